This design comes from an exercise in tuning for small area on the open sky130 flow, not from production work.
RTL that was checked went through simulation tests only; none was proved equivalent to the original.
Runs are listed by start time; runs that overlapped did not see each other's results, and the first one shown may already differ from the original design.
Not every run is shown, and edits may drop behaviour that the tests do not exercise.
For runs 7, 8 and 21, only the layout was checked, not whether the RTL still works.
The clock cells of runs 12 to 22 come from the design's own scripts or RTL, not from TritonCTS.
The flow treats the clock pin as an ideal source. Dropping or thinning the clock tree relies on that and would not hold on a real chip.
Power and IR drop assume default switching activity.

## flow/run.sh

```bash
#!/bin/bash
# synth_recipe.tcl (not shown) runs the flow's synth.tcl, then flattens the netlist and writes it again
# the make line also repeats each setting of config.mk as NAME=value (left out here)
make -C /OpenROAD-flow-scripts/flow DESIGN_CONFIG=/design/flow/config.mk WORK_HOME=/design/flow/orfs CLKGATE_MAP_FILE= SYNTH_SCRIPT=/design/flow/synth_recipe.tcl finish
```

## flow/config.mk

```make
export PLATFORM = sky130hd
export DESIGN_NAME = adc_ctrl
export DESIGN_NICKNAME = adc_ctrl
export VERILOG_FILES = /design/flow/design.v
export SDC_FILE = /design/flow/constraint.sdc
export NUM_CORES = 4
export LEC_CHECK = 0
export CAP_MARGIN = 20
export CORE_MARGIN = 2
export CORE_UTILIZATION = 40
export SLEW_MARGIN = 20
```

## flow/design.v

```verilog
module adc128s022(
    input               clk,
    input               rstn,
    input       [2:0]   channel,
    output  reg [11:0]  data,    
    input               wr,
    output  reg         rdy,
    input       [7:0]   clk_div,
    output reg          adc_sclk,
    output reg          adc_css,
    input               adc_dout,
    output reg          adc_din
);
reg [2:0]chnl_rg;
reg [11:0]r_data;
reg [7:0]div_cnt;
reg sclk2x;
reg [5:0]sclk_cnt;    
reg en;    
always@(posedge clk)
    if(!rstn)     chnl_rg <= 3'd0;
    else if(wr) chnl_rg <= channel;
always@(posedge clk)
    if(!rstn)     en <= 1'b0;
    else if(wr) en <= 1'b1;
    else if(rdy)en <= 1'b0;
wire div_cmp = (div_cnt == (clk_div - 1'b1));
always@(posedge clk)
    if(en)  div_cnt  <= (div_cmp)?'h0:(div_cnt + 1'b1);
    else    div_cnt  <= 'h0;
always@(posedge clk)
    if(!rstn)                 sclk2x  <= 1'b0;
    else if(en && div_cmp)  sclk2x  <= 1'b1;
    else                    sclk2x  <= 1'b0;
wire sclk_cmp = (sclk_cnt == 6'd33);
always@(posedge clk)
    if(!en)         sclk_cnt  <= 'h0;
    else if(sclk2x) sclk_cnt  <= (sclk_cmp)?'h0:(sclk_cnt + 1'b1);
always@(posedge clk)
if(!rstn)begin
    adc_sclk    <= 1'b1;
    adc_css     <= 1'b1;
    adc_din     <= 1'b1;
end else if(en) begin
    if(sclk2x)begin
        case(sclk_cnt)
            6'd0:begin adc_css <= 1'b0; end
            6'd1:begin adc_sclk <= 1'b0; adc_din  <= 1'b0; end
            6'd2:begin adc_sclk <= 1'b1; end
            6'd3:begin adc_sclk <= 1'b0; end
            6'd4:begin adc_sclk <= 1'b1; end
            6'd5:begin adc_sclk <= 1'b0; adc_din  <= chnl_rg[2];end     
            6'd6:begin adc_sclk <= 1'b1; end
            6'd7:begin adc_sclk <= 1'b0; adc_din  <= chnl_rg[1];end     
            6'd8:begin adc_sclk <= 1'b1; end
            6'd9:begin adc_sclk <= 1'b0; adc_din  <= chnl_rg[0];end     
            6'd10,6'd12,6'd14,6'd16,6'd18,6'd20,6'd22,6'd24,6'd26,6'd28,6'd30,6'd32:
                begin adc_sclk <= 1'b1; r_data <= {r_data[10:0], adc_dout};  adc_din<=adc_din; end     
            6'd11,6'd13,6'd15,6'd17,6'd19,6'd21,6'd23,6'd25,6'd27,6'd29,6'd31:
                begin adc_sclk <= 1'b0; adc_din<=1'b0; end
            6'd33:begin adc_css <= 1'b1; end
            default:begin adc_css <= 1'b1; end
        endcase
    end
    else ;
end else begin
    adc_css <= 1'b1;
end
always@(posedge clk)
    if(!rstn)
        rdy     <= 1'b0;
    else if(en && sclk2x && sclk_cmp && !rdy)begin
        data    <= r_data; 
        rdy     <= 1'b1;
    end 
    else
        rdy     <= 1'b0;
endmodule
module slpf (
    input                       clk,
    input                       rstn,
    input           [2:0]       chnl,
    input                       we,
    input           [11:0]      di,
    output  logic   [17:0]      fres0,
    output  logic   [17:0]      fres1,
    output  logic               fres_val
);
localparam ADC_N = 2;
localparam ADC_W = 12;
localparam ADC_MAX = 1 << ADC_W;
localparam ADC_H = (ADC_MAX>>1);
localparam EXP_FLT_W = 18;
localparam EXP_FLT_A = 18'h07ca8;
localparam EXP_FLT_B = 18'h18358;
logic [2:0]chnl_rg;
logic [ADC_W-1:0]di_rg;
logic [EXP_FLT_W-1:0]acc_hi0, acc_hi1;
logic [EXP_FLT_W-1:0]acc_lo0, acc_lo1;
logic [EXP_FLT_W-1:0]a, b;
logic [3:0]est;
wire [EXP_FLT_W-1:0]acc_hi_c = (chnl_rg == 3'd0) ? acc_hi0 : acc_hi1;
wire [EXP_FLT_W-1:0]acc_lo_c = (chnl_rg == 3'd0) ? acc_lo0 : acc_lo1;
wire [2*EXP_FLT_W-1:0]prod_mul = a * b;
logic [2*EXP_FLT_W-1:0]acc;
always_comb begin
    if(est == 4'h0) begin
        a = EXP_FLT_B;
        b = acc_lo_c;
    end
    else if(est == 4'h1) begin
        a = EXP_FLT_B;
        b = acc_hi_c;
    end
    else begin
        a = EXP_FLT_A;
        b = {{(EXP_FLT_W-ADC_W){1'b0}}, di_rg};
    end
end
always_ff @(posedge clk)
    if(!rstn)   est <= 'h0;
    else        est <= {est[2:0], we};
always_ff @(posedge clk)
    if(est == 'h0)
        acc <= {{{(EXP_FLT_W-1)}{1'b0}}, prod_mul>>(EXP_FLT_W-1)};
    else if((est == 4'b0001) || (est == 4'b0010))
        acc <= acc + prod_mul;
always_ff @(posedge clk) begin
    if(!rstn) begin
        acc_hi0 <= (ADC_MAX>>1);
        acc_lo0 <= 'h0;
        acc_hi1 <= (ADC_MAX>>1);
        acc_lo1 <= 'h0;
    end
    else if((est == 4'b0100) && (chnl_rg == 3'd0))begin
        acc_hi0 <= acc >> (EXP_FLT_W-1);
        acc_lo0[EXP_FLT_W-1] <= 1'b0;
        acc_lo0[(EXP_FLT_W-2):0] <= acc[(EXP_FLT_W-2):0];
    end
    else if((est == 4'b0100) && (chnl_rg == 3'd1))begin
        acc_hi1 <= acc >> (EXP_FLT_W-1);
        acc_lo1[EXP_FLT_W-1] <= 1'b0;
        acc_lo1[(EXP_FLT_W-2):0] <= acc[(EXP_FLT_W-2):0];
    end
end
always_ff @(posedge clk)
    if(est == 4'b1000) begin
        if(chnl_rg == 3'd0)
            fres0 <= $signed(ADC_H - (acc_hi0[(EXP_FLT_W-3):0] + acc_lo0[(EXP_FLT_W-2)]));
        else if(chnl_rg == 3'd1)
            fres1 <= $signed(ADC_H - (acc_hi1[(EXP_FLT_W-3):0] + acc_lo1[(EXP_FLT_W-2)]));
    end
always_ff @(posedge clk)
    if(!rstn) begin
        chnl_rg <= 'h0;
        di_rg   <= 'h0;
    end
    else if(we) begin
        chnl_rg <= chnl;
        di_rg   <= di;
    end
always_ff @(posedge clk)
    if((est[3] == 1'b1) && (chnl_rg == (ADC_N-1)))
        fres_val <= 1'b1;
    else
        fres_val <= 1'b0;
endmodule
module adc_ctrl (
    input                   clk,
    input                   rstn,
    input                   adc_ce,
    output  logic   [11:0]  adc_data0,
    output  logic   [11:0]  adc_data1,
    output  logic           adc_val,
    output          [17:0]  flt_data0,
    output          [17:0]  flt_data1,
    output                  flt_val,
    output                  adc_sclk,
    output                  adc_css,
    output                  adc_dout,
    input                   adc_din
);
localparam ADC_N = 2;
localparam ADC_W = 12;
localparam [7:0] ADC_CLK_DIV = 8'h8;    
wire adc_rdy;
logic [2:0]adc_channel;
wire chnl_done = (adc_channel == (ADC_N-1));
localparam [1:0] IDLE = 2'd0, ADC_START = 2'd1, ADC_WAIT = 2'd2, ADC_FRDY = 2'd3;
logic [1:0] fsm, nfsm;
always_ff @(posedge clk)
    if(!rstn)   fsm <= IDLE;
    else        fsm <= nfsm;
always_comb
case (fsm)
    IDLE        :
        if(adc_ce)      nfsm = ADC_START;
        else            nfsm = IDLE;
    ADC_START   :       nfsm = ADC_WAIT;
    ADC_WAIT    :
        if(adc_rdy)     nfsm = ADC_FRDY;
        else            nfsm = ADC_WAIT;
    ADC_FRDY     :
        if(chnl_done & !adc_ce)
                        nfsm = IDLE;
        else            nfsm = ADC_START;
    default     :       nfsm = IDLE;
endcase
wire [ADC_W-1:0]adc_res;
adc128s022
adc128s022_u(
    .clk            ( clk                           ),
    .rstn           ( rstn                          ),
    .channel        ( adc_channel                   ),
    .data           ( adc_res                       ),
    .wr             ( (fsm == ADC_START)            ),
    .rdy            ( adc_rdy                       ),
    .clk_div        ( ADC_CLK_DIV                   ),
    .adc_sclk       ( adc_sclk                      ),
    .adc_css        ( adc_css                       ),
    .adc_dout       ( adc_din                       ),
    .adc_din        ( adc_dout                      )
);
always_ff @(posedge clk)
    if(adc_rdy) begin
        if(adc_channel == 3'd0)         adc_data0 <= adc_res;
        else if(adc_channel == 3'd1)    adc_data1 <= adc_res;
    end
always_ff @(posedge clk)
    if(adc_rdy && chnl_done)    adc_val <= 1'b1;
    else                        adc_val <= 1'b0;
always_ff @(posedge clk)
    if(fsm == IDLE)
        adc_channel <= '0;
    else if(fsm == ADC_FRDY)
        adc_channel <= (chnl_done)? '0: (adc_channel + 1'b1);
slpf
slpf_u (
    .clk            ( clk                           ),
    .rstn           ( rstn                          ),
    .chnl           ( adc_channel                   ),
    .we             ( adc_rdy                       ),
    .di             ( adc_res                       ),
    .fres0          ( flt_data0                     ),
    .fres1          ( flt_data1                     ),
    .fres_val       ( flt_val                       )
);
endmodule
```

## flow/constraint.sdc

```tcl
create_clock -name core_clock -period 20.0 [get_ports {clk}]
set_input_delay 4.0000 -clock core_clock [delete_from_list [all_inputs] [get_ports {clk}]]
set_output_delay 4.0000 -clock core_clock [all_outputs]
set_load 0.01 [all_outputs]
```

==> results of run 1 <==
logic make-up (layout without fill, tap and decap cells):
family	Yosys count	in the layout	share of synthesized area
buffers and inverters	355	392	0.07157
flip-flops	238	238	0.3000
AO/OA/AOI/OAI	374	374	0.1271
XOR/XNOR	121	121	0.05680
AND/OR/NAND/NOR	588	588	0.1452
adder cells (fa/ha/maj)	325	325	0.2676
multiplexers	60	60	0.03135
other	2	24	0.0003888
registers in the layout (all words and copies together), names as in the netlist, 4 cells and up:
| signal | cells |
|---|---|
| adc128s022_u.data | 12 |
| adc128s022_u.div_cnt | 8 |
| adc128s022_u.r_data | 12 |
| adc128s022_u.sclk_cnt | 6 |
| adc_data0 | 12 |
| adc_data1 | 12 |
| slpf_u.acc | 35 |
| slpf_u.acc_hi0 | 18 |
| slpf_u.acc_hi1 | 18 |
| slpf_u.acc_lo0 | 17 |
| slpf_u.acc_lo1 | 17 |
| slpf_u.di_rg | 12 |
| slpf_u.est | 4 |
| slpf_u.fres0 | 18 |
| slpf_u.fres1 | 18 |
synth_stat cells, types with 3 or more instances:
| library cell | n | share of area |
|---|---|---|
| nand2b_1 | 12 | 0.0039 |
| mux2_2 | 4 | 0.0023 |
| a31oi_1 | 16 | 0.0052 |
| o22ai_1 | 13 | 0.0042 |
| edfxtp_1 | 103 | 0.16 |
| dfxtp_1 | 135 | 0.14 |
| nor2b_1 | 22 | 0.0071 |
| or2_2 | 8 | 0.0026 |
| buf_6 | 3 | 0.0017 |
| nand3_1 | 34 | 0.0088 |
| nor3_1 | 25 | 0.0065 |
| nand2_1 | 267 | 0.052 |
| a21boi_0 | 72 | 0.028 |
| o211ai_1 | 10 | 0.0039 |
| a21oi_2 | 3 | 0.0014 |
| o221ai_1 | 4 | 0.0018 |
| o21ai_0 | 56 | 0.015 |
| o21a_1 | 10 | 0.0039 |
| nor4_1 | 18 | 0.0058 |
| a21oi_1 | 100 | 0.026 |
| clkbuf_1 | 66 | 0.013 |
| nor3_4 | 3 | 0.0025 |
| a21o_1 | 27 | 0.010 |
| and3_1 | 21 | 0.0068 |
| nand4b_1 | 4 | 0.0018 |
| o21ai_1 | 5 | 0.0013 |
| inv_1 | 258 | 0.050 |
| a31o_2 | 3 | 0.0014 |
| a211o_1 | 4 | 0.0018 |
| mux2i_1 | 56 | 0.029 |
| nand4_1 | 12 | 0.0039 |
| fa_1 | 147 | 0.15 |
| buf_1 | 9 | 0.0017 |
| inv_2 | 3 | 0.00058 |
| xor2_1 | 48 | 0.022 |
| and2_1 | 21 | 0.0068 |
| a211oi_1 | 13 | 0.0051 |
| xnor2_1 | 71 | 0.032 |
| o21bai_1 | 10 | 0.0039 |
| or3_1 | 10 | 0.0032 |
| buf_2 | 13 | 0.0034 |
| nor2_1 | 109 | 0.021 |
| buf_4 | 3 | 0.0012 |
| ha_1 | 178 | 0.12 |
power groups by stage:
| stage | Clock [mW] | Combinational (mW) | Sequential (mW) |
|---|---|---|---|
| floorplan | 0 | 0.241 | 0.539 |
| global placement | 0 | 0.311 | 0.546 |
| detailed placement | 0 | 0.315 | 0.545 |
| CTS | 0.480 | 0.318 | 0.535 |
| global route | 0.499 | 0.361 | 0.536 |
| finish | 0.470 | 0.323 | 0.535 |
placed cells by master (no fill, tap or decap), types with 10 or more instances in the layout:
master,count
clkbuf_16,28
nand2b_1,12
a31oi_1,16
nor3_1,24
nor2_1,109
nor2b_1,22
fa_1,147
o22ai_1,13
o211ai_1,10
xor2_1,48
nand3_1,33
edfxtp_1,103
nor4_1,16
a21o_1,27
a21oi_1,99
nand2_1,267
or3_1,10
and2_1,20
nand4_1,12
ha_1,178
and3_1,20
o21bai_1,10
buf_4,12
o21ai_0,56
mux2i_1,56
a21boi_0,72
xnor2_1,71
clkdlybuf4s50_1,67
a211oi_1,13
conb_1,22
dfxtp_1,135
clkbuf_1,10
o21a_1,10
inv_1,258
per-stage QoR:
| step | instances | cell area (um2) |
|---|---|---|
| finish | 2737 | 21420 |
| global route | 2735 | 21410 |
| CTS | 2735 | 21410 |
| detailed placement | 2684 | 20560 |
| global placement | 2684 | 20560 |
| floorplan | 2083 | 19390 |
worst paths after layout:
path	slack, ps	end	cells after the start
max	10010	slpf_u.acc[34]	36
min	420	adc128s022_u.data[11]	0
min reg2reg	420	adc128s022_u.data[11]	0
max reg2reg	10010	slpf_u.acc[34]	36
cell type report:
type,count,share of cell area
Antenna cell,2,0.0002337
Clock inverter,11,0.004031
Tap cell,615,0.03593
Timing Repair Buffer,80,0.03575
Clock buffer,40,0.03575
Multi-Input combinational cell,1490,0.5719
Inverter,261,0.04574
Sequential cell,238,0.2706
metal layers:
layer / up-vias / global-route usage / routed length (um)
met1: 6946 / 0.2644 / 22010
met2: 385 / 0.3229 / 22380
li1: 6973 / - / -
met4: 0 / 0.06473 / 1539
met5: - / 0 / 0
met3: 86 / 0.02820 / 2719
==> run summary, run 1 <==
Reg-to-Reg Start=slpf_u.est[1]; worst skew pair latency=570 ps; initial DRC count=954; crit path launch=slpf_u.est[1]; register area share after synthesis=0.3000; core area=approximately 48000 um2; I/O Pins=69; first-pass GRT wire length=78020 um; PwrDens=62.06 nW/um2; final period utilization=0.4993; Max stage delay on crit path=around 750 ps; CP Class=reg -> reg; Die W=223.8 um; CP max stage cell=nor3_4; setup bufs post-CTS=0; Setup TNS Final=0 ps; Tot Pwr=1.329 mW; Setup WS pre-CTS=a little over 10000 ps; vias in the first global route=around 14000; via count=14390; Critical Path Fanout Max=36; initial antenna violation count=1; status=no timing/DRC/antenna violations; Hold Path Class=reg -> reg; Final Util=0.4486; CTS tree=yes; final setup fails=0; worst slew pin tran=947.3 ps; Initial Utilization=0.4046; Max Fclk=0.1001 GHz; routed length per instance=17.77 um; layout cell share with drive strength beyond 1=0.04811; final WL=48650 um; number of synthesized flops with an enable pin=103; Leak Pwr=9.739 nW; Worst setup SP type=flip-flop; min Tclk post-route=9986 ps; CTS Hold Bufs=0; DRC=0; CTS Root Cell=clkbuf_16; Flop pwr share=0.403; Yosys cell types=84; DRT antenna net count=0; post-CTS sizing=0; Pins Over Slew Limit=0; Yosys warnings=3; Rel. slew slack=0.3678; required time of the critical path=20410 ps; Clk pwr share=0.354; Clk pin slew, worst setup/hold paths=60 ps; total CTS buffers=28; Mapped Cells=2063; Fin. Hold Viols=0; Crit. End Element=flip-flop; flops & latches, synth=238; RSZ-0062 raised after global routing=no; cell repeated most along the worst path=fa_1; Mapped Avg Cell Area=9.364 um2; Total Nets Final=2428; buffers and inverters on the worst path=5; CTS max path bufs=3; P_int=0.9150 mW; RePlAce Congestion=0.9435; worst setup margin=10010 ps; FFs w/ async S/R, synth=0; MaxCap Viol Count=0; CTS Sinks=238; Crit path max-delay family=adder cells; worst vdd ir=roughly 61 uV; IO buf count=68; die area=50070 um2; drt first pass iters=7; switching power=roughly 0.41 mW; mapped cell area=approximately 19000 um2; start point of the worst hold path=adc128s022_u.r_data[11]; area growth from synthesis to final layout=10.87%; worst hold slack=between 400 and 500 ps; sw frac=0.3116; worst clock skew=roughly 50 ps; H-tree Lvls=1; CP arrival=roughly 10000 ps; sequential cell area=approximately 5800 um2; GRT overflow=0; dpl hpwl=between 30000 and 40000 um; Die Y=223.8 um; via density per instance=about 5.3; GRT Total Usage=0.1957; Core Rows=80; fillcell total=4512; Post-synth top flop=dfxtp_1; Multi-input gate area=12250 um2; largest net degree at the start of global routing=101; Comb pwr share=0.243
==> inputs of run 2 (changes only) <==
==> flow/design.v (replaced) <==
module adc128s022 (
    input               clk,
    input               rstn,
    input               ce,
    input               miso,
    output reg  [8:0]   cnt,
    output reg          ch,
    output reg  [11:0]  sdata,
    output              sclk,
    output              css,
    output              mosi
);
localparam [8:0] C_IDLE  = 9'd0,
                 C_START = 9'd14,
                 C_T0    = 9'd15,
                 C_FRDY  = 9'd289,
                 C_GO    = 9'd290,
                 C_STOP  = 9'd291;
reg dflag;
always @(posedge clk)
    if (!rstn) cnt <= C_IDLE;
    else case (cnt)
        C_IDLE, C_STOP: cnt <= ce ? C_START : C_IDLE;
        C_FRDY:         cnt <= (ch & ~ce) ? C_STOP : C_GO;
        C_GO:           cnt <= C_T0;
        default:        cnt <= cnt + 1'b1;
    endcase
always @(posedge clk)
    if (cnt == C_IDLE)                      ch <= 1'b0;
    else if (cnt == C_GO || cnt == C_STOP)  ch <= ~ch;
always @(posedge clk)
    if (!rstn)              dflag <= 1'b1;
    else if (cnt == 9'd31)  dflag <= 1'b0;
wire samp = (cnt[3:0] == 4'd7) && (cnt >= 9'd103) && (cnt <= 9'd279);
always @(posedge clk)
    if (samp) sdata <= {sdata[10:0], miso};
assign css  = ~((cnt >= 9'd24) && (cnt <= 9'd287));
assign sclk = ~((cnt >= 9'd32) && (cnt <= 9'd279) && ~cnt[3]);
assign mosi = dflag | (ch && (cnt >= 9'd96) && (cnt <= 9'd111));
endmodule
module slpf (
    input               clk,
    input               rstn,
    input       [8:0]   cnt,
    input               ch,
    input       [11:0]  sdata,
    input               miso,
    output reg  [12:0]  f0,
    output reg  [12:0]  f1
);
localparam [17:0] B = 18'h18358;
localparam [17:0] A = 18'h07ca8;
reg [33:0] R;
reg r0, r1, fl0, fl1, k;
wire win  = (cnt >= 9'd64) && (cnt <= 9'd85);
wire p2   = (cnt >= 9'd279) && (cnt <= 9'd291);
wire last = (cnt == 9'd290) || (cnt == 9'd291);
reg xj, fj;
always @* begin
    case (cnt[3:0])
        4'd7:    begin xj = miso;      fj = ch ? f1[0]  : f0[0];  end
        4'd8:    begin xj = sdata[1];  fj = ch ? f1[1]  : f0[1];  end
        4'd9:    begin xj = sdata[2];  fj = ch ? f1[2]  : f0[2];  end
        4'd10:   begin xj = sdata[3];  fj = ch ? f1[3]  : f0[3];  end
        4'd11:   begin xj = sdata[4];  fj = ch ? f1[4]  : f0[4];  end
        4'd12:   begin xj = sdata[5];  fj = ch ? f1[5]  : f0[5];  end
        4'd13:   begin xj = sdata[6];  fj = ch ? f1[6]  : f0[6];  end
        4'd14:   begin xj = sdata[7];  fj = ch ? f1[7]  : f0[7];  end
        4'd15:   begin xj = sdata[8];  fj = ch ? f1[8]  : f0[8];  end
        4'd0:    begin xj = sdata[9];  fj = ch ? f1[9]  : f0[9];  end
        4'd1:    begin xj = sdata[10]; fj = ch ? f1[10] : f0[10]; end
        default: begin xj = sdata[11]; fj = ch ? f1[11] : f0[11]; end
    endcase
end
wire j0  = (cnt[3:0] == 4'd7);
wire j11 = (cnt[3:1] == 3'd1);
wire rsel = ch ? r1 : r0;
wire fsel = ch ? fl1 : fl0;
wire kin  = j0 ? ~rsel : k;
wire hj   = fsel ? j11 : (~fj ^ kin ^ j11);
always @(posedge clk)
    if (p2) k <= ~fj & kin;
wire mb = win ? (R[0] & ~fl0) : hj;
wire xb = p2 & xj;
reg [17:0] c;
always @* begin
    case ({mb, xb})
        2'b10:   c = B;
        2'b01:   c = A;
        2'b11:   c = 18'h20000;
        default: c = 18'h0;
    endcase
end
wire [17:0] s  = {1'b0, R[33:17]} + c;
wire [33:0] Rn = {s, R[16:1]};
wire [11:0] hi   = s[17:6];
wire        rr   = s[5];
wire [12:0] fnew = 13'd2048 - {1'b0, hi} - {12'b0, rr};
always @(posedge clk)
    if (win || p2) R <= last ? {12'b0, Rn[21:5], 5'b0} : Rn;
always @(posedge clk) begin
    if (last && !ch) begin f0 <= fnew; r0 <= rr; end
    if (last &&  ch) begin f1 <= fnew; r1 <= rr; end
end
always @(posedge clk)
    if (!rstn) begin
        fl0 <= 1'b1;
        fl1 <= 1'b1;
    end else if (last) begin
        if (ch) fl1 <= 1'b0;
        else    fl0 <= 1'b0;
    end
endmodule
module adc_ctrl (
    input                   clk,
    input                   rstn,
    input                   adc_ce,
    output  logic   [11:0]  adc_data0,
    output  logic   [11:0]  adc_data1,
    output  logic           adc_val,
    output          [17:0]  flt_data0,
    output          [17:0]  flt_data1,
    output  logic           flt_val,
    output                  adc_sclk,
    output                  adc_css,
    output                  adc_dout,
    input                   adc_din
);
wire [8:0]  cnt;
wire        ch;
wire [11:0] sdata;
wire [12:0] f0, f1;
adc128s022 adc128s022_u (
    .clk    ( clk       ),
    .rstn   ( rstn      ),
    .ce     ( adc_ce    ),
    .miso   ( adc_din   ),
    .cnt    ( cnt       ),
    .ch     ( ch        ),
    .sdata  ( sdata     ),
    .sclk   ( adc_sclk  ),
    .css    ( adc_css   ),
    .mosi   ( adc_dout  )
);
slpf slpf_u (
    .clk    ( clk       ),
    .rstn   ( rstn      ),
    .cnt    ( cnt       ),
    .ch     ( ch        ),
    .sdata  ( sdata     ),
    .miso   ( adc_din   ),
    .f0     ( f0        ),
    .f1     ( f1        )
);
always_ff @(posedge clk) begin
    adc_val <= (cnt == 9'd288) & ch;
    if (cnt == 9'd288 && !ch) adc_data0 <= sdata;
end
assign adc_data1 = sdata;
logic fa, fb;
always_ff @(posedge clk) begin
    fa      <= rstn & ch & ((cnt == 9'd290) || (cnt == 9'd291));
    fb      <= rstn & fa;
    flt_val <= fb;
end
assign flt_data0 = {{5{f0[12]}}, f0};
assign flt_data1 = {{5{f1[12]}}, f1};
endmodule
==> run 2 against run 1 <==
Critical path depth decreased by 14. Critical path type is now in -> reg. Core utilization increased by 3.8 points. Highest routed layer unchanged. Worst hold slack got worse by 93 ps. Via count decreased by 75%. Area after synthesis decreased by 72%. First-iteration DRC count decreased by 61%. Non-clock buffer count decreased by 10. Final area decreased by 70%. Sequential power decreased by about 50%. Clock power decreased by 64%. Die area decreased by 72%. Still clean.
==> run summary, run 2 <==
Leak Pwr=2.326 nW; vias in the first global route=3479; Crit. End Element=flip-flop; most frequent cells after synthesis=edfxtp_1 (87), nor2_1 (36), ha_1 (34); sw frac=0.3264; start point of the worst hold path=fb; most common cell after layout, fill and taps aside=edfxtp_1; Reg-to-Reg Start=adc128s022_u.ch; placed cell areas=6103 um2; area growth from synthesis to final layout=19.97%; switching power=about 0.21 mW; worst skew pair latency=roughly 350 ps; initial DRC count=370; crit-path cells=clkdlybuf4s50_1, nand2_1, mux4_2, a21oi_1, and3_1, inv_1, ha_1, ha_1, a21o_1, a21oi_2, nand2_1, a21o_1, a21oi_1, xor2_1, inv_1, ha_1, a21oi_1, o21bai_1, a21oi_1, a31oi_1, a221oi_1, nand3_1; Hold Path Class=reg -> reg; register area share after synthesis=0.5545; Multi-input gate area=2141 um2; Area contributors post-synth=edfxtp_1 (49%), ha_1 (8.0%), dfxtp_1 (6.4%), nor2_1 (2.5%), xnor2_1 (2.5%); Core Rows=42; Yosys warnings=3; die area=14250 um2; drt first pass iters=4; design area=6389 um2; post-CTS sizing=0; routed length per instance=~17 um; Setup TNS Final=0 ps; Non-Filler Instances=680; number of synthesized flops with an enable pin=87; placed cell count=664; largest net degree at the start of global routing=35; cell repeated most along the worst path=a21oi_1; Clk pwr share=0.264; most frequent cells in the layout=edfxtp_1 (87), clkdlybuf4s50_1 (68), nor2_1 (36), ha_1 (34), nand2_1 (29); Worst setup SP type=input pin; Mapped Cells=between 400 and 500; most flop-heavy register=slpf_u.R; total CTS buffers=9; Mapped Avg Cell Area=11.99 um2; worst vdd ir=47.02 uV; Largest regs=slpf_u.R x34, slpf_u.f0 x13, slpf_u.f1 x13; core area=between 10000 and 15000 um2; RSZ-0062 raised after global routing=no; Die Y=119.4 um; buffers and inverters on the worst path=3; most frequent cell after synthesis=edfxtp_1; worst clock skew=between 9 and 10 ps; Yosys cell types=66; PwrDens=100.0 nW/um2; dpl hpwl=a little over 8000 um; max reg flops=34; Tot Pwr=around 0.64 mW; CTS Sinks=104; GRT overflow=0; crit path launch=adc_din; initial antenna violation count=0; final WL=11290 um; Total Nets Final=538; CP max stage cell=clkdlybuf4s50_1; mapped cell area=5325 um2; DRC=0; required time of the critical path=20090 ps; Initial Utilization=0.4053; Synth area leader=edfxtp_1; DRT antenna net count=0; H-tree Lvls=3; Die W=between 100 and 150 um; P_int=0.4304 mW; setup bufs post-CTS=0; MaxCap Viol Count=0; Post-synth top flop=edfxtp_1; I/O Pins=roughly 70; CTS tree=yes; Comb pwr share=0.313; IO buf count=68; layout cell share with drive strength beyond 1=0.08929; worst slew pin tran=990.4 ps; diodes inserted=0; FFs w/ async S/R, synth=0; Flop pwr share=0.423; CP Class=in -> reg; final setup fails=0; CTS Root Cell=clkbuf_16; fillcell total=1157; Pins Over Slew Limit=0; CP arrival=9020 ps; Max Fclk=between 0.1 and 0.15 GHz; flops & latches, synth=104; first-pass GRT wire length=approximately 18000 um; Rel. slew slack=0.3373; RePlAce Congestion=between 0.8 and 0.9; Clk pin slew, worst setup/hold paths=about 70 ps; status=no timing/DRC/antenna violations; sequential cell area=2953 um2; GRT Total Usage=0.1666; Max stage delay on crit path=about 500 ps; final period utilization=0.4467; min Tclk post-route=8935 ps; worst setup margin=11070 ps; CTS Hold Bufs=0; CTS max path bufs=2; Yosys top cell area share=0.4906; Fin. Hold Viols=0; via count=around 3600; Critical Path Fanout Max=7; Setup WS pre-CTS=between 10000 and 15000 ps; via density per instance=5.224; Crit path max-delay family=compound AO/OA/AOI/OAI gates
-- run 2: kinds of logic (layout without fill, tap and decap cells) --
| logic type | Yosys count | after routing | share of synthesized area |
|---|---|---|---|
| simple gates | 124 | 124 | 0.1137 |
| flops | 104 | 104 | 0.5545 |
| compound gates | 88 | 88 | 0.1194 |
| buf+inv | 51 | 111 | 0.04394 |
| fa+ha+maj | 35 | 35 | 0.08365 |
| xor+xnor | 30 | 30 | 0.05357 |
| mux | 12 | 12 | 0.03125 |
-- run 2: layer usage --
layer / GRT usage / routed length (um) / up-vias
met3: 0.03736 / 438 / 17
met4: 0.05662 / 170 / 0
li1: - / - / 1726
met2: 0.2726 / 5466 / 83
met5: 0 / 0 / -
met1: 0.2195 / 5217 / 1726
-- run 2: final timing paths --
path / endpoint / slack [ps] / cells after the start
worst max-delay path: slpf_u.f1[11] / 11070 / 22
worst min-delay path: flt_val / 330 / 0
worst max register to register: slpf_u.f1[11] / 13230 / 26
worst min register to register: flt_val / 330 / 0
-- run 2: area by class of cell --
| type | count | area share |
|---|---|---|
| flip-flops and latches | 104 | 0.4622 |
| multi-input cells | 289 | 0.3351 |
| repair buffers | 70 | 0.1089 |
| clock buffers | 12 | 0.04034 |
| well taps | 176 | 0.03447 |
| inverters | 25 | 0.01469 |
| clock inverters | 4 | 0.004309 |
-- run 2: power by group through the flow --
stage	logic [mW]	registers [mW]	clock network [mW]
3_5_place_dp	0.200	0.275	0
5_1_grt	0.226	0.271	0.182
4_1_cts	0.201	0.270	0.173
3_3_place_gp	0.194	0.275	0
2_1_floorplan	0.162	0.265	0
6_report	0.200	0.270	0.168
-- run 2: through the flow --
stage,util,hold slack [ps]
after floorplan,-,309.6
after global placement,0.4646,310.0
after detailed placement,0.4646,312.1
after CTS,0.4863,328.5
after global routing,0.4863,341.4
final,0.4863,328.5
==> inputs of run 3 (changes only) <==
==> flow/flow/run.sh (new file) <==
#!/bin/bash
# Standard layout, but with the smallest buffer on the ports.
set -euo pipefail
cd "$(dirname "$0")/.."
bash standard.sh BUFFER_PORTS_ARGS="-buffer_cell sky130_fd_sc_hd__buf_1" finish > flow_make.log 2>&1
==> flow/standard.sh (new file) <==
#!/bin/bash
# synth_recipe.tcl (not shown) runs the flow's synth.tcl, then flattens the netlist and writes it again
# the make line also repeats each setting of config.mk as NAME=value (left out here)
make -C /OpenROAD-flow-scripts/flow DESIGN_CONFIG=/design/flow/config.mk WORK_HOME=/design/flow/orfs CLKGATE_MAP_FILE= SYNTH_SCRIPT=/design/flow/synth_recipe.tcl "${@:-finish}"
removed: flow/run.sh
==> run 3 against run 2 <==
First-iteration DRC count fell by 10%. Die area did not move. Register-to-register slack got worse by 20 ps. Clock skew barely moved. Highest routed layer unchanged. Area after synthesis did not move. Clock power barely moved. Critical path depth did not move. Critical endpoint unchanged. Combinational power barely moved. Largest power group unchanged.
==> run summary, run 3 <==
status=no timing/DRC/antenna violations; WL met3=526 um; mapped cell area=5325 um2; CTS Root Cell=clkbuf_16; GRT Total Usage=0.1633; MaxCap Viol Count=0; most common cell after layout, fill and taps aside=edfxtp_1; Post-Synth XOR/XNOR Area=0.05357; Fin. Hold Viols=0; worst vdd ir=between 50 and 60 uV; Rel. slew slack=0.3716; Register-to-Register Path Depth=26; CTS Sinks=104; via count=3573; RePlAce Congestion=0.8742; Area contributors post-synth=edfxtp_1 (49%), ha_1 (8.0%), dfxtp_1 (6.4%), nor2_1 (2.5%), xnor2_1 (2.5%); flops & latches, synth=104; P_int=roughly 0.43 mW; number of synthesized flops with an enable pin=87; uppermost layer routed=met4; total CTS buffers=9; CP Class=in -> reg; Largest regs=slpf_u.R x34, slpf_u.f0 x13, slpf_u.f1 x13; Clk pin slew, worst setup/hold paths=60 ps; die area=14250 um2; IO buf count=68; first-pass GRT wire length=17880 um; initial DRC count=333; compound-cell area share of the yosys netlist=0.1194; Initial Utilization=0.4053; setup bufs post-CTS=0; Setup TNS Final=0 ps; WL met2=5526 um; sw frac=0.3295; Non-Filler Instances=680; switching power=0.2110 mW; most frequent cells after synthesis=edfxtp_1 (87), nor2_1 (36), ha_1 (34); DRT antenna net count=0; Die Y=119.4 um; Pins Over Slew Limit=0; Multi-input gate area=2141 um2; post-CTS sizing=0; adder-cell share of the synthesized area=0.08365; Crit. End Element=flip-flop; Synth area leader=edfxtp_1; H-tree Lvls=3; fillcell total=1204; mux cell area share after synthesis=0.03125; CTS Hold Bufs=0; Tot Pwr=0.6406 mW; worst hold path depth=0; FFs w/ async S/R, synth=0; initial antenna violation count=0; Yosys cell types=66; worst clock skew=9.390 ps; Hold Path Class=reg -> reg; routed length per instance=16.54 um; reg2reg end=slpf_u.f1[11]; core area=13140 um2; Worst Hold Endpoint=flt_val; largest net degree at the start of global routing=35; Max Fclk=0.1168 GHz; CTS max path bufs=2; I/O Pins=69; Core Rows=42; Yosys top cell area share=0.4906; layout cell share with drive strength beyond 1=0.08929; DRC=0; largest family of logic cells by synthesized area=compound AO/OA/AOI/OAI gates; worst hold slack=roughly 330 ps; register area share after synthesis=0.5545; Reg-to-Reg Start=adc128s022_u.ch; final WL=11250 um; start point of the worst hold path=fb; Worst setup SP type=input pin; CTS tree=yes; min Tclk post-route=8561 ps; area growth from synthesis to final layout=11.98%; Flop pwr share=0.423; placed cell count=around 660; diodes inserted=0; Final Util=0.4539; GRT overflow=0; dpl hpwl=8039 um; PwrDens=107.4 nW/um2; drt first pass iters=4; sequential cell area=2953 um2; most frequent cell after synthesis=edfxtp_1; Leak Pwr=2.140 nW; Die W=119.4 um; flop2flop setup slack=between 10000 and 15000 ps; Mapped Cells=444; Yosys warnings=3; CP arrival=8640 ps; vias in the first global route=3409; most flop-heavy register=slpf_u.R; Total Nets Final=538; final period utilization=0.4280; required time of the critical path=approximately 20000 ps; Clk pwr share=0.261; Comb pwr share=0.316; Post-synth top flop=edfxtp_1; worst slew pin tran=939.1 ps; Mapped Avg Cell Area=11.99 um2; max reg flops=34; RSZ-0062 raised after global routing=no; M1 WL=5049 um; most frequent cells in the layout=edfxtp_1 (87), buf_1 (68), nor2_1 (36), ha_1 (34), nand2_1 (29); final setup fails=0; Synth Area in Simple Gates=0.1137; via density per instance=5.254; Critical Path Fanout Max=7; worst skew pair latency=350 ps
run 3: cell types whose count changed in the layout (fill, tap and decap cells not counted), sizes merged:
cell | previous run | this run
clkinv | 4 | 5
buf | 2 | 70
clkdlybuf4s50 | 68 | 0
clkbuf | 12 | 11
run 3: per-layer routing:
layer,GRT usage,vias up
li1,-,1728
met1,0.2122,1745
met2,0.2662,91
met3,0.04071,9
met4,0.05735,0
met5,0,-
run 3: power by group through the flow:
stage / Sequential, mW / Combinational [mW] / Clock, mW
2_1_floorplan: 0.265 / 0.162 / 0
3_3_place_gp: 0.275 / 0.193 / 0
3_5_place_dp: 0.276 / 0.201 / 0
4_1_cts: 0.271 / 0.202 / 0.172
5_1_grt: 0.272 / 0.225 / 0.181
6_report: 0.271 / 0.202 / 0.167
run 3: area by class of cell:
cell class              instances  share of cell area
clock buffers                  11             0.04259
multi-input cells             289              0.3590
well taps                     176             0.03693
inverters                      25             0.01574
clock inverters                 5            0.005245
flip-flops and latches        104              0.4952
repair buffers                 70             0.04532
run 3: how the worst max path moves through the flow:
stage	startpoint	end	slack, ps	cells past startpoint
2_1_floorplan	adc_din	slpf_u.f0[11]	11780	23
3_3_place_gp	adc_din	slpf_u.f0[11]	11280	22
3_5_place_dp	adc_din	slpf_u.f1[11]	11110	21
4_1_cts	adc_din	slpf_u.f1[11]	11480	22
5_1_grt	adc_din	slpf_u.f0[11]	11070	22
6_report	adc_din	slpf_u.f1[11]	11440	22
run 3: critical path, stage by stage:
cell and delay, ps:
buf_1 100, nand2_1 60, mux4_2 460, a21oi_1 170, and3_1 260, inv_1 70
ha_1 300, ha_1 380, a21o_1 210, a21oi_2 160, nand2_1 100, a21o_1 190
a21oi_1 160, xor2_1 300, inv_1 80, ha_1 350, a21oi_1 230, o21bai_1 100
a21oi_1 380, a31oi_1 180, a221oi_1 270, nand3_1 130
run 3: cells by family after synthesis:
kind of cell | after synthesis
simple gates | 124
xor+xnor | 30
flops | 104
mux | 12
compound gates | 88
fa+ha+maj | 35
buf+inv | 51
run 3: metrics by stage:
stage                     instance area (um2)  setup WS [ps]
after floorplan                          5325          11780
after global placement                   5678          11280
after detailed placement                 5678          11110
after CTS                                5963          11480
after global routing                     5963          11070
final                                    5963          11440
==> inputs of run 4 (changes only) <==
--- a/flow/design.v
+++ b/flow/design.v
@@ -18,4 +18,27 @@
                  C_STOP  = 9'd291;
 reg dflag;
+function automatic ge9(input [8:0] x, input [8:0] k);
+    integer b;
+    reg r;
+    begin
+        r = 1'b1;
+        for (b = 0; b < 9; b = b + 1)
+            r = k[b] ? (x[b] & r) : (x[b] | r);
+        ge9 = r;
+    end
+endfunction
+function automatic in9(input [8:0] x, input [8:0] lo, input [8:0] hi);
+    in9 = ge9(x, lo) & ~ge9(x, hi + 9'd1);
+endfunction
+wire [8:0] inc;
+wire [8:0] icy;
+assign icy[0] = 1'b1;
+genvar i;
+generate for (i = 0; i < 9; i = i + 1) begin : g_inc
+    assign inc[i] = cnt[i] ^ icy[i];
+    if (i < 8) begin : g_c
+        assign icy[i+1] = cnt[i] & icy[i];
+    end
+end endgenerate
 always @(posedge clk)
     if (!rstn) cnt <= C_IDLE;
@@ -24,5 +47,5 @@
         C_FRDY:         cnt <= (ch & ~ce) ? C_STOP : C_GO;
         C_GO:           cnt <= C_T0;
-        default:        cnt <= cnt + 1'b1;
+        default:        cnt <= inc;
     endcase
 always @(posedge clk)
@@ -32,10 +55,10 @@
     if (!rstn)              dflag <= 1'b1;
     else if (cnt == 9'd31)  dflag <= 1'b0;
-wire samp = (cnt[3:0] == 4'd7) && (cnt >= 9'd103) && (cnt <= 9'd279);
+wire samp = (cnt[3:0] == 4'd7) && in9(cnt, 9'd103, 9'd279);
 always @(posedge clk)
     if (samp) sdata <= {sdata[10:0], miso};
-assign css  = ~((cnt >= 9'd24) && (cnt <= 9'd287));
-assign sclk = ~((cnt >= 9'd32) && (cnt <= 9'd279) && ~cnt[3]);
-assign mosi = dflag | (ch && (cnt >= 9'd96) && (cnt <= 9'd111));
+assign css  = ~in9(cnt, 9'd24, 9'd287);
+assign sclk = ~(in9(cnt, 9'd32, 9'd279) && ~cnt[3]);
+assign mosi = dflag | (ch && in9(cnt, 9'd96, 9'd111));
 endmodule
 module slpf (
@@ -53,6 +76,19 @@
 reg [33:0] R;
 reg r0, r1, fl0, fl1, k;
-wire win  = (cnt >= 9'd64) && (cnt <= 9'd85);
-wire p2   = (cnt >= 9'd279) && (cnt <= 9'd291);
+function automatic ge9(input [8:0] x, input [8:0] k);
+    integer b;
+    reg r;
+    begin
+        r = 1'b1;
+        for (b = 0; b < 9; b = b + 1)
+            r = k[b] ? (x[b] & r) : (x[b] | r);
+        ge9 = r;
+    end
+endfunction
+function automatic in9(input [8:0] x, input [8:0] lo, input [8:0] hi);
+    in9 = ge9(x, lo) & ~ge9(x, hi + 9'd1);
+endfunction
+wire win  = in9(cnt, 9'd64, 9'd85);
+wire p2   = in9(cnt, 9'd279, 9'd291);
 wire last = (cnt == 9'd290) || (cnt == 9'd291);
 reg xj, fj;
@@ -92,9 +128,26 @@
     endcase
 end
-wire [17:0] s  = {1'b0, R[33:17]} + c;
+wire [17:0] s;
+wire [18:0] cy;
+assign cy[0] = 1'b0;
+genvar i;
+generate for (i = 0; i < 18; i = i + 1) begin : g_add
+    wire a = (i < 17) ? R[17 + i] : 1'b0;
+    assign s[i]     = a ^ c[i] ^ cy[i];
+    assign cy[i+1]  = (a & c[i]) | (cy[i] & (a ^ c[i]));
+end endgenerate
 wire [33:0] Rn = {s, R[16:1]};
 wire [11:0] hi   = s[17:6];
 wire        rr   = s[5];
-wire [12:0] fnew = 13'd2048 - {1'b0, hi} - {12'b0, rr};
+wire [12:0] fnew;
+wire [11:0] ic;
+assign ic[0] = ~rr;
+generate for (i = 0; i < 12; i = i + 1) begin : g_f
+    assign fnew[i] = ~hi[i] ^ ic[i] ^ (i == 11);
+    if (i < 11) begin : g_c
+        assign ic[i+1] = ~hi[i] & ic[i];
+    end
+end endgenerate
+assign fnew[12] = hi[11] & ~ic[11];
 always @(posedge clk)
     if (win || p2) R <= last ? {12'b0, Rn[21:5], 5'b0} : Rn;
==> run 4 against run 3 <==
Register-to-register slack worse by 2200 ps. Setup slack worse by 2100 ps. Worst hold slack better by 1.3 ps. Sequential power is 6% lower. Total power is 15% lower. Non-clock buffer count is 3 higher. Combinational power is 43% lower. Maximum frequency is 20% lower. Routed wire length is 16% lower. Largest cell class unchanged.
==> run summary, run 4 <==
status=no timing/DRC/antenna violations; final period utilization=0.5345; RSZ-0062 raised after global routing=no; CTS max path bufs=2; worst vdd ir=56.21 uV; mapped cell area=4798 um2; GRT overflow=0; drt first pass iters=5; MaxCap Viol Count=0; CTS Hold Bufs=0; Max stage delay on crit path=460 ps; initial DRC count=170; Mapped Cells=340; final WL=9424 um; Worst Hold Endpoint=flt_val; most frequent cells after synthesis=edfxtp_1 (87), inv_1 (35), ha_1 (28); most frequent cell after synthesis=edfxtp_1; post-CTS sizing=0; worst slew pin tran=914.6 ps; CP arrival=10800 ps; CTS Root Cell=clkbuf_16; setup bufs post-CTS=0; total CTS buffers=9; GRT Total Usage=0.1527; CP Class=in -> reg; Max Fclk=approximately 0.094 GHz; flop2flop setup slack=11020 ps; FFs w/ async S/R, synth=0; routed length per instance=16.98 um; Total Nets Final=between 400 and 500; Die W=approximately 110 um; initial antenna violation count=0; Setup WS pre-CTS=8866 ps; PwrDens=100.5 nW/um2; worst clock skew=roughly 6.6 ps; Critical Path Fanout Max=2; dpl hpwl=6732 um; Synth area leader=edfxtp_1; sequential cell area=2953 um2; Mapped Avg Cell Area=14.11 um2; H-tree Lvls=3; Setup TNS Final=0 ps; final setup fails=0; DRT antenna net count=0; fillcell total=1036; design area=5446 um2; Yosys top cell area share=0.5445; diodes inserted=0; DRC=0; register area share after synthesis=0.6154; min Tclk post-route=10690 ps; I/O Pins=69; Post-synth top flop=edfxtp_1; most frequent cells in the layout=edfxtp_1 (87), buf_1 (68), inv_1 (35), ha_1 (28); most common cell after layout, fill and taps aside=edfxtp_1; Clk pin slew, worst setup/hold paths=about 70 ps; Multi-input gate area=1578 um2; layout cell share with drive strength beyond 1=0.09069; Initial Utilization=0.4045; CTS tree=yes; Pins Over Slew Limit=0; Hold Path Class=reg -> reg; reg2reg end=slpf_u.f0[11]; required time of the critical path=about 20000 ps; CTS Sinks=roughly 100; Yosys warnings=3; via count=2845; max reg flops=34; Core Rows=40; cell repeated most along the worst path=fa_1; number of synthesized flops with an enable pin=between 80 and 90; placed cell areas=5139 um2; vias in the first global route=~2800; Fin. Hold Viols=0; CP max stage cell=fa_1; Largest regs=slpf_u.R x34, slpf_u.f0 x13, slpf_u.f1 x13; Leak Pwr=2.015 nW; Crit. End Element=flip-flop; via density per instance=roughly 5; Area contributors post-synth=edfxtp_1 (54%), ha_1 (7.3%), dfxtp_1 (7.1%), fa_1 (5.4%), inv_1 (2.7%); RePlAce Congestion=0.7676; IO buf count=approximately 70; worst hold slack=between 300 and 400 ps; Rel. slew slack=0.3894; worst hold path depth=0; die area=between 10000 and 15000 um2; area growth from synthesis to final layout=13.51%; most flop-heavy register=slpf_u.R; flops & latches, synth=104; Worst setup SP type=input pin; worst skew pair latency=between 300 and 400 ps; Reg-to-Reg Start=adc128s022_u.cnt[2]; Yosys cell types=between 50 and 60; start point of the worst hold path=fb; core area=11860 um2; worst setup margin=9309 ps; Register-to-Register Path Depth=32; largest net degree at the start of global routing=35; Die Y=113.5 um; first-pass GRT wire length=14900 um
==> run 4: changes by cell type in the layout (fill, tap and decap cells not counted), moves of 11 or more <==
cell	before	now
a21oi_1	23	9
fa_1	1	13
inv_1	24	35
nand2_1	29	17
nor2_1	36	16
xnor2_1	15	1
==> run 4: cell families (layout without fill, tap and decap cells) <==
| logic type | count (synthesis) | after routing | synth area share |
|---|---|---|---|
| buffers and inverters | 56 | 124 | 0.05711 |
| AND/OR/NAND/NOR | 78 | 78 | 0.09074 |
| XOR/XNOR | 4 | 4 | 0.007303 |
| AO/OA/AOI/OAI | 43 | 43 | 0.06675 |
| multiplexers | 14 | 14 | 0.03546 |
| flip-flops | 104 | 104 | 0.6154 |
| adder cells (fa/ha/maj) | 41 | 41 | 0.1272 |
==> run 4: through the flow <==
stage	std cells	util	total power [mW]
after floorplan	340	-	0.3434
after CTS	555	0.4592	0.5530
after global routing	555	0.4592	0.5744
after global placement	539	0.4332	0.3705
after detailed placement	539	0.4332	0.3727
final	555	0.4592	0.5475
==> run 4: where the power goes <==
part | internal, mW | total [mW] | switching (mW)
clock | 0.0973 | 0.177 | 0.0800
sequential | 0.245 | 0.254 | 0.00881
combinational | 0.0460 | 0.116 | 0.0704
total | 0.388 | 0.547 | 0.159
==> run 4: cell type report <==
type | instances | share of cell area
clock buffers | 11 | 0.04847
clock inverters | 5 | 0.008040
inverters | 35 | 0.02412
multi-input cells | 180 | 0.2897
flip-flops and latches | 104 | 0.5422
well taps | 147 | 0.03377
repair buffers | 73 | 0.05376
==> run 4: worst max-delay path by stage <==
stage,start,endpoint,cells after the start
after CTS,adc_din,slpf_u.f1[11],29
after detailed placement,adc_din,slpf_u.f1[11],29
after global routing,adc_din,slpf_u.f0[11],29
after global placement,adc_din,slpf_u.f0[11],29
after floorplan,adc_din,slpf_u.f0[11],28
final,adc_din,slpf_u.f0[11],29
==> run 4: worst max-delay path: cells and delay by family <==
family                   cells  cell delay, ps
buffers and inverters        8             550
AND/OR/NAND/NOR              1              60
AO/OA/AOI/OAI                3             720
adder cells (fa/ha/maj)     17            5450
==> run 4: per-layer routing <==
| layer | up-vias | track usage | part of all wire |
|---|---|---|---|
| li1 | 1339 | - | - |
| met1 | 1427 | 0.2154 | 0.47 |
| met2 | 67 | 0.2299 | 0.47 |
| met3 | 12 | 0.04251 | 0.050 |
| met4 | 0 | 0.05122 | 0.014 |
| met5 | - | 0 | 0 |
==> inputs of run 5 (changes only) <==
--- a/flow/config.mk
+++ b/flow/config.mk
@@ -9,3 +9,6 @@
 export CORE_MARGIN = 2
 export CORE_UTILIZATION = 40
+export CTS_BUF_LIST = sky130_fd_sc_hd__clkbuf_8
+export CTS_CLUSTER_DIAMETER = 100
+export CTS_CLUSTER_SIZE = 30
 export SLEW_MARGIN = 20
==> run 5 against run 4 <==
First-iteration DRC count grew 15%. Still clean on timing, DRC and antenna. Clock skew grew 6.4 ps. Cell count is the same. Critical path type unchanged. Highest routed layer unchanged. Worst hold slack gained 8.1 ps. Total power shrank 7.4%. Non-clock buffer count is the same. Critical path depth is the same. Area after synthesis is the same. Via count shrank 0.67%. Register-to-register slack is essentially flat. Critical endpoint unchanged. Clock power shrank 22%.
==> run summary, run 5 <==
status=no timing/DRC/antenna violations; CP arrival=about 11000 ps; initial DRC count=195; most frequent cells after synthesis=edfxtp_1 (87), inv_1 (35), ha_1 (28); most frequent cell after synthesis=edfxtp_1; Initial Utilization=0.4045; most common cell after layout, fill and taps aside=edfxtp_1; mapped cell area=roughly 4800 um2; diodes inserted=0; vias in the first global route=2757; required time of the critical path=20140 ps; Total Nets Final=448; CP Class=in -> reg; die area=12890 um2; cell repeated most along the worst path=fa_1; setup bufs post-CTS=0; placed cell count=between 500 and 600; final period utilization=0.5335; Mapped Cells=340; Crit path max-delay family=adder cells; GRT Total Usage=0.1506; I/O Pins=69; CTS tree=yes; worst hold path depth=0; post-CTS sizing=0; sequential cell area=2953 um2; CTS max path bufs=2; CTS Root Cell=clkbuf_8; Max Fclk=0.09372 GHz; Core Rows=40; max reg flops=34; Register-to-Register Path Depth=32; RSZ-0062 raised after global routing=no; core area=roughly 12000 um2; Non-Filler Instances=555; IO buf count=68; routed length per instance=about 17 um; Die W=113.5 um; MaxCap Viol Count=0; drt first pass iters=6; DRC=0; DRT antenna net count=0; worst clock skew=around 13 ps; Synth area leader=edfxtp_1; Fin. Hold Viols=0; FFs w/ async S/R, synth=0; Multi-input gate area=approximately 1600 um2; CTS Hold Bufs=0; buffers and inverters on the worst path=8; most frequent cells in the layout=edfxtp_1 (87), buf_1 (68), inv_1 (35), ha_1 (28); fillcell total=1046; Pins Over Slew Limit=0; Crit path depth=29; total CTS buffers=9; Max stage delay on crit path=460 ps; Critical Path Fanout Max=2; final setup fails=0; Die Y=113.5 um; layout cell share with drive strength beyond 1=0.09069; worst slew pin tran=between 800 and 900 ps; min Tclk post-route=10670 ps; Rel. slew slack=0.4018; H-tree Lvls=3; Yosys cell types=54; worst vdd ir=a little under 60 uV; worst skew pair latency=370 ps; Hold Path Class=reg -> reg; Leak Pwr=1.971 nW; largest net degree at the start of global routing=35; Area contributors post-synth=edfxtp_1 (54%), ha_1 (7.3%), dfxtp_1 (7.1%), fa_1 (5.4%), inv_1 (2.7%); worst hold slack=338.4 ps; Largest regs=slpf_u.R x34, slpf_u.f0 x13, slpf_u.f1 x13; via density per instance=5.092; Setup TNS Final=0 ps; GRT overflow=0; Mapped Avg Cell Area=approximately 14 um2; flops & latches, synth=~100; worst setup margin=slightly above 9000 ps; RePlAce Congestion=0.7676; number of synthesized flops with an enable pin=87; CP max stage cell=fa_1; area growth from synthesis to final layout=11.50%; via count=2826; final WL=roughly 9400 um; dpl hpwl=6732 um; first-pass GRT wire length=about 15000 um; most flop-heavy register=slpf_u.R; register area share after synthesis=0.6154; Yosys warnings=3; Clk pin slew, worst setup/hold paths=100 ps; Setup WS pre-CTS=8866 ps; Yosys top cell area share=0.5445; PwrDens=94.72 nW/um2; Worst setup SP type=input pin; Post-synth top flop=edfxtp_1; CTS Sinks=104; initial antenna violation count=0; Crit. End Element=flip-flop
[run 5: stage by stage]
step / power (mW) / util / instance area [um2]
2_1_floorplan: 0.3434 / - / 4798
3_3_place_gp: 0.3705 / 0.4332 / 5139
3_5_place_dp: 0.3727 / 0.4332 / 5139
4_1_cts: 0.5123 / 0.4511 / 5350
5_1_grt: 0.5340 / 0.4511 / 5350
6_report: 0.5068 / 0.4511 / 5350
[run 5: kinds of logic (layout without fill, tap and decap cells)]
group / Yosys count / after routing / share of synthesized area
DFF: 104 / 104 / 0.6154
and+or+nand+nor: 78 / 78 / 0.09074
buffers and inverters: 56 / 124 / 0.05711
AOI/OAI and AO/OA: 43 / 43 / 0.06675
adders and majority gates: 41 / 41 / 0.1272
muxes: 14 / 14 / 0.03546
xor gates and xnor gates: 4 / 4 / 0.007303
[run 5: per-layer routing]
layer,part of all wire,wire length (um),vias to the layer above,global-route usage
li1,-,-,1334,-
met1,0.48,4476,1418,0.2133
met2,0.47,4407,69,0.2299
met3,0.050,473,5,0.04091
met4,0.0043,40,0,0.04390
met5,0,0,-,0
[run 5: worst paths after layout]
kind	from	to	slack (ps)
setup / recovery	adc_din	slpf_u.f0[11]	9330
hold / removal	fb	flt_val	340
setup reg to reg	adc128s022_u.cnt[2]	slpf_u.f0[11]	11030
hold reg to reg	fb	flt_val	340
[run 5: area by class of cell]
cell class                      count  area share
Clock inverter                      6     0.01380
Clock buffer                       10     0.02572
Multi-Input combinational cell    180      0.2949
Inverter                           35     0.02456
Timing Repair Buffer               73     0.05472
Tap cell                          147     0.03438
Sequential cell                   104      0.5519
[run 5: power breakdown]
| part | total, mW | leakage, nW | internal (mW) | switching (mW) |
|---|---|---|---|---|
| combinational | 0.115 | 0.941 | 0.0456 | 0.0699 |
| clock | 0.138 | 0.109 | 0.0632 | 0.0745 |
| sequential | 0.254 | 0.921 | 0.245 | 0.00874 |
==> inputs of run 6 (changes only) <==
--- a/flow/design.v
+++ b/flow/design.v
@@ -4,4 +4,8 @@
     input               ce,
     input               miso,
+    input               fl0,         
+    input               ld,          
+    input       [4:0]   ldv,
+    input               xsh,         
     output reg  [8:0]   cnt,
     output reg          ch,
@@ -17,5 +21,4 @@
                  C_GO    = 9'd290,
                  C_STOP  = 9'd291;
-reg dflag;
 function automatic ge9(input [8:0] x, input [8:0] k);
     integer b;
@@ -52,13 +55,13 @@
     if (cnt == C_IDLE)                      ch <= 1'b0;
     else if (cnt == C_GO || cnt == C_STOP)  ch <= ~ch;
-always @(posedge clk)
-    if (!rstn)              dflag <= 1'b1;
-    else if (cnt == 9'd31)  dflag <= 1'b0;
 wire samp = (cnt[3:0] == 4'd7) && in9(cnt, 9'd103, 9'd279);
 always @(posedge clk)
-    if (samp) sdata <= {sdata[10:0], miso};
+    if (ld)
+        sdata <= {ldv, sdata[6:0]};
+    else if (samp || xsh)
+        sdata <= {sdata[10:0], miso};
 assign css  = ~in9(cnt, 9'd24, 9'd287);
 assign sclk = ~(in9(cnt, 9'd32, 9'd279) && ~cnt[3]);
-assign mosi = dflag | (ch && in9(cnt, 9'd96, 9'd111));
+assign mosi = (fl0 & ~in9(cnt, 9'd32, 9'd291)) | (ch & in9(cnt, 9'd96, 9'd111));
 endmodule
 module slpf (
@@ -70,10 +73,15 @@
     input               miso,
     output reg  [12:0]  f0,
-    output reg  [12:0]  f1
+    output reg  [12:0]  f1,
+    output reg          fl0,
+    output              last,
+    output      [4:0]   ldv,
+    output              xsh,
+    output              fa
 );
 localparam [17:0] B = 18'h18358;
 localparam [17:0] A = 18'h07ca8;
-reg [33:0] R;
-reg r0, r1, fl0, fl1, k;
+reg [28:0] R;
+reg r0, r1, fl1, k;
 function automatic ge9(input [8:0] x, input [8:0] k);
     integer b;
@@ -89,7 +97,8 @@
     in9 = ge9(x, lo) & ~ge9(x, hi + 9'd1);
 endfunction
-wire win  = in9(cnt, 9'd64, 9'd85);
-wire p2   = in9(cnt, 9'd279, 9'd291);
-wire last = (cnt == 9'd290) || (cnt == 9'd291);
+wire win  = in9(cnt, 9'd64, 9'd80);      
+assign xsh = in9(cnt, 9'd76, 9'd80);     
+wire p2   = in9(cnt, 9'd279, 9'd291);    
+assign last = (cnt == 9'd290) || (cnt == 9'd291);
 reg xj, fj;
 always @* begin
@@ -116,6 +125,8 @@
 wire hj   = fsel ? j11 : (~fj ^ kin ^ j11);
 always @(posedge clk)
-    if (p2) k <= ~fj & kin;
-wire mb = win ? (R[0] & ~fl0) : hj;
+    k <= p2 & (last ? (rstn & ch) : (~fj & kin));
+assign fa = k & ~p2;
+wire lb = xsh ? sdata[11] : R[0];
+wire mb = win ? (lb & ~fl0) : hj;
 wire xb = p2 & xj;
 reg [17:0] c;
@@ -133,23 +144,22 @@
 genvar i;
 generate for (i = 0; i < 18; i = i + 1) begin : g_add
-    wire a = (i < 17) ? R[17 + i] : 1'b0;
+    wire a = (i < 17) ? R[12 + i] : 1'b0;
     assign s[i]     = a ^ c[i] ^ cy[i];
     assign cy[i+1]  = (a & c[i]) | (cy[i] & (a ^ c[i]));
 end endgenerate
-wire [33:0] Rn = {s, R[16:1]};
 wire [11:0] hi   = s[17:6];
 wire        rr   = s[5];
+assign      ldv  = {s[1], s[2], s[3], s[4], s[5]};
 wire [12:0] fnew;
 wire [11:0] ic;
-assign ic[0] = ~rr;
-generate for (i = 0; i < 12; i = i + 1) begin : g_f
-    assign fnew[i] = ~hi[i] ^ ic[i] ^ (i == 11);
-    if (i < 11) begin : g_c
-        assign ic[i+1] = ~hi[i] & ic[i];
-    end
+assign ic[0] = rr;
+generate for (i = 0; i < 11; i = i + 1) begin : g_f
+    assign fnew[i]  = hi[i] ^ ic[i];
+    assign ic[i+1]  = hi[i] | ic[i];
 end endgenerate
-assign fnew[12] = hi[11] & ~ic[11];
-always @(posedge clk)
-    if (win || p2) R <= last ? {12'b0, Rn[21:5], 5'b0} : Rn;
+assign fnew[11] = ~(hi[11] ^ ic[11]);
+assign fnew[12] = hi[11] & ic[11];
+always @(posedge clk)
+    if (win || p2) R <= last ? {17'b0, s[0], R[11:1]} : {s, R[11:1]};
 always @(posedge clk) begin
     if (last && !ch) begin f0 <= fnew; r0 <= rr; end
@@ -184,4 +194,6 @@
 wire [11:0] sdata;
 wire [12:0] f0, f1;
+wire        fl0, last, xsh, fa;
+wire [4:0]  ldv;
 adc128s022 adc128s022_u (
     .clk    ( clk       ),
@@ -189,4 +201,8 @@
     .ce     ( adc_ce    ),
     .miso   ( adc_din   ),
+    .fl0    ( fl0       ),
+    .ld     ( last      ),
+    .ldv    ( ldv       ),
+    .xsh    ( xsh       ),
     .cnt    ( cnt       ),
     .ch     ( ch        ),
@@ -204,5 +220,10 @@
     .miso   ( adc_din   ),
     .f0     ( f0        ),
-    .f1     ( f1        )
+    .f1     ( f1        ),
+    .fl0    ( fl0       ),
+    .last   ( last      ),
+    .ldv    ( ldv       ),
+    .xsh    ( xsh       ),
+    .fa     ( fa        )
 );
 always_ff @(posedge clk) begin
@@ -211,7 +232,6 @@
 end
 assign adc_data1 = sdata;
-logic fa, fb;
+logic fb;
 always_ff @(posedge clk) begin
-    fa      <= rstn & ch & ((cnt == 9'd290) || (cnt == 9'd291));
     fb      <= rstn & fa;
     flt_val <= fb;
==> flow/flow/run.sh (replaced) <==
#!/bin/bash
# The standard layout (standard.sh) with these changes:
#  - synthesis: ABC maps for area (flow/synth.tcl); no full/half-adder cells
#  - the smallest buffer on the ports
#  - clock tree from clkbuf_8, larger sink clusters, no dummy loads
set -euo pipefail
cd "$(dirname "$0")/.."
bash standard.sh \
  SYNTH_SCRIPT="$PWD/flow/synth.tcl" \
  ADDER_MAP_FILE= \
  BUFFER_PORTS_ARGS="-buffer_cell sky130_fd_sc_hd__buf_1" \
  CTS_ARGS="-sink_clustering_enable -repair_clock_nets -buf_list sky130_fd_sc_hd__clkbuf_8 -sink_clustering_size 30 -sink_clustering_max_diameter 100 -dont_use_dummy_load" \
  finish > flow_make.log 2>&1
==> flow/flow/synth.tcl (new file) <==
# The standard flow's synthesis script (synth_recipe.tcl), with one change: ABC maps the
# logic with an area-oriented script instead of ORFS's delay-driven one (the
# delay target ORFS derives here is 20 ps, far below the 20 ns clock).
# Registers are left as they are, so they match the standard synthesis.
proc synth {args} { yosys synth -nofsm -noshare {*}$args }
proc abc {args} {
  set keep {}
  set i 0
  while { $i < [llength $args] } {
    set a [lindex $args $i]
    if { $a in {-script -constr -D} } {
      incr i 2
      continue
    }
    lappend keep $a
    incr i
  }
  lappend keep -script "+strash;&get -n;&deepsyn -J 100;&put;dch -f;amap"
  yosys abc {*}$keep
}
source $::env(SCRIPTS_DIR)/synth.tcl
# left out here: clear keep_hierarchy, flatten, clean up, hide names made inside functions, write 1_2_yosys.v
--- a/flow/config.mk
+++ b/flow/config.mk
@@ -9,6 +9,3 @@
 export CORE_MARGIN = 2
 export CORE_UTILIZATION = 40
-export CTS_BUF_LIST = sky130_fd_sc_hd__clkbuf_8
-export CTS_CLUSTER_DIAMETER = 100
-export CTS_CLUSTER_SIZE = 30
 export SLEW_MARGIN = 20
==> run 6 against run 5 <==
Combinational power decreased by 18%. Critical path depth shrank 4. Sequential share of layout area up 3.5 points. Global-route usage rose by 1.9 points. Routed wire length shrank 1.8%. Die area fell by 13%. Clock-buffer cell count decreased by 1. First-iteration DRC count down 25%. Non-clock buffer count grew 1. Setup slack better by 2400 ps. Core utilization grew 0.72 points. Register-to-register slack improved by 1700 ps. Critical endpoint is now slpf_u.f1[11]. Largest power group unchanged.
==> run summary, run 6 <==
status=no timing/DRC/antenna violations; Final Util=0.4582; mux cell area share after synthesis=0; most common cell after layout, fill and taps aside=edfxtp_1; FFs w/ async S/R, synth=0; crit path launch=adc_din; Critical Path Fanout Max=8; via count=3085; post-CTS sizing=0; DRT antenna net count=0; register area share after synthesis=0.6603; PwrDens=91.24 nW/um2; most frequent cells after synthesis=edfxtp_1 (81), nor2_1 (71), clkinv_1 (45); IO buf count=68; sw frac=0.2962; Multi-input gate area=1172 um2; worst vdd ir=42.92 uV; worst hold slack=between 300 and 400 ps; Comb pwr share=0.221; Reg-to-Reg Start=adc128s022_u.ch; flop2flop setup slack=12770 ps; largest family of logic cells by synthesized area=compound AO/OA/AOI/OAI gates; initial antenna violation count=0; Setup TNS Final=0 ps; Area contributors post-synth=edfxtp_1 (58%), dfxtp_1 (7.7%), nor2_1 (6.4%), clkinv_1 (4.1%), o22ai_1 (3.2%); Pins Over Slew Limit=0; max reg flops=29; Yosys top cell area share=0.5834; placed cell count=577; Flop pwr share=0.550; number of synthesized flops with an enable pin=81; reg2reg end=slpf_u.f1[11]; drt first pass iters=5; compound-cell area share of the yosys netlist=0.1438; CTS Hold Bufs=0; I/O Pins=between 60 and 70; Synth area leader=edfxtp_1; Fin. Hold Viols=0; dpl hpwl=approximately 6900 um; RePlAce Congestion=0.8822; switching power=0.1267 mW; Crit. End Element=flip-flop; Die Y=106.1 um; sequential cell area=2753 um2; largest net degree at the start of global routing=25; Die W=about 110 um; Worst setup SP type=input pin; DRC=0; final WL=9225 um; H-tree Lvls=3; Yosys cell types=34; RSZ-0062 raised after global routing=no; flops & latches, synth=97; Synth Area in Simple Gates=0.1375; P_int=0.3011 mW; Rel. slew slack=0.4684; most frequent cells in the layout=edfxtp_1 (81), nor2_1 (71), buf_1 (68), clkinv_1 (45), nand2_1 (34); CP arrival=~8300 ps; Hold Path Class=reg -> reg; worst clock skew=24.08 ps; CP Capture Point=slpf_u.f1[11]; layout cell share with drive strength beyond 1=0.03333; Non-Filler Instances=about 590; worst setup margin=11750 ps; Leak Pwr=about 1.5 nW; Post-Synth XOR/XNOR Area=0; min Tclk post-route=roughly 8200 ps; GRT overflow=0; Setup WS pre-CTS=11420 ps; mapped cell area=~4200 um2; diodes inserted=0; vias in the first global route=2868; Mapped Avg Cell Area=about 11 um2; worst hold path depth=0; Core Rows=37; Total Nets Final=about 460; first-pass GRT wire length=roughly 14000 um; fillcell total=981; Clk pin slew, worst setup/hold paths=approximately 70 ps; CTS tree=yes; routed length per instance=~16 um; Register-to-Register Path Depth=31; CTS Sinks=97; die area=11260 um2; Yosys warnings=3; Max Fclk=between 0.1 and 0.15 GHz; Post-synth top flop=edfxtp_1; required time of the critical path=20090 ps; setup bufs post-CTS=0; Initial Utilization=0.4075; most flop-heavy register=slpf_u.R; most frequent cell after synthesis=edfxtp_1; MaxCap Viol Count=0; CP Class=in -> reg; area growth from synthesis to final layout=12.46%; total CTS buffers=9; final setup fails=0; worst skew pair latency=370 ps; Clk pwr share=0.229; final period utilization=0.4124; via density per instance=between 5 and 6; initial DRC count=147; Largest regs=slpf_u.R x29, slpf_u.f0 x13, slpf_u.f1 x13; Mapped Cells=about 380; GRT Total Usage=0.1697; adder-cell share of the synthesized area=0; worst slew pin tran=787.1 ps; CTS Root Cell=clkbuf_8; CTS max path bufs=2; core area=10230 um2
run 6: cell types whose count changed in the layout (fill, tap and decap cells not counted), moves of 13 or more:
cell      before  now
clkinv_1       0   45
nor2_1        16   71
inv_1         35    0
o22ai_1        0   21
fa_1          13    0
ha_1          28    0
o21ai_0        3   17
nand2_1       17   34
run 6: power by group through the flow:
stage	Combinational, mW	Clock [mW]	Sequential, mW
3_5_place_dp	0.0933	0	0.240
2_1_floorplan	0.0728	0	0.237
3_3_place_gp	0.0920	0	0.240
6_report	0.0946	0.0978	0.235
5_1_grt	0.108	0.108	0.236
4_1_cts	0.0940	0.102	0.235
run 6: per-layer routing:
metal,up-vias,global-route usage,part of all wire
met3,19,0.04537,0.066
met1,1453,0.2254,0.45
met5,-,0,0
li1,1514,-,-
met2,99,0.2664,0.46
met4,0,0.06673,0.021
run 6: per-stage QoR:
stage	power [mW]	area, um2
2_1_floorplan	0.3102	4169
5_1_grt	0.4518	4688
4_1_cts	0.4310	4688
6_report	0.4277	4688
3_5_place_dp	0.3332	4564
3_3_place_gp	0.3316	4564
run 6: worst min path at each step:
| stage | startpoint | endpoint |
|---|---|---|
| 2_1_floorplan | fb | flt_val |
| 3_3_place_gp | fb | flt_val |
| 3_5_place_dp | fb | flt_val |
| 4_1_cts | fb | flt_val |
| 5_1_grt | fb | flt_val |
| 6_report | fb | flt_val |
run 6: kinds of logic (layout without fill, tap and decap cells):
logic type / Yosys count / count (layout)
buf+inv: 55 / 128
flops: 97 / 97
simple gates: 136 / 136
compound gates: 89 / 89
run 6: cell type report:
type / count / share of cell area
clock buffer: 9 / 0.02642
timing repair buffer: 74 / 0.06405
sequential: 97 / 0.5871
tap: 136 / 0.03630
inverter: 45 / 0.03603
multi-input combinational: 225 / 0.2501
run 6: critical path: stages:
cell and delay (ps):
buf_1 100, a222oi_1 90, o221ai_1 180, o21ai_0 170
nor2_1 450, clkinv_1 250, o22ai_1 260, o221ai_1 180
o221ai_1 130, nand2_1 100, o21ai_0 350, clkinv_1 150
nor3_1 230, nand2_1 100, o22ai_1 200, clkinv_1 120
o21ai_0 290, and2_0 200, nor2_1 50, a21oi_1 200
nand2_1 130, nor2_1 150, nor2_1 70, nand2_1 80
o21ai_0 100
==> inputs of run 7 (changes only) <==
--- a/flow/design.v
+++ b/flow/design.v
@@ -82,5 +82,5 @@
 localparam [17:0] B = 18'h18358;
 localparam [17:0] A = 18'h07ca8;
-reg [28:0] R;
+reg [29:0] R;
 reg r0, r1, fl1, k;
 function automatic ge9(input [8:0] x, input [8:0] k);
@@ -127,39 +127,35 @@
     k <= p2 & (last ? (rstn & ch) : (~fj & kin));
 assign fa = k & ~p2;
-wire lb = xsh ? sdata[11] : R[0];
+wire lb = xsh ? sdata[11] : ~R[0];
 wire mb = win ? (lb & ~fl0) : hj;
 wire xb = p2 & xj;
-reg [17:0] c;
+wire e  = (cnt == 9'd80) | last;
+reg [18:0] c;
 always @* begin
-    case ({mb, xb})
-        2'b10:   c = B;
-        2'b01:   c = A;
-        2'b11:   c = 18'h20000;
-        default: c = 18'h0;
+    case ({e, mb, xb})
+        3'b000:  c = 19'h0;
+        3'b010:  c = -{1'b0, B};
+        3'b001:  c = -{1'b0, A};
+        3'b011:  c = 19'h60000;     
+        3'b100:  c = 19'h20000;     
+        3'b110:  c = {1'b0, A};
+        3'b101:  c = {1'b0, B};
+        default: c = 19'h0;
     endcase
 end
-wire [17:0] s;
-wire [18:0] cy;
+wire [18:0] s;
+wire [19:0] cy;
 assign cy[0] = 1'b0;
 genvar i;
-generate for (i = 0; i < 18; i = i + 1) begin : g_add
-    wire a = (i < 17) ? R[12 + i] : 1'b0;
+generate for (i = 0; i < 19; i = i + 1) begin : g_add
+    wire a = (i < 18) ? R[12 + i] : R[29];
     assign s[i]     = a ^ c[i] ^ cy[i];
     assign cy[i+1]  = (a & c[i]) | (cy[i] & (a ^ c[i]));
 end endgenerate
-wire [11:0] hi   = s[17:6];
+wire [12:0] fnew = s[18:6];
 wire        rr   = s[5];
-assign      ldv  = {s[1], s[2], s[3], s[4], s[5]};
-wire [12:0] fnew;
-wire [11:0] ic;
-assign ic[0] = rr;
-generate for (i = 0; i < 11; i = i + 1) begin : g_f
-    assign fnew[i]  = hi[i] ^ ic[i];
-    assign ic[i+1]  = hi[i] | ic[i];
-end endgenerate
-assign fnew[11] = ~(hi[11] ^ ic[11]);
-assign fnew[12] = hi[11] & ic[11];
-always @(posedge clk)
-    if (win || p2) R <= last ? {17'b0, s[0], R[11:1]} : {s, R[11:1]};
+assign      ldv  = {~s[1], ~s[2], ~s[3], ~s[4], s[5]};
+always @(posedge clk)
+    if (win || p2 || !rstn) R <= (last || !rstn) ? {18'h3ffff, s[0], R[11:1]} : {s, R[11:1]};
 always @(posedge clk) begin
     if (last && !ch) begin f0 <= fnew; r0 <= rr; end
==> run 7 against run 6 <==
Via count is 3.2% lower. Die area decreased by 0.78%. Clock power is 2% higher. First-iteration DRC count decreased by 4.8%. Critical path depth rose by 1. Maximum frequency decreased by 0.54%. Register-to-register slack lost 640 ps. Worst hold slack got worse by 10 ps. Clock skew fell by 8.8 ps. Routed wire length rose by 0.94%. Final area decreased by 1.0%. Setup slack got worse by 45 ps. Critical endpoint is now slpf_u.R[28]. Largest cell class unchanged. Largest power group unchanged.
==> run summary, run 7 <==
status=no timing/DRC/antenna violations; routed length per instance=16.48 um; Total Nets Final=roughly 440; Initial Utilization=0.4060; MaxCap Viol Count=0; Pins Over Slew Limit=0; diodes inserted=0; FFs w/ async S/R, synth=0; Die W=105.7 um; required time of the critical path=20110 ps; worst clock skew=15.23 ps; flops & latches, synth=98; Crit path max-delay family=simple AND/OR/NAND/NOR gates; Non-Filler Instances=565; most frequent cells after synthesis=edfxtp_1 (82), nor2_1 (53), clkinv_1 (32); most frequent cell after synthesis=edfxtp_1; Setup TNS Final=0 ps; final setup fails=0; placed cell count=556; Largest regs=slpf_u.R x30, slpf_u.f0 x13, slpf_u.f1 x13; GRT overflow=0; drt first pass iters=5; Yosys cell types=34; post-CTS sizing=0; initial antenna violation count=0; max reg flops=30; Mapped Cells=358; Post-synth top flop=edfxtp_1; Reg-to-Reg Start=adc128s022_u.ch; Critical Path Fanout Max=10; cell repeated most along the worst path=nor2_1; number of synthesized flops with an enable pin=82; mapped cell area=just over 4000 um2; GRT Total Usage=0.1712; via count=between 2000 and 3000; via density per instance=5.287; register area share after synthesis=0.6729; final WL=9312 um; CTS max path bufs=2; Yosys warnings=3; final period utilization=0.4147; Clk pin slew, worst setup/hold paths=80 ps; RePlAce Congestion=0.9211; Max stage delay on crit path=490 ps; worst vdd ir=~40 uV; H-tree Lvls=3; Area contributors post-synth=edfxtp_1 (60%), dfxtp_1 (7.7%), nor2_1 (4.8%), or2_0 (3.3%), o21ai_0 (2.9%); PwrDens=95.06 nW/um2; min Tclk post-route=8293 ps; I/O Pins=69; Rel. slew slack=0.3257; CTS Root Cell=clkbuf_8; CP max stage cell=nor2_1; Crit path depth=26; DRT antenna net count=0; Max Fclk=0.1206 GHz; IO buf count=68; CTS Sinks=98; Register-to-Register Path Depth=33; Fin. Hold Viols=0; Yosys top cell area share=0.5955; Synth area leader=edfxtp_1; RSZ-0062 raised after global routing=no; Setup WS pre-CTS=~11000 ps; layout cell share with drive strength beyond 1=0.03030; Mapped Avg Cell Area=11.55 um2; worst skew pair latency=about 360 ps; first-pass GRT wire length=around 15000 um; worst hold slack=between 300 and 400 ps; buffers and inverters on the worst path=2; DRC=0; dpl hpwl=6713 um; area growth from synthesis to final layout=12.19%; largest net degree at the start of global routing=31; worst hold path depth=0; most common cell after layout, fill and taps aside=edfxtp_1; crit path launch=adc_din; Core Rows=37; total CTS buffers=9; Die Y=105.7 um; worst slew pin tran=1011 ps; Leak Pwr=1.415 nW; worst setup margin=11710 ps; die area=11170 um2; vias in the first global route=2750; setup bufs post-CTS=0; Worst setup SP type=input pin; most frequent cells in the layout=edfxtp_1 (82), buf_1 (68), nor2_1 (53), clkinv_1 (32), nand2_1 (31); start point of the worst hold path=fb; CP Class=in -> reg; core area=10180 um2; Hold Path Class=reg -> reg; Crit. End Element=flip-flop; most flop-heavy register=slpf_u.R; CTS Hold Bufs=0; CP arrival=between 8000 and 9000 ps; initial DRC count=140; CTS tree=yes
[run 7: cell type report]
class                           count  area [um2]
Inverter                           32       120.1
Multi-Input combinational cell    218        1157
Sequential cell                    98        2783
Fill cell                        1005        5545
Timing Repair Buffer               72       285.3
Tap cell                          136       170.2
Clock buffer                        9       123.9
[run 7: path summary, 6_finish.rpt]
path | end | slack (ps)
worst max-delay path | slpf_u.R[28] | 11710
worst max register to register | slpf_u.R[28] | 12130
worst min-delay path | flt_val | 330
worst min register to register | flt_val | 330
[run 7: layer usage]
metal | share of wire | track usage | vias to the layer above
met2 | 0.47 | 0.2631 | 105
met4 | 0.013 | 0.05545 | 0
met5 | 0 | 0 | -
li1 | - | - | 1441
met3 | 0.065 | 0.04082 | 12
met1 | 0.46 | 0.2398 | 1429
[run 7: power by group]
part	switching [mW]	leakage, nW	total (mW)	internal (mW)
combinational	0.0651	0.499	0.0966	0.0315
clock	0.0594	0.0647	0.0998	0.0405
sequential	0.00757	0.851	0.245	0.237
[run 7: logic make-up after synthesis]
group	synth area share
AOI/OAI and AO/OA	0.1362
buffers and inverters	0.04720
DFF	0.6729
and+or+nand+nor	0.1437
[run 7: stage by stage]
step                total power [mW]  utilization  area, um2
floorplan                     0.3176            -       4135
global placement              0.3422       0.4434       4516
detailed placement            0.3432       0.4434       4516
CTS                           0.4427       0.4555       4639
global route                  0.4643       0.4555       4639
finish                        0.4410       0.4555       4639
==> inputs of run 8 (changes only) <==
--- a/flow/flow/run.sh
+++ b/flow/flow/run.sh
@@ -10,4 +10,4 @@
   ADDER_MAP_FILE= \
   BUFFER_PORTS_ARGS="-buffer_cell sky130_fd_sc_hd__buf_1" \
-  CTS_ARGS="-sink_clustering_enable -repair_clock_nets -buf_list sky130_fd_sc_hd__clkbuf_8 -sink_clustering_size 30 -sink_clustering_max_diameter 100 -dont_use_dummy_load" \
+  CTS_ARGS="-sink_clustering_enable -repair_clock_nets -buf_list sky130_fd_sc_hd__clkbuf_8 -sink_clustering_size 50 -sink_clustering_max_diameter 200 -dont_use_dummy_load" \
   finish > flow_make.log 2>&1
==> run 8 against run 7 <==
Routed wire length unchanged. Clock power is essentially flat. Still clean on timing, DRC and antenna. Critical path type unchanged. Setup slack unchanged. Maximum frequency is the same. Sequential power about the same. Total power did not move.
==> run summary, run 8 <==
required time of the critical path=around 20000 ps; Fin. Hold Viols=0; Worst setup SP type=input pin; Rel. slew slack=0.3257; via density per instance=5.287; area growth from synthesis to final layout=12.19%; core area=10180 um2; Yosys top cell area share=0.5955; IO buf count=68; most frequent cells in the layout=edfxtp_1 (82), buf_1 (68), nor2_1 (53), clkinv_1 (32), nand2_1 (31); FFs w/ async S/R, synth=0; Area contributors post-synth=edfxtp_1 (60%), dfxtp_1 (7.7%), nor2_1 (4.8%), or2_0 (3.3%), o21ai_0 (2.9%); largest net degree at the start of global routing=31; most frequent cells after synthesis=edfxtp_1 (82), nor2_1 (53), clkinv_1 (32); status=no timing/DRC/antenna violations; CTS Root Cell=clkbuf_8; Worst Hold Endpoint=flt_val; Crit. End Element=flip-flop; setup bufs post-CTS=0; routed length per instance=around 16 um; GRT Total Usage=0.1712; Tot Pwr=0.4410 mW; final setup fails=0; Synth area leader=edfxtp_1; number of synthesized flops with an enable pin=82; PwrDens=95.06 nW/um2; CTS max path bufs=2; layout cell share with drive strength beyond 1=0.03030; Mapped Cells=~360; diodes inserted=0; worst slew pin tran=1011 ps; CP arrival=8400 ps; GRT overflow=0; reg2reg end=slpf_u.R[28]; flops & latches, synth=98; post-CTS sizing=0; final period utilization=0.4147; Setup WS pre-CTS=11400 ps; Core Rows=37; worst skew pair latency=about 360 ps; initial DRC count=between 100 and 150; initial antenna violation count=0; RePlAce Congestion=0.9211; DRC=0; Pins Over Slew Limit=0; dpl hpwl=between 6000 and 7000 um; Mapped Avg Cell Area=11.55 um2; total CTS buffers=9; mapped cell area=just over 4000 um2; Yosys cell types=34; vias in the first global route=2750; Max Fclk=0.1206 GHz; via count=2987; Clk pin slew, worst setup/hold paths=about 80 ps; MaxCap Viol Count=0; worst hold slack=328.7 ps; die area=between 10000 and 15000 um2; Largest regs=slpf_u.R x30, slpf_u.f0 x13, slpf_u.f1 x13; worst setup margin=between 10000 and 15000 ps; worst vdd ir=41.01 uV; CTS Sinks=98; Final Util=0.4555; Hold Path Class=reg -> reg; first-pass GRT wire length=14530 um; Register-to-Register Path Depth=33; flop2flop setup slack=around 12000 ps; CTS Hold Bufs=0; most flop-heavy register=slpf_u.R; start point of the worst hold path=fb; most frequent cell after synthesis=edfxtp_1; Die Y=105.7 um; Reg-to-Reg Start=adc128s022_u.ch; most common cell after layout, fill and taps aside=edfxtp_1; RSZ-0062 raised after global routing=no; min Tclk post-route=roughly 8300 ps; H-tree Lvls=3; Die W=105.7 um; CP Class=in -> reg; register area share after synthesis=0.6729; Critical Path Fanout Max=10; Setup TNS Final=0 ps; Initial Utilization=0.4060; Post-synth top flop=edfxtp_1; DRT antenna net count=0; worst hold path depth=0; CTS tree=yes; I/O Pins=between 60 and 70; worst clock skew=15.23 ps; final WL=9312 um; Total Nets Final=435; drt first pass iters=5; Yosys warnings=3; max reg flops=30; Leak Pwr=around 1.4 nW
==> run 8: cell counts in the layout (fill, tap and decap cells not counted) <==
No cell type changed its count.
==> run 8: routing by layer <==
metal | GRT usage | share of wire | vias to the layer above
met3 | 0.04082 | 0.065 | 12
met4 | 0.05545 | 0.013 | 0
met5 | 0 | 0 | -
met1 | 0.2398 | 0.46 | 1429
li1 | - | - | 1441
met2 | 0.2631 | 0.47 | 105
==> run 8: layout make-up <==
cell class | instances | area (um2)
fill | 1005 | 5545
sequential | 98 | 2783
multi-input combinational | 218 | 1157
timing repair buffer | 72 | 285.3
tap | 136 | 170.2
clock buffer | 9 | 123.9
inverter | 32 | 120.1
==> run 8: cell families after synthesis <==
group                  share of synthesized area
AND/OR/NAND/NOR                           0.1437
flip-flops                                0.6729
buffers and inverters                    0.04720
AO/OA/AOI/OAI                             0.1362
==> run 8: power by group <==
group	switching, mW	internal [mW]
sequential	0.00757	0.237
clock	0.0594	0.0405
combinational	0.0651	0.0315
==> run 8: how the worst max path moves through the flow <==
| stage | from | end | slack, ps | cells after the start |
|---|---|---|---|---|
| global route | adc_din | slpf_u.R[28] | 11140 | 26 |
| global placement | adc_din | slpf_u.R[28] | 11510 | 26 |
| detailed placement | adc_din | slpf_u.R[28] | 11400 | 26 |
| finish | adc_din | slpf_u.R[28] | 11710 | 26 |
| floorplan | adc_din | slpf_u.R[28] | 12070 | 25 |
| CTS | adc_din | slpf_u.R[28] | 11770 | 26 |
==> run 8: through the flow <==
| step | std cells | instance area, um2 |
|---|---|---|
| 3_3_place_gp | 556 | 4516 |
| 3_5_place_dp | 556 | 4516 |
| 2_1_floorplan | 358 | 4135 |
| 6_report | 565 | 4639 |
| 4_1_cts | 565 | 4639 |
| 5_1_grt | 565 | 4639 |
==> run 8: critical path, stage by stage <==
cell and delay [ps]:
buf_1 120, a22oi_1 80, o311ai_0 110, o211ai_1 210, nor2_1 490, o21ai_0 220, nor2_1 160, nor3_1 80
and2_0 170, or2_0 220, nand2_1 80, o21ai_0 110, and2_0 190, nor2_1 90, a21oi_1 60, and2_0 210
nor2_1 110, nand2_1 100, o32ai_1 350, clkinv_1 170, nor2_1 160, a211oi_1 90, o21a_1 200, or2_0 230
a21boi_0 150, or2_0 240
==> inputs of run 9 (changes only) <==
--- a/flow/design.v
+++ b/flow/design.v
@@ -16,4 +16,5 @@
 );
 localparam [8:0] C_IDLE  = 9'd0,
+                 C_IDLV  = 9'd1,
                  C_START = 9'd14,
                  C_T0    = 9'd15,
@@ -45,7 +46,7 @@
 end endgenerate
 always @(posedge clk)
-    if (!rstn) cnt <= C_IDLE;
+    if (!rstn) cnt <= (cnt == 9'd288) ? C_IDLV : C_IDLE;
     else case (cnt)
-        C_IDLE, C_STOP: cnt <= ce ? C_START : C_IDLE;
+        C_IDLE, C_IDLV, C_STOP: cnt <= ce ? C_START : C_IDLE;
         C_FRDY:         cnt <= (ch & ~ce) ? C_STOP : C_GO;
         C_GO:           cnt <= C_T0;
@@ -53,5 +54,5 @@
     endcase
 always @(posedge clk)
-    if (cnt == C_IDLE)                      ch <= 1'b0;
+    if (cnt[8:1] == 8'd0)                   ch <= 1'b0;
     else if (cnt == C_GO || cnt == C_STOP)  ch <= ~ch;
 wire samp = (cnt[3:0] == 4'd7) && in9(cnt, 9'd103, 9'd279);
@@ -223,8 +224,7 @@
     .fa     ( fa        )
 );
-always_ff @(posedge clk) begin
-    adc_val <= (cnt == 9'd288) & ch;
+always_ff @(posedge clk)
     if (cnt == 9'd288 && !ch) adc_data0 <= sdata;
-end
+assign adc_val = ((cnt == 9'd289) || (cnt == 9'd1)) & ch;
 assign adc_data1 = sdata;
 logic fb;
--- a/flow/flow/run.sh
+++ b/flow/flow/run.sh
@@ -10,4 +10,4 @@
   ADDER_MAP_FILE= \
   BUFFER_PORTS_ARGS="-buffer_cell sky130_fd_sc_hd__buf_1" \
-  CTS_ARGS="-sink_clustering_enable -repair_clock_nets -buf_list sky130_fd_sc_hd__clkbuf_8 -sink_clustering_size 50 -sink_clustering_max_diameter 200 -dont_use_dummy_load" \
+  CTS_ARGS="-sink_clustering_enable -repair_clock_nets -buf_list sky130_fd_sc_hd__clkbuf_8 -sink_clustering_size 30 -sink_clustering_max_diameter 100 -dont_use_dummy_load" \
   finish > flow_make.log 2>&1
--- a/flow/flow/synth.tcl
+++ b/flow/flow/synth.tcl
@@ -16,5 +16,5 @@
     incr i
   }
-  lappend keep -script "+strash;&get -n;&deepsyn -J 100;&put;dch -f;amap"
+  lappend keep -script "+strash;&get -n;&deepsyn -J 100;&put;dch -f;amap;strash;dch -f;amap"
   yosys abc {*}$keep
 }
==> run 9 against run 8 <==
Still clean. Combinational power down 2%. Critical path depth grew 3. Synthesized cell count is 1.1% higher. Clock skew up 19 ps. Total power down 0.48%. Cell count up 0.53%. Maximum frequency increased by 4.1%. Worst hold slack got worse by 3.6 ps. Core utilization about the same.
==> run summary, run 9 <==
CTS max path bufs=2; largest net degree at the start of global routing=31; most frequent cells after synthesis=edfxtp_1 (82), clkinv_1 (38), nor2_1 (37); placed cell count=~560; DRT antenna net count=0; Largest regs=slpf_u.R x30, slpf_u.f0 x13, slpf_u.f1 x13; via density per instance=~5.3; CTS Hold Bufs=0; final period utilization=0.3985; Hold Path Class=reg -> reg; PwrDens=94.20 nW/um2; initial antenna violation count=0; RSZ-0062 raised after global routing=no; mapped cell area=4163 um2; Crit path depth=29; H-tree Lvls=3; Register-to-Register Path Depth=30; routed length per instance=16.44 um; MaxCap Viol Count=0; core area=between 10000 and 15000 um2; Crit path max-delay family=simple AND/OR/NAND/NOR gates; Final Util=0.4554; IO buf count=between 60 and 70; GRT met1 Usage=0.2240; Rel. slew slack=0.3998; Mapped Cells=362; RePlAce Congestion=0.9358; dpl hpwl=6810 um; I/O Pins=69; max reg flops=30; GRT overflow=0; worst clock skew=34.63 ps; Clk pin slew, worst setup/hold paths=80 ps; CP max stage cell=nor3_1; required time of the critical path=20120 ps; Yosys warnings=3; CTS Root Cell=clkbuf_8; Yosys cell types=37; Max Fclk=roughly 0.13 GHz; placed cell areas=4536 um2; via count=3019; drt first pass iters=5; number of synthesized flops with an enable pin=82; die area=11240 um2; area growth from synthesis to final layout=11.93%; met2 GRT Util=0.2751; final WL=9340 um; design area=4659 um2; setup bufs post-CTS=0; most frequent cells in the layout=edfxtp_1 (82), buf_1 (68), clkinv_1 (38), nor2_1 (37), nand2_1 (36); Worst setup SP type=input pin; Area contributors post-synth=edfxtp_1 (59%), dfxtp_1 (7.2%), o21ai_0 (4.0%), or2_0 (3.6%), clkinv_1 (3.4%); total CTS buffers=9; most frequent cell after synthesis=edfxtp_1; Crit. End Element=flip-flop; final setup fails=0; Pins Over Slew Limit=0; Synth area leader=edfxtp_1; Fin. Hold Viols=0; FFs w/ async S/R, synth=0; CTS Sinks=between 90 and 100; worst slew pin tran=approximately 900 ps; DRC=0; Die Y=106.0 um; Total Nets Final=about 440; most common cell after layout, fill and taps aside=edfxtp_1; CTS tree=yes; min Tclk post-route=~8000 ps; flops & latches, synth=between 90 and 100; met3 Track Usage GR=0.03801; status=no timing/DRC/antenna violations; most flop-heavy register=slpf_u.R; Initial Utilization=0.4069; Max stage delay on crit path=330 ps; CP arrival=8090 ps; Yosys top cell area share=0.5915; worst skew pair latency=~380 ps; diodes inserted=0; layout cell share with drive strength beyond 1=0.02778; buffers and inverters on the worst path=3; Post-synth top flop=edfxtp_1; post-CTS sizing=0; initial DRC count=~170; gr busiest metal=met2; Mapped Avg Cell Area=11.50 um2; Non-Filler Instances=568; GRT Total Usage=0.1724; worst hold path depth=0; worst vdd ir=a little under 30 uV; CP Class=in -> reg; Core Rows=37; Critical Path Fanout Max=5; vias in the first global route=~2800; Die W=around 110 um; Leak Pwr=between 1 and 1.5 nW; first-pass GRT wire length=14630 um; register area share after synthesis=0.6637; Setup TNS Final=0 ps
==> run 9: path summary, 6_finish.rpt <==
kind | from | end | slack [ps]
max reg2reg | adc128s022_u.ch | slpf_u.R[26] | 13320
min reg2reg | fb | flt_val | 330
min | fb | flt_val | 330
max | adc_din | slpf_u.R[26] | 12030
==> run 9: layout make-up <==
| type | count | area (um2) |
|---|---|---|
| multi-input combinational | 217 | 1182 |
| tap | 136 | 170.2 |
| inverter | 38 | 142.6 |
| sequential | 97 | 2763 |
| fill | 958 | 5572 |
| clock buffer | 9 | 123.9 |
| timing repair buffer | 71 | 277.8 |
==> run 9: layer usage <==
| layer | wire length [um] | vias to the layer above | share of wire |
|---|---|---|---|
| li1 | - | 1465 | - |
| met5 | 0 | - | 0 |
| met4 | 238 | 0 | 0.025 |
| met2 | 4363 | 102 | 0.47 |
| met1 | 4179 | 1434 | 0.45 |
| met3 | 559 | 18 | 0.060 |
==> run 9: report_power, final <==
part | switching [mW] | internal, mW
clock | 0.0581 | 0.0404
combinational | 0.0623 | 0.0328
sequential | 0.0116 | 0.234
total | 0.132 | 0.307
==> run 9: kinds of logic after synthesis <==
logic type      Yosys count  synth area share
xor+xnor                  1          0.002104
flops                    97            0.6637
simple gates            124            0.1380
buf+inv                  48           0.05230
compound gates           92            0.1440
==> run 9: stage by stage <==
step                      hold WS, ps  setup slack, ps  power (mW)
after floorplan                 309.6            12340      0.3159
after global placement          313.3            11870      0.3421
after detailed placement        314.3            11690      0.3427
after CTS                       329.0            12080      0.4415
after global routing            346.7            11570      0.4614
final                           325.0            12030      0.4389
==> inputs of run 10 (changes only) <==
--- a/flow/config.mk
+++ b/flow/config.mk
@@ -8,4 +8,4 @@
 export CAP_MARGIN = 20
 export CORE_MARGIN = 2
-export CORE_UTILIZATION = 40
+export CORE_UTILIZATION = 75
 export SLEW_MARGIN = 20
==> run 10 against run 9 <==
Sequential power about the same. Highest routed layer unchanged. Setup slack worse by 380 ps. Synthesized cell count unchanged. Combinational power increased by 3.2%. Worst hold slack improved by 4.1 ps. Largest power group unchanged. Still clean. Critical path depth stayed put. Total power increased by 0.42%. Critical endpoint unchanged.
==> run summary, run 10 <==
CTS Sinks=97; register area share after synthesis=0.6637; Critical Path Fanout Max=5; H-tree Lvls=3; Final Util=0.8410; FFs w/ async S/R, synth=0; Worst setup SP type=input pin; post-CTS sizing=0; worst skew pair latency=about 360 ps; CTS max path bufs=2; via count=~3200; I/O Pins=69; Pins Over Slew Limit=0; GRT overflow=0; Fin. Hold Viols=0; PwrDens=96.35 nW/um2; Area contributors post-synth=edfxtp_1 (59%), dfxtp_1 (7.2%), o21ai_0 (4.0%), or2_0 (3.6%), clkinv_1 (3.4%); first-pass GRT wire length=14140 um; worst clock skew=27.66 ps; Leak Pwr=1.446 nW; Post-synth top flop=edfxtp_1; worst slew pin tran=907.1 ps; via density per instance=6.292; CTS Hold Bufs=0; Clk pin slew, worst setup/hold paths=70 ps; total CTS buffers=9; CP max stage cell=a222oi_1; drt first pass iters=6; Comb pwr share=0.223; P_int=0.3069 mW; flops & latches, synth=97; mapped cell area=approximately 4200 um2; Die W=about 80 um; Setup TNS Final=0 ps; final WL=approximately 9000 um; Mapped Cells=362; most frequent cell after synthesis=edfxtp_1; dpl hpwl=6616 um; RSZ-0062 raised after global routing=no; fillcell total=287; Flop pwr share=0.557; Max stage delay on crit path=between 300 and 400 ps; Yosys warnings=3; most common cell after layout, fill and taps aside=edfxtp_1; switching power=around 0.13 mW; CTS tree=yes; final period utilization=0.4177; final setup fails=0; Clk pwr share=0.220; Yosys top cell area share=0.5915; most flop-heavy register=slpf_u.R; initial antenna violation count=0; layout cell share with drive strength beyond 1=0.02784; core area=5439 um2; status=no timing/DRC/antenna violations; Total Nets Final=437; Mapped Avg Cell Area=11.50 um2; required time of the critical path=about 20000 ps; area growth from synthesis to final layout=9.889%; Initial Utilization=0.7654; MaxCap Viol Count=0; setup bufs post-CTS=0; Hold Path Class=reg -> reg; RePlAce Congestion=0.9612; worst vdd ir=about 63 uV; Core Rows=27; Synth area leader=edfxtp_1; Max Fclk=approximately 0.12 GHz; max reg flops=30; Die Y=78.50 um; most frequent cells in the layout=edfxtp_1 (82), buf_1 (68), clkinv_1 (38), nand2_1 (36), nor2_1 (36); largest net degree at the start of global routing=31; most frequent cells after synthesis=edfxtp_1 (82), clkinv_1 (38), nor2_1 (37); CP Class=in -> reg; die area=6162 um2; min Tclk post-route=8354 ps; diodes inserted=0; DRT antenna net count=0; Yosys cell types=37; DRC=0; sw frac=0.3036; initial DRC count=about 370; CTS Root Cell=clkbuf_8; CP arrival=8440 ps; vias in the first global route=2824; number of synthesized flops with an enable pin=82; IO buf count=68; Rel. slew slack=0.3930; routed length per instance=about 18 um; Crit. End Element=flip-flop; GRT Total Usage=0.3078; Largest regs=slpf_u.R x30, slpf_u.f0 x13, slpf_u.f1 x13
run 10: cell types whose count changed in the layout (fill, tap and decap cells not counted):
cell	delta
buf_4	-1
nor2_2	+1
nor2_1	-1
run 10: critical path: cells and delay by family:
family | cells | cell delay (ps)
buf+inv | 3 | 370
compound gates | 12 | 1910
simple gates | 14 | 2130
run 10: per-stage QoR:
step	hold slack, ps	worst slack (ps)	power (mW)	cell area, um2	std cells
floorplan	309.6	12340	0.3159	4163	362
global placement	310.1	11940	0.3377	4448	494
detailed placement	315.0	11480	0.3431	4451	494
CTS	331.2	11790	0.4365	4574	503
global route	344.9	11260	0.4570	4574	503
finish	329.1	11650	0.4407	4574	503
run 10: cell type report:
| cell class | instances | area (um2) | share of cell area |
|---|---|---|---|
| timing repair buffer | 70 | 270.3 | 0.05908 |
| clock buffer | 9 | 123.9 | 0.02708 |
| sequential | 97 | 2763 | 0.6039 |
| tap | 72 | 90.09 | 0.01969 |
| inverter | 38 | 142.6 | 0.03118 |
| multi-input combinational | 217 | 1185 | 0.2590 |
run 10: cells by family after synthesis:
family / count (synthesis) / synth area share
AND/OR/NAND/NOR: 124 / 0.1380
AO/OA/AOI/OAI: 92 / 0.1440
flip-flops: 97 / 0.6637
XOR/XNOR: 1 / 0.002104
buffers and inverters: 48 / 0.05230
run 10: per-layer routing:
layer,GRT usage,wire (um),vias to the layer above
met4,0.1544,308,0
met2,0.4855,4407,170
met3,0.05057,633,31
met1,0.4204,3777,1510
li1,-,-,1454
met5,0,0,-
run 10: power groups by stage:
stage               Sequential, mW  Clock (mW)  Combinational [mW]
floorplan                    0.245           0              0.0707
global placement             0.249           0              0.0886
detailed placement           0.249           0              0.0940
CTS                          0.245      0.0972              0.0946
global route                 0.247       0.103               0.107
finish                       0.246      0.0971              0.0981
run 10: final timing paths:
check	startpoint	to	slack, ps	depth (start not counted)
setup / recovery	adc_din	slpf_u.R[26]	11650	29
hold / removal	fb	flt_val	330	0
hold reg to reg	fb	flt_val	330	0
setup reg to reg	adc128s022_u.ch	slpf_u.R[26]	13120	30
==> inputs of run 11 (changes only) <==
--- a/flow/config.mk
+++ b/flow/config.mk
@@ -8,4 +8,4 @@
 export CAP_MARGIN = 20
 export CORE_MARGIN = 2
-export CORE_UTILIZATION = 75
+export CORE_UTILIZATION = 60
 export SLEW_MARGIN = 20
==> run 11 against run 10 <==
Sequential share of layout area down 0.20 points. Clock power about the same. Critical endpoint is now slpf_u.R[27]. Sequential power about the same. Core utilization down 16 points. Highest routed layer unchanged. Cell count up 1.8%. Clock-buffer cell count unchanged. Die area up 24%. Maximum frequency up 4.2%. Setup slack better by 340 ps. First-iteration DRC count down 45%. Still clean on timing, DRC and antenna. Total power down 0.99%.
==> run summary, run 11 <==
Mapped Avg Cell Area=11.50 um2; fillcell total=532; RSZ-0062 raised after global routing=no; Yosys warnings=3; Max stage delay on crit path=330 ps; WL met2=4128 um; Pins Over Slew Limit=0; RePlAce Congestion=0.9011; worst skew pair latency=roughly 360 ps; CTS max path bufs=2; most frequent cells in the layout=edfxtp_1 (82), buf_1 (68), clkinv_1 (38), nor2_1 (37), nand2_1 (36); most frequent cells after synthesis=edfxtp_1 (82), clkinv_1 (38), nor2_1 (37); largest net degree at the start of global routing=31; Initial Utilization=0.6161; compound-cell area share of the yosys netlist=0.1440; via count=2994; final WL=8737 um; Worst Hold Endpoint=flt_val; Crit path max-delay family=compound AO/OA/AOI/OAI gates; Crit. End Element=flip-flop; Setup TNS Final=0 ps; Yosys top cell area share=0.5915; total CTS buffers=9; flops & latches, synth=97; Hold Path Class=reg -> reg; Synth area leader=edfxtp_1; Post-synth top flop=edfxtp_1; reg2reg end=slpf_u.R[27]; uppermost layer routed=met4; CTS Root Cell=clkbuf_8; DRC=0; Flop pwr share=0.562; Rel. slew slack=0.3797; CP arrival=between 8000 and 9000 ps; worst hold path depth=0; layout cell share with drive strength beyond 1=0.02778; mux cell area share after synthesis=0; Register-to-Register Path Depth=32; vias in the first global route=~2700; GRT overflow=0; placed cell areas=4466 um2; max reg flops=30; die area=7620 um2; CP max stage cell=a222oi_1; initial DRC count=203; initial antenna violation count=0; CTS Sinks=between 90 and 100; Post-Synth XOR/XNOR Area=0.002104; Clk pwr share=0.223; Worst setup SP type=input pin; Max Fclk=between 0.1 and 0.15 GHz; Reg-to-Reg Start=adc128s022_u.cnt[2]; H-tree Lvls=3; via density per instance=5.848; worst slew pin tran=927.0 ps; Leak Pwr=around 1.5 nW; required time of the critical path=between 20000 and 25000 ps; most common cell after layout, fill and taps aside=edfxtp_1; number of synthesized flops with an enable pin=82; PwrDens=95.09 nW/um2; most frequent cell after synthesis=edfxtp_1; worst vdd ir=52.69 uV; area growth from synthesis to final layout=10.25%; Yosys cell types=37; Die W=87.30 um; worst hold slack=338.9 ps; Core Rows=30; Critical Path Fanout Max=5; first-pass GRT wire length=13940 um; min Tclk post-route=8014 ps; CTS tree=yes; CTS Hold Bufs=0; I/O Pins=69; switching power=0.1295 mW; setup bufs post-CTS=0; DRT antenna net count=0; Area contributors post-synth=edfxtp_1 (59%), dfxtp_1 (7.2%), o21ai_0 (4.0%), or2_0 (3.6%), clkinv_1 (3.4%); start point of the worst hold path=fb; Tot Pwr=approximately 0.44 mW; Total Nets Final=438; IO buf count=68; Synth Area in Simple Gates=0.1380; largest family of logic cells by synthesized area=compound AO/OA/AOI/OAI gates; Clk pin slew, worst setup/hold paths=70 ps; Comb pwr share=0.215; P_int=0.3069 mW; drt first pass iters=5; post-CTS sizing=0; status=no timing/DRC/antenna violations; mapped cell area=4163 um2; buffers and inverters on the worst path=3; dpl hpwl=6309 um; worst clock skew=22.71 ps; MaxCap Viol Count=0; Die Y=between 80 and 90 um; Largest regs=slpf_u.R x30, slpf_u.f0 x13, slpf_u.f1 x13; core area=6756 um2; FFs w/ async S/R, synth=0; most flop-heavy register=slpf_u.R; register area share after synthesis=0.6637; sw frac=0.2968; WL met3=roughly 520 um; final setup fails=0; GRT Total Usage=0.2447; M1 WL=about 3900 um; Mapped Cells=362; flop2flop setup slack=13240 ps; adder-cell share of the synthesized area=0; final period utilization=0.4007; CP Class=in -> reg; diodes inserted=0; Fin. Hold Viols=0; routed length per instance=approximately 17 um; design area=~4600 um2
## run 11: cell types whose count changed in the layout (fill, tap and decap cells not counted), sizes merged
cell  delta
buf      +1
## run 11: worst register-to-register path: cells and delay by family, from the launching register on
kind	cells	cell delay, ps
buf+inv	3	750
flops	1	590
simple gates	15	2650
compound gates	14	2540
## run 11: metrics by stage
stage               instances  setup WS (ps)    util
floorplan                 362          12340       -
global placement          503          11900  0.6609
detailed placement        503          11700  0.6609
CTS                       512          12040  0.6793
global route              512          11420  0.6793
finish                    512          11990  0.6793
## run 11: worst max-delay path by stage
stage	endpoint	cells after the start	startpoint	slack, ps
CTS	slpf_u.R[27]	29	adc_din	12040
global placement	slpf_u.R[27]	29	adc_din	11900
global route	slpf_u.R[27]	29	adc_din	11420
finish	slpf_u.R[27]	29	adc_din	11990
floorplan	slpf_u.R[27]	27	adc_din	12340
detailed placement	slpf_u.R[27]	29	adc_din	11700
## run 11: cell families after synthesis
| kind of cell | after synthesis |
|---|---|
| and+or+nand+nor | 124 |
| DFF | 97 |
| AOI/OAI and AO/OA | 92 |
| buffers and inverters | 48 |
| xor gates and xnor gates | 1 |
## run 11: per-layer routing
layer / vias to the layer above / GRT usage
met1: 1414 / 0.3380
met3: 20 / 0.03791
li1: 1461 / -
met5: - / 0
met4: 0 / 0.09930
met2: 99 / 0.3905
## run 11: power by group through the flow
stage	Sequential (mW)	Clock [mW]	Combinational (mW)
global placement	0.249	0	0.0899
CTS	0.244	0.0998	0.0923
global route	0.246	0.107	0.105
detailed placement	0.249	0	0.0920
finish	0.245	0.0974	0.0940
floorplan	0.245	0	0.0707
## run 11: area by class of cell
type | count | area (um2) | area share
multi-input combinational | 217 | 1182 | 0.2576
timing repair buffer | 71 | 277.8 | 0.06052
sequential | 97 | 2763 | 0.6020
clock buffer | 9 | 123.9 | 0.02699
inverter | 38 | 142.6 | 0.03108
tap | 80 | 100.1 | 0.02181
==> inputs of run 12 (changes only) <==
==> flow/flow/run.sh (replaced) <==
#!/bin/bash
# The standard layout (standard.sh) with these changes:
#  - synthesis: ABC maps for area (flow/synth.tcl); no full/half-adder cells
#  - the smallest buffer on the ports
#  - the clock tree built by flow/cts_pre.tcl instead of TritonCTS
set -euo pipefail
cd "$(dirname "$0")/.."
bash standard.sh \
  SYNTH_SCRIPT="$PWD/flow/synth.tcl" \
  ADDER_MAP_FILE= \
  BUFFER_PORTS_ARGS="-buffer_cell sky130_fd_sc_hd__buf_1" \
  PRE_CTS_TCL="$PWD/flow/cts_pre.tcl" \
  finish > flow_make.log 2>&1
==> flow/flow/cts_pre.tcl (new file) <==
# Sourced by ORFS's cts.tcl before clock tree synthesis (PRE_CTS_TCL).
# Builds the clock tree here (flow/tree.tcl: one root buffer, five leaf
# buffers over balanced groups of sinks) in place of TritonCTS, whose H-tree
# uses nine clkbuf_8 for this design's ~100 registers.
source [file join [file dirname [info script]] tree.tcl]
my_clock_tree 5 sky130_fd_sc_hd__clkbuf_8 sky130_fd_sc_hd__clkbuf_4
rename clock_tree_synthesis my_unused_clock_tree_synthesis
proc clock_tree_synthesis {args} { puts "clock tree built by flow/cts_pre.tcl" }
set_propagated_clock [all_clocks]
==> flow/flow/tree.tcl (new file) <==
# Clock tree: the clock sinks are split into K groups by position (k-means),
# each group driven by one clock buffer next to it; the clock port drives the
# K buffers. Replaces TritonCTS's H-tree (9 buffers) for this small design.
proc my_clock_tree { K master_name {root_name ""} } {
  set db [ord::get_db]
  set block [ord::get_db_block]
  set master [$db findMaster $master_name]
  set clk_net [$block findNet clk]
  set sinks {}
  foreach it [$clk_net getITerms] {
    set loc [[$it getInst] getLocation]
    lappend sinks [list $it [lindex $loc 0] [lindex $loc 1]]
  }
  set n [llength $sinks]
  # initial centres: spread along x
  set sorted [lsort -integer -index 1 $sinks]
  set cx {}; set cy {}
  for {set k 0} {$k < $K} {incr k} {
    set s [lindex $sorted [expr {int(($k + 0.5) * $n / $K)}]]
    lappend cx [lindex $s 1]; lappend cy [lindex $s 2]
  }
  set cap [expr {($n + $K - 1) / $K}]
  for {set iter 0} {$iter < 30} {incr iter} {
    # capacity-limited greedy assignment: closest sink-centre pairs first
    set pairs {}
    set i 0
    foreach s $sinks {
      for {set k 0} {$k < $K} {incr k} {
        lappend pairs [list [expr {abs([lindex $s 1] - [lindex $cx $k]) + abs([lindex $s 2] - [lindex $cy $k])}] $i $k]
      }
      incr i
    }
    set assign [lrepeat $n -1]
    set sn [lrepeat $K 0]
    foreach p [lsort -integer -index 0 $pairs] {
      lassign $p d i k
      if {[lindex $assign $i] >= 0 || [lindex $sn $k] >= $cap} { continue }
      lset assign $i $k
      lset sn $k [expr {[lindex $sn $k] + 1}]
    }
    set sx [lrepeat $K 0.0]; set sy [lrepeat $K 0.0]
    set i 0
    foreach s $sinks {
      set k [lindex $assign $i]
      lset sx $k [expr {[lindex $sx $k] + [lindex $s 1]}]
      lset sy $k [expr {[lindex $sy $k] + [lindex $s 2]}]
      incr i
    }
    for {set k 0} {$k < $K} {incr k} {
      if {[lindex $sn $k] > 0} {
        lset cx $k [expr {int([lindex $sx $k] / [lindex $sn $k])}]
        lset cy $k [expr {int([lindex $sy $k] / [lindex $sn $k])}]
      }
    }
  }
  set top_net $clk_net
  if {$root_name ne ""} {
    set rinst [odb::dbInst_create $block [$db findMaster $root_name] "clkbuf_bench_root"]
    set rnet [odb::dbNet_create $block "clknet_bench_root"]
    $rnet setSigType CLOCK
    [$rinst findITerm A] connect $clk_net
    [$rinst findITerm X] connect $rnet
    set mx 0; set my 0
    for {set k 0} {$k < $K} {incr k} { set mx [expr {$mx + [lindex $cx $k]}]; set my [expr {$my + [lindex $cy $k]}] }
    $rinst setLocation [expr {int($mx / $K)}] [expr {int($my / $K)}]
    $rinst setPlacementStatus PLACED
    set top_net $rnet
  }
  for {set k 0} {$k < $K} {incr k} {
    set inst [odb::dbInst_create $block $master "clkbuf_bench_$k"]
    set net [odb::dbNet_create $block "clknet_bench_$k"]
    $net setSigType CLOCK
    [$inst findITerm A] connect $top_net
    [$inst findITerm X] connect $net
    $inst setLocation [lindex $cx $k] [lindex $cy $k]
    $inst setPlacementStatus PLACED
    set nets($k) $net
  }
  set i 0
  foreach s $sinks {
    set it [lindex $s 0]
    set k [lindex $assign $i]
    $it disconnect
    $it connect $nets($k)
    incr i
  }
  puts "my_clock_tree: $n sinks in $K groups: [lindex [list $sn] 0]"
}
--- a/flow/config.mk
+++ b/flow/config.mk
@@ -8,4 +8,4 @@
 export CAP_MARGIN = 20
 export CORE_MARGIN = 2
-export CORE_UTILIZATION = 60
+export CORE_UTILIZATION = 75
 export SLEW_MARGIN = 20
==> run 12 against run 11 <==
Maximum frequency is 3.3% lower. Worst hold slack improved by 1.9 ps. Sequential power about the same. Clock skew fell by 7.1 ps. Die area down 19%. Core utilization increased by 15 points. Critical path depth is the same. Area after synthesis did not move. First-iteration DRC count rose by 73%. Critical endpoint unchanged. Largest power group unchanged.
==> run summary, run 12 <==
worst clock skew=15.61 ps; Setup TNS Final=0 ps; Synth area leader=edfxtp_1; most common cell after layout, fill and taps aside=edfxtp_1; MaxCap Viol Count=0; via density per instance=6.352; IO buf count=68; Largest regs=slpf_u.R x30, slpf_u.f0 x13, slpf_u.f1 x13; Fin. Hold Viols=0; Initial Utilization=0.7654; initial antenna violation count=0; register area share after synthesis=0.6637; largest net degree at the start of global routing=31; PwrDens=92.89 nW/um2; most frequent cell after synthesis=edfxtp_1; Rel. slew slack=0.3967; Tot Pwr=0.4205 mW; fillcell total=294; flop2flop setup slack=13150 ps; Pins Over Slew Limit=0; required time of the critical path=between 20000 and 25000 ps; worst hold slack=340.8 ps; Hold Path Class=reg -> reg; P_int=about 0.29 mW; area growth from synthesis to final layout=8.747%; Critical Path Fanout Max=5; sw frac=0.3068; drt first pass iters=5; GRT overflow=0; CP arrival=8440 ps; first-pass GRT wire length=approximately 14000 um; Post-synth top flop=edfxtp_1; DRT antenna net count=0; Clk pin slew, worst setup/hold paths=120 ps; post-CTS sizing=0; RePlAce Congestion=0.9612; most frequent cells after synthesis=edfxtp_1 (82), clkinv_1 (38), nor2_1 (37); Yosys top cell area share=0.5915; switching power=between 0.1 and 0.15 mW; layout cell share with drive strength beyond 1=0.02103; Max Fclk=0.1207 GHz; RSZ-0062 raised after global routing=no; GRT Total Usage=0.2918; most frequent cells in the layout=edfxtp_1 (82), buf_1 (68), clkinv_1 (38), nand2_1 (36), nor2_1 (36); Yosys cell types=37; Worst setup SP type=input pin; Area contributors post-synth=edfxtp_1 (59%), dfxtp_1 (7.2%), o21ai_0 (4.0%), or2_0 (3.6%), clkinv_1 (3.4%); final setup fails=0; Total Nets Final=~430; Crit. End Element=flip-flop; status=no timing/DRC/antenna violations; worst slew pin tran=~900 ps; via count=roughly 3200; setup bufs post-CTS=0; Clk pwr share=0.184; FFs w/ async S/R, synth=0; number of synthesized flops with an enable pin=82; diodes inserted=0; most flop-heavy register=slpf_u.R; DRC=0; Final Util=0.8323; Leak Pwr=1.422 nW; Max stage delay on crit path=approximately 350 ps; Yosys warnings=3; flops & latches, synth=97; Mapped Avg Cell Area=~11 um2; dpl hpwl=6616 um; final WL=8965 um; mapped cell area=4163 um2; vias in the first global route=2821; routed length per instance=about 18 um; worst vdd ir=around 80 uV; worst skew pair latency=400 ps; die area=around 6000 um2; CP Class=in -> reg; Flop pwr share=0.584; Die W=78.50 um; CTS Hold Bufs=0; Die Y=78.50 um; CP max stage cell=a222oi_1; final period utilization=0.4142; min Tclk post-route=8285 ps; I/O Pins=69; core area=between 5000 and 6000 um2; Core Rows=27; initial DRC count=352; max reg flops=30; Mapped Cells=362; Comb pwr share=0.232
==> run 12: cell counts after synthesis <==
No cell type changed its count.
==> run 12: metrics by stage <==
step / cell area, um2 / cells / setup WS [ps]
4_1_cts: 4527 / 500 / 11900
2_1_floorplan: 4163 / 362 / 12340
3_5_place_dp: 4451 / 494 / 11480
5_1_grt: 4527 / 500 / 11390
6_report: 4527 / 500 / 11720
3_3_place_gp: 4448 / 494 / 11940
==> run 12: power by group through the flow <==
stage	clock, mW	sequential (mW)	combinational (mW)
6_report	0.0774	0.245	0.0977
5_1_grt	0.0844	0.247	0.107
4_1_cts	0.0779	0.245	0.0945
3_5_place_dp	0	0.249	0.0940
3_3_place_gp	0	0.249	0.0886
2_1_floorplan	0	0.245	0.0707
==> run 12: final cells by class <==
cell class,count,area (um2),share of cell area
Sequential cell,97,2763,0.6103
Multi-Input combinational cell,217,1185,0.2617
Timing Repair Buffer,70,270.3,0.05970
Inverter,38,142.6,0.03151
Tap cell,72,90.09,0.01990
Buffer,6,76.32,0.01686
==> run 12: worst max-delay path, delay by kind of cell <==
family | cells | cell delay (ps)
simple gates | 13 | 2040
compound gates | 13 | 2030
buf+inv | 3 | 380
==> run 12: final timing paths <==
kind / from / endpoint / depth (start not counted)
setup / recovery: adc_din / slpf_u.R[27] / 29
hold / removal: fb / flt_val / 0
setup reg to reg: adc128s022_u.ch / slpf_u.R[27] / 30
hold reg to reg: fb / flt_val / 0
==> run 12: metal layers <==
| metal | track usage | vias to the layer above | part of all wire |
|---|---|---|---|
| li1 | - | 1457 | - |
| met1 | 0.4154 | 1506 | 0.39 |
| met2 | 0.4821 | 179 | 0.50 |
| met3 | 0.03333 | 34 | 0.079 |
| met4 | 0.08772 | 0 | 0.031 |
| met5 | 0 | - | 0 |
==> run 12: cells by family after synthesis <==
kind of cell | synth area share
AND/OR/NAND/NOR | 0.1380
buffers and inverters | 0.05230
flip-flops | 0.6637
AO/OA/AOI/OAI | 0.1440
XOR/XNOR | 0.002104
==> inputs of run 13 (changes only) <==
--- a/flow/design.v
+++ b/flow/design.v
@@ -45,16 +45,19 @@
     end
 end endgenerate
-always @(posedge clk)
-    if (!rstn) cnt <= (cnt == 9'd288) ? C_IDLV : C_IDLE;
-    else case (cnt)
-        C_IDLE, C_IDLV, C_STOP: cnt <= ce ? C_START : C_IDLE;
-        C_FRDY:         cnt <= (ch & ~ce) ? C_STOP : C_GO;
-        C_GO:           cnt <= C_T0;
-        default:        cnt <= inc;
-    endcase
-always @(posedge clk)
-    if (cnt[8:1] == 8'd0)                   ch <= 1'b0;
-    else if (cnt == C_GO || cnt == C_STOP)  ch <= ~ch;
-wire samp = (cnt[3:0] == 4'd7) && in9(cnt, 9'd103, 9'd279);
+wire top   = cnt[8] & cnt[5];
+wire idle  = ~|cnt[8:1];
+wire frdy  = top & ~cnt[1] &  cnt[0];
+wire go    = top &  cnt[1] & ~cnt[0];
+wire stop  = top &  cnt[1] &  cnt[0];
+always @(posedge clk)
+    if (!rstn)              cnt <= {8'd0, top & ~cnt[1] & ~cnt[0]};
+    else if (idle || stop)  cnt <= ce ? C_START : C_IDLE;
+    else if (frdy)          cnt <= (ch & ~ce) ? C_STOP : C_GO;
+    else if (go)            cnt <= C_T0;
+    else                    cnt <= inc;
+always @(posedge clk)
+    if (idle)                   ch <= 1'b0;
+    else if (top & cnt[1])      ch <= ~ch;
+wire samp = (cnt[3:0] == 4'd7) & (cnt[8] | cnt[7] | (cnt[6] & cnt[5]));
 always @(posedge clk)
     if (ld)
@@ -62,7 +65,7 @@
     else if (samp || xsh)
         sdata <= {sdata[10:0], miso};
-assign css  = ~in9(cnt, 9'd24, 9'd287);
-assign sclk = ~(in9(cnt, 9'd32, 9'd279) && ~cnt[3]);
-assign mosi = (fl0 & ~in9(cnt, 9'd32, 9'd291)) | (ch & in9(cnt, 9'd96, 9'd111));
+assign css  = top | (~|cnt[8:5] & ~(cnt[4] & cnt[3]));
+assign sclk = ~(|cnt[8:5] & ~cnt[3] & ~top);
+assign mosi = (fl0 & ~|cnt[8:5]) | (ch & (cnt[8:4] == 5'd6));
 endmodule
 module slpf (
@@ -98,8 +101,9 @@
     in9 = ge9(x, lo) & ~ge9(x, hi + 9'd1);
 endfunction
-wire win  = in9(cnt, 9'd64, 9'd80);      
-assign xsh = in9(cnt, 9'd76, 9'd80);     
-wire p2   = in9(cnt, 9'd279, 9'd291);    
-assign last = (cnt == 9'd290) || (cnt == 9'd291);
+wire c80  = (cnt == 9'd80);
+wire win  = (cnt[8:4] == 5'd4) | c80;                       
+assign xsh = ((cnt[8:4] == 5'd4) & cnt[3] & cnt[2]) | c80;   
+wire p2   = cnt[8] & (cnt[5] | (cnt[4] & (cnt[3] | (cnt[2] & cnt[1] & cnt[0]))));  
+assign last = cnt[8] & cnt[5] & cnt[1];                       
 reg xj, fj;
 always @* begin
@@ -131,5 +135,5 @@
 wire mb = win ? (lb & ~fl0) : hj;
 wire xb = p2 & xj;
-wire e  = (cnt == 9'd80) | last;
+wire e  = c80 | last;
 reg [18:0] c;
 always @* begin
@@ -225,6 +229,6 @@
 );
 always_ff @(posedge clk)
-    if (cnt == 9'd288 && !ch) adc_data0 <= sdata;
-assign adc_val = ((cnt == 9'd289) || (cnt == 9'd1)) & ch;
+    if (cnt[8] & cnt[5] & ~cnt[1] & ~cnt[0] & ~ch) adc_data0 <= sdata;
+assign adc_val = ((cnt[8] & cnt[5] & ~cnt[1] & cnt[0]) | (cnt == 9'd1)) & ch;
 assign adc_data1 = sdata;
 logic fb;
==> run 13 against run 12 <==
Still clean on timing, DRC and antenna. Critical path type unchanged. Global-route usage is 4.4 points higher. Sequential share of layout area rose by 0.91 points. Clock skew is 2.5 ps higher. Critical endpoint is now slpf_u.R[29].
==> run summary, run 13 <==
status=no timing/DRC/antenna violations; mapped cell area=4091 um2; IO buf count=68; Worst setup SP type=input pin; layout cell share with drive strength beyond 1=0.02375; Setup TNS Final=0 ps; worst slew pin tran=953.1 ps; switching power=0.1253 mW; Register-to-Register Path Depth=35; Max Fclk=0.1153 GHz; area growth from synthesis to final layout=9.021%; placed cell areas=4384 um2; largest family of logic cells by synthesized area=compound AO/OA/AOI/OAI gates; most frequent cell after synthesis=edfxtp_1; worst skew pair latency=about 420 ps; design area=4461 um2; flops & latches, synth=just under 100; mux cell area share after synthesis=0; setup bufs post-CTS=0; M1 WL=between 3000 and 4000 um; Mapped Avg Cell Area=11.56 um2; Yosys warnings=3; uppermost layer routed=met4; DRC=0; routed length per instance=a little over 20 um; sw frac=0.3065; I/O Pins=69; drt first pass iters=5; first-pass GRT wire length=15770 um; Initial Utilization=0.7910; Largest regs=slpf_u.R x30, slpf_u.f0 x13, slpf_u.f1 x13; Flop pwr share=0.587; core area=5172 um2; Final Util=0.8624; compound-cell area share of the yosys netlist=0.1431; DRT antenna net count=0; Area contributors post-synth=edfxtp_1 (60%), dfxtp_1 (7.3%), nor2_1 (4.9%), o21ai_0 (4.4%), clkinv_1 (3.4%); dpl hpwl=7114 um; Die W=77.86 um; Clk pwr share=0.191; Fin. Hold Viols=0; die area=between 6000 and 7000 um2; initial DRC count=368; CP arrival=8850 ps; Synth area leader=edfxtp_1; Comb pwr share=0.221; adder-cell share of the synthesized area=0; Mapped Cells=354; WL met2=5067 um; PwrDens=about 92 nW/um2; max reg flops=30; Rel. slew slack=0.3639; Pins Over Slew Limit=0; Post-synth top flop=edfxtp_1; final setup fails=0; most flop-heavy register=slpf_u.R; Leak Pwr=about 1.4 nW; P_int=0.2835 mW; most common cell after layout, fill and taps aside=edfxtp_1; required time of the critical path=~20000 ps; via density per instance=6.544; RePlAce Congestion=0.9137; most frequent cells in the layout=edfxtp_1 (82), buf_1 (68), nor2_1 (52), clkinv_1 (37), o21ai_0 (36); CP Class=in -> reg; largest net degree at the start of global routing=31; CTS Hold Bufs=0; worst clock skew=18.06 ps; final WL=10010 um; RSZ-0062 raised after global routing=no; worst hold path depth=0; GRT Total Usage=0.3356; initial antenna violation count=0; Yosys cell types=37; Yosys top cell area share=0.6018; Synth Area in Simple Gates=0.1294; Hold Path Class=reg -> reg; worst vdd ir=94.96 uV; diodes inserted=0; Clk pin slew, worst setup/hold paths=110 ps; Die Y=77.86 um; Critical Path Fanout Max=7; FFs w/ async S/R, synth=0; min Tclk post-route=8672 ps; most frequent cells after synthesis=edfxtp_1 (82), nor2_1 (53), clkinv_1 (37); Post-Synth XOR/XNOR Area=0; Total Nets Final=427; GRT overflow=0; number of synthesized flops with an enable pin=82; WL met3=902 um; vias in the first global route=between 3000 and 4000; Core Rows=26; register area share after synthesis=0.6752; MaxCap Viol Count=0; post-CTS sizing=0; final period utilization=0.4336; via count=3213; Crit. End Element=flip-flop
run 13: changes by cell type after synthesis, sizes merged, moves of 3 or more:
cell    previous run  this run
nand2             36        22
a22oi              4         7
nor2              37        53
o22ai             12         6
or2               24        21
a211oi             4         1
o21ai             33        36
a21oi              9        16
nor2b              3         0
nand3              8         3
run 13: worst paths after layout:
kind              slack, ps            start           end
setup / recovery      11330          adc_din  slpf_u.R[29]
hold / removal          340               fb       flt_val
setup reg to reg      12150  adc128s022_u.ch  slpf_u.R[29]
hold reg to reg         340               fb       flt_val
run 13: stage by stage:
| step | worst slack (ps) | hold slack (ps) | cells | power [mW] |
|---|---|---|---|---|
| after CTS | 11550 | 339.2 | 491 | 0.4028 |
| after global routing | 10920 | 351.8 | 491 | 0.4224 |
| after detailed placement | 11060 | 313.2 | 485 | 0.3293 |
| after floorplan | 12270 | 309.6 | 354 | 0.3022 |
| final | 11330 | 341.8 | 491 | 0.4087 |
| after global placement | 11840 | 312.8 | 485 | 0.3240 |
run 13: critical path, stage by stage:
cell and delay, ps:
buf_1 90, a222oi_1 270, nor3_1 140, nor2_1 440, clkinv_1 260, o21ai_0 370
o21ai_0 240, o21a_1 240, nor2_1 160, nor2_1 100, o21ai_0 230, o21ai_0 150
nor2_1 160, nand2_1 90, clkinv_1 60, nand2_1 80, o21ai_0 210, o221ai_1 260
nor2_1 190, nor2_1 80, a22o_1 260, nand2_1 100, o21ai_0 130, nand2_1 110
o21ai_0 170, or2_0 260
run 13: metal layers:
metal  up-vias  global-route usage
met1      1497              0.4380
li1       1417                   -
met4         0              0.1054
met3        51             0.03372
met2       248              0.5966
met5         -                   0
run 13: power groups by stage:
| stage | sequential, mW | clock [mW] | combinational [mW] |
|---|---|---|---|
| final | 0.240 | 0.0782 | 0.0904 |
| after global routing | 0.241 | 0.0841 | 0.0977 |
| after CTS | 0.239 | 0.0768 | 0.0868 |
| after detailed placement | 0.244 | 0 | 0.0858 |
| after global placement | 0.243 | 0 | 0.0809 |
| after floorplan | 0.241 | 0 | 0.0612 |
run 13: cell families (layout without fill, tap and decap cells):
group                  count (synthesis)  count (layout)
flip-flops                            97              97
buffers and inverters                 47             114
AND/OR/NAND/NOR                      117             117
AO/OA/AOI/OAI                         93              93
run 13: final cells by class:
cell class,count,area (um2)
timing repair buffer,71,277.8
sequential,97,2763
fill,262,711.9
multi-input combinational,210,1117
inverter,37,138.9
tap,70,87.58
buffer,6,76.32
==> inputs of run 14 (changes only) <==
--- a/flow/design.v
+++ b/flow/design.v
@@ -130,5 +130,5 @@
 wire hj   = fsel ? j11 : (~fj ^ kin ^ j11);
 always @(posedge clk)
-    k <= p2 & (last ? (rstn & ch) : (~fj & kin));
+    k <= rstn & p2 & (last ? ch : (~fj & kin));
 assign fa = k & ~p2;
 wire lb = xsh ? sdata[11] : ~R[0];
==> run 14 against run 13 <==
Global-route usage decreased by 2.2 points. Cell count increased by 1.4%. Worst hold slack improved by 29 ps. Final area increased by 0.53%. Area after synthesis increased by 0.52%. Register-to-register slack got worse by 140 ps. Die area increased by 0.49%. Synthesized cell count increased by 2.0%. Clock power increased by 0.6%. Sequential share of layout area decreased by 0.33 points. Sequential power decreased by 3%. Routed wire length decreased by 5.3%. Largest cell class unchanged.
==> run summary, run 14 <==
status=no timing/DRC/antenna violations; worst slew pin tran=just under 1000 ps; Setup TNS Final=0 ps; fillcell total=260; crit path launch=adc_din; Critical Path Fanout Max=8; Yosys top cell area share=0.5987; via density per instance=6.520; number of synthesized flops with an enable pin=82; Initial Utilization=0.7901; MaxCap Viol Count=0; Largest regs=slpf_u.R x30, slpf_u.f0 x13, slpf_u.f1 x13; register area share after synthesis=0.6717; Core Rows=26; Clk pin slew, worst setup/hold paths=120 ps; largest net degree at the start of global routing=31; Mapped Avg Cell Area=11.39 um2; Synth area leader=edfxtp_1; diodes inserted=0; CP arrival=8730 ps; flop2flop setup slack=12010 ps; CP Capture Point=slpf_u.R[28]; final period utilization=0.4269; Fin. Hold Viols=0; DRT antenna net count=0; Die W=78.05 um; Max Fclk=0.1171 GHz; GRT overflow=0; I/O Pins=69; final WL=9472 um; Pins Over Slew Limit=0; via count=3247; area growth from synthesis to final layout=9.036%; Register-to-Register Path Depth=34; max reg flops=30; core area=5205 um2; most common cell after layout, fill and taps aside=edfxtp_1; post-CTS sizing=0; reg2reg end=slpf_u.R[28]; Die Y=78.05 um; IO buf count=68; worst skew pair latency=440 ps; worst clock skew=approximately 25 ps; required time of the critical path=between 20000 and 25000 ps; RSZ-0062 raised after global routing=no; CP Class=in -> reg; min Tclk post-route=between 8000 and 9000 ps; Yosys cell types=36; Hold Path Class=reg -> reg; initial antenna violation count=0; DRC=0; Total Nets Final=434; flops & latches, synth=97; Area contributors post-synth=edfxtp_1 (60%), dfxtp_1 (7.3%), nor2_1 (5.3%), o21ai_0 (3.4%), clkinv_1 (3.0%); start point of the worst hold path=fb; RePlAce Congestion=0.9326; setup bufs post-CTS=0; Crit. End Element=flip-flop; Leak Pwr=1.400 nW; Reg-to-Reg Start=adc128s022_u.cnt[0]; mapped cell area=4113 um2; Rel. slew slack=0.3363; routed length per instance=between 15 and 20 um; first-pass GRT wire length=14830 um; Final Util=0.8615; most flop-heavy register=slpf_u.R; Yosys warnings=3; GRT Total Usage=0.3138; Worst setup SP type=input pin; most frequent cell after synthesis=edfxtp_1; worst vdd ir=96.69 uV; initial DRC count=485; FFs w/ async S/R, synth=0; dpl hpwl=6893 um; Mapped Cells=361; vias in the first global route=~3100; most frequent cells in the layout=edfxtp_1 (82), buf_1 (68), nor2_1 (58), clkinv_1 (33), o21ai_0 (28); die area=6092 um2; Post-synth top flop=edfxtp_1; drt first pass iters=6; final setup fails=0; layout cell share with drive strength beyond 1=0.02336; most frequent cells after synthesis=edfxtp_1 (82), nor2_1 (58), clkinv_1 (33); Tot Pwr=0.3643 mW; CTS Hold Bufs=0; PwrDens=81.23 nW/um2
-- run 14: cell count changes in the layout (fill, tap and decap cells not counted), sizes merged, moves of 3 or more --
cell / before / now
and3: 2 / 5
o21ai: 36 / 28
a22oi: 7 / 1
nor2b: 0 / 3
nand3: 3 / 10
nor2: 53 / 58
clkinv: 37 / 33
nor4: 1 / 4
nand2: 22 / 25
-- run 14: per-layer routing --
| layer | vias up | share of wire | track usage |
|---|---|---|---|
| li1 | 1431 | - | - |
| met1 | 1501 | 0.34 | 0.3943 |
| met2 | 265 | 0.50 | 0.5707 |
| met3 | 50 | 0.12 | 0.03103 |
| met4 | 0 | 0.037 | 0.1140 |
| met5 | - | 0 | 0 |
-- run 14: critical path: stages --
cell       delay, ps
buf_1             90
nor2_1           100
o31ai_1           70
a2111oi_0        320
nor3_1           150
nor2_1           460
nand2_1          200
o22ai_1          210
a21oi_1           90
a21oi_1          210
and2_0           180
nor2_1            70
o22ai_1          180
nor2_1            80
o21ai_0          210
nand2_1          130
or3_1            400
or2_0            290
nor2_1           150
o22ai_1          100
o221a_1          150
o21ai_0          430
a21oi_1          180
or2_0            270
-- run 14: power by group --
group / switching, mW / total (mW) / internal, mW
logic: 0.0357 / 0.0520 / 0.0164
registers: 0.00711 / 0.234 / 0.226
clock network: 0.0537 / 0.0787 / 0.0250
total: 0.0965 / 0.364 / 0.268
-- run 14: logic make-up after synthesis --
kind of cell	Yosys count	synth area share
and+or+nand+nor	140	0.1564
DFF	97	0.6717
AOI/OAI and AO/OA	80	0.1214
buffers and inverters	43	0.04837
xor gates and xnor gates	1	0.002130
-- run 14: how the worst min path moves through the flow --
stage              end  slack, ps  cells after the start
6_report       flt_val        370                      0
5_1_grt        flt_val        370                      0
4_1_cts        flt_val        370                      0
3_5_place_dp   flt_val        350                      0
3_3_place_gp   flt_val        310                      0
2_1_floorplan  flt_val        310                      0
-- run 14: cell type report --
cell class / count / area, um2 / area share
Buffer: 6 / 76.32 / 0.01702
Inverter: 33 / 123.9 / 0.02762
Multi-Input combinational cell: 221 / 1156 / 0.2578
Sequential cell: 97 / 2763 / 0.6161
Tap cell: 70 / 87.58 / 0.01953
Timing Repair Buffer: 71 / 277.8 / 0.06194
-- run 14: metrics by stage --
step | worst slack [ps] | std cells | cell area (um2) | hold slack (ps)
after floorplan | 12100 | 361 | 4113 | 309.6
after global placement | 11560 | 492 | 4408 | 309.5
after detailed placement | 11150 | 492 | 4408 | 345.9
after CTS | 11650 | 498 | 4484 | 365.7
after global routing | 11070 | 498 | 4484 | 365.4
final | 11460 | 498 | 4484 | 370.5
==> inputs of run 15 (changes only) <==
--- a/flow/design.v
+++ b/flow/design.v
@@ -127,8 +127,9 @@
 wire rsel = ch ? r1 : r0;
 wire fsel = ch ? fl1 : fl0;
-wire kin  = j0 ? ~rsel : k;
-wire hj   = fsel ? j11 : (~fj ^ kin ^ j11);
-always @(posedge clk)
-    k <= rstn & p2 & (last ? ch : (~fj & kin));
+wire fjz  = fj & ~fsel;
+wire kin  = j0 ? ~(rsel & ~fsel) : k;
+wire hj   = ~fjz ^ kin ^ j11;
+always @(posedge clk)
+    k <= rstn & p2 & (last ? ch : (~fjz & kin));
 assign fa = k & ~p2;
 wire lb = xsh ? sdata[11] : ~R[0];
==> run 15 against run 14 <==
Largest cell class unchanged. Still clean. Final area is 1.1% lower. Combinational power is 86% higher. Critical path depth is 4 lower. Sequential power is 5% higher. Critical path type unchanged. Die area is 1.1% lower. Setup slack better by 990 ps. Total power is 16% higher. Area after synthesis is 1.2% lower. Sequential share of layout area is 0.71 points higher.
==> run summary, run 15 <==
status=no timing/DRC/antenna violations; RSZ-0062 raised after global routing=no; RePlAce Congestion=1.007; GRT Total Usage=0.3257; worst skew pair latency=440 ps; Yosys warnings=3; Setup TNS Final=0 ps; CP arrival=around 7700 ps; final setup fails=0; area growth from synthesis to final layout=9.082%; most flop-heavy register=slpf_u.R; reg2reg end=slpf_u.R[28]; Die W=77.61 um; initial antenna violation count=0; Synth area leader=edfxtp_1; GRT overflow=0; Clk pin slew, worst setup/hold paths=120 ps; Critical Path Fanout Max=7; CTS Hold Bufs=0; Crit path depth=20; Multi-input gate area=approximately 1100 um2; CP max stage cell=a221oi_1; Post-synth top flop=edfxtp_1; Pins Over Slew Limit=0; Mapped Cells=344; Reg-to-Reg Start=adc128s022_u.cnt[0]; number of synthesized flops with an enable pin=82; most frequent cell after synthesis=edfxtp_1; register area share after synthesis=0.6798; mapped cell area=4064 um2; worst vdd ir=75.95 uV; FFs w/ async S/R, synth=0; setup bufs post-CTS=0; Max Fclk=0.1325 GHz; Core Rows=26; crit path launch=adc_din; fillcell total=approximately 270; Fin. Hold Viols=0; worst clock skew=16.64 ps; MaxCap Viol Count=0; most frequent cells in the layout=edfxtp_1 (82), buf_1 (68), nor2_1 (49), clkinv_1 (33), o21ai_0 (26); IO buf count=68; worst slew pin tran=989.4 ps; CP Capture Point=slpf_u.R[28]; DRC=0; crit-path cells=buf_1, nor2_1, nor3_1, a2111oi_0, a31oi_1, o21ai_0, nand2_1, clkinv_1, o21ai_0, nor2b_1, a221oi_1, o221ai_1, clkinv_1, o221ai_1, clkinv_1, o221ai_1, o221a_1, o21ai_0, a21oi_1, or2_0; via count=3210; sequential cell area=2763 um2; Mapped Avg Cell Area=11.81 um2; most common cell after layout, fill and taps aside=edfxtp_1; Hold Path Class=reg -> reg; Total Nets Final=417; Register-to-Register Path Depth=28; PwrDens=95.54 nW/um2; layout cell share with drive strength beyond 1=0.02433; max reg flops=30; start point of the worst hold path=fb; min Tclk post-route=about 7500 ps; final WL=9632 um; Largest regs=slpf_u.R x30, slpf_u.f0 x13, slpf_u.f1 x13; Yosys top cell area share=0.6059; via density per instance=roughly 6.7; dpl hpwl=6863 um; Rel. slew slack=0.3397; Final Util=0.8570; core area=5172 um2; die area=6023 um2; flop2flop setup slack=between 10000 and 15000 ps; DRT antenna net count=0; Crit. End Element=flip-flop; post-CTS sizing=0; I/O Pins=69; Leak Pwr=1.402 nW; flops & latches, synth=97; largest net degree at the start of global routing=31; Max stage delay on crit path=470 ps; vias in the first global route=approximately 3000; Worst setup SP type=input pin; Initial Utilization=0.7857; most frequent cells after synthesis=edfxtp_1 (82), nor2_1 (50), clkinv_1 (33); routed length per instance=20.02 um; initial DRC count=445; drt first pass iters=6; required time of the critical path=20180 ps; diodes inserted=0; Area contributors post-synth=edfxtp_1 (61%), dfxtp_1 (7.4%), nor2_1 (4.6%), o21ai_0 (3.2%), or2_0 (3.1%); Crit path max-delay family=compound AO/OA/AOI/OAI gates; buffers and inverters on the worst path=4; CP Class=in -> reg; Die Y=between 70 and 80 um; Yosys cell types=34; first-pass GRT wire length=15430 um; final period utilization=0.3773
[run 15: cell count changes in the layout (fill, tap and decap cells not counted), sizes merged, moves of 3 or more]
| cell | before | now |
|---|---|---|
| nor2 | 58 | 50 |
| nor4 | 4 | 1 |
| o22ai | 7 | 14 |
| nand3 | 10 | 5 |
| nand2 | 25 | 20 |
| nor2b | 3 | 6 |
| o221ai | 1 | 4 |
[run 15: worst min-delay path by stage]
| stage | to | slack, ps | cells after the start |
|---|---|---|---|
| after floorplan | flt_val | 310 | 0 |
| after global placement | flt_val | 310 | 0 |
| after detailed placement | flt_val | 320 | 0 |
| after CTS | flt_val | 350 | 0 |
| after global routing | flt_val | 370 | 0 |
| final | flt_val | 350 | 0 |
[run 15: metal layers]
| metal | track usage | part of all wire | up-vias |
|---|---|---|---|
| li1 | - | - | 1392 |
| met1 | 0.4277 | 0.35 | 1472 |
| met2 | 0.5526 | 0.49 | 282 |
| met3 | 0.05581 | 0.11 | 64 |
| met4 | 0.1161 | 0.048 | 0 |
| met5 | 0 | 0 | - |
[run 15: power breakdown]
group / internal, mW / switching [mW] / total, mW
combinational: 0.0302 / 0.0666 / 0.0968
sequential: 0.234 / 0.0123 / 0.246
clock: 0.0250 / 0.0554 / 0.0804
total: 0.289 / 0.134 / 0.424
[run 15: area by class of cell]
type / count / share of cell area
Buffer: 6 / 0.01722
Sequential cell: 97 / 0.6232
Timing Repair Buffer: 71 / 0.06266
Inverter: 33 / 0.02794
Tap cell: 70 / 0.01976
Multi-Input combinational cell: 204 / 0.2492
[run 15: metrics by stage]
stage / std cells / hold slack, ps / power (mW) / setup WS [ps] / instance area (um2)
6_report: 481 / 349.1 / 0.4235 / 12450 / 4433
5_1_grt: 481 / 365.4 / 0.4384 / 12090 / 4433
4_1_cts: 481 / 345.9 / 0.4174 / 12640 / 4433
3_5_place_dp: 475 / 319.1 / 0.3414 / 12220 / 4357
3_3_place_gp: 475 / 313.3 / 0.3345 / 12440 / 4357
2_1_floorplan: 344 / 309.6 / 0.3122 / 12960 / 4064
[run 15: cell families after synthesis]
group | after synthesis | synth area share
and+or+nand+nor | 117 | 0.1324
buffers and inverters | 43 | 0.04895
DFF | 97 | 0.6798
AOI/OAI and AO/OA | 87 | 0.1389
==> inputs of run 16 (changes only) <==
==> flow/flow/cts_pre.tcl (replaced) <==
# Sourced by ORFS's cts.tcl before clock tree synthesis (PRE_CTS_TCL).
# Builds the clock tree here (flow/tree.tcl: one root buffer, six leaf
# buffers over balanced groups of sinks) in place of TritonCTS, whose H-tree
# uses nine clkbuf_8 for this design's ~100 registers.
source [file join [file dirname [info script]] tree.tcl]
my_clock_tree 6 sky130_fd_sc_hd__clkbuf_8 sky130_fd_sc_hd__clkbuf_4
rename clock_tree_synthesis my_unused_clock_tree_synthesis
proc clock_tree_synthesis {args} { puts "clock tree built by flow/cts_pre.tcl" }
set_propagated_clock [all_clocks]
==> run 16 against run 15 <==
Clock power is 3.4% higher. Core utilization is 0.27 points higher. Cell count is 0.21% higher. Worst hold slack worse by 5.8 ps. Combinational power hardly changed. Via count is 1.0% lower. Sequential share of layout area is 0.19 points lower. Routed wire length is 0.42% lower. Area after synthesis stayed put. Setup slack worse by 14 ps. Largest power group unchanged. Highest routed layer unchanged.
==> run summary, run 16 <==
status=no timing/DRC/antenna violations; vias in the first global route=2997; PwrDens=95.86 nW/um2; routed length per instance=around 20 um; design area=between 4000 and 5000 um2; worst hold slack=343.4 ps; Worst Hold Endpoint=flt_val; reg2reg end=slpf_u.R[28]; Non-Filler Instances=approximately 480; required time of the critical path=20160 ps; worst vdd ir=approximately 88 uV; Pins Over Slew Limit=0; Setup TNS Final=0 ps; Largest regs=slpf_u.R x30, slpf_u.f0 x13, slpf_u.f1 x13; final setup fails=0; register area share after synthesis=0.6798; Reg-to-Reg Start=adc128s022_u.cnt[0]; Final Util=0.8597; GRT overflow=0; Initial Utilization=0.7857; FFs w/ async S/R, synth=0; mapped cell area=4064 um2; Leak Pwr=around 1.4 nW; flop2flop setup slack=13310 ps; diodes inserted=0; dpl hpwl=between 6000 and 7000 um; Yosys top cell area share=0.6059; CP Class=in -> reg; Yosys cell types=34; worst hold path depth=0; RePlAce Congestion=1.007; Max Fclk=0.1323 GHz; start point of the worst hold path=fb; Critical Path Fanout Max=7; area growth from synthesis to final layout=9.421%; Rel. slew slack=0.3111; drt first pass iters=6; Die W=77.61 um; I/O Pins=roughly 70; Mapped Avg Cell Area=11.81 um2; most frequent cell after synthesis=edfxtp_1; Synth area leader=edfxtp_1; worst clock skew=15.73 ps; max reg flops=30; initial antenna violation count=0; RSZ-0062 raised after global routing=no; Total Nets Final=418; Worst setup SP type=input pin; Tot Pwr=0.4262 mW; post-CTS sizing=0; Mapped Cells=between 300 and 400; first-pass GRT wire length=roughly 15000 um; flops & latches, synth=just under 100; DRC=0; CTS Hold Bufs=0; Register-to-Register Path Depth=28; DRT antenna net count=0; number of synthesized flops with an enable pin=just over 80; Area contributors post-synth=edfxtp_1 (61%), dfxtp_1 (7.4%), nor2_1 (4.6%), o21ai_0 (3.2%), or2_0 (3.1%); worst skew pair latency=420 ps; fillcell total=268; most frequent cells after synthesis=edfxtp_1 (82), nor2_1 (50), clkinv_1 (33); placed cell count=475; Clk pin slew, worst setup/hold paths=90 ps; Post-synth top flop=edfxtp_1; via density per instance=between 6 and 7; initial DRC count=423; core area=5172 um2; die area=6023 um2; most flop-heavy register=slpf_u.R; worst setup margin=12440 ps; Yosys warnings=3; via count=about 3200; most common cell after layout, fill and taps aside=edfxtp_1; Crit. End Element=flip-flop; Die Y=77.61 um; final WL=9592 um; most frequent cells in the layout=edfxtp_1 (82), buf_1 (68), nor2_1 (49), clkinv_1 (33), o21ai_0 (26); worst slew pin tran=1032 ps; placed cell areas=4357 um2; Fin. Hold Viols=0; largest net degree at the start of global routing=31; Hold Path Class=reg -> reg; layout cell share with drive strength beyond 1=0.02670; Core Rows=26; final period utilization=0.3780; min Tclk post-route=roughly 7600 ps; MaxCap Viol Count=0; CP arrival=7720 ps; Setup WS pre-CTS=12220 ps; GRT Total Usage=0.3210; setup bufs post-CTS=0; IO buf count=68
run 16: cell counts after synthesis:
Identical to the previous run, type by type.
run 16: where the power goes:
part           internal, mW  switching (mW)
sequential            0.234          0.0123
combinational        0.0302          0.0666
clock                0.0293          0.0538
total                 0.294           0.133
run 16: how the worst max path moves through the flow:
| stage | start | endpoint | slack, ps | cells after the start |
|---|---|---|---|---|
| after floorplan | adc_din | slpf_u.R[28] | 12960 | 21 |
| after global placement | adc_din | slpf_u.R[29] | 12440 | 19 |
| after detailed placement | adc_din | slpf_u.R[28] | 12220 | 20 |
| after CTS | adc_din | slpf_u.R[28] | 12650 | 20 |
| after global routing | adc_din | slpf_u.R[28] | 12080 | 20 |
| final | adc_din | slpf_u.R[28] | 12440 | 20 |
run 16: cells by family after synthesis:
| kind of cell | Yosys count | synth area share |
|---|---|---|
| AOI/OAI and AO/OA | 87 | 0.1389 |
| and+or+nand+nor | 117 | 0.1324 |
| DFF | 97 | 0.6798 |
| buffers and inverters | 43 | 0.04895 |
run 16: routing by layer:
layer  up-vias  wire [um]  track usage
met5         -          0            0
met3        49       1021      0.05233
met2       258       4771       0.5336
met4         0        372       0.1161
li1       1394          -            -
met1      1476       3427       0.4332
run 16: final cells by class:
type	instances	area [um2]	area share
sequential	97	2763	0.6213
buffer	7	90.09	0.02026
inverter	33	123.9	0.02786
multi-input combinational	204	1105	0.2485
timing repair buffer	71	277.8	0.06246
tap	70	87.58	0.01970
run 16: critical path: stages:
cell and delay (ps):
buf_1 100, nor2_1 50, nor3_1 170, a2111oi_0 90, a31oi_1 170, o21ai_0 170
nand2_1 250, clkinv_1 230, o21ai_0 170, nor2b_1 110, a221oi_1 510, o221ai_1 270
clkinv_1 120, o221ai_1 150, clkinv_1 90, o221ai_1 130, o221a_1 180, o21ai_0 350
a21oi_1 170, or2_0 260
==> inputs of run 17 (changes only) <==
==> flow/flow/cts_pre.tcl (replaced) <==
# Sourced by ORFS's cts.tcl before clock tree synthesis (PRE_CTS_TCL).
# Builds the clock tree here (flow/tree.tcl: one root buffer, five leaf
# buffers over balanced groups of sinks) in place of TritonCTS, whose H-tree
# uses nine clkbuf_8 for this design's ~100 registers.
source [file join [file dirname [info script]] tree.tcl]
my_clock_tree 5 sky130_fd_sc_hd__clkbuf_8 sky130_fd_sc_hd__clkbuf_4
rename clock_tree_synthesis my_unused_clock_tree_synthesis
proc clock_tree_synthesis {args} { puts "clock tree built by flow/cts_pre.tcl" }
set_propagated_clock [all_clocks]
--- a/flow/config.mk
+++ b/flow/config.mk
@@ -8,4 +8,4 @@
 export CAP_MARGIN = 20
 export CORE_MARGIN = 2
-export CORE_UTILIZATION = 75
+export CORE_UTILIZATION = 85
 export SLEW_MARGIN = 20
==> run 17 against run 16 <==
Still clean. Combinational power is 16% higher. First-iteration DRC count grew to 2.5 times the previous value. Critical path depth stayed put. Core utilization is 8.8 points higher. Area after synthesis stayed put. Maximum frequency is 7.0% lower. Die area is 11% lower. Global-route usage is 16 points higher. Clock power is 0.8% lower. Largest cell class unchanged.
==> run summary, run 17 <==
status=no timing/DRC/antenna violations; Worst Hold Endpoint=flt_val; Synth area leader=edfxtp_1; Core Rows=25; Leak Pwr=1.408 nW; post-CTS sizing=0; drt first pass iters=9; final setup fails=0; Register-to-Register Path Depth=27; mapped cell area=4064 um2; crit-path cells=buf_1, nor2_1, nor3_1, a2111oi_0, a31oi_1, o21ai_0, nand2_1, clkinv_1, o21ai_0, nor2b_1, a221oi_1, o221ai_1, clkinv_1, o221ai_1, clkinv_1, o221ai_1, o221a_1, o21ai_0, a21oi_1, or2_0; Non-Filler Instances=between 400 and 500; most common cell after layout, fill and taps aside=edfxtp_1; worst skew pair latency=~440 ps; worst clock skew=17.11 ps; RePlAce Congestion=~1.1; dpl hpwl=7619 um; Clk pin slew, worst setup/hold paths=120 ps; most flop-heavy register=slpf_u.R; Fin. Hold Viols=0; flops & latches, synth=97; area growth from synthesis to final layout=8.713%; fillcell total=124; die area=5350 um2; Largest regs=slpf_u.R x30, slpf_u.f0 x13, slpf_u.f1 x13; via count=3664; Pins Over Slew Limit=0; diodes inserted=0; core area=4661 um2; max reg flops=30; most frequent cells after synthesis=edfxtp_1 (82), nor2_1 (50), clkinv_1 (33); Post-synth top flop=edfxtp_1; worst hold path depth=0; Worst setup SP type=input pin; Critical Path Fanout Max=7; CP Class=in -> reg; I/O Pins=69; Crit path max-delay family=compound AO/OA/AOI/OAI gates; PwrDens=around 100 nW/um2; Area contributors post-synth=edfxtp_1 (61%), dfxtp_1 (7.4%), nor2_1 (4.6%), o21ai_0 (3.2%), or2_0 (3.1%); initial DRC count=about 1100; MaxCap Viol Count=0; Hold Path Class=reg -> reg; most frequent cells in the layout=edfxtp_1 (82), buf_1 (68), nor2_1 (50), clkinv_1 (33), o21ai_0 (26); layout cell share with drive strength beyond 1=0.02427; worst vdd ir=98.97 uV; Die Y=roughly 73 um; Yosys top cell area share=0.6059; Mapped Avg Cell Area=11.81 um2; worst setup margin=between 10000 and 15000 ps; Crit. End Element=flip-flop; CP max stage cell=a221oi_1; Reg-to-Reg Start=adc128s022_u.cnt[0]; min Tclk post-route=8126 ps; buffers and inverters on the worst path=4; IO buf count=68; design area=4418 um2; Die W=~73 um; Max stage delay on crit path=520 ps; final period utilization=0.4063; largest net degree at the start of global routing=31; placed cell count=460; Final Util=0.9479; Tot Pwr=0.4420 mW; DRC=0; Total Nets Final=418; Yosys warnings=3; Mapped Cells=about 340; Rel. slew slack=0.3414; vias in the first global route=3406; worst hold slack=approximately 350 ps; flop2flop setup slack=12510 ps; Setup TNS Final=0 ps; DRT antenna net count=0; number of synthesized flops with an enable pin=82; register area share after synthesis=0.6798; placed cell areas=4342 um2; Max Fclk=0.1231 GHz; Setup WS pre-CTS=11970 ps; most frequent cell after synthesis=edfxtp_1; start point of the worst hold path=fb; GRT Total Usage=0.4773; FFs w/ async S/R, synth=0; via density per instance=around 7.9; setup bufs post-CTS=0; CTS Hold Bufs=0; Yosys cell types=34; worst slew pin tran=984.2 ps; initial antenna violation count=1; final WL=around 12000 um; reg2reg end=slpf_u.R[29]; Initial Utilization=0.8719; required time of the critical path=20200 ps; GRT overflow=0; CP arrival=8330 ps; RSZ-0062 raised after global routing=no; routed length per instance=approximately 27 um; first-pass GRT wire length=18510 um
run 17: cell types whose count changed in the layout (fill, tap and decap cells not counted), sizes merged:
cell,change
buf,+1
clkbuf,-1
run 17: logic make-up after synthesis:
group                  synth area share
AOI/OAI and AO/OA                0.1389
buffers and inverters           0.04895
DFF                              0.6798
and+or+nand+nor                  0.1324
run 17: worst max-delay path by stage:
stage          slack [ps]  cells after the start      endpoint     from
5_1_grt             11690                     20  slpf_u.R[29]  adc_din
3_3_place_gp        12440                     20  slpf_u.R[29]  adc_din
3_5_place_dp        11970                     20  slpf_u.R[28]  adc_din
2_1_floorplan       12960                     21  slpf_u.R[28]  adc_din
6_report            11870                     20  slpf_u.R[29]  adc_din
4_1_cts             12230                     20  slpf_u.R[29]  adc_din
run 17: layer usage:
metal / wire length (um) / GRT usage / up-vias
met1: 3717 / 0.6069 / 1607
met5: 0 / 0 / -
li1: - / - / 1393
met4: 1156 / 0.2449 / 0
met2: 5648 / 0.7718 / 491
met3: 1876 / 0.1105 / 173
run 17: layout make-up:
type	instances	area, um2	share of cell area
well taps	54	67.56	0.01529
repair buffers	72	285.3	0.06457
inverters	33	123.9	0.02804
flip-flops and latches	97	2763	0.6253
plain buffers	6	76.32	0.01728
multi-input cells	204	1102	0.2495
run 17: worst reg2reg max path, stage by stage (launching register included):
cell	delay, ps
dfxtp_1	550
clkinv_1	320
nor2_1	500
clkinv_1	220
nor2_1	240
clkinv_1	180
nor2_1	210
clkinv_1	200
o21ai_0	290
o32a_1	250
nor2_1	80
a21o_1	180
nor2_1	110
a21oi_1	70
o21ai_0	600
nor2_1	350
o21ai_0	280
nor2_1	130
a221oi_1	540
o221ai_1	300
clkinv_1	140
o221ai_1	170
clkinv_1	130
o221ai_1	160
o221a_1	200
o21ai_0	390
a21oi_1	180
or2_0	260
run 17: where the power goes:
part | switching, mW | internal (mW) | total (mW) | leakage (nW)
registers | 0.0138 | 0.234 | 0.248 | 0.860
logic | 0.0815 | 0.0302 | 0.112 | 0.507
clock network | 0.0573 | 0.0251 | 0.0824 | 0.0406
==> inputs of run 18 (changes only) <==
--- a/flow/design.v
+++ b/flow/design.v
@@ -102,4 +102,5 @@
 endfunction
 wire c80  = (cnt == 9'd80);
+wire c64  = (cnt == 9'd64);
 wire win  = (cnt[8:4] == 5'd4) | c80;                       
 assign xsh = ((cnt[8:4] == 5'd4) & cnt[3] & cnt[2]) | c80;   
@@ -155,5 +156,5 @@
 genvar i;
 generate for (i = 0; i < 19; i = i + 1) begin : g_add
-    wire a = (i < 18) ? R[12 + i] : R[29];
+    wire a = ((i < 18) ? R[12 + i] : R[29]) | c64;
     assign s[i]     = a ^ c[i] ^ cy[i];
     assign cy[i+1]  = (a & c[i]) | (cy[i] & (a ^ c[i]));
@@ -163,5 +164,5 @@
 assign      ldv  = {~s[1], ~s[2], ~s[3], ~s[4], s[5]};
 always @(posedge clk)
-    if (win || p2 || !rstn) R <= (last || !rstn) ? {18'h3ffff, s[0], R[11:1]} : {s, R[11:1]};
+    if (win || p2) R <= {s, R[11:1]};
 always @(posedge clk) begin
     if (last && !ch) begin f0 <= fnew; r0 <= rr; end
--- a/flow/flow/synth.tcl
+++ b/flow/flow/synth.tcl
@@ -16,5 +16,5 @@
     incr i
   }
-  lappend keep -script "+strash;&get -n;&deepsyn -J 100;&put;dch -f;amap;strash;dch -f;amap"
+  lappend keep -script "+strash;&get -n;&deepsyn -J 100 -S 3;&put;dch -f;amap"
   yosys abc {*}$keep
 }
--- a/flow/config.mk
+++ b/flow/config.mk
@@ -8,4 +8,4 @@
 export CAP_MARGIN = 20
 export CORE_MARGIN = 2
-export CORE_UTILIZATION = 85
+export CORE_UTILIZATION = 75
 export SLEW_MARGIN = 20
==> run 18 against run 17 <==
Still clean. Total power fell by 9.6%. First-iteration DRC count fell by 62%. Die area rose by 13%. Area after synthesis rose by 0.12%. Clock power fell by 5.3%. Final area rose by 0.74%. Global-route usage fell by 14 points. Synthesized cell count rose by 2.9%. Core utilization fell by 8.7 points. Clock skew fell by 11 ps. Critical path depth rose by 3. Maximum frequency fell by 2.4%. Critical endpoint is now slpf_u.f0[11]. Largest cell class unchanged.
==> run summary, run 18 <==
IO buf count=68; Rel. slew slack=0.5246; Clk pwr share=0.195; CP arrival=8540 ps; Setup TNS Final=0 ps; crit-path cells=buf_1, o21a_1, a222oi_1, nor3_1, nor2_1, clkinv_1, o21ai_0, and2_0, nor2_1, a21oi_1, nor2_1, nand2_1, o31ai_1, a31oi_1, clkinv_1, o21ai_0, nor3_1, o22ai_1, clkinv_1, o221ai_1, o221ai_1, a21o_1, o21ai_0; Mapped Avg Cell Area=~11 um2; Comb pwr share=0.222; drt first pass iters=6; flops & latches, synth=between 90 and 100; DRT antenna net count=0; switching power=0.1227 mW; mapped cell area=4069 um2; most frequent cells in the layout=edfxtp_1 (82), buf_1 (68), nor2_1 (63), clkinv_1 (37), nand2_1 (25); initial DRC count=405; setup bufs post-CTS=0; GRT overflow=0; final setup fails=0; Critical Path Fanout Max=6; max reg flops=30; most frequent cell after synthesis=edfxtp_1; Hold Path Class=reg -> reg; CP Class=in -> reg; Total Nets Final=429; P_int=0.2767 mW; Flop pwr share=0.583; Yosys warnings=3; most flop-heavy register=slpf_u.R; die area=6030 um2; most frequent cells after synthesis=edfxtp_1 (82), nor2_1 (63), clkinv_1 (37); vias in the first global route=3130; initial antenna violation count=0; layout cell share with drive strength beyond 1=0.02600; worst skew pair latency=430 ps; FFs w/ async S/R, synth=0; RePlAce Congestion=0.9115; sw frac=0.3071; start point of the worst hold path=fb; Area contributors post-synth=edfxtp_1 (61%), dfxtp_1 (7.4%), nor2_1 (5.8%), clkinv_1 (3.4%), o21ai_0 (3.0%); Crit path max-delay family=compound AO/OA/AOI/OAI gates; MaxCap Viol Count=0; area growth from synthesis to final layout=9.379%; worst slew pin tran=710.5 ps; min Tclk post-route=8325 ps; CTS Hold Bufs=0; DRC=0; Largest regs=slpf_u.R x30, slpf_u.f0 x13, slpf_u.f1 x13; Initial Utilization=0.7866; register area share after synthesis=0.6790; Reg-to-Reg Start=adc128s022_u.cnt[0]; Synth area leader=edfxtp_1; worst vdd ir=76.29 uV; Worst setup SP type=input pin; worst clock skew=approximately 5.9 ps; diodes inserted=0; Fin. Hold Viols=0; Post-synth top flop=edfxtp_1; Final Util=0.8604; PwrDens=89.73 nW/um2; via count=3134; RSZ-0062 raised after global routing=no; Die W=approximately 78 um; I/O Pins=69; dpl hpwl=~7200 um; Die Y=77.66 um; number of synthesized flops with an enable pin=82; Mapped Cells=354; CP max stage cell=o21ai_0; buffers and inverters on the worst path=4; crit path launch=adc_din; Crit. End Element=flip-flop; GRT Total Usage=0.3385; Clk pin slew, worst setup/hold paths=about 110 ps; Yosys cell types=33; routed length per instance=20.05 um; final period utilization=0.4163; via density per instance=about 6.4; required time of the critical path=20210 ps; core area=about 5200 um2; Core Rows=26; final WL=9884 um; Max Fclk=0.1201 GHz; most common cell after layout, fill and taps aside=edfxtp_1; Yosys top cell area share=0.6052; Pins Over Slew Limit=0; largest net degree at the start of global routing=31; status=no timing/DRC/antenna violations; first-pass GRT wire length=15900 um; Leak Pwr=roughly 1.5 nW; Max stage delay on crit path=about 320 ps; post-CTS sizing=0
run 18: final cells by class:
class | instances | area, um2
multi-input combinational | 210 | 1092
sequential | 97 | 2763
timing repair buffer | 73 | 292.8
buffer | 6 | 76.32
fill | 270 | 721.9
tap | 70 | 87.58
inverter | 37 | 138.9
run 18: power by group through the flow:
| stage | Sequential, mW | Combinational (mW) | Clock [mW] |
|---|---|---|---|
| after global routing | 0.233 | 0.0963 | 0.0830 |
| final | 0.233 | 0.0887 | 0.0780 |
| after floorplan | 0.234 | 0.0604 | 0 |
| after detailed placement | 0.236 | 0.0847 | 0 |
| after CTS | 0.232 | 0.0852 | 0.0781 |
| after global placement | 0.236 | 0.0782 | 0 |
run 18: cell families after synthesis:
| family | Yosys count | share of synthesized area |
|---|---|---|
| and+or+nand+nor | 125 | 0.1350 |
| DFF | 97 | 0.6790 |
| AOI/OAI and AO/OA | 84 | 0.1313 |
| buffers and inverters | 47 | 0.05258 |
| xor gates and xnor gates | 1 | 0.002153 |
run 18: per-layer routing:
| layer | GRT usage | wire, um |
|---|---|---|
| met5 | 0 | 0 |
| met4 | 0.1089 | 396 |
| met1 | 0.4371 | 3640 |
| met2 | 0.6017 | 5012 |
| met3 | 0.03953 | 835 |
run 18: final timing paths:
kind                    to  slack (ps)  cells after the start
min                flt_val         340                      0
min reg2reg        flt_val         340                      0
max          slpf_u.f0[11]       11670                     23
max reg2reg  slpf_u.f0[11]       12720                     33
run 18: metrics by stage:
stage	power [mW]	instance area, um2	hold WS, ps	setup WS (ps)	std cells
2_1_floorplan	0.2947	4069	309.6	12410	354
3_3_place_gp	0.3147	4374	310.1	11930	487
3_5_place_dp	0.3210	4374	314.7	11470	487
4_1_cts	0.3953	4451	339.3	11870	493
5_1_grt	0.4123	4451	351.0	11200	493
6_report	0.3994	4451	338.6	11670	493
run 18: worst register-to-register path: cells and delay by family, from the launching register on:
kind            cells  cell delay, ps
compound gates     17            3590
simple gates       11            2050
buf+inv             5             920
flops               1             490
==> inputs of run 19 (changes only) <==
==> flow/flow/cts_pre.tcl (replaced) <==
# Sourced by ORFS's cts.tcl before clock tree synthesis (PRE_CTS_TCL).
# Builds the clock tree here (flow/tree.tcl: one root buffer, six leaf
# buffers over balanced groups of sinks) in place of TritonCTS, whose H-tree
# uses nine clkbuf_8 for this design's ~100 registers.
source [file join [file dirname [info script]] tree.tcl]
my_clock_tree 6 sky130_fd_sc_hd__clkbuf_8 sky130_fd_sc_hd__clkbuf_4
rename clock_tree_synthesis my_unused_clock_tree_synthesis
proc clock_tree_synthesis {args} { puts "clock tree built by flow/cts_pre.tcl" }
set_propagated_clock [all_clocks]
--- a/flow/flow/synth.tcl
+++ b/flow/flow/synth.tcl
@@ -16,5 +16,5 @@
     incr i
   }
-  lappend keep -script "+strash;&get -n;&deepsyn -J 100 -S 3;&put;dch -f;amap"
+  lappend keep -script "+strash;&get -n;&deepsyn -J 100;&put;dch -f;amap;strash;dch -f;amap"
   yosys abc {*}$keep
 }
==> run 19 against run 18 <==
First-iteration DRC count grew 26%. Worst hold slack lost 1.9 ps. Critical path depth shrank 1. Register-to-register slack gained 330 ps. Sequential cell count is the same. Largest power group unchanged. Highest routed layer unchanged.
==> run summary, run 19 <==
DRT antenna net count=0; Pins Over Slew Limit=0; most frequent cells after synthesis=edfxtp_1 (82), nor2_1 (56), clkinv_1 (34); min Tclk post-route=7860 ps; max reg flops=30; register area share after synthesis=0.6851; Yosys cell types=30; area growth from synthesis to final layout=9.805%; Multi-input gate area=1067 um2; initial antenna violation count=0; via density per instance=around 6.5; Initial Utilization=0.7846; P_int=0.2814 mW; sw frac=0.2967; Reg-to-Reg Start=adc128s022_u.cnt[0]; Flop pwr share=0.582; most frequent cells in the layout=edfxtp_1 (82), buf_1 (68), nor2_1 (56), clkinv_1 (34), nand2_1 (33); Yosys warnings=3; diodes inserted=0; worst vdd ir=78.49 uV; final WL=9436 um; most common cell after layout, fill and taps aside=edfxtp_1; Core Rows=26; Yosys top cell area share=0.6106; layout cell share with drive strength beyond 1=0.02850; dpl hpwl=6742 um; Synth area leader=edfxtp_1; Largest regs=slpf_u.R x30, slpf_u.f0 x13, slpf_u.f1 x13; Rel. slew slack=0.5748; Die W=77.33 um; fillcell total=267; Max Fclk=0.1272 GHz; switching power=0.1187 mW; sequential cell area=2763 um2; Worst setup SP type=input pin; die area=~6000 um2; CP Capture Point=slpf_u.f1[11]; Hold Path Class=reg -> reg; PwrDens=90.35 nW/um2; GRT Total Usage=0.3162; Mapped Avg Cell Area=11.49 um2; most frequent cell after synthesis=edfxtp_1; core area=between 5000 and 6000 um2; drt first pass iters=6; placed cell areas=4338 um2; via count=around 3200; MaxCap Viol Count=0; CP arrival=8010 ps; flops & latches, synth=97; FFs w/ async S/R, synth=0; status=no timing/DRC/antenna violations; first-pass GRT wire length=14970 um; Crit. End Element=flip-flop; post-CTS sizing=0; worst slew pin tran=631.1 ps; Die Y=between 70 and 80 um; CTS Hold Bufs=0; RePlAce Congestion=0.9920; required time of the critical path=roughly 20000 ps; Total Nets Final=427; Setup TNS Final=0 ps; DRC=0; RSZ-0062 raised after global routing=no; design area=around 4400 um2; I/O Pins=69; most flop-heavy register=slpf_u.R; Critical Path Fanout Max=7; Mapped Cells=351; reg2reg end=slpf_u.f1[11]; largest net degree at the start of global routing=31; initial DRC count=509; Clk pin slew, worst setup/hold paths=90 ps; Area contributors post-synth=edfxtp_1 (61%), dfxtp_1 (7.4%), nor2_1 (5.2%), o21ai_0 (3.7%), clkinv_1 (3.2%); final period utilization=0.3930; crit path launch=adc_din; Leak Pwr=1.414 nW; vias in the first global route=2906; number of synthesized flops with an enable pin=82; flop2flop setup slack=13050 ps; routed length per instance=about 19 um; IO buf count=68; Clk pwr share=0.206; final setup fails=0; Register-to-Register Path Depth=35; worst skew pair latency=420 ps; CP Class=in -> reg; GRT overflow=0; worst clock skew=roughly 11 ps; mapped cell area=4033 um2; Comb pwr share=0.212; worst hold slack=336.7 ps; Post-synth top flop=edfxtp_1; Fin. Hold Viols=0; setup bufs post-CTS=0
==> run 19: changes by cell type after synthesis, sizes merged, moves of 3 or more <==
cell | previous run | this run
nand2 | 25 | 33
nor2 | 63 | 56
o21ai | 24 | 30
a211oi | 1 | 4
a21o | 3 | 0
a22oi | 4 | 1
and2 | 3 | 0
and3 | 5 | 2
clkinv | 37 | 34
nand3 | 1 | 4
nor3 | 9 | 12
==> run 19: cells by family after synthesis <==
family,after synthesis,share of synthesized area
AO/OA/AOI/OAI,86,0.1325
buffers and inverters,44,0.05026
flip-flops,97,0.6851
AND/OR/NAND/NOR,124,0.1322
==> run 19: cell type report <==
type	count	area share
Sequential cell	97	0.6239
Inverter	34	0.02882
Tap cell	70	0.01978
Buffer	7	0.02034
Multi-Input combinational cell	210	0.2410
Timing Repair Buffer	73	0.06612
==> run 19: through the flow <==
step / cells / total power [mW] / util / setup slack, ps
4_1_cts: 491 / 0.3962 / 0.8615 / 12320
2_1_floorplan: 351 / 0.2945 / - / 12770
6_report: 491 / 0.4001 / 0.8615 / 12140
3_5_place_dp: 484 / 0.3161 / 0.8440 / 11970
5_1_grt: 491 / 0.4151 / 0.8615 / 11840
3_3_place_gp: 484 / 0.3118 / 0.8440 / 12230
==> run 19: worst max-delay path: stages <==
cell and delay, ps:
buf_1 110, o21ai_0 110, nor4_1 470, nand2_1 280
clkinv_1 150, o21ai_0 130, o21ai_0 320, nor3_1 140
nor2_1 150, nand2_1 110, clkinv_1 70, nor2_1 50
a21oi_1 230, o221ai_1 260, o21ai_0 390, a31oi_1 120
clkinv_1 110, o22ai_1 110, o21a_1 130, or3_1 390
nor2_1 100, a21oi_1 70
==> run 19: routing by layer <==
metal | wire length [um] | global-route usage
met1 | 3303 | 0.4293
met2 | 4670 | 0.5443
met3 | 1141 | 0.04000
met4 | 321 | 0.08750
met5 | 0 | 0
==> run 19: power by group through the flow <==
stage                     combinational, mW  sequential, mW  clock (mW)
final                                0.0847           0.233      0.0826
after global routing                 0.0918           0.233      0.0900
after CTS                            0.0807           0.232      0.0831
after detailed placement             0.0792           0.237           0
after global placement               0.0750           0.237           0
after floorplan                      0.0591           0.235           0
==> run 19: how the worst min path moves through the flow <==
stage,depth (start not counted),slack [ps],endpoint,from
2_1_floorplan,0,310,flt_val,fb
3_3_place_gp,0,310,flt_val,fb
3_5_place_dp,0,320,flt_val,fb
4_1_cts,0,340,flt_val,fb
5_1_grt,0,350,flt_val,fb
6_report,0,340,flt_val,fb
==> inputs of run 20 (changes only) <==
==> flow/flow/cts_pre.tcl (replaced) <==
# Sourced by ORFS's cts.tcl before clock tree synthesis (PRE_CTS_TCL).
# Builds the clock tree here (flow/tree.tcl: one root buffer, five leaf
# buffers over balanced groups of sinks) in place of TritonCTS, whose H-tree
# uses nine clkbuf_8 for this design's ~100 registers.
source [file join [file dirname [info script]] tree.tcl]
my_clock_tree 5 sky130_fd_sc_hd__clkbuf_8 sky130_fd_sc_hd__clkbuf_4
rename clock_tree_synthesis my_unused_clock_tree_synthesis
proc clock_tree_synthesis {args} { puts "clock tree built by flow/cts_pre.tcl" }
set_propagated_clock [all_clocks]
==> run 20 against run 19 <==
Still clean on timing, DRC and antenna. Synthesized cell count unchanged. Area after synthesis unchanged. Die area unchanged. Via count down 0.25%. Combinational power down 1%. Routed wire length down 0.71%. Register-to-register slack about the same. Sequential cell count unchanged. First-iteration DRC count up 6.5%. Worst hold slack better by 5.4 ps. Total power down 1.2%. Core utilization down 0.27 points. Critical endpoint is now slpf_u.f0[11]. Highest routed layer unchanged.
==> run summary, run 20 <==
Comb pwr share=0.212; Worst setup SP type=input pin; RSZ-0062 raised after global routing=no; FFs w/ async S/R, synth=0; GRT met1 Usage=0.4273; Synth Area in Simple Gates=0.1322; area growth from synthesis to final layout=9.463%; Hold Path Class=reg -> reg; Post-Synth XOR/XNOR Area=0; I/O Pins=69; MaxCap Viol Count=0; met3 Track Usage GR=0.03647; Core Rows=26; die area=5979 um2; max reg flops=30; compound-cell area share of the yosys netlist=0.1325; Critical Path Fanout Max=7; mux cell area share after synthesis=0; initial DRC count=about 540; IO buf count=68; core area=5140 um2; Mapped Avg Cell Area=11.49 um2; Mapped Cells=approximately 350; routed length per instance=19.12 um; Rel. slew slack=0.5893; GRT Total Usage=0.3127; required time of the critical path=approximately 20000 ps; worst clock skew=15.06 ps; CP Class=in -> reg; mapped cell area=4033 um2; Clk pwr share=0.199; CTS Hold Bufs=0; Leak Pwr=1.407 nW; adder-cell share of the synthesized area=0; DRC=0; Area contributors post-synth=edfxtp_1 (61%), dfxtp_1 (7.4%), nor2_1 (5.2%), o21ai_0 (3.7%), clkinv_1 (3.2%); Final Util=0.8588; most frequent cells after synthesis=edfxtp_1 (82), nor2_1 (56), clkinv_1 (34); Pins Over Slew Limit=0; sw frac=0.2986; Flop pwr share=0.589; fillcell total=277; Die W=a little under 80 um; switching power=about 0.12 mW; Yosys warnings=3; met2 GRT Util=0.5426; drt first pass iters=5; flops & latches, synth=97; layout cell share with drive strength beyond 1=0.02619; worst slew pin tran=slightly above 600 ps; P_int=0.2772 mW; via count=3166; Yosys top cell area share=0.6106; Max Fclk=0.1261 GHz; gr busiest metal=met2; most frequent cell after synthesis=edfxtp_1; PwrDens=89.53 nW/um2; setup bufs post-CTS=0; worst skew pair latency=430 ps; final setup fails=0; largest family of logic cells by synthesized area=compound AO/OA/AOI/OAI gates; final WL=9369 um; post-CTS sizing=0; min Tclk post-route=about 7900 ps; diodes inserted=0; most common cell after layout, fill and taps aside=edfxtp_1; largest net degree at the start of global routing=31; worst vdd ir=71.39 uV; Largest regs=slpf_u.R x30, slpf_u.f0 x13, slpf_u.f1 x13; Crit. End Element=flip-flop; vias in the first global route=2884; RePlAce Congestion=0.9920; initial antenna violation count=0; most frequent cells in the layout=edfxtp_1 (82), buf_1 (68), nor2_1 (56), clkinv_1 (34), nand2_1 (33); Fin. Hold Viols=0; Die Y=77.33 um; DRT antenna net count=0; Initial Utilization=0.7846; Setup TNS Final=0 ps; via density per instance=6.461; most flop-heavy register=slpf_u.R; Post-synth top flop=edfxtp_1; Synth area leader=edfxtp_1; status=no timing/DRC/antenna violations; first-pass GRT wire length=14860 um; Clk pin slew, worst setup/hold paths=roughly 120 ps; register area share after synthesis=0.6851; dpl hpwl=6742 um; Yosys cell types=30; GRT overflow=0; final period utilization=0.3964; number of synthesized flops with an enable pin=82; CP arrival=8080 ps; Total Nets Final=426
run 20: final cells by class:
type                       count  area, um2  area share
multi-input combinational    210       1067      0.2418
sequential                    97       2763      0.6259
timing repair buffer          73      292.8     0.06633
buffer                         6      76.32     0.01729
inverter                      34      127.6     0.02891
tap                           70      87.58     0.01984
run 20: routing by layer:
metal / vias up / share of wire
li1: 1416 / -
met5: - / 0
met2: 272 / 0.50
met4: 0 / 0.027
met3: 35 / 0.11
met1: 1443 / 0.37
run 20: path summary, 6_finish.rpt:
| check | startpoint | to | slack (ps) | cells after the start |
|---|---|---|---|---|
| hold / removal | fb | flt_val | 340 | 0 |
| hold reg to reg | fb | flt_val | 340 | 0 |
| setup reg to reg | adc128s022_u.cnt[0] | slpf_u.f0[11] | 13050 | 35 |
| setup / recovery | adc_din | slpf_u.f0[11] | 12070 | 22 |
run 20: cells by family (layout without fill, tap and decap cells):
family / count (synthesis) / after routing
simple gates: 124 / 124
flops: 97 / 97
compound gates: 86 / 86
buf+inv: 44 / 113
run 20: worst max-delay path, stage by stage:
cell	delay, ps
buf_1	110
o21ai_0	110
nor4_1	460
nand2_1	290
clkinv_1	150
o21ai_0	150
o21ai_0	400
nor3_1	160
nor2_1	160
nand2_1	120
clkinv_1	90
nor2_1	60
a21oi_1	230
o221ai_1	260
o21ai_0	360
a31oi_1	110
clkinv_1	90
o22ai_1	90
o21a_1	120
or3_1	390
nor2_1	100
a21oi_1	80
run 20: metrics by stage:
stage	setup slack, ps	total power [mW]	hold slack [ps]	std cells	cell area, um2
2_1_floorplan	12770	0.2945	309.6	351	4033
3_5_place_dp	11970	0.3161	315.7	484	4338
3_3_place_gp	12230	0.3118	309.5	484	4338
5_1_grt	11800	0.4088	352.4	490	4414
4_1_cts	12230	0.3904	341.6	490	4414
6_report	12070	0.3952	342.1	490	4414
run 20: power by group through the flow:
stage	Sequential (mW)	Clock, mW	Combinational [mW]
after floorplan	0.235	0	0.0591
after global placement	0.237	0	0.0750
after detailed placement	0.237	0	0.0792
after CTS	0.232	0.0780	0.0800
after global routing	0.233	0.0839	0.0915
final	0.233	0.0786	0.0837
==> inputs of run 21 (changes only) <==
--- a/flow/design.v
+++ b/flow/design.v
@@ -134,5 +134,15 @@
     k <= rstn & p2 & (last ? ch : (~fjz & kin));
 assign fa = k & ~p2;
-wire lb = xsh ? sdata[11] : ~R[0];
+reg lh;
+always @* begin
+    case (cnt[2:0])
+        3'd4:    lh = sdata[11];
+        3'd5:    lh = sdata[10];
+        3'd6:    lh = sdata[9];
+        3'd7:    lh = sdata[8];
+        default: lh = sdata[7];
+    endcase
+end
+wire lb = xsh ? lh : ~R[0];
 wire mb = win ? (lb & ~fl0) : hj;
 wire xb = p2 & xj;
@@ -207,5 +217,5 @@
     .ld     ( last      ),
     .ldv    ( ldv       ),
-    .xsh    ( xsh       ),
+    .xsh    ( 1'b0      ),
     .cnt    ( cnt       ),
     .ch     ( ch        ),
==> run 21 against run 20 <==
Still clean on timing, DRC and antenna. Global-route usage rose by 1.8 points. Clock power hardly changed. Sequential cell count stayed put. Clock skew is 5.1 ps lower. Maximum frequency up 3.5%. Highest routed layer unchanged.
==> run summary, run 21 <==
status=no timing/DRC/antenna violations; RePlAce Congestion=0.9357; RSZ-0062 raised after global routing=no; Reg-to-Reg Start=adc128s022_u.cnt[0]; required time of the critical path=20160 ps; fillcell total=roughly 260; Die Y=77.90 um; most frequent cells in the layout=edfxtp_1 (82), nor2_1 (68), buf_1 (68), clkinv_1 (44); register area share after synthesis=0.6746; Pins Over Slew Limit=0; via count=3273; Clk pin slew, worst setup/hold paths=between 100 and 150 ps; Rel. slew slack=0.5297; mapped cell area=4095 um2; IO buf count=68; drt first pass iters=6; I/O Pins=69; flop2flop setup slack=13850 ps; Critical Path Fanout Max=6; design area=approximately 4500 um2; GRT overflow=0; CP Class=in -> reg; post-CTS sizing=0; Yosys cell types=30; Fin. Hold Viols=0; Total Nets Final=443; Crit. End Element=flip-flop; most common cell after layout, fill and taps aside=edfxtp_1; Synth area leader=edfxtp_1; Worst setup SP type=input pin; worst slew pin tran=698.1 ps; CTS Hold Bufs=0; via density per instance=6.456; worst hold slack=341.0 ps; routed length per instance=19.80 um; Largest regs=slpf_u.R x30, slpf_u.f0 x13, slpf_u.f1 x13; Non-Filler Instances=507; most frequent cell after synthesis=edfxtp_1; crit path launch=adc_din; MaxCap Viol Count=0; first-pass GRT wire length=15570 um; most frequent cells after synthesis=edfxtp_1 (82), nor2_1 (68), clkinv_1 (44); Hold Path Class=reg -> reg; Tot Pwr=0.4035 mW; Mapped Cells=roughly 370; layout cell share with drive strength beyond 1=0.02517; final WL=10040 um; setup bufs post-CTS=0; FFs w/ async S/R, synth=0; placed cell count=between 500 and 600; final period utilization=0.3830; GRT Total Usage=0.3312; CP arrival=slightly below 8000 ps; DRT antenna net count=0; Yosys top cell area share=0.6013; Die W=77.90 um; worst skew pair latency=430 ps; Leak Pwr=1.471 nW; reg2reg end=slpf_u.R[29]; flops & latches, synth=97; most flop-heavy register=slpf_u.R; placed cell areas=about 4400 um2; area growth from synthesis to final layout=9.319%; Setup TNS Final=0 ps; dpl hpwl=7045 um; diodes inserted=0; vias in the first global route=just under 3000; Mapped Avg Cell Area=11.13 um2; max reg flops=30; Yosys warnings=3; die area=6068 um2; core area=about 5200 um2; PwrDens=90.13 nW/um2; Core Rows=26; worst vdd ir=92.27 uV; Initial Utilization=0.7917; Post-synth top flop=edfxtp_1; initial antenna violation count=0; DRC=0; largest net degree at the start of global routing=31; number of synthesized flops with an enable pin=82; min Tclk post-route=approximately 7700 ps; Area contributors post-synth=edfxtp_1 (60%), dfxtp_1 (7.3%), nor2_1 (6.2%), clkinv_1 (4.0%), o21ai_0 (3.8%); CP Capture Point=slpf_u.R[29]; worst clock skew=between 9 and 10 ps; Register-to-Register Path Depth=33; Max Fclk=roughly 0.13 GHz; final setup fails=0; initial DRC count=561
==> run 21: cell count changes after synthesis, sizes merged, moves of 3 or more <==
cell and delta:
a221oi -3, a222oi -3, a22oi +3, clkinv +10, nor2 +12, nor3 -3, o22ai +5, o32ai +5
or2 -3
==> run 21: cells by family after synthesis <==
logic type / share of synthesized area
AND/OR/NAND/NOR: 0.1268
flip-flops: 0.6746
AO/OA/AOI/OAI: 0.1399
buffers and inverters: 0.05866
==> run 21: metal layers <==
layer | global-route usage | vias up | wire [um]
met3 | 0.03023 | 41 | 949
met4 | 0.09123 | 0 | 350
li1 | - | 1458 | -
met2 | 0.6121 | 268 | 5236
met1 | 0.4192 | 1506 | 3505
met5 | 0 | - | 0
==> run 21: stage by stage <==
| stage | utilization | worst slack, ps |
|---|---|---|
| 6_report | 0.8655 | 12340 |
| 5_1_grt | 0.8655 | 11900 |
| 4_1_cts | 0.8655 | 12550 |
| 3_5_place_dp | 0.8508 | 12150 |
| 3_3_place_gp | 0.8508 | 12530 |
| 2_1_floorplan | - | 13070 |
==> run 21: where the power goes <==
group	internal [mW]	leakage (nW)	switching [mW]	total [mW]
Sequential	0.227	0.864	0.00643	0.233
Clock	0.0250	0.0406	0.0539	0.0789
Combinational	0.0262	0.566	0.0654	0.0916
Total	0.278	1.47	0.126	0.404
==> run 21: how the worst min path moves through the flow <==
stage	endpoint	startpoint	cells after the start	slack [ps]
finish	flt_val	fb	0	340
global route	flt_val	fb	0	350
CTS	flt_val	fb	0	340
detailed placement	flt_val	fb	0	310
global placement	flt_val	fb	0	310
floorplan	flt_val	fb	0	310
==> run 21: layout make-up <==
| cell class | count | area, um2 | share of cell area |
|---|---|---|---|
| Sequential cell | 97 | 2763 | 0.6171 |
| Timing Repair Buffer | 73 | 292.8 | 0.06540 |
| Buffer | 6 | 76.32 | 0.01705 |
| Tap cell | 70 | 87.58 | 0.01956 |
| Multi-Input combinational cell | 217 | 1092 | 0.2440 |
| Inverter | 44 | 165.2 | 0.03689 |
==> run 21: critical path: stages <==
cell	delay (ps)
buf_1	100
nand2_1	60
o21ai_0	70
o41ai_1	600
nand2_1	270
clkinv_1	180
nor2_1	70
clkinv_1	110
o21ai_0	90
a21oi_1	160
nand2_1	100
o21ai_0	130
nand2_1	180
clkinv_1	100
nor2_1	60
a21oi_1	270
o221ai_1	250
clkinv_1	130
o221ai_1	150
o221ai_1	160
clkinv_1	160
nand2_1	120
nand2_1	80
clkinv_1	60
o211ai_1	130
==> inputs of run 22 (changes only) <==
--- a/flow/design.v
+++ b/flow/design.v
@@ -134,15 +134,5 @@
     k <= rstn & p2 & (last ? ch : (~fjz & kin));
 assign fa = k & ~p2;
-reg lh;
-always @* begin
-    case (cnt[2:0])
-        3'd4:    lh = sdata[11];
-        3'd5:    lh = sdata[10];
-        3'd6:    lh = sdata[9];
-        3'd7:    lh = sdata[8];
-        default: lh = sdata[7];
-    endcase
-end
-wire lb = xsh ? lh : ~R[0];
+wire lb = xsh ? sdata[11] : ~R[0];
 wire mb = win ? (lb & ~fl0) : hj;
 wire xb = p2 & xj;
@@ -217,5 +207,5 @@
     .ld     ( last      ),
     .ldv    ( ldv       ),
-    .xsh    ( 1'b0      ),
+    .xsh    ( xsh       ),
     .cnt    ( cnt       ),
     .ch     ( ch        ),
--- a/flow/config.mk
+++ b/flow/config.mk
@@ -6,6 +6,6 @@
 export NUM_CORES = 4
 export LEC_CHECK = 0
-export CAP_MARGIN = 20
+export CAP_MARGIN = 0
 export CORE_MARGIN = 2
 export CORE_UTILIZATION = 75
-export SLEW_MARGIN = 20
+export SLEW_MARGIN = 0
==> run 22 against run 21 <==
Area after synthesis fell by 1.5%. Via count decreased by 3.3%. Clock skew grew 5.1 ps. Still clean on timing, DRC and antenna. Largest cell class unchanged.
==> run summary, run 22 <==
crit-path cells=buf_1, o21ai_0, nor4_1, nand2_1, clkinv_1, o21ai_0, o21ai_0, nor3_1, nor2_1, nand2_1, clkinv_1, nor2_1, a21oi_1, o221ai_1, o21ai_0, a31oi_1, clkinv_1, o22ai_1, o21a_1, or3_1, nor2_1, a21oi_1; fillcell total=277; Mapped Avg Cell Area=11.49 um2; setup bufs post-CTS=0; final setup fails=0; initial DRC count=542; Post-synth top flop=edfxtp_1; Setup TNS Final=0 ps; worst clock skew=15.06 ps; GRT Total Usage=0.3127; Die W=77.33 um; compound-cell area share of the yosys netlist=0.1325; DRC=0; number of synthesized flops with an enable pin=82; final WL=9369 um; drt first pass iters=5; Max Fclk=0.1261 GHz; Critical Path Fanout Max=7; PwrDens=about 90 nW/um2; worst slew pin tran=613.8 ps; I/O Pins=69; Yosys cell types=30; Yosys top cell area share=0.6106; Crit path max-delay family=compound AO/OA/AOI/OAI gates; mapped cell area=around 4000 um2; buffers and inverters on the worst path=4; most common cell after layout, fill and taps aside=edfxtp_1; Synth area leader=edfxtp_1; mux cell area share after synthesis=0; die area=between 5000 and 6000 um2; vias in the first global route=2884; FFs w/ async S/R, synth=0; Setup WS pre-CTS=between 10000 and 15000 ps; dpl hpwl=6742 um; adder-cell share of the synthesized area=0; Area contributors post-synth=edfxtp_1 (61%), dfxtp_1 (7.4%), nor2_1 (5.2%), o21ai_0 (3.7%), clkinv_1 (3.2%); DRT antenna net count=0; via count=3166; Max stage delay on crit path=460 ps; Leak Pwr=roughly 1.4 nW; most frequent cells in the layout=edfxtp_1 (82), buf_1 (68), nor2_1 (56), clkinv_1 (34), nand2_1 (33); Post-Synth XOR/XNOR Area=0; area growth from synthesis to final layout=9.463%; diodes inserted=0; IO buf count=between 60 and 70; CTS Hold Bufs=0; layout cell share with drive strength beyond 1=0.02619; Pins Over Slew Limit=0; RePlAce Congestion=0.9920; largest family of logic cells by synthesized area=compound AO/OA/AOI/OAI gates; Yosys warnings=3; status=no timing/DRC/antenna violations; flops & latches, synth=97; flop2flop setup slack=13050 ps; most frequent cell after synthesis=edfxtp_1; Fin. Hold Viols=0; first-pass GRT wire length=14860 um; CP max stage cell=nor4_1; placed cell count=484; worst vdd ir=between 70 and 80 uV; placed cell areas=4338 um2; min Tclk post-route=around 8000 ps; worst skew pair latency=between 400 and 500 ps; final period utilization=0.3964; largest net degree at the start of global routing=31; MaxCap Viol Count=0; CP Class=in -> reg; Crit. End Element=flip-flop; Die Y=77.33 um; post-CTS sizing=0; max reg flops=30; Mapped Cells=351; RSZ-0062 raised after global routing=no; routed length per instance=19.12 um; Clk pin slew, worst setup/hold paths=120 ps; Worst setup SP type=input pin; CP arrival=8080 ps; Non-Filler Instances=490; most frequent cells after synthesis=edfxtp_1 (82), nor2_1 (56), clkinv_1 (34); design area=around 4400 um2; Hold Path Class=reg -> reg; GRT overflow=0; Largest regs=slpf_u.R x30, slpf_u.f0 x13, slpf_u.f1 x13; via density per instance=6.461; initial antenna violation count=0; worst setup margin=12070 ps; most flop-heavy register=slpf_u.R; register area share after synthesis=0.6851; Rel. slew slack=0.5893; Core Rows=26; cell repeated most along the worst path=o21ai_0; core area=slightly above 5000 um2; Initial Utilization=0.7846; required time of the critical path=20150 ps; Total Nets Final=between 400 and 500; Synth Area in Simple Gates=0.1322
run 22: cell count changes after synthesis, sizes merged, moves of 3 or more:
cell and delta:
o32ai -5, nor2 -12, nor3 +3, a222oi +3, clkinv -10, or2 +3, a22oi -3, a221oi +3
o22ai -5
run 22: where the power goes:
part	switching (mW)	internal (mW)	leakage (nW)	total, mW
logic	0.0587	0.0250	0.504	0.0837
clock network	0.0535	0.0250	0.0406	0.0786
registers	0.00578	0.227	0.862	0.233
total	0.118	0.277	1.41	0.395
run 22: cell type report:
type / count / area, um2 / area share
Sequential cell: 97 / 2763 / 0.6259
Timing Repair Buffer: 73 / 292.8 / 0.06633
Buffer: 6 / 76.32 / 0.01729
Multi-Input combinational cell: 210 / 1067 / 0.2418
Inverter: 34 / 127.6 / 0.02891
Tap cell: 70 / 87.58 / 0.01984
run 22: layer usage:
| layer | wire (um) | GRT usage | vias to the layer above | share of wire |
|---|---|---|---|---|
| met5 | 0 | 0 | - | 0 |
| met4 | 250 | 0.07679 | 0 | 0.027 |
| met3 | 985 | 0.03647 | 35 | 0.11 |
| met2 | 4693 | 0.5426 | 272 | 0.50 |
| met1 | 3439 | 0.4273 | 1443 | 0.37 |
| li1 | - | - | 1416 | - |
run 22: cell families after synthesis:
kind of cell / count (synthesis)
AO/OA/AOI/OAI: 86
buffers and inverters: 44
flip-flops: 97
AND/OR/NAND/NOR: 124
run 22: worst paths after layout:
kind	startpoint	to	cells after the start
max	adc_din	slpf_u.f0[11]	22
min	fb	flt_val	0
max reg2reg	adc128s022_u.cnt[0]	slpf_u.f0[11]	35
min reg2reg	fb	flt_val	0
run 22: per-stage QoR:
| stage | hold slack [ps] | power (mW) | utilization |
|---|---|---|---|
| after floorplan | 309.6 | 0.2945 | - |
| after global placement | 309.5 | 0.3118 | 0.8440 |
| after detailed placement | 315.7 | 0.3161 | 0.8440 |
| after CTS | 341.6 | 0.3904 | 0.8588 |
| after global routing | 352.4 | 0.4088 | 0.8588 |
| final | 342.1 | 0.3952 | 0.8588 |

==> afterwards: timing with drivers on the ports <==
No port has a modelled driver above. Below, the same layouts with a new extraction and two added sets of constraints. Step 1 (the two cells are an assumption about what drives the block):
set clk [get_ports {clk}]
set_driving_cell -lib_cell sky130_fd_sc_hd__clkbuf_16 $clk
set_driving_cell -lib_cell sky130_fd_sc_hd__buf_2 [delete_from_list [all_inputs] $clk]
Step 2 moves the port delays by t, midway between the first and last clock arrival at a register: inputs arrive t later, outputs are due t later. That takes back most of the time a late clock gives input paths. Three values: ideal ports, drivers, drivers and shift; two values: the first two.
run | t (ns) | setup slack, ns | hold WS [ns] | slew at the worst register clock pin (ns) | cell pins on the clock port's net
run 1 | 0.597 | 10.014 / 10.014 / 10.014 | 0.422 / 0.422 / 0.422 | 0.06 / 0.06 | 1
run 2 | 0.384 | 11.065 / 11.076 / 10.692 | 0.328 / 0.328 / 0.328 | 0.07 / 0.07 | 1
run 3 | 0.388 | 11.439 / 11.457 / 11.070 | 0.329 / 0.329 / 0.329 | 0.07 / 0.07 | 1
run 4 | 0.383 | 9.309 / 9.319 / 8.937 | 0.330 / 0.330 / 0.330 | 0.07 / 0.07 | 1
run 5 | 0.394 | 9.330 / 9.335 / 8.941 | 0.338 / 0.338 / 0.338 | 0.10 / 0.10 | 1
run 6 | 0.391 | 11.751 / 11.747 / 11.356 | 0.339 / 0.339 / 0.339 | 0.10 / 0.10 | 1
run 7 | 0.385 | 11.707 / 11.713 / 11.328 | 0.329 / 0.329 / 0.329 | 0.09 / 0.09 | 1
run 8 | 0.385 | 11.707 / 11.713 / 11.328 | 0.329 / 0.329 / 0.329 | 0.09 / 0.09 | 1
run 9 | 0.396 | 12.030 / 12.032 / 11.635 | 0.325 / 0.325 / 0.325 | 0.10 / 0.10 | 1
run 10 | 0.377 | 11.646 / 11.658 / 11.281 | 0.329 / 0.329 / 0.329 | 0.09 / 0.09 | 1
run 11 | 0.379 | 11.986 / 11.986 / 11.607 | 0.339 / 0.339 / 0.339 | 0.09 / 0.09 | 1
run 12 | 0.424 | 11.716 / 11.723 / 11.299 | 0.341 / 0.341 / 0.341 | 0.12 / 0.12 | 1
run 13 | 0.440 | 11.328 / 11.336 / 10.896 | 0.342 / 0.342 / 0.342 | 0.11 / 0.11 | 1
run 14 | 0.452 | 11.462 / 11.468 / 11.016 | 0.371 / 0.371 / 0.371 | 0.12 / 0.12 | 1
run 15 | 0.456 | 12.454 / 12.446 / 11.990 | 0.349 / 0.349 / 0.349 | 0.12 / 0.12 | 1
run 16 | 0.447 | 12.439 / 12.434 / 11.987 | 0.343 / 0.343 / 0.343 | 0.10 / 0.10 | 1
run 17 | 0.461 | 11.874 / 11.855 / 11.395 | 0.345 / 0.345 / 0.345 | 0.12 / 0.12 | 1
run 18 | 0.451 | 11.675 / 11.681 / 11.230 | 0.339 / 0.339 / 0.339 | 0.11 / 0.11 | 1
run 19 | 0.445 | 12.140 / 12.140 / 11.696 | 0.337 / 0.337 / 0.337 | 0.10 / 0.10 | 1
run 20 | 0.447 | 12.072 / 12.072 / 11.625 | 0.342 / 0.342 / 0.342 | 0.12 / 0.12 | 1
run 21 | 0.455 | 12.341 / 12.350 / 11.895 | 0.341 / 0.341 / 0.341 | 0.11 / 0.11 | 1
run 22 | 0.447 | 12.072 / 12.072 / 11.625 | 0.342 / 0.342 / 0.342 | 0.12 / 0.12 | 1
After both steps every run listed still meets setup and hold. For run 17, which loses most, drivers alone change the setup slack by -0.019 ns; drivers and shift together by -0.479 ns.
